This design comes from an exercise in tuning for a short achievable clock period and few clock cycles on the open sky130 flow, not from production work.
In this exercise RTL edits were held to simulation tests only and were not proved equivalent to the original.
Order is by start time. A run may have started before the one above it ended, and the first run may already hold edits.
Some runs may be left out. An edit can pass the tests and still lose a function that they never use.

--- design.v ---
`timescale 1ns / 1ps
`default_nettype none
module Nbit_reg #(parameter n=1, r=0)
   (input  wire [n-1:0] in,
    output wire [n-1:0] out,
    input  wire         clk,
    input  wire         we,
    input  wire         gwe,
    input  wire         rst
    );
   reg [n-1:0] state;
   assign out = state;
   always @(posedge clk) 
     begin 
       if (gwe & rst) 
         state <= r;
       else if (gwe & we) 
         state <= in; 
     end
endmodule
`timescale 1ns / 1ps
`default_nettype none
module lc4_decoder(input  wire [15:0] insn,                
                   output wire [ 2:0] r1sel,               
                   output wire        r1re,                
                   output wire [ 2:0] r2sel,               
                   output wire        r2re,                
                   output wire [ 2:0] wsel,                
                   output wire        regfile_we,          
                   output wire        nzp_we,              
                   output wire        select_pc_plus_one,  
                   output wire        is_load,             
                   output wire        is_store,            
                   output wire        is_branch,           
                   output wire        is_control_insn      
                   );
   wire [3:0] opcode = insn[15:12];
   assign     is_branch = (opcode == 4'b0000 & insn != 0);
   wire       is_arith = (opcode == 4'b0001);
   wire       is_add = (is_arith & (insn[5:3] == 3'b000));
   wire       is_mul = (is_arith & (insn[5:3] == 3'b001));
   wire       is_sub = (is_arith & (insn[5:3] == 3'b010));
   wire       is_div = (is_arith & (insn[5:3] == 3'b011));
   wire       is_addi = (is_arith & insn[5]);
   wire       is_compare = (opcode == 4'b0010);
   wire       is_cmp = (is_compare & (insn[8:7] == 2'b00));
   wire       is_cmpu = (is_compare & (insn[8:7] == 2'b01));
   wire       is_cmpi = (is_compare & (insn[8:7] == 2'b10));
   wire       is_cmpiu = (is_compare & (insn[8:7] == 2'b11));
   wire       is_jsr = (insn[15:11] == 5'b01001);
   wire       is_jsrr = (insn[15:11] == 5'b01000);
   wire       is_logic = (opcode == 4'b0101);
   wire       is_and = (is_logic & (insn[5:3] == 3'b000));
   wire       is_not = (is_logic & (insn[5:3] == 3'b001));
   wire       is_or = (is_logic & (insn[5:3] == 3'b010));
   wire       is_xor = (is_logic & (insn[5:3] == 3'b011));
   wire       is_andi = (is_logic & insn[5]);
   wire       is_ldr = (opcode == 4'b0110);
   wire       is_str = (opcode == 4'b0111);
   wire       is_rti = (opcode == 4'b1000);
   wire       is_const = (opcode == 4'b1001);
   wire       is_shift = (opcode == 4'b1010);
   wire       is_sll = (is_shift & (insn[5:4] == 2'b00));
   wire       is_sra = (is_shift & (insn[5:4] == 2'b01));
   wire       is_srl = (is_shift & (insn[5:4] == 2'b10));
   wire       is_mod = (is_shift & (insn[5:4] == 2'b11));
   wire       is_jmpr = (insn[15:11] == 5'b11000);
   wire       is_jmp = (insn[15:11] == 5'b11001);
   wire       is_hiconst = (opcode == 4'b1101);
   wire       is_trap = (opcode == 4'b1111);
   assign r1sel = (is_compare | is_hiconst) ? insn[11:9] :   
                  (is_rti) ? 3'd7 : insn[8:6];
   assign r1re = is_arith | 
                 is_compare | 
                 is_jsrr | 
                 is_logic | 
                 is_ldr | 
                 is_str | 
                 is_rti | 
                 is_shift | 
                 is_jmpr |
                 is_hiconst
                 ;
   assign r2sel = (is_str) ? insn[11:9] : insn[2:0];  
   assign r2re = is_add | is_mul |  is_sub | is_div |
                 is_cmp | is_cmpu |
                 is_and | is_or | is_xor |
                 is_str |
                 is_mod;
   assign wsel = (is_jsr | is_jsrr | is_trap) ? 3'd7 : insn[11:9];   
   assign regfile_we = is_arith | is_jsr | is_jsrr | is_logic | is_ldr | is_const | is_shift | is_hiconst | is_trap;
   assign nzp_we = regfile_we | is_compare;
   assign select_pc_plus_one = is_trap | is_jsrr | is_jsr;
   assign is_load = is_ldr;
   assign is_store = is_str;
   assign is_control_insn =  is_jsr | is_jsrr | is_rti | is_jmpr | is_jmp | is_trap;
endmodule
`timescale 1ns / 1ps
`default_nettype none
module lc4_divider(input  wire [15:0] i_dividend,
                   input  wire [15:0] i_divisor,
                   output wire [15:0] o_remainder,
                   output wire [15:0] o_quotient);
      wire [15:0] dvd0, dvd1, dvd2, dvd3, dvd4, dvd5, dvd6, dvd7, dvd8, dvd9, dvd10, dvd11, dvd12, dvd13, dvd14, dvd15;
      wire [15:0] rem0, rem1, rem2, rem3, rem4, rem5, rem6, rem7, rem8, rem9, rem10, rem11, rem12, rem13, rem14, rem15; 
      wire [15:0] quo0, quo1, quo2, quo3, quo4, quo5, quo6, quo7, quo8, quo9, quo10, quo11, quo12, quo13, quo14, quo15; 
      lc4_divider_one_iter div0(.i_dividend(i_dividend), .i_divisor(i_divisor), .i_remainder(16'h0000), .i_quotient(16'h0000), .o_dividend(dvd0), .o_remainder(rem0), .o_quotient(quo0));
      lc4_divider_one_iter div1(.i_dividend(dvd0), .i_divisor(i_divisor), .i_remainder(rem0), .i_quotient(quo0), .o_dividend(dvd1), .o_remainder(rem1), .o_quotient(quo1));
      lc4_divider_one_iter div2(.i_dividend(dvd1), .i_divisor(i_divisor), .i_remainder(rem1), .i_quotient(quo1), .o_dividend(dvd2), .o_remainder(rem2), .o_quotient(quo2));
      lc4_divider_one_iter div3(.i_dividend(dvd2), .i_divisor(i_divisor), .i_remainder(rem2), .i_quotient(quo2), .o_dividend(dvd3), .o_remainder(rem3), .o_quotient(quo3));
      lc4_divider_one_iter div4(.i_dividend(dvd3), .i_divisor(i_divisor), .i_remainder(rem3), .i_quotient(quo3), .o_dividend(dvd4), .o_remainder(rem4), .o_quotient(quo4));
      lc4_divider_one_iter div5(.i_dividend(dvd4), .i_divisor(i_divisor), .i_remainder(rem4), .i_quotient(quo4), .o_dividend(dvd5), .o_remainder(rem5), .o_quotient(quo5));
      lc4_divider_one_iter div6(.i_dividend(dvd5), .i_divisor(i_divisor), .i_remainder(rem5), .i_quotient(quo5), .o_dividend(dvd6), .o_remainder(rem6), .o_quotient(quo6));
      lc4_divider_one_iter div7(.i_dividend(dvd6), .i_divisor(i_divisor), .i_remainder(rem6), .i_quotient(quo6), .o_dividend(dvd7), .o_remainder(rem7), .o_quotient(quo7));
      lc4_divider_one_iter div8(.i_dividend(dvd7), .i_divisor(i_divisor), .i_remainder(rem7), .i_quotient(quo7), .o_dividend(dvd8), .o_remainder(rem8), .o_quotient(quo8));
      lc4_divider_one_iter div9(.i_dividend(dvd8), .i_divisor(i_divisor), .i_remainder(rem8), .i_quotient(quo8), .o_dividend(dvd9), .o_remainder(rem9), .o_quotient(quo9));
      lc4_divider_one_iter div10(.i_dividend(dvd9), .i_divisor(i_divisor), .i_remainder(rem9), .i_quotient(quo9), .o_dividend(dvd10), .o_remainder(rem10), .o_quotient(quo10));
      lc4_divider_one_iter div11(.i_dividend(dvd10), .i_divisor(i_divisor), .i_remainder(rem10), .i_quotient(quo10), .o_dividend(dvd11), .o_remainder(rem11), .o_quotient(quo11));
      lc4_divider_one_iter div12(.i_dividend(dvd11), .i_divisor(i_divisor), .i_remainder(rem11), .i_quotient(quo11), .o_dividend(dvd12), .o_remainder(rem12), .o_quotient(quo12));
      lc4_divider_one_iter div13(.i_dividend(dvd12), .i_divisor(i_divisor), .i_remainder(rem12), .i_quotient(quo12), .o_dividend(dvd13), .o_remainder(rem13), .o_quotient(quo13));
      lc4_divider_one_iter div14(.i_dividend(dvd13), .i_divisor(i_divisor), .i_remainder(rem13), .i_quotient(quo13), .o_dividend(dvd14), .o_remainder(rem14), .o_quotient(quo14));
      lc4_divider_one_iter div15(.i_dividend(dvd14), .i_divisor(i_divisor), .i_remainder(rem14), .i_quotient(quo14), .o_dividend(), .o_remainder(rem15), .o_quotient(quo15));
      assign o_quotient = (i_divisor != 16'h0000) ? quo15 : 16'h0000;
      assign o_remainder = (i_divisor != 16'h0000) ? rem15 : 16'h0000;
endmodule  
module lc4_divider_one_iter(input  wire [15:0] i_dividend,
                            input  wire [15:0] i_divisor,
                            input  wire [15:0] i_remainder,
                            input  wire [15:0] i_quotient,
                            output wire [15:0] o_dividend,
                            output wire [15:0] o_remainder,
                            output wire [15:0] o_quotient);
      wire [15:0] remainder_temp, quotient_temp;
	assign remainder_temp = (i_remainder << 1) | ((i_dividend >> 15)&16'h0001);
	assign quotient_temp = i_quotient << 1;
	assign o_quotient = 	(i_divisor == 16'h0000) ? 16'h0000 :
				(remainder_temp < i_divisor) ? quotient_temp : 
				(quotient_temp | 16'h0001);
	assign o_remainder = 	(i_divisor == 16'h0000) ? 16'h0000 : 
				(remainder_temp < i_divisor) ? remainder_temp : 
				(remainder_temp - i_divisor);
	assign o_dividend = i_dividend << 1;
endmodule
`timescale 1ns / 1ps
`default_nettype none
module lc4_alu(input  wire [15:0] i_insn,
               input wire [15:0]  i_pc,
               input wire [15:0]  i_r1data,
               input wire [15:0]  i_r2data,
               output wire [15:0] o_result);
    wire [3:0] op = i_insn[15:12];
    wire [2:0] func0 = i_insn[5:3];
    wire [1:0] func1 = i_insn[8:7];
    wire func2 = i_insn[11];
    wire [2:0] func3 = i_insn[11:9];
    wire [16:0] zx_r1 = {1'b0, i_r1data};
    wire [16:0] sx_r1 = {{1{i_r1data[15]}}, i_r1data};
    wire [16:0] zx_r2 = {1'b0, i_r2data};
    wire [16:0] sx_r2 = {{1{i_r2data[15]}}, i_r2data};
    wire [4:0] imm5 = i_insn[4:0];
    wire [5:0] imm6 = i_insn[5:0];
    wire [6:0] imm7 = i_insn[6:0];
    wire [8:0] imm9 = i_insn[8:0];
    wire [10:0] imm11 = i_insn[10:0];
    wire [15:0] sx_imm5 = {{11{imm5[4]}}, imm5};
    wire [15:0] sx_imm6 = {{10{imm6[5]}}, imm6};
    wire [15:0] sx_imm7 = {{9{imm7[6]}}, imm7};
    wire [16:0] sx17_imm7 = {{10{imm7[6]}}, imm7};
    wire [15:0] sx_imm9 = {{7{imm9[8]}}, imm9};
    wire [15:0] sx_imm11 = {{5{imm11[10]}}, imm11};
    wire [3:0] uimm4 = i_insn[3:0];
    wire [7:0] uimm8 = i_insn[7:0];
    wire [16:0] zx17_uimm7 = {10'h0, imm7};
    wire [15:0] zx_uimm8 = {8'h0, uimm8};
    wire [15:0] zx_imm11 = {5'h0, imm11};
    wire is_arith = (op == 4'h1);
    wire is_log = (op == 4'h5); 
    wire is_compare = (op == 4'h2); 
    wire is_shift = (op == 4'hA); 
    wire is_branch = (op == 4'h0);
    wire is_jump = (op == 4'hC);
    wire is_jump_sub = (op == 4'h4);
    wire is_ldr = (op == 4'h6);
    wire is_str = (op == 4'h7);
    wire is_rti = (op == 4'h8);
    wire is_trap = (op == 4'hF);
    wire is_const = (op == 4'h9);
    wire is_hiconst = (op == 4'hD);
    wire [15:0] o_div, o_mod, o_sra;
    lc4_divider alu_div(.i_dividend(i_r1data), .i_divisor(i_r2data), .o_remainder(o_mod), .o_quotient(o_div));
    barrel_shift alu_shift(.shift_in(i_r1data), .shift_amt(uimm4), .shift_out(o_sra));
    wire [15:0] o_add = i_r1data + i_r2data;
    wire [15:0] o_mul = i_r1data * i_r2data;
    wire [15:0] o_sub = i_r1data - i_r2data;
    wire [15:0] o_addi = i_r1data + sx_imm5;
    wire [15:0] o_arith = 	(func0 == 3'h0) ? o_add :
                        (func0 == 3'h1) ? o_mul :
                        (func0 == 3'h2) ? o_sub :
                        (func0 == 3'h3) ? o_div :
                        (func0[2] == 3'b1) ? o_addi :
                        16'h0000;
    wire [15:0] o_and = i_r1data & i_r2data;
    wire [15:0] o_not = ~i_r1data;
    wire [15:0] o_or = i_r1data | i_r2data;
    wire [15:0] o_xor = i_r1data ^ i_r2data;
    wire [15:0] o_andi = i_r1data & sx_imm5;
    wire [15:0] o_log = 	(func0 == 3'h0) ? o_and :
                        (func0 == 3'h1) ? o_not :
                        (func0 == 3'h2) ? o_or :
                        (func0 == 3'h3) ? o_xor :
                        (func0[2] == 3'b1) ? o_andi :
                        16'h0000;
    wire [15:0] o_cmp, o_cmpu, o_cmpi, o_cmpiu;
    lc4_comparator lc4_cmp_cmp(.cmp_in1(sx_r1), .cmp_in2(sx_r2), .o_NZP(o_cmp));
    lc4_comparator lc4_cmp_cmpu(.cmp_in1(zx_r1), .cmp_in2(zx_r2), .o_NZP(o_cmpu));
    lc4_comparator lc4_cmp_cmpi(.cmp_in1(sx_r1), .cmp_in2(sx17_imm7), .o_NZP(o_cmpi));
    lc4_comparator lc4_cmp_cmpiu(.cmp_in1(zx_r1), .cmp_in2(zx17_uimm7), .o_NZP(o_cmpiu));
    wire [15:0] o_compare = 	(func1 == 2'h0) ? o_cmp :
                            (func1 == 2'h1) ? o_cmpu :
                            (func1 == 2'h2) ? o_cmpi :
                            (func1 == 2'h3) ? o_cmpiu :
                            16'h0000;	
    wire [15:0] o_sll = i_r1data << uimm4;
    wire [15:0] o_srl = i_r1data >> uimm4;
    wire [15:0] o_shift = 		(func0[2:1] == 2'h0) ? o_sll :
                            (func0[2:1] == 2'h1) ? o_sra :
                            (func0[2:1] == 2'h2) ? o_srl :
                            (func0[2:1] == 2'h3) ? o_mod :
                            16'h0000;
    wire [15:0] o_nop = i_pc + 16'h1 + sx_imm9;
    wire [15:0] o_br = i_pc + 16'h1 + sx_imm9;
    wire [15:0] o_branch = func3 ? o_br : o_nop; 
    wire [15:0] o_jmpr = i_r1data;
    wire [15:0] o_jmp = i_pc + 16'h1 + sx_imm11;
    wire [15:0] o_jump = func2 ? o_jmp : o_jmpr;
    wire [15:0] o_jsrr = i_r1data;
    wire [15:0] o_jsr = (i_pc & 16'h8000) | (zx_imm11 << 4);
    wire [15:0] o_jump_sub = func2 ? o_jsr : o_jsrr;
    wire [15:0] o_ldr = i_r1data + sx_imm6;
    wire [15:0] o_str = i_r1data + sx_imm6; 
    wire [15:0] o_rti = i_r1data;
    wire [15:0] o_trap = (16'h8000 | zx_uimm8);
    wire [15:0] o_const = sx_imm9;
    wire [15:0] o_hiconst = (i_r1data & 16'hFF) | (zx_uimm8 << 8);
    assign o_result = 	is_arith ? o_arith :
                    is_log ? o_log :
                    is_compare ? o_compare :  
                    is_shift ? o_shift :
                    is_branch ? o_branch : 
                    is_jump ? o_jump :
                    is_jump_sub ? o_jump_sub :
                    is_ldr ? o_ldr : 
                    is_str ? o_str :
                    is_rti ? o_rti :
                    is_trap ? o_trap :
                    is_const ? o_const :
                    is_hiconst ? o_hiconst :
                    16'h0000;
    endmodule
    module barrel_shift(input wire [15:0] shift_in,
                input wire [3:0] shift_amt,
                output wire [15:0] shift_out);
    wire [15:0] shift1 = shift_amt[0] ? {{1{shift_in[15]}}, shift_in[15:1]} : shift_in;
    wire [15:0] shift2 = shift_amt[1] ? {{2{shift1[15]}}, shift1[15:2]} : shift1;
    wire [15:0] shift4 = shift_amt[2] ? {{4{shift2[15]}}, shift2[15:4]} : shift2;
    assign shift_out = shift_amt[3] ? {{8{shift4[15]}}, shift4[15:8]} : shift4;
    endmodule			
    module lc4_comparator(	input wire [16:0] cmp_in1,
                input wire [16:0] cmp_in2,
                output wire [15:0] o_NZP);
    wire [16:0] sub_result = cmp_in1 - cmp_in2;
    assign o_NZP = 	(&(~(sub_result))) ? 16'h0 :
                sub_result[16] ? 16'hFFFF :
                16'h0001;
endmodule
`timescale 1ns / 1ps
`default_nettype none
module lc4_regfile_ss #(parameter n = 16)
   (input  wire         clk,
    input  wire         gwe,
    input  wire         rst,
    input  wire [  2:0] i_rs_A,       
    output wire [n-1:0] o_rs_data_A,  
    input  wire [  2:0] i_rt_A,       
    output wire [n-1:0] o_rt_data_A,  
    input  wire [  2:0] i_rs_B,       
    output wire [n-1:0] o_rs_data_B,  
    input  wire [  2:0] i_rt_B,       
    output wire [n-1:0] o_rt_data_B,  
    input  wire [  2:0]  i_rd_A,      
    input  wire [n-1:0]  i_wdata_A,   
    input  wire          i_rd_we_A,   
    input  wire [  2:0]  i_rd_B,      
    input  wire [n-1:0]  i_wdata_B,   
    input  wire          i_rd_we_B    
    );
    wire [n-1:0] r0_in, r1_in, r2_in, r3_in, r4_in, r5_in, r6_in, r7_in;  
    wire [n-1:0] r0_out, r1_out, r2_out, r3_out, r4_out, r5_out, r6_out, r7_out;  
    wire we_0, we_1, we_2, we_3, we_4, we_5, we_6, we_7;  
	assign r0_in = ((i_rd_B == 3'h0) && i_rd_we_B) ? i_wdata_B : i_wdata_A;
	assign r1_in = ((i_rd_B == 3'h1) && i_rd_we_B) ? i_wdata_B : i_wdata_A;
	assign r2_in = ((i_rd_B == 3'h2) && i_rd_we_B) ? i_wdata_B : i_wdata_A;
	assign r3_in = ((i_rd_B == 3'h3) && i_rd_we_B) ? i_wdata_B : i_wdata_A;
	assign r4_in = ((i_rd_B == 3'h4) && i_rd_we_B) ? i_wdata_B : i_wdata_A;
	assign r5_in = ((i_rd_B == 3'h5) && i_rd_we_B) ? i_wdata_B : i_wdata_A;
	assign r6_in = ((i_rd_B == 3'h6) && i_rd_we_B) ? i_wdata_B : i_wdata_A;
	assign r7_in = ((i_rd_B == 3'h7) && i_rd_we_B) ? i_wdata_B : i_wdata_A;
	assign we_0 = ((i_rd_A == 3'h0) & i_rd_we_A) | ((i_rd_B == 3'h0) & i_rd_we_B);
	assign we_1 = ((i_rd_A == 3'h1) & i_rd_we_A) | ((i_rd_B == 3'h1) & i_rd_we_B);
	assign we_2 = ((i_rd_A == 3'h2) & i_rd_we_A) | ((i_rd_B == 3'h2) & i_rd_we_B);
	assign we_3 = ((i_rd_A == 3'h3) & i_rd_we_A) | ((i_rd_B == 3'h3) & i_rd_we_B);
	assign we_4 = ((i_rd_A == 3'h4) & i_rd_we_A) | ((i_rd_B == 3'h4) & i_rd_we_B);
	assign we_5 = ((i_rd_A == 3'h5) & i_rd_we_A) | ((i_rd_B == 3'h5) & i_rd_we_B);
	assign we_6 = ((i_rd_A == 3'h6) & i_rd_we_A) | ((i_rd_B == 3'h6) & i_rd_we_B);
	assign we_7 = ((i_rd_A == 3'h7) & i_rd_we_A) | ((i_rd_B == 3'h7) & i_rd_we_B);
    Nbit_reg #(.n(n), .r(16'd0)) r0 (.in(r0_in), .out(r0_out), .clk(clk), .we(we_0), .gwe(gwe), .rst(rst));
    Nbit_reg #(.n(n), .r(16'd0)) r1 (.in(r1_in), .out(r1_out), .clk(clk), .we(we_1), .gwe(gwe), .rst(rst));
    Nbit_reg #(.n(n), .r(16'd0)) r2 (.in(r2_in), .out(r2_out), .clk(clk), .we(we_2), .gwe(gwe), .rst(rst));
    Nbit_reg #(.n(n), .r(16'd0)) r3 (.in(r3_in), .out(r3_out), .clk(clk), .we(we_3), .gwe(gwe), .rst(rst));
    Nbit_reg #(.n(n), .r(16'd0)) r4 (.in(r4_in), .out(r4_out), .clk(clk), .we(we_4), .gwe(gwe), .rst(rst));
    Nbit_reg #(.n(n), .r(16'd0)) r5 (.in(r5_in), .out(r5_out), .clk(clk), .we(we_5), .gwe(gwe), .rst(rst));
    Nbit_reg #(.n(n), .r(16'd0)) r6 (.in(r6_in), .out(r6_out), .clk(clk), .we(we_6), .gwe(gwe), .rst(rst));
    Nbit_reg #(.n(n), .r(16'd0)) r7 (.in(r7_in), .out(r7_out), .clk(clk), .we(we_7), .gwe(gwe), .rst(rst));
	assign o_rs_data_A = 	((i_rs_A == i_rd_B) && i_rd_we_B) ? i_wdata_B :  
							((i_rs_A == i_rd_A) && i_rd_we_A) ? i_wdata_A :  
							(i_rs_A == 3'h0) ? r0_out :
							(i_rs_A == 3'h1) ? r1_out :
							(i_rs_A == 3'h2) ? r2_out :
							(i_rs_A == 3'h3) ? r3_out :
							(i_rs_A == 3'h4) ? r4_out :
							(i_rs_A == 3'h5) ? r5_out :
							(i_rs_A == 3'h6) ? r6_out :
							r7_out; 
	assign o_rt_data_A = 	((i_rt_A == i_rd_B) && i_rd_we_B) ? i_wdata_B :  
							((i_rt_A == i_rd_A) && i_rd_we_A) ? i_wdata_A :  
							(i_rt_A == 3'h0) ? r0_out :
							(i_rt_A == 3'h1) ? r1_out :
							(i_rt_A == 3'h2) ? r2_out :
							(i_rt_A == 3'h3) ? r3_out :
							(i_rt_A == 3'h4) ? r4_out :
							(i_rt_A == 3'h5) ? r5_out :
							(i_rt_A == 3'h6) ? r6_out :
							r7_out;
	assign o_rs_data_B = 	((i_rs_B == i_rd_B) && i_rd_we_B) ? i_wdata_B :  
							((i_rs_B == i_rd_A) && i_rd_we_A) ? i_wdata_A :  
							(i_rs_B == 3'h0) ? r0_out :
							(i_rs_B == 3'h1) ? r1_out :
							(i_rs_B == 3'h2) ? r2_out :
							(i_rs_B == 3'h3) ? r3_out :
							(i_rs_B == 3'h4) ? r4_out :
							(i_rs_B == 3'h5) ? r5_out :
							(i_rs_B == 3'h6) ? r6_out :
							r7_out; 
	assign o_rt_data_B = 	((i_rt_B == i_rd_B) && i_rd_we_B) ? i_wdata_B :  
							((i_rt_B == i_rd_A) && i_rd_we_A) ? i_wdata_A :  
							(i_rt_B == 3'h0) ? r0_out :
							(i_rt_B == 3'h1) ? r1_out :
							(i_rt_B == 3'h2) ? r2_out :
							(i_rt_B == 3'h3) ? r3_out :
							(i_rt_B == 3'h4) ? r4_out :
							(i_rt_B == 3'h5) ? r5_out :
							(i_rt_B == 3'h6) ? r6_out :
							r7_out; 
endmodule
`timescale 1ns / 1ps
`default_nettype none
module lc4_processor(input wire         clk,              
                     input wire         rst,              
                     input wire         gwe,              
                     output wire [15:0] o_cur_pc,         
                     input wire [15:0]  i_cur_insn_A,     
                     input wire [15:0]  i_cur_insn_B,     
                     output wire [15:0] o_dmem_addr,      
                     input wire [15:0]  i_cur_dmem_data,  
                     output wire        o_dmem_we,        
                     output wire [15:0] o_dmem_towrite,   
                     output wire [ 1:0] test_stall_A,         
                     output wire [ 1:0] test_stall_B,         
                     output wire [15:0] test_cur_pc_A,        
                     output wire [15:0] test_cur_pc_B,
                     output wire [15:0] test_cur_insn_A,      
                     output wire [15:0] test_cur_insn_B,
                     output wire        test_regfile_we_A,    
                     output wire        test_regfile_we_B,
                     output wire [ 2:0] test_regfile_wsel_A,  
                     output wire [ 2:0] test_regfile_wsel_B,
                     output wire [15:0] test_regfile_data_A,  
                     output wire [15:0] test_regfile_data_B,
                     output wire        test_nzp_we_A,        
                     output wire        test_nzp_we_B,
                     output wire [ 2:0] test_nzp_new_bits_A,  
                     output wire [ 2:0] test_nzp_new_bits_B,
                     output wire        test_dmem_we_A,       
                     output wire        test_dmem_we_B,
                     output wire [15:0] test_dmem_addr_A,     
                     output wire [15:0] test_dmem_addr_B,
                     output wire [15:0] test_dmem_data_A,     
                     output wire [15:0] test_dmem_data_B
                     );
   wire [1:0] stall_A, stall_B;
   wire swap, flush, flush_A, flush_B;
   wire [15:0] F_pc_reg_out;
   wire [15:0] F_pc_A = swap ? D_IR_pc_B : F_pc_reg_out;
   wire [15:0] F_pc_B = F_pc_A + 16'h1;  
   wire [15:0] F_next_pc = flush_A ? X_alu_result_A : flush_B ? X_alu_result_B : F_pc_A + 16'h2;  
   wire F_we = flush | (~load_use_A);  
   Nbit_reg #(16, 16'h8200) pc_reg (.in(F_next_pc), .out(F_pc_reg_out), .clk(clk), .we(F_we), .gwe(gwe), .rst(rst));  
   wire [15:0] F_insn_A =  flush ? 16'h0 : i_cur_insn_A;
   wire [15:0] F_insn_B =  flush ? 16'h0 : i_cur_insn_B;
   assign o_cur_pc = F_pc_A;
   wire [1:0] F_stall = flush ? 2'h2 : 2'h0;
    wire [15:0] D_IR_pc_A;
    wire [15:0] D_IR_insn_A;
    wire [1:0] D_IR_stall_A;
    Nbit_reg #(16, 16'h0) FD_pc_A (.in(F_pc_A), .out(D_IR_pc_A), .clk(clk), .we(F_we), .gwe(gwe), .rst(rst));
    Nbit_reg #(16, 16'h0) FD_insn_A (.in(F_insn_A), .out(D_IR_insn_A), .clk(clk), .we(F_we), .gwe(gwe), .rst(rst));
    Nbit_reg #(2, 2'h2) FD_stall_A (.in(F_stall), .out(D_IR_stall_A), .clk(clk), .we(F_we), .gwe(gwe), .rst(rst));
    wire [15:0] D_IR_pc_B;
    wire [15:0] D_IR_insn_B;
    wire [1:0] D_IR_stall_B;
    Nbit_reg #(16, 16'h0) FD_pc_B (.in(F_pc_B), .out(D_IR_pc_B), .clk(clk), .we(F_we), .gwe(gwe), .rst(rst));
    Nbit_reg #(16, 16'h0) FD_insn_B (.in(F_insn_B), .out(D_IR_insn_B), .clk(clk), .we(F_we), .gwe(gwe), .rst(rst));
    Nbit_reg #(2, 2'h2) FD_stall_B (.in(F_stall), .out(D_IR_stall_B), .clk(clk), .we(F_we), .gwe(gwe), .rst(rst));
    wire [2:0] D_stall_r1_A;
    wire [2:0] D_stall_r2_A;
    wire [2:0] D_stall_rd_A;
    wire D_stall_r1re_A;
    wire D_stall_r2re_A;
    wire D_stall_is_load_A;
    wire D_stall_is_store_A;
    wire D_stall_is_branch_A;
    wire D_stall_regfile_we_A;
    wire [2:0] D_stall_r1_B;
    wire [2:0] D_stall_r2_B;
    wire [2:0] D_stall_rd_B;
    wire D_stall_r1re_B;
    wire D_stall_r2re_B;
    wire D_stall_is_load_B;
    wire D_stall_is_store_B;
    wire D_stall_is_branch_B;
    wire D_stall_regfile_we_B;
    wire D_stall_nzp_we_A;
    lc4_decoder stall_decoder_A(.insn(D_IR_insn_A), .r1sel(D_stall_r1_A), .r1re(D_stall_r1re_A), .r2sel(D_stall_r2_A), .r2re(D_stall_r2re_A), .wsel(D_stall_rd_A), 
    .regfile_we(D_stall_regfile_we_A), .nzp_we(D_stall_nzp_we_A), .select_pc_plus_one(), .is_load(D_stall_is_load_A), .is_store(D_stall_is_store_A), .is_branch(D_stall_is_branch_A), .is_control_insn());
    lc4_decoder stall_decoder_B(.insn(D_IR_insn_B), .r1sel(D_stall_r1_B), .r1re(D_stall_r1re_B), .r2sel(D_stall_r2_B), .r2re(D_stall_r2re_B), .wsel(D_stall_rd_B),
    .regfile_we(D_stall_regfile_we_B), .nzp_we(), .select_pc_plus_one(), .is_load(D_stall_is_load_B), .is_store(D_stall_is_store_B), .is_branch(D_stall_is_branch_B), .is_control_insn());
    wire load_use_A =   (    
                            X_IR_is_load_A &  
                            (
                                ((D_stall_r1_A == X_IR_rd_A) & D_stall_r1re_A) |  
                                ((D_stall_r2_A == X_IR_rd_A) & D_stall_r2re_A & ~D_stall_is_store_A) |  
                                (D_stall_is_branch_A & ~X_IR_nzp_we_B) 
                            ) 
                        ) |
                        (    
                            X_IR_is_load_B &  
                            (
                                ((D_stall_r1_A == X_IR_rd_B) & D_stall_r1re_A) |  
                                ((D_stall_r2_A == X_IR_rd_B) & D_stall_r2re_A & ~D_stall_is_store_A) |  
                                D_stall_is_branch_A  
                            )
                        );
    wire load_use_B =   (    
                            X_IR_is_load_A &  
                            (
                                ((D_stall_r1_B == X_IR_rd_A) & D_stall_r1re_B) |  
                                ((D_stall_r2_B == X_IR_rd_A) & D_stall_r2re_B & ~D_stall_is_store_B) |  
                                (D_stall_is_branch_B & ~X_IR_nzp_we_B)  
                            ) 
                        ) |
                        (    
                            X_IR_is_load_B &  
                            (
                                ((D_stall_r1_B == X_IR_rd_B) & D_stall_r1re_B) |  
                                ((D_stall_r2_B == X_IR_rd_B) & D_stall_r2re_B & ~D_stall_is_store_B) |  
                                D_stall_is_branch_B  
                            )
                        );
    wire ss_stall = (    
                        D_stall_regfile_we_A &
                        (
                            ((D_stall_rd_A == D_stall_r1_B) & D_stall_r1re_B) |
                            ((D_stall_rd_A == D_stall_r2_B) & D_stall_r2re_B & ~D_stall_is_store_B)
                        )
                    ) |
                    (D_stall_is_load_A & D_stall_is_load_B) |
                    (D_stall_is_load_A & D_stall_is_store_B) |
                    (D_stall_is_store_A & D_stall_is_load_B) |
                    (D_stall_is_store_A & D_stall_is_store_B) |
                    (D_stall_nzp_we_A & D_stall_is_branch_B);
    assign swap = ss_stall | load_use_B;
    wire [1:0] D_stall_A = flush ? 2'h2 : load_use_A ? 2'h3 : D_IR_stall_A;
    wire [1:0] D_stall_B = flush ? 2'h2 : (ss_stall | load_use_A) ? 2'h1 : load_use_B ? 2'h3 : D_IR_stall_B;
    wire [2:0] D_r1_A;
    wire [2:0] D_r2_A;
    wire [2:0] D_rd_A;
    wire D_r1re_A;
    wire D_r2re_A;
    wire D_select_pc_plus_one_A;
    wire D_is_load_A;
    wire D_is_store_A;
    wire D_is_branch_A;
    wire D_is_control_insn_A;
    wire D_regfile_we_A;
    wire D_nzp_we_A;
    wire [2:0] D_r1_B;
    wire [2:0] D_r2_B;
    wire [2:0] D_rd_B;
    wire D_r1re_B;
    wire D_r2re_B;
    wire D_select_pc_plus_one_B;
    wire D_is_load_B;
    wire D_is_store_B;
    wire D_is_branch_B;
    wire D_is_control_insn_B;
    wire D_regfile_we_B;
    wire D_nzp_we_B;
    wire [15:0] D_insn_A = (flush | load_use_A) ? 16'h0 : D_IR_insn_A;
    wire [15:0] D_insn_B = (flush | load_use_A | swap) ? 16'h0 : D_IR_insn_B; 
    lc4_decoder decoder_A (.insn(D_insn_A), .r1sel(D_r1_A), .r1re(D_r1re_A), .r2sel(D_r2_A), .r2re(D_r2re_A), .wsel(D_rd_A), .regfile_we(D_regfile_we_A), .nzp_we(D_nzp_we_A), .select_pc_plus_one(D_select_pc_plus_one_A),
                            .is_load(D_is_load_A), .is_store(D_is_store_A), .is_branch(D_is_branch_A), .is_control_insn(D_is_control_insn_A));
    lc4_decoder decoder_B (.insn(D_insn_B), .r1sel(D_r1_B), .r1re(D_r1re_B), .r2sel(D_r2_B), .r2re(D_r2re_B), .wsel(D_rd_B), .regfile_we(D_regfile_we_B), .nzp_we(D_nzp_we_B), .select_pc_plus_one(D_select_pc_plus_one_B),
                            .is_load(D_is_load_B), .is_store(D_is_store_B), .is_branch(D_is_branch_B), .is_control_insn(D_is_control_insn_B));
    wire [15:0] D_r1_data_A, D_r2_data_A, D_r1_data_B, D_r2_data_B;  
    lc4_regfile_ss regfile(.i_rs_A(D_r1_A), .i_rt_A(D_r2_A), .i_rd_A(W_IR_rd_A), .i_rd_we_A(W_IR_regfile_we_A), .i_wdata_A(W_rd_data_A), .o_rs_data_A(D_r1_data_A), .o_rt_data_A(D_r2_data_A),
                            .i_rs_B(D_r1_B), .i_rt_B(D_r2_B), .i_rd_B(W_IR_rd_B), .i_rd_we_B(W_IR_regfile_we_B), .i_wdata_B(W_rd_data_B), .o_rs_data_B(D_r1_data_B), .o_rt_data_B(D_r2_data_B),
                            .clk(clk) , .gwe(gwe), .rst(rst));  
    wire [15:0] X_IR_r1_data_A;
    wire [15:0] X_IR_r2_data_A;
    wire [2:0] X_IR_r1_A;
    wire [2:0] X_IR_r2_A;
    wire [2:0] X_IR_rd_A;
    wire X_IR_r1re_A;
    wire X_IR_r2re_A;
    wire X_IR_select_pc_plus_one_A;
    wire X_IR_is_load_A;
    wire X_IR_is_store_A;
    wire X_IR_is_branch_A;
    wire X_IR_is_control_insn_A;
    wire X_IR_regfile_we_A;
    wire X_IR_nzp_we_A;
    wire [1:0] X_IR_stall_A;
    wire [15:0] X_IR_pc_A;
    wire [15:0] X_IR_insn_A;
    wire [15:0] X_IR_r1_data_B;
    wire [15:0] X_IR_r2_data_B;
    wire [2:0] X_IR_r1_B;
    wire [2:0] X_IR_r2_B;
    wire [2:0] X_IR_rd_B;
    wire X_IR_r1re_B;
    wire X_IR_r2re_B;
    wire X_IR_select_pc_plus_one_B;
    wire X_IR_is_load_B;
    wire X_IR_is_store_B;
    wire X_IR_is_branch_B;
    wire X_IR_is_control_insn_B;
    wire X_IR_regfile_we_B;
    wire X_IR_nzp_we_B;
    wire [1:0] X_IR_stall_B;
    wire [15:0] X_IR_pc_B;
    wire [15:0] X_IR_insn_B;
    Nbit_reg #(16, 16'h0) DX_r1_data_A (.in(D_r1_data_A), .out(X_IR_r1_data_A), .clk(clk), .we(1'b1), .gwe(gwe), .rst(rst));
    Nbit_reg #(16, 16'h0) DX_r2_data_A (.in(D_r2_data_A), .out(X_IR_r2_data_A), .clk(clk), .we(1'b1), .gwe(gwe), .rst(rst));
    Nbit_reg #(3, 3'h0) DX_r1_A (.in(D_r1_A), .out(X_IR_r1_A), .clk(clk), .we(1'b1), .gwe(gwe), .rst(rst));
    Nbit_reg #(3, 3'h0) DX_r2_A (.in(D_r2_A), .out(X_IR_r2_A), .clk(clk), .we(1'b1), .gwe(gwe), .rst(rst));
    Nbit_reg #(3, 3'h0) DX_rd_A (.in(D_rd_A), .out(X_IR_rd_A), .clk(clk), .we(1'b1), .gwe(gwe), .rst(rst));
    Nbit_reg #(1, 1'h0) DX_r1re_A (.in(D_r1re_A), .out(X_IR_r1re_A), .clk(clk), .we(1'b1), .gwe(gwe), .rst(rst));
    Nbit_reg #(1, 1'h0) DX_r2re_A (.in(D_r2re_A), .out(X_IR_r2re_A), .clk(clk), .we(1'b1), .gwe(gwe), .rst(rst));
    Nbit_reg #(1, 1'h0) DX_select_pc_plus_one_A (.in(D_select_pc_plus_one_A), .out(X_IR_select_pc_plus_one_A), .clk(clk), .we(1'b1), .gwe(gwe), .rst(rst));
    Nbit_reg #(1, 1'h0) DX_is_load_A (.in(D_is_load_A), .out(X_IR_is_load_A), .clk(clk), .we(1'b1), .gwe(gwe), .rst(rst));
    Nbit_reg #(1, 1'h0) DX_is_store_A (.in(D_is_store_A), .out(X_IR_is_store_A), .clk(clk), .we(1'b1), .gwe(gwe), .rst(rst));
    Nbit_reg #(1, 1'h0) DX_is_branch_A (.in(D_is_branch_A), .out(X_IR_is_branch_A), .clk(clk), .we(1'b1), .gwe(gwe), .rst(rst));
    Nbit_reg #(1, 1'h0) DX_is_control_insn_A (.in(D_is_control_insn_A), .out(X_IR_is_control_insn_A), .clk(clk), .we(1'b1), .gwe(gwe), .rst(rst));
    Nbit_reg #(1, 1'h0) DX_regfile_we_A (.in(D_regfile_we_A), .out(X_IR_regfile_we_A), .clk(clk), .we(1'b1), .gwe(gwe), .rst(rst));
    Nbit_reg #(1, 1'h0) DX_nzp_we_A (.in(D_nzp_we_A), .out(X_IR_nzp_we_A), .clk(clk), .we(1'b1), .gwe(gwe), .rst(rst));
    Nbit_reg #(16, 16'h0) DX_pc_A (.in(D_IR_pc_A), .out(X_IR_pc_A), .clk(clk), .we(1'b1), .gwe(gwe), .rst(rst));
    Nbit_reg #(16, 16'h0) DX_insn_A (.in(D_insn_A), .out(X_IR_insn_A), .clk(clk), .we(1'b1), .gwe(gwe), .rst(rst));
    Nbit_reg #(2, 2'h2) DX_stall_A (.in(D_stall_A), .out(X_IR_stall_A), .clk(clk), .we(1'b1), .gwe(gwe), .rst(rst));
    Nbit_reg #(16, 16'h0) DX_r1_data_B (.in(D_r1_data_B), .out(X_IR_r1_data_B), .clk(clk), .we(1'b1), .gwe(gwe), .rst(rst));
    Nbit_reg #(16, 16'h0) DX_r2_data_B (.in(D_r2_data_B), .out(X_IR_r2_data_B), .clk(clk), .we(1'b1), .gwe(gwe), .rst(rst));
    Nbit_reg #(3, 3'h0) DX_r1_B (.in(D_r1_B), .out(X_IR_r1_B), .clk(clk), .we(1'b1), .gwe(gwe), .rst(rst));
    Nbit_reg #(3, 3'h0) DX_r2_B (.in(D_r2_B), .out(X_IR_r2_B), .clk(clk), .we(1'b1), .gwe(gwe), .rst(rst));
    Nbit_reg #(3, 3'h0) DX_rd_B (.in(D_rd_B), .out(X_IR_rd_B), .clk(clk), .we(1'b1), .gwe(gwe), .rst(rst));
    Nbit_reg #(1, 1'h0) DX_r1re_B (.in(D_r1re_B), .out(X_IR_r1re_B), .clk(clk), .we(1'b1), .gwe(gwe), .rst(rst));
    Nbit_reg #(1, 1'h0) DX_r2re_B (.in(D_r2re_B), .out(X_IR_r2re_B), .clk(clk), .we(1'b1), .gwe(gwe), .rst(rst));
    Nbit_reg #(1, 1'h0) DX_select_pc_plus_one_B (.in(D_select_pc_plus_one_B), .out(X_IR_select_pc_plus_one_B), .clk(clk), .we(1'b1), .gwe(gwe), .rst(rst));
    Nbit_reg #(1, 1'h0) DX_is_load_B (.in(D_is_load_B), .out(X_IR_is_load_B), .clk(clk), .we(1'b1), .gwe(gwe), .rst(rst));
    Nbit_reg #(1, 1'h0) DX_is_store_B (.in(D_is_store_B), .out(X_IR_is_store_B), .clk(clk), .we(1'b1), .gwe(gwe), .rst(rst));
    Nbit_reg #(1, 1'h0) DX_is_branch_B (.in(D_is_branch_B), .out(X_IR_is_branch_B), .clk(clk), .we(1'b1), .gwe(gwe), .rst(rst));
    Nbit_reg #(1, 1'h0) DX_is_control_insn_B (.in(D_is_control_insn_B), .out(X_IR_is_control_insn_B), .clk(clk), .we(1'b1), .gwe(gwe), .rst(rst));
    Nbit_reg #(1, 1'h0) DX_regfile_we_B (.in(D_regfile_we_B), .out(X_IR_regfile_we_B), .clk(clk), .we(1'b1), .gwe(gwe), .rst(rst));
    Nbit_reg #(1, 1'h0) DX_nzp_we_B (.in(D_nzp_we_B), .out(X_IR_nzp_we_B), .clk(clk), .we(1'b1), .gwe(gwe), .rst(rst));
    Nbit_reg #(16, 16'h0) DX_pc_B (.in(D_IR_pc_B), .out(X_IR_pc_B), .clk(clk), .we(1'b1), .gwe(gwe), .rst(rst));
    Nbit_reg #(16, 16'h0) DX_insn_B (.in(D_insn_B), .out(X_IR_insn_B), .clk(clk), .we(1'b1), .gwe(gwe), .rst(rst));
    Nbit_reg #(2, 2'h2) DX_stall_B (.in(D_stall_B), .out(X_IR_stall_B), .clk(clk), .we(1'b1), .gwe(gwe), .rst(rst));
    wire [15:0] X_r1_data_A = ((X_IR_r1_A == M_IR_rd_B) & M_IR_regfile_we_B & X_IR_r1re_A) ? M_IR_rd_data_B : 
                              ((X_IR_r1_A == M_IR_rd_A) & M_IR_regfile_we_A & X_IR_r1re_A) ? M_IR_rd_data_A :
                              ((X_IR_r1_A == W_IR_rd_B) & W_IR_regfile_we_B & X_IR_r1re_A) ? W_rd_data_B : 
                              ((X_IR_r1_A == W_IR_rd_A) & W_IR_regfile_we_A & X_IR_r1re_A) ? W_rd_data_A :
                              X_IR_r1_data_A;
    wire [15:0] X_r2_data_A = ((X_IR_r2_A == M_IR_rd_B) & M_IR_regfile_we_B & X_IR_r2re_A) ? M_IR_rd_data_B :
                              ((X_IR_r2_A == M_IR_rd_A) & M_IR_regfile_we_A & X_IR_r2re_A) ? M_IR_rd_data_A : 
                              ((X_IR_r2_A == W_IR_rd_B) & W_IR_regfile_we_B & X_IR_r2re_A) ? W_rd_data_B :
                              ((X_IR_r2_A == W_IR_rd_A) & W_IR_regfile_we_A & X_IR_r2re_A) ? W_rd_data_A :
                              X_IR_r2_data_A;
    wire [15:0] X_r1_data_B =   ((X_IR_r1_B == M_IR_rd_B) & M_IR_regfile_we_B & X_IR_r1re_B) ? M_IR_rd_data_B :
                                ((X_IR_r1_B == M_IR_rd_A) & M_IR_regfile_we_A & X_IR_r1re_B) ? M_IR_rd_data_A :
                                ((X_IR_r1_B == W_IR_rd_B) & W_IR_regfile_we_B & X_IR_r1re_B) ? W_rd_data_B : 
                                ((X_IR_r1_B == W_IR_rd_A) & W_IR_regfile_we_A & X_IR_r1re_B) ? W_rd_data_A :
                                X_IR_r1_data_B;
    wire [15:0] X_r2_data_B =   ((X_IR_r2_B == M_IR_rd_B) & M_IR_regfile_we_B & X_IR_r2re_B) ? M_IR_rd_data_B :
                                ((X_IR_r2_B == M_IR_rd_A) & M_IR_regfile_we_A & X_IR_r2re_B) ? M_IR_rd_data_A :
                                ((X_IR_r2_B == W_IR_rd_B) & W_IR_regfile_we_B & X_IR_r2re_B) ? W_rd_data_B : 
                                ((X_IR_r2_B == W_IR_rd_A) & W_IR_regfile_we_A & X_IR_r2re_B) ? W_rd_data_A :
                                X_IR_r2_data_B;
    wire [15:0] X_alu_result_A, X_alu_result_B;
    lc4_alu alu_A(.i_insn(X_IR_insn_A), .i_pc(X_IR_pc_A), .i_r1data(X_r1_data_A), .i_r2data(X_r2_data_A), .o_result(X_alu_result_A));
    wire [15:0] X_rd_data_A = X_IR_select_pc_plus_one_A ? (X_IR_pc_A+16'b1) : X_alu_result_A;
    lc4_alu alu_B(.i_insn(X_IR_insn_B), .i_pc(X_IR_pc_B), .i_r1data(X_r1_data_B), .i_r2data(X_r2_data_B), .o_result(X_alu_result_B));
    wire [15:0] X_rd_data_B = X_IR_select_pc_plus_one_B ? (X_IR_pc_B+16'b1) : X_alu_result_B;
    wire [15:0] X_nzp_in =  M_IR_nzp_we_B ? M_IR_rd_data_B :
                            M_IR_nzp_we_A ? M_IR_rd_data_A :
                            W_IR_nzp_we_B ? W_rd_data_B :
                            W_rd_data_A;
    wire [2:0] X_nzp_new_bits = X_nzp_in[15] ? 3'h4 : (X_nzp_in == 16'h0) ? 3'h2 : 3'h1;
    wire [2:0] X_nzp_bits = (M_IR_nzp_we_A | W_IR_nzp_we_A | M_IR_nzp_we_B | W_IR_nzp_we_B) ? X_nzp_new_bits : X_nzp_reg_out;
    wire [2:0] X_nzp_reg_out;
    Nbit_reg #(3, 3'b000) NZP_reg (.in(X_nzp_new_bits), .out(X_nzp_reg_out), .clk(clk), .we(W_IR_nzp_we_A | W_IR_nzp_we_B), .gwe(gwe), .rst(rst));
    wire X_p = X_nzp_bits[0];
    wire X_z = X_nzp_bits[1];
    wire X_n = X_nzp_bits[2];
    wire [2:0] X_nzp_se_A = X_IR_insn_A[11:9];
    wire X_bre_A =      X_nzp_se_A == 3'h0 ? 1'b0 :
                        X_nzp_se_A == 3'h1 ? X_p :
                        X_nzp_se_A == 3'h2 ? X_z :
                        X_nzp_se_A == 3'h3 ? X_z | X_p :
                        X_nzp_se_A == 3'h4 ? X_n :
                        X_nzp_se_A == 3'h5 ? X_n | X_p :
                        X_nzp_se_A == 3'h6 ? X_n | X_z :
                        X_n | X_z | X_p ;
    wire [2:0] X_nzp_se_B = X_IR_insn_B[11:9];
    wire X_bre_B =      X_nzp_se_B == 3'h0 ? 1'b0 :
                        X_nzp_se_B == 3'h1 ? X_p :
                        X_nzp_se_B == 3'h2 ? X_z :
                        X_nzp_se_B == 3'h3 ? X_z | X_p :
                        X_nzp_se_B == 3'h4 ? X_n :
                        X_nzp_se_B == 3'h5 ? X_n | X_p :
                        X_nzp_se_B == 3'h6 ? X_n | X_z :
                        X_n | X_z | X_p ;
    assign flush_A = (X_bre_A & X_IR_is_branch_A) | X_IR_is_control_insn_A;
    assign flush_B = ~flush_A & ((X_bre_B & X_IR_is_branch_B) | X_IR_is_control_insn_B);
    assign flush = (flush_A | flush_B);
    wire [1:0] X_stall_B = flush_A ? 2'h2 : X_IR_stall_B;
    wire [15:0] M_IR_alu_result_A;
    wire [15:0] M_IR_rd_data_A;
    wire [15:0] M_IR_r1_data_A;
    wire [15:0] M_IR_r2_data_A;
    wire [2:0] M_IR_r1_A;
    wire [2:0] M_IR_r2_A;
    wire [2:0] M_IR_rd_A;
    wire M_IR_r1re_A;
    wire M_IR_r2re_A;
    wire M_IR_select_pc_plus_one_A;
    wire M_IR_is_load_A;
    wire M_IR_is_store_A;
    wire M_IR_is_branch_A;
    wire M_IR_is_control_insn_A;
    wire M_IR_regfile_we_A;
    wire M_IR_nzp_we_A;
    wire [15:0] M_IR_pc_A;
    wire [15:0] M_IR_insn_A;
    wire [1:0] M_IR_stall_A;
    wire [15:0] M_IR_alu_result_B;
    wire [15:0] M_IR_rd_data_B;
    wire [15:0] M_IR_r1_data_B;
    wire [15:0] M_IR_r2_data_B;
    wire [2:0] M_IR_r1_B;
    wire [2:0] M_IR_r2_B;
    wire [2:0] M_IR_rd_B;
    wire M_IR_r1re_B;
    wire M_IR_r2re_B;
    wire M_IR_select_pc_plus_one_B;
    wire M_IR_is_load_B;
    wire M_IR_is_store_B;
    wire M_IR_is_branch_B;
    wire M_IR_is_control_insn_B;
    wire M_IR_regfile_we_B;
    wire M_IR_nzp_we_B;
    wire [15:0] M_IR_pc_B;
    wire [15:0] M_IR_insn_B;
    wire [1:0] M_IR_stall_B;
    Nbit_reg #(16, 16'h0) XM_alu_result_A (.in(X_alu_result_A), .out(M_IR_alu_result_A), .clk(clk), .we(1'b1), .gwe(gwe), .rst(rst));
    Nbit_reg #(16, 16'h0) XM_rd_data_A (.in(X_rd_data_A), .out(M_IR_rd_data_A), .clk(clk), .we(1'b1), .gwe(gwe), .rst(rst));
    Nbit_reg #(16, 16'h0) XM_r1_data_A (.in(X_r1_data_A), .out(M_IR_r1_data_A), .clk(clk), .we(1'b1), .gwe(gwe), .rst(rst));
    Nbit_reg #(16, 16'h0) XM_r2_data_A (.in(X_r2_data_A), .out(M_IR_r2_data_A), .clk(clk), .we(1'b1), .gwe(gwe), .rst(rst));
    Nbit_reg #(3, 3'h0) XM_r1_A (.in(X_IR_r1_A), .out(M_IR_r1_A), .clk(clk), .we(1'b1), .gwe(gwe), .rst(rst));
    Nbit_reg #(3, 3'h0) XM_r2_A (.in(X_IR_r2_A), .out(M_IR_r2_A), .clk(clk), .we(1'b1), .gwe(gwe), .rst(rst));
    Nbit_reg #(3, 3'h0) XM_rd_A (.in(X_IR_rd_A), .out(M_IR_rd_A), .clk(clk), .we(1'b1), .gwe(gwe), .rst(rst));
    Nbit_reg #(1, 1'h0) XM_r1re_A (.in(X_IR_r1re_A), .out(M_IR_r1re_A), .clk(clk), .we(1'b1), .gwe(gwe), .rst(rst));
    Nbit_reg #(1, 1'h0) XM_r2re_A (.in(X_IR_r2re_A), .out(M_IR_r2re_A), .clk(clk), .we(1'b1), .gwe(gwe), .rst(rst));
    Nbit_reg #(1, 1'h0) XM_select_pc_plus_one_A (.in(X_IR_select_pc_plus_one_A), .out(M_IR_select_pc_plus_one_A), .clk(clk), .we(1'b1), .gwe(gwe), .rst(rst));
    Nbit_reg #(1, 1'h0) XM_is_load_A (.in(X_IR_is_load_A), .out(M_IR_is_load_A), .clk(clk), .we(1'b1), .gwe(gwe), .rst(rst));
    Nbit_reg #(1, 1'h0) XM_is_store_A (.in(X_IR_is_store_A), .out(M_IR_is_store_A), .clk(clk), .we(1'b1), .gwe(gwe), .rst(rst));
    Nbit_reg #(1, 1'h0) XM_is_branch_A (.in(X_IR_is_branch_A), .out(M_IR_is_branch_A), .clk(clk), .we(1'b1), .gwe(gwe), .rst(rst));
    Nbit_reg #(1, 1'h0) XM_is_control_insn_A (.in(X_IR_is_control_insn_A), .out(M_IR_is_control_insn_A), .clk(clk), .we(1'b1), .gwe(gwe), .rst(rst));
    Nbit_reg #(1, 1'h0) XM_regfile_we_A (.in(X_IR_regfile_we_A), .out(M_IR_regfile_we_A), .clk(clk), .we(1'b1), .gwe(gwe), .rst(rst));
    Nbit_reg #(1, 1'h0) XM_nzp_we_A (.in(X_IR_nzp_we_A), .out(M_IR_nzp_we_A), .clk(clk), .we(1'b1), .gwe(gwe), .rst(rst));
    Nbit_reg #(16, 16'h0) XM_pc_A (.in(X_IR_pc_A), .out(M_IR_pc_A), .clk(clk), .we(1'b1), .gwe(gwe), .rst(rst));
    Nbit_reg #(16, 16'h0) XM_insn_A (.in(X_IR_insn_A), .out(M_IR_insn_A), .clk(clk), .we(1'b1), .gwe(gwe), .rst(rst));
    Nbit_reg #(2, 2'h2) XM_stall_A (.in(X_IR_stall_A), .out(M_IR_stall_A), .clk(clk), .we(1'b1), .gwe(gwe), .rst(rst));
    Nbit_reg #(16, 16'h0) XM_alu_result_B (.in(flush_A ? 16'h0 : X_alu_result_B), .out(M_IR_alu_result_B), .clk(clk), .we(1'b1), .gwe(gwe), .rst(rst));
    Nbit_reg #(16, 16'h0) XM_rd_data_B (.in(flush_A ? 16'h0 : X_rd_data_B), .out(M_IR_rd_data_B), .clk(clk), .we(1'b1), .gwe(gwe), .rst(rst));
    Nbit_reg #(16, 16'h0) XM_r1_data_B (.in(flush_A ? 16'h0 : X_r1_data_B), .out(M_IR_r1_data_B), .clk(clk), .we(1'b1), .gwe(gwe), .rst(rst));
    Nbit_reg #(16, 16'h0) XM_r2_data_B (.in(flush_A ? 16'h0 : X_r2_data_B), .out(M_IR_r2_data_B), .clk(clk), .we(1'b1), .gwe(gwe), .rst(rst));
    Nbit_reg #(3, 3'h0) XM_r1_B (.in(flush_A ? 3'h0 : X_IR_r1_B), .out(M_IR_r1_B), .clk(clk), .we(1'b1), .gwe(gwe), .rst(rst));
    Nbit_reg #(3, 3'h0) XM_r2_B (.in(flush_A ? 3'h0 : X_IR_r2_B), .out(M_IR_r2_B), .clk(clk), .we(1'b1), .gwe(gwe), .rst(rst));
    Nbit_reg #(3, 3'h0) XM_rd_B (.in(flush_A ? 3'h0 : X_IR_rd_B), .out(M_IR_rd_B), .clk(clk), .we(1'b1), .gwe(gwe), .rst(rst));
    Nbit_reg #(1, 1'h0) XM_r1re_B (.in(flush_A ? 1'h0 : X_IR_r1re_B), .out(M_IR_r1re_B), .clk(clk), .we(1'b1), .gwe(gwe), .rst(rst));
    Nbit_reg #(1, 1'h0) XM_r2re_B (.in(flush_A ? 1'h0 : X_IR_r2re_B), .out(M_IR_r2re_B), .clk(clk), .we(1'b1), .gwe(gwe), .rst(rst));
    Nbit_reg #(1, 1'h0) XM_select_pc_plus_one_B (.in(flush_A ? 1'h0 : X_IR_select_pc_plus_one_B), .out(M_IR_select_pc_plus_one_B), .clk(clk), .we(1'b1), .gwe(gwe), .rst(rst));
    Nbit_reg #(1, 1'h0) XM_is_load_B (.in(flush_A ? 1'h0 : X_IR_is_load_B), .out(M_IR_is_load_B), .clk(clk), .we(1'b1), .gwe(gwe), .rst(rst));
    Nbit_reg #(1, 1'h0) XM_is_store_B (.in(flush_A ? 1'h0 : X_IR_is_store_B), .out(M_IR_is_store_B), .clk(clk), .we(1'b1), .gwe(gwe), .rst(rst));
    Nbit_reg #(1, 1'h0) XM_is_branch_B (.in(flush_A ? 1'h0 : X_IR_is_branch_B), .out(M_IR_is_branch_B), .clk(clk), .we(1'b1), .gwe(gwe), .rst(rst));
    Nbit_reg #(1, 1'h0) XM_is_control_insn_B (.in(flush_A ? 1'h0 : X_IR_is_control_insn_B), .out(M_IR_is_control_insn_B), .clk(clk), .we(1'b1), .gwe(gwe), .rst(rst));
    Nbit_reg #(1, 1'h0) XM_regfile_we_B (.in(flush_A ? 1'h0 : X_IR_regfile_we_B), .out(M_IR_regfile_we_B), .clk(clk), .we(1'b1), .gwe(gwe), .rst(rst));
    Nbit_reg #(1, 1'h0) XM_nzp_we_B (.in(flush_A ? 1'h0 : X_IR_nzp_we_B), .out(M_IR_nzp_we_B), .clk(clk), .we(1'b1), .gwe(gwe), .rst(rst));
    Nbit_reg #(16, 16'h0) XM_pc_B (.in(flush_A ? 16'h0 : X_IR_pc_B), .out(M_IR_pc_B), .clk(clk), .we(1'b1), .gwe(gwe), .rst(rst));
    Nbit_reg #(16, 16'h0) XM_insn_B (.in(flush_A ? 16'h0 : X_IR_insn_B), .out(M_IR_insn_B), .clk(clk), .we(1'b1), .gwe(gwe), .rst(rst));
    Nbit_reg #(2, 2'h2) XM_stall_B (.in(X_stall_B), .out(M_IR_stall_B), .clk(clk), .we(1'b1), .gwe(gwe), .rst(rst));
    wire [15:0] M_dmem_addr_A = (M_IR_is_load_A | M_IR_is_store_A) ? M_IR_alu_result_A : 16'h0; 
    wire [15:0] M_dmem_addr_B = (M_IR_is_load_B | M_IR_is_store_B) ? M_IR_alu_result_B : 16'h0; 
    wire [15:0] M_dmem_wdata_A =    ~M_IR_is_store_A ? 16'h0 :
                                    ((M_IR_r2_A == W_IR_rd_B) & W_IR_regfile_we_B) ? W_rd_data_B :  
                                    ((M_IR_r2_A == W_IR_rd_A) & W_IR_regfile_we_A) ? W_rd_data_A : 
                                    M_IR_r2_data_A;
    wire [15:0] M_dmem_wdata_B =    ~M_IR_is_store_B ? 16'h0 :
                                    ((M_IR_r2_B == M_IR_rd_A) & M_IR_regfile_we_A) ? M_IR_rd_data_A :
                                    ((M_IR_r2_B == W_IR_rd_B) & W_IR_regfile_we_B) ? W_rd_data_B:  
                                    ((M_IR_r2_B == W_IR_rd_A) & W_IR_regfile_we_A) ? W_rd_data_A: 
                                    M_IR_r2_data_B;
    wire [15:0] M_dmem_rdata_A = M_IR_is_load_A ? i_cur_dmem_data : 16'h0;  
    wire [15:0] M_dmem_rdata_B = M_IR_is_load_B ? i_cur_dmem_data : 16'h0;
    assign o_dmem_towrite = M_IR_is_store_A ? M_dmem_wdata_A : M_dmem_wdata_B;
    assign o_dmem_we = M_IR_is_store_A | M_IR_is_store_B;
    assign o_dmem_addr =    (M_IR_is_load_A | M_IR_is_store_A) ? M_IR_alu_result_A : 
                            (M_IR_is_load_B | M_IR_is_store_B) ? M_IR_alu_result_B :
                            16'h0;
    wire [15:0] W_IR_dmem_addr_A;
    wire [15:0] W_IR_dmem_wdata_A;
    wire [15:0] W_IR_dmem_rdata_A;
    wire [15:0] W_IR_alu_result_A;
    wire [15:0] W_IR_rd_data_A;
    wire [15:0] W_IR_r1_data_A;
    wire [15:0] W_IR_r2_data_A;
    wire [2:0] W_IR_r1_A;
    wire [2:0] W_IR_r2_A;
    wire [2:0] W_IR_rd_A;
    wire W_IR_r1re_A;
    wire W_IR_r2re_A;
    wire W_IR_select_pc_plus_one_A;
    wire W_IR_is_load_A;
    wire W_IR_is_store_A;
    wire W_IR_is_branch_A;
    wire W_IR_is_control_insn_A;
    wire W_IR_regfile_we_A;
    wire W_IR_nzp_we_A;
    wire [15:0] W_IR_pc_A;
    wire [15:0] W_IR_insn_A;
    wire [1:0] W_IR_stall_A;
    wire [15:0] W_IR_dmem_addr_B;
    wire [15:0] W_IR_dmem_wdata_B;
    wire [15:0] W_IR_dmem_rdata_B;
    wire [15:0] W_IR_alu_result_B;
    wire [15:0] W_IR_rd_data_B;
    wire [15:0] W_IR_r1_data_B;
    wire [15:0] W_IR_r2_data_B;
    wire [2:0] W_IR_r1_B;
    wire [2:0] W_IR_r2_B;
    wire [2:0] W_IR_rd_B;
    wire W_IR_r1re_B;
    wire W_IR_r2re_B;
    wire W_IR_select_pc_plus_one_B;
    wire W_IR_is_load_B;
    wire W_IR_is_store_B;
    wire W_IR_is_branch_B;
    wire W_IR_is_control_insn_B;
    wire W_IR_regfile_we_B;
    wire W_IR_nzp_we_B;
    wire [15:0] W_IR_pc_B;
    wire [15:0] W_IR_insn_B;
    wire [1:0] W_IR_stall_B;
    Nbit_reg #(16, 16'h0) MW_dmem_addr_A (.in(M_dmem_addr_A), .out(W_IR_dmem_addr_A), .clk(clk), .we(1'b1), .gwe(gwe), .rst(rst));
    Nbit_reg #(16, 16'h0) MW_dmem_wdata_A (.in(M_dmem_wdata_A), .out(W_IR_dmem_wdata_A), .clk(clk), .we(1'b1), .gwe(gwe), .rst(rst));
    Nbit_reg #(16, 16'h0) MW_dmem_rdata_A (.in(M_dmem_rdata_A), .out(W_IR_dmem_rdata_A), .clk(clk), .we(1'b1), .gwe(gwe), .rst(rst));
    Nbit_reg #(16, 16'h0) MW_alu_result_A (.in(M_IR_alu_result_A), .out(W_IR_alu_result_A), .clk(clk), .we(1'b1), .gwe(gwe), .rst(rst));
    Nbit_reg #(16, 16'h0) MW_rd_data_A (.in(M_IR_rd_data_A), .out(W_IR_rd_data_A), .clk(clk), .we(1'b1), .gwe(gwe), .rst(rst));
    Nbit_reg #(16, 16'h0) MW_r1_data_A (.in(M_IR_r1_data_A), .out(W_IR_r1_data_A), .clk(clk), .we(1'b1), .gwe(gwe), .rst(rst));
    Nbit_reg #(16, 16'h0) MW_r2_data_A (.in(M_IR_r2_data_A), .out(W_IR_r2_data_A), .clk(clk), .we(1'b1), .gwe(gwe), .rst(rst));
    Nbit_reg #(3, 3'h0) MW_r1_A (.in(M_IR_r1_A), .out(W_IR_r1_A), .clk(clk), .we(1'b1), .gwe(gwe), .rst(rst));
    Nbit_reg #(3, 3'h0) MW_r2_A (.in(M_IR_r2_A), .out(W_IR_r2_A), .clk(clk), .we(1'b1), .gwe(gwe), .rst(rst));
    Nbit_reg #(3, 3'h0) MW_rd_A (.in(M_IR_rd_A), .out(W_IR_rd_A), .clk(clk), .we(1'b1), .gwe(gwe), .rst(rst));
    Nbit_reg #(1, 1'h0) MW_r1re_A (.in(M_IR_r1re_A), .out(W_IR_r1re_A), .clk(clk), .we(1'b1), .gwe(gwe), .rst(rst));
    Nbit_reg #(1, 1'h0) MW_r2re_A (.in(M_IR_r2re_A), .out(W_IR_r2re_A), .clk(clk), .we(1'b1), .gwe(gwe), .rst(rst));
    Nbit_reg #(1, 1'h0) MW_select_pc_plus_one_A (.in(M_IR_select_pc_plus_one_A), .out(W_IR_select_pc_plus_one_A), .clk(clk), .we(1'b1), .gwe(gwe), .rst(rst));
    Nbit_reg #(1, 1'h0) MW_is_load_A (.in(M_IR_is_load_A), .out(W_IR_is_load_A), .clk(clk), .we(1'b1), .gwe(gwe), .rst(rst));
    Nbit_reg #(1, 1'h0) MW_is_store_A (.in(M_IR_is_store_A), .out(W_IR_is_store_A), .clk(clk), .we(1'b1), .gwe(gwe), .rst(rst));
    Nbit_reg #(1, 1'h0) MW_is_branch_A (.in(M_IR_is_branch_A), .out(W_IR_is_branch_A), .clk(clk), .we(1'b1), .gwe(gwe), .rst(rst));
    Nbit_reg #(1, 1'h0) MW_is_control_insn_A (.in(M_IR_is_control_insn_A), .out(W_IR_is_control_insn_A), .clk(clk), .we(1'b1), .gwe(gwe), .rst(rst));
    Nbit_reg #(1, 1'h0) MW_regfile_we_A (.in(M_IR_regfile_we_A), .out(W_IR_regfile_we_A), .clk(clk), .we(1'b1), .gwe(gwe), .rst(rst));
    Nbit_reg #(1, 1'h0) MW_nzp_we_A (.in(M_IR_nzp_we_A), .out(W_IR_nzp_we_A), .clk(clk), .we(1'b1), .gwe(gwe), .rst(rst));
    Nbit_reg #(16, 16'h0) MW_pc_A (.in(M_IR_pc_A), .out(W_IR_pc_A), .clk(clk), .we(1'b1), .gwe(gwe), .rst(rst));
    Nbit_reg #(16, 16'h0) MW_insn_A (.in(M_IR_insn_A), .out(W_IR_insn_A), .clk(clk), .we(1'b1), .gwe(gwe), .rst(rst));
    Nbit_reg #(2, 2'h2) MW_stall_A (.in(M_IR_stall_A), .out(W_IR_stall_A), .clk(clk), .we(1'b1), .gwe(gwe), .rst(rst));
    Nbit_reg #(16, 16'h0) MW_dmem_addr_B (.in(M_dmem_addr_B), .out(W_IR_dmem_addr_B), .clk(clk), .we(1'b1), .gwe(gwe), .rst(rst));
    Nbit_reg #(16, 16'h0) MW_dmem_wdata_B (.in(M_dmem_wdata_B), .out(W_IR_dmem_wdata_B), .clk(clk), .we(1'b1), .gwe(gwe), .rst(rst));
    Nbit_reg #(16, 16'h0) MW_dmem_rdata_B (.in(M_dmem_rdata_B), .out(W_IR_dmem_rdata_B), .clk(clk), .we(1'b1), .gwe(gwe), .rst(rst));
    Nbit_reg #(16, 16'h0) MW_alu_result_B (.in(M_IR_alu_result_B), .out(W_IR_alu_result_B), .clk(clk), .we(1'b1), .gwe(gwe), .rst(rst));
    Nbit_reg #(16, 16'h0) MW_rd_data_B (.in(M_IR_rd_data_B), .out(W_IR_rd_data_B), .clk(clk), .we(1'b1), .gwe(gwe), .rst(rst));
    Nbit_reg #(16, 16'h0) MW_r1_data_B (.in(M_IR_r1_data_B), .out(W_IR_r1_data_B), .clk(clk), .we(1'b1), .gwe(gwe), .rst(rst));
    Nbit_reg #(16, 16'h0) MW_r2_data_B (.in(M_IR_r2_data_B), .out(W_IR_r2_data_B), .clk(clk), .we(1'b1), .gwe(gwe), .rst(rst));
    Nbit_reg #(3, 3'h0) MW_r1_B (.in(M_IR_r1_B), .out(W_IR_r1_B), .clk(clk), .we(1'b1), .gwe(gwe), .rst(rst));
    Nbit_reg #(3, 3'h0) MW_r2_B (.in(M_IR_r2_B), .out(W_IR_r2_B), .clk(clk), .we(1'b1), .gwe(gwe), .rst(rst));
    Nbit_reg #(3, 3'h0) MW_rd_B (.in(M_IR_rd_B), .out(W_IR_rd_B), .clk(clk), .we(1'b1), .gwe(gwe), .rst(rst));
    Nbit_reg #(1, 1'h0) MW_r1re_B (.in(M_IR_r1re_B), .out(W_IR_r1re_B), .clk(clk), .we(1'b1), .gwe(gwe), .rst(rst));
    Nbit_reg #(1, 1'h0) MW_r2re_B (.in(M_IR_r2re_B), .out(W_IR_r2re_B), .clk(clk), .we(1'b1), .gwe(gwe), .rst(rst));
    Nbit_reg #(1, 1'h0) MW_select_pc_plus_one_B (.in(M_IR_select_pc_plus_one_B), .out(W_IR_select_pc_plus_one_B), .clk(clk), .we(1'b1), .gwe(gwe), .rst(rst));
    Nbit_reg #(1, 1'h0) MW_is_load_B (.in(M_IR_is_load_B), .out(W_IR_is_load_B), .clk(clk), .we(1'b1), .gwe(gwe), .rst(rst));
    Nbit_reg #(1, 1'h0) MW_is_store_B (.in(M_IR_is_store_B), .out(W_IR_is_store_B), .clk(clk), .we(1'b1), .gwe(gwe), .rst(rst));
    Nbit_reg #(1, 1'h0) MW_is_branch_B (.in(M_IR_is_branch_B), .out(W_IR_is_branch_B), .clk(clk), .we(1'b1), .gwe(gwe), .rst(rst));
    Nbit_reg #(1, 1'h0) MW_is_control_insn_B (.in(M_IR_is_control_insn_B), .out(W_IR_is_control_insn_B), .clk(clk), .we(1'b1), .gwe(gwe), .rst(rst));
    Nbit_reg #(1, 1'h0) MW_regfile_we_B (.in(M_IR_regfile_we_B), .out(W_IR_regfile_we_B), .clk(clk), .we(1'b1), .gwe(gwe), .rst(rst));
    Nbit_reg #(1, 1'h0) MW_nzp_we_B (.in(M_IR_nzp_we_B), .out(W_IR_nzp_we_B), .clk(clk), .we(1'b1), .gwe(gwe), .rst(rst));
    Nbit_reg #(16, 16'h0) MW_pc_B (.in(M_IR_pc_B), .out(W_IR_pc_B), .clk(clk), .we(1'b1), .gwe(gwe), .rst(rst));
    Nbit_reg #(16, 16'h0) MW_insn_B (.in(M_IR_insn_B), .out(W_IR_insn_B), .clk(clk), .we(1'b1), .gwe(gwe), .rst(rst));
    Nbit_reg #(2, 2'h2) MW_stall_B (.in(M_IR_stall_B), .out(W_IR_stall_B), .clk(clk), .we(1'b1), .gwe(gwe), .rst(rst));
    wire [15:0] W_rd_data_A = W_IR_is_load_A ? W_IR_dmem_rdata_A : W_IR_rd_data_A;  
    wire [15:0] W_rd_data_B = W_IR_is_load_B ? W_IR_dmem_rdata_B : W_IR_rd_data_B;  
    assign test_stall_A = W_IR_stall_A;
    assign test_cur_pc_A = W_IR_pc_A;
    assign test_cur_insn_A = W_IR_insn_A;
    assign test_regfile_we_A = W_IR_regfile_we_A; 
    assign test_regfile_wsel_A = W_IR_rd_A;
    assign test_regfile_data_A = W_rd_data_A;
    assign test_nzp_we_A = W_IR_nzp_we_A;
    assign test_nzp_new_bits_A = (W_rd_data_A[15] == 1) ? 3'b100 : (W_rd_data_A == 16'b0) ? 3'b010 : 3'b001;
    assign test_dmem_we_A = W_IR_is_store_A;
    assign test_dmem_addr_A = W_IR_dmem_addr_A;
    assign test_dmem_data_A = W_IR_is_store_A ? W_IR_dmem_wdata_A : W_IR_dmem_rdata_A;
    assign test_stall_B = W_IR_stall_B;
    assign test_cur_pc_B = W_IR_pc_B;
    assign test_cur_insn_B = W_IR_insn_B;
    assign test_regfile_we_B = W_IR_regfile_we_B; 
    assign test_regfile_wsel_B = W_IR_rd_B;
    assign test_regfile_data_B = W_rd_data_B;
    assign test_nzp_we_B = W_IR_nzp_we_B;
    assign test_nzp_new_bits_B = (W_rd_data_B[15] == 1) ? 3'b100 : (W_rd_data_B == 16'b0) ? 3'b010 : 3'b001;
    assign test_dmem_we_B = W_IR_is_store_B;
    assign test_dmem_addr_B = W_IR_dmem_addr_B;
    assign test_dmem_data_B = W_IR_is_store_B ? W_IR_dmem_wdata_B : W_IR_dmem_rdata_B;
endmodule
--- config.mk ---
export PLATFORM = sky130hd
export DESIGN_NAME = lc4_processor
export DESIGN_NICKNAME = lc4_processor
export VERILOG_FILES = /design/flow/design.v
export SDC_FILE = /design/flow/constraint.sdc
export NUM_CORES = 4
export LEC_CHECK = 0
export CAP_MARGIN = 20
export CORE_MARGIN = 2
export CORE_UTILIZATION = 40
export SLEW_MARGIN = 20
--- constraint.sdc ---
create_clock -name core_clock -period 40.0 [get_ports {clk}]
set_input_delay 8.0000 -clock core_clock [delete_from_list [all_inputs] [get_ports {clk}]]
set_output_delay 8.0000 -clock core_clock [all_outputs]
set_load 0.01 [all_outputs]
--- run.sh ---
#!/bin/bash
# synth_recipe.tcl (not shown) runs the flow's synth.tcl, then flattens the netlist and writes it again
# the make line also repeats each setting of config.mk as NAME=value (left out here)
make -C /OpenROAD-flow-scripts/flow DESIGN_CONFIG=/design/flow/config.mk WORK_HOME=/design/flow/orfs CLKGATE_MAP_FILE= SYNTH_SCRIPT=/design/flow/synth_recipe.tcl finish
==> results of run 1 <==
critical path: cells and delay by family (launching register included):
kind / cells / cell delay (ns)
fa+ha+maj: 15 / 4.92
xor+xnor: 1 / 0.14
simple gates: 40 / 9.07
buf+inv: 21 / 4.09
mux: 4 / 0.90
compound gates: 79 / 18.27
flops: 1 / 0.35
worst paths after layout:
kind	end	slack (ns)	depth (start not counted)
worst max-delay path	pc_reg.state[15]	2.14	160
worst min-delay path	MW_pc_B.state[11]	0.44	2
worst max register to register	pc_reg.state[15]	2.14	160
worst min register to register	MW_pc_B.state[11]	0.44	2
layer usage:
metal	vias to the layer above	part of all wire
met5	-	0.00030
met4	24	0.082
met3	1680	0.10
met2	6488	0.43
met1	51502	0.39
li1	46920	-
area by class of cell:
type                            count  area [um^2]  area share
Tap cell                         3026         3786     0.03475
Clock inverter                     55        754.5    0.006925
Multi-Input combinational cell  10200        72740      0.6677
Timing Repair Buffer             1368        11060      0.1015
Antenna cell                       11        27.53   0.0002527
Inverter                          651         2467     0.02265
Sequential cell                   774        15530      0.1426
Clock buffer                      122         2577     0.02366
kinds of logic (layout without fill, tap and decap cells):
logic type,count (synthesis),in the layout
xor+xnor,659,659
compound gates,4157,4157
simple gates,3937,3937
buf+inv,1518,2196
fa+ha+maj,1039,1039
mux,394,394
flops,774,774
other cells,1,25
what timing repair did:
item / 4_1_cts / 5_1_grt
pin swaps: 1 / 8
resized for setup: 7 / 187
setup endpoints to repair: 60 / 80
buffers inserted: 2 / 14
hold buffers: 0 / 0
endpoints found under the hold margin: 0 / 0
through the flow:
step           instance area (um^2)  utilization  hold slack (ns)  cells  setup TNS (ns)
3_5_place_dp                 104700       0.4544           0.4402  16001          -3.004
4_1_cts                      108100       0.4691           0.4427  16180               0
3_3_place_gp                 104700       0.4544           0.4364  16001         -0.1721
6_report                     108900       0.4730           0.4366  16207               0
2_1_floorplan                 92920            -           0.4254  12492               0
5_1_grt                      108900       0.4729           0.4556  16199         -0.1148
cells in the mapped netlist (45+ instances only):
| cell type | instances |
|---|---|
| a211o_1 | 55 |
| a211oi_1 | 346 |
| a21boi_0 | 65 |
| a21o_1 | 172 |
| a21oi_1 | 946 |
| a221oi_1 | 61 |
| a22o_1 | 215 |
| a22oi_1 | 79 |
| a31oi_1 | 120 |
| and2_1 | 109 |
| and3_1 | 88 |
| buf_1 | 64 |
| buf_2 | 45 |
| clkbuf_1 | 739 |
| dfxtp_1 | 774 |
| fa_1 | 200 |
| ha_1 | 838 |
| inv_1 | 599 |
| mux2_2 | 68 |
| mux2i_1 | 259 |
| mux4_2 | 65 |
| nand2_1 | 1207 |
| nand2b_1 | 116 |
| nand3_1 | 236 |
| nand4_1 | 68 |
| nor2_1 | 1421 |
| nor2b_1 | 85 |
| nor3_1 | 241 |
| nor4_1 | 85 |
| o2111ai_1 | 50 |
| o211ai_1 | 121 |
| o21a_1 | 168 |
| o21ai_0 | 670 |
| o21bai_1 | 50 |
| o221ai_1 | 121 |
| o22ai_1 | 132 |
| o2bb2ai_1 | 260 |
| o31ai_1 | 79 |
| or2_2 | 55 |
| or3_1 | 91 |
| xnor2_1 | 414 |
| xor2_1 | 234 |
==> results.yml, run 1 <==
status:
  status: "no timing/DRC/antenna violations"
synth:
  ys_warn_count: 5
  synthArstFlopShare: 0
  synth_seq_cells: 774
  synth_area_leaders: "dfxtp_1 17%, ha_1 11%, nor2_1 5.7%"
  synthCells: 12479
  synth_compound_gate_area_share: 0.3073
  synth_top_area_cell: "dfxtp_1"
  synthXorXnorAreaFrac: 0.06371
  ys.flop_type: "dfxtp_1"
  synth_adder_area_share: 0.1561
  synth_top_area_share: 0.1668
  synth_edf_count: 0
  synth_top_family_by_area: "compound AO/OA/AOI/OAI gates"
  ys_types: 112
  yosys.area_share.simple: 0.1910
  syn_area_um2: 92870
  syn_avg_cell_area_um2: 7.442
  ys_seq_area_frac: 0.1668
  synth.mux.area_fraction: 0.05219
global_routing:
  grt_pass1_vias: 102012
  top_usage_layer: "met2"
  overflow: 0
  use_met1: 0.4910
  grt_use_total: 0.3944
  grt_util_met3: 0.09102
  grt_pass1_wl_um: 701300
  grt_max_degree: 95
  antenna_found_initial: 22
  met2_usage: 0.6048
clock_network:
  cts_tree: "built"
  cts_made_buffers: 94
  cts_root_buffer: "clkbuf_16"
  clkLatencyLatePin_ns: 0.82
  cts_max_level: 3
  cts_buffer_depth: 3
  cts_sinks: 774
  path_clk_slew_ns: 0.07
sta:
  finClkSkew_ns: 0.06176
  slew_viol_final: 0
  setup_ws_ns: 2.144
  fmax_ghz: 0.02642
  finalHoldViolCount: 0
  worst_slew_pin_slew_ns: 1.220
  period_minus_slack_ns: 37.86
  slew_headroom: 0.1705
  finalCritPeriodShare: 0.9464
  setup_viol: 0
setup_path:
  cp.arrival_ns: 38.60
  crit_path_frequent_cell: "buf_4"
  worstSetupPathType: "flop to flop"
  crit_required_ns: 40.74
  crit_start: "MW_rd_B.state[0]"
  cpPeakStageDelay_ns: 0.61
  end_kind: "flop"
  crit_fanout: 23
  worst_setup_path_start_kind: "flop"
  worstReg2RegStart: "MW_rd_B.state[0]"
  critPathSlowestCell: "or4b_2"
place:
  portBuffers: 281
  gp_congestion: 1.068
  dp_worst_setup_slack_ns: -0.4121
  hpwlAfterDp_um: 368700
min_path:
  hp-class: "flop to flop"
  min_from: "XM_pc_B.state[11]"
drt:
  vias_per_cell: 6.578
  drc_errors: 0
  drt_wl_total_um: 487900
  routedWlPerCell_um: 30.11
  postRouteAntennaNets: 0
  dr.pass1.iters: 10
  dr_total_vias: 106614
  drt-initial-drc-count: 13241
floorplan:
  die_y_um: 485.9
  io-pin-count: 282
  initial_core_util: 0.4032
  die_w_um: 485.9
  die-area_um2: 236100
  fp.coreArea_um2: 230300
  num_rows: 176
flow_run:
  drv_cap: 0
layout:
  drive_above_1_share: 0.1330
  nFillCells: 22917
  final_common_cell: "nor2_1"
  final_nets: 14178
  final_cell_mix: "1400 x nor2_1, 1204 x nand2_1, 1078 x buf_4, 939 x a21oi_1, 838 x ha_1"
  area_delta_synth_final_pct: 17.31
Testbench counts, summed over its fixed seeds: cycles 26,228.
Power of run 1 is not shown: default switching activity piles up to over one toggle a cycle in this logic, so the estimate is an artifact.
==> run 2: changes to the inputs <==
==> design.v (replaced) <==
`timescale 1ns / 1ps
`default_nettype none
module Nbit_reg #(parameter n=1, r=0)
   (input  wire [n-1:0] in,
    output wire [n-1:0] out,
    input  wire         clk,
    input  wire         we,
    input  wire         gwe,
    input  wire         rst
    );
   reg [n-1:0] state;
   assign out = state;
   always @(posedge clk) 
     begin 
       if (gwe & rst) 
         state <= r;
       else if (gwe & we) 
         state <= in; 
     end
endmodule
`timescale 1ns / 1ps
`default_nettype none
module lc4_decoder(input  wire [15:0] insn,
                   output wire [ 2:0] r1sel,       
                   output wire        r1re,
                   output wire [ 2:0] r2sel,       
                   output wire        r2re,
                   output wire [ 2:0] wsel,        
                   output wire        regfile_we,
                   output wire        nzp_we,
                   output wire        is_load,
                   output wire        is_store,
                   output wire        is_br,       
                   output wire        is_jdir,     
                   output wire        is_jind,     
                   output wire        is_div,      
                   output wire        is_mul,
                   output wire        is_pcp1      
                   );
   wire [3:0] op = insn[15:12];
   wire is_arith   = (op == 4'h1);
   wire is_cmp     = (op == 4'h2);
   wire is_jsr     = (insn[15:11] == 5'b01001);
   wire is_jsrr    = (insn[15:11] == 5'b01000);
   wire is_logic   = (op == 4'h5);
   wire is_ldr     = (op == 4'h6);
   wire is_str     = (op == 4'h7);
   wire is_rti     = (op == 4'h8);
   wire is_const   = (op == 4'h9);
   wire is_shift   = (op == 4'hA);
   wire is_jmpr    = (insn[15:11] == 5'b11000);
   wire is_jmp     = (insn[15:11] == 5'b11001);
   wire is_hiconst = (op == 4'hD);
   wire is_trap    = (op == 4'hF);
   wire is_mod     = is_shift & (insn[5:4] == 2'b11);
   assign r1sel = (is_cmp | is_hiconst) ? insn[11:9] : is_rti ? 3'd7 : insn[8:6];
   assign r1re  = is_arith | is_cmp | is_jsrr | is_logic | is_ldr | is_str | is_rti |
                  is_shift | is_jmpr | is_hiconst;
   assign r2sel = is_str ? insn[11:9] : insn[2:0];
   assign r2re  = (is_arith & ~insn[5]) | (is_cmp & ~insn[8]) |
                  (is_logic & ~insn[5] & (insn[4:3] != 2'b01)) | is_str | is_mod;
   assign wsel  = (is_jsr | is_jsrr | is_trap) ? 3'd7 : insn[11:9];
   assign regfile_we = is_arith | is_jsr | is_jsrr | is_logic | is_ldr | is_const |
                       is_shift | is_hiconst | is_trap;
   assign nzp_we   = regfile_we | is_cmp;
   assign is_load  = is_ldr;
   assign is_store = is_str;
   assign is_br    = (op == 4'h0) & (insn[11:9] != 3'b000);
   assign is_jdir  = is_jmp | is_jsr | is_trap;
   assign is_jind  = is_jmpr | is_jsrr | is_rti;
   assign is_div   = (is_arith & (insn[5:3] == 3'b011)) | is_mod;
   assign is_mul   = is_arith & (insn[5:3] == 3'b001);
   assign is_pcp1  = is_jsr | is_jsrr | is_trap;
endmodule
`timescale 1ns / 1ps
`default_nettype none
module lc4_divider
  (input  wire        clk,
   input  wire        gwe,
   input  wire        start,
   input  wire [15:0] i_dividend,
   input  wire [15:0] i_divisor,
   output wire [15:0] o_remainder,
   output wire [15:0] o_quotient);
   reg [15:0] s_rem, s_dvd, s_dsr;
   reg [17:0] s_dsr3;
   function [31:0] step4;
      input [31:0] st;
      input [15:0] d;
      input [17:0] d3;
      reg [17:0] r4;
      reg [18:0] t1, t2, t3;
      begin
         r4 = {st[31:16], st[15:14]};
         t1 = {1'b0, r4} - {3'b000, d};
         t2 = {1'b0, r4} - {2'b00, d, 1'b0};
         t3 = {1'b0, r4} - {1'b0, d3};
         if (!t3[18])      step4 = {t3[15:0], st[13:0], 2'd3};
         else if (!t2[18]) step4 = {t2[15:0], st[13:0], 2'd2};
         else if (!t1[18]) step4 = {t1[15:0], st[13:0], 2'd1};
         else              step4 = {r4[15:0], st[13:0], 2'd0};
      end
   endfunction
   wire [0:0] fr1;
   wire [1:0] fr2;
   wire [2:0] fr3;
   wire [3:0] fr4;
   wire [3:0] fq;
   wire       g1 = (i_divisor[15:1] == 15'd0) & ({i_dividend[15]} >= i_divisor[0:0]);
   assign fr1 = g1 ? {i_dividend[15]} - i_divisor[0:0] : {i_dividend[15]};
   wire [1:0] c2 = {fr1, i_dividend[14]};
   wire       g2 = (i_divisor[15:2] == 14'd0) & (c2 >= i_divisor[1:0]);
   assign fr2 = g2 ? c2 - i_divisor[1:0] : c2;
   wire [2:0] c3 = {fr2, i_dividend[13]};
   wire       g3 = (i_divisor[15:3] == 13'd0) & (c3 >= i_divisor[2:0]);
   assign fr3 = g3 ? c3 - i_divisor[2:0] : c3;
   wire [3:0] c4 = {fr3, i_dividend[12]};
   wire       g4 = (i_divisor[15:4] == 12'd0) & (c4 >= i_divisor[3:0]);
   assign fr4 = g4 ? c4 - i_divisor[3:0] : c4;
   assign fq = {g1, g2, g3, g4};
   wire [31:0] f4 = {12'h000, fr4, i_dividend[11:0], fq};
   wire [31:0] n1 = step4({s_rem, s_dvd}, s_dsr, s_dsr3);
   wire [31:0] n2 = step4(n1, s_dsr, s_dsr3);
   always @(posedge clk) begin
      if (gwe) begin
         if (start) begin
            s_rem  <= f4[31:16];
            s_dvd  <= f4[15:0];
            s_dsr  <= i_divisor;
            s_dsr3 <= {2'b00, i_divisor} + {1'b0, i_divisor, 1'b0};
         end else begin
            s_rem <= n2[31:16];
            s_dvd <= n2[15:0];
         end
      end
   end
   wire dz = (s_dsr == 16'h0000);
   assign o_remainder = dz ? 16'h0000 : n2[31:16];
   assign o_quotient  = dz ? 16'h0000 : n2[15:0];
endmodule
`timescale 1ns / 1ps
`default_nettype none
module lc4_alu(input  wire [15:0] i_insn,
               input  wire [15:0] i_pcp1,
               input  wire [15:0] i_r1data,
               input  wire [15:0] i_r2data,
               output wire [15:0] o_result,
               output reg  [15:0] o_fast);    
   wire [15:0] rs = i_r1data;
   wire [15:0] rt = i_r2data;
   wire [15:0] sx5 = {{11{i_insn[4]}}, i_insn[4:0]};
   wire        cmp_signed = ~i_insn[7];
   wire [16:0] c1 = {cmp_signed & rs[15], rs};
   wire [16:0] c2 = i_insn[8] ? (cmp_signed ? {{10{i_insn[6]}}, i_insn[6:0]} : {10'h0, i_insn[6:0]})
                              : {cmp_signed & rt[15], rt};
   wire [16:0] cd = c1 - c2;
   wire [15:0] cmp_res = (c1 == c2) ? 16'h0000 : cd[16] ? 16'hFFFF : 16'h0001;
   wire [31:0] sra32 = {{16{rs[15]}}, rs} >> i_insn[3:0];
   wire [15:0] sra = sra32[15:0];
   wire is_mul = (i_insn[15:12] == 4'h1) & (i_insn[5:3] == 3'b001);
   wire [15:0] mul = rs * rt;
   assign o_result = is_mul ? mul : o_fast;
   always @(*) begin
      case (i_insn[15:12])
        4'h1: begin
           if (i_insn[5]) o_fast = rs + sx5;
           else case (i_insn[4:3])
                  2'd0: o_fast = rs + rt;
                  2'd1: o_fast = 16'h0000;
                  2'd2: o_fast = rs - rt;
                  default: o_fast = 16'h0000;
                endcase
        end
        4'h2: o_fast = cmp_res;
        4'h5: begin
           if (i_insn[5]) o_fast = rs & sx5;
           else case (i_insn[4:3])
                  2'd0: o_fast = rs & rt;
                  2'd1: o_fast = ~rs;
                  2'd2: o_fast = rs | rt;
                  default: o_fast = rs ^ rt;
                endcase
        end
        4'h9: o_fast = {{7{i_insn[8]}}, i_insn[8:0]};
        4'hA: case (i_insn[5:4])
                2'd0: o_fast = rs << i_insn[3:0];
                2'd1: o_fast = sra;
                2'd2: o_fast = rs >> i_insn[3:0];
                default: o_fast = 16'h0000;
              endcase
        4'hD: o_fast = {i_insn[7:0], rs[7:0]};
        4'h4, 4'hF: o_fast = i_pcp1;
        default: o_fast = 16'h0000;
      endcase
   end
endmodule
`timescale 1ns / 1ps
`default_nettype none
module lc4_regfile_ss #(parameter n = 16)
   (input  wire         clk,
    input  wire         gwe,
    input  wire         rst,
    input  wire [  2:0] i_rs_A,
    output wire [n-1:0] o_rs_data_A,
    input  wire [  2:0] i_rt_A,
    output wire [n-1:0] o_rt_data_A,
    input  wire [  2:0] i_rs_B,
    output wire [n-1:0] o_rs_data_B,
    input  wire [  2:0] i_rt_B,
    output wire [n-1:0] o_rt_data_B,
    input  wire [  2:0] i_rd_A,
    input  wire [n-1:0] i_wdata_A,
    input  wire         i_rd_we_A,
    input  wire [  2:0] i_rd_B,
    input  wire [n-1:0] i_wdata_B,
    input  wire         i_rd_we_B);
   reg [n-1:0] r [0:7];
   integer i;
   always @(posedge clk) begin
      if (gwe) begin
         for (i = 0; i < 8; i = i + 1) begin
            if (rst) r[i] <= {n{1'b0}};
            else if (i_rd_we_B && i_rd_B == i) r[i] <= i_wdata_B;
            else if (i_rd_we_A && i_rd_A == i) r[i] <= i_wdata_A;
         end
      end
   end
   wire [n-1:0] q0 = r[0], q1 = r[1], q2 = r[2], q3 = r[3], q4 = r[4], q5 = r[5], q6 = r[6], q7 = r[7];
   function [n-1:0] rd;
      input [2:0] s;
      input weA, weB;
      input [2:0] dA, dB;
      input [n-1:0] wA, wB, v0, v1, v2, v3, v4, v5, v6, v7;
      begin
         if (weB && dB == s) rd = wB;
         else if (weA && dA == s) rd = wA;
         else case (s)
           3'd0: rd = v0; 3'd1: rd = v1; 3'd2: rd = v2; 3'd3: rd = v3;
           3'd4: rd = v4; 3'd5: rd = v5; 3'd6: rd = v6; default: rd = v7;
         endcase
      end
   endfunction
   assign o_rs_data_A = rd(i_rs_A, i_rd_we_A, i_rd_we_B, i_rd_A, i_rd_B, i_wdata_A, i_wdata_B, q0, q1, q2, q3, q4, q5, q6, q7);
   assign o_rt_data_A = rd(i_rt_A, i_rd_we_A, i_rd_we_B, i_rd_A, i_rd_B, i_wdata_A, i_wdata_B, q0, q1, q2, q3, q4, q5, q6, q7);
   assign o_rs_data_B = rd(i_rs_B, i_rd_we_A, i_rd_we_B, i_rd_A, i_rd_B, i_wdata_A, i_wdata_B, q0, q1, q2, q3, q4, q5, q6, q7);
   assign o_rt_data_B = rd(i_rt_B, i_rd_we_A, i_rd_we_B, i_rd_A, i_rd_B, i_wdata_A, i_wdata_B, q0, q1, q2, q3, q4, q5, q6, q7);
endmodule
`timescale 1ns / 1ps
`default_nettype none
module lc4_processor(input wire         clk,
                     input wire         rst,
                     input wire         gwe,
                     output wire [15:0] o_cur_pc,
                     input wire [15:0]  i_cur_insn_A,
                     input wire [15:0]  i_cur_insn_B,
                     output wire [15:0] o_dmem_addr,
                     input wire [15:0]  i_cur_dmem_data,
                     output wire        o_dmem_we,
                     output wire [15:0] o_dmem_towrite,
                     output wire [ 1:0] test_stall_A,
                     output wire [ 1:0] test_stall_B,
                     output wire [15:0] test_cur_pc_A,
                     output wire [15:0] test_cur_pc_B,
                     output wire [15:0] test_cur_insn_A,
                     output wire [15:0] test_cur_insn_B,
                     output wire        test_regfile_we_A,
                     output wire        test_regfile_we_B,
                     output wire [ 2:0] test_regfile_wsel_A,
                     output wire [ 2:0] test_regfile_wsel_B,
                     output wire [15:0] test_regfile_data_A,
                     output wire [15:0] test_regfile_data_B,
                     output wire        test_nzp_we_A,
                     output wire        test_nzp_we_B,
                     output wire [ 2:0] test_nzp_new_bits_A,
                     output wire [ 2:0] test_nzp_new_bits_B,
                     output wire        test_dmem_we_A,
                     output wire        test_dmem_we_B,
                     output wire [15:0] test_dmem_addr_A,
                     output wire [15:0] test_dmem_addr_B,
                     output wire [15:0] test_dmem_data_A,
                     output wire [15:0] test_dmem_data_B
                     );
   localparam DIV_N     = 4;      
   function [2:0] nzp_of;
      input [15:0] v;
      begin
         nzp_of = v[15] ? 3'b100 : (v == 16'h0000) ? 3'b010 : 3'b001;
      end
   endfunction
   reg [15:0] f_pc;
   reg [3:0]  q_v;
   reg [15:0] q_insn [0:3];
   reg [15:0] q_pc   [0:3];
   reg [15:0] q_pnpc [0:3];
   reg [15:0] q_pcp1 [0:3];
   reg [3:0]  q_pn;                  
   reg        btb_v   [0:31];
   reg [10:0] btb_tag [0:31];
   reg [15:0] btb_tgt [0:31];
   reg        xA_v, xB_v;
   reg [15:0] xA_insn, xB_insn, xA_pc, xB_pc, xA_pcp1, xB_pcp1;
   reg [15:0] xA_pnpc, xB_pnpc, xA_tgt, xB_tgt;
   reg        xA_badt, xB_badt, xA_badnt, xB_badnt;
   reg        xA_we, xB_we, xA_nzw, xB_nzw, xA_ld, xB_ld, xA_st, xB_st;
   reg        xA_br, xB_br, xA_jd, xB_jd, xA_ji, xB_ji, xA_div;
   reg [2:0]  xA_rd, xB_rd;
   reg [15:0] xA_op1, xA_op2, xB_op1, xB_op2;
   reg [3:0]  xA_s1, xA_s2, xB_s1, xB_s2;      
   reg [4:0]  xA_sd;                           
   reg [5:0]  xB_sd;                           
   reg [3:0]  xA_ns;                           
   reg [4:0]  xB_ns;                           
   reg [2:0]  div_cnt;
   reg        mA_v, mB_v;
   reg [15:0] mA_insn, mB_insn, mA_pc, mB_pc, mA_res, mB_res;
   reg        mA_we, mB_we, mA_nzw, mB_nzw, mA_ld, mB_ld, mA_st, mB_st;
   reg [2:0]  mA_rd, mB_rd, mA_nzp, mB_nzp;
   reg [15:0] mem_addr, mem_wdata;
   reg        mem_we;
   reg [1:0]  wA_stall, wB_stall;
   reg [15:0] wA_insn, wB_insn, wA_pc, wB_pc, wA_data, wB_data;
   reg        wA_we, wB_we, wA_nzw, wB_nzw, wA_st, wB_st;
   reg [2:0]  wA_rd, wB_rd, wA_nzp, wB_nzp;
   reg [15:0] w_daddr, w_ddata;
   reg [2:0]  nzp_reg;
   wire [15:0] f_pcp1 = f_pc + 16'd1;
   wire [15:0] f_pcp2 = f_pc + 16'd2;
   wire [4:0]  bi0 = f_pc[4:0];
   wire [4:0]  bi1 = f_pcp1[4:0];
   wire        hit0 = btb_v[bi0] & (btb_tag[bi0] == f_pc[15:5]);
   wire        hit1 = btb_v[bi1] & (btb_tag[bi1] == f_pcp1[15:5]);
   wire [15:0] tgt0 = btb_tgt[bi0];
   wire [15:0] tgt1 = btb_tgt[bi1];
   wire [15:0] pnpc0 = hit0 ? tgt0 : f_pcp1;
   wire [15:0] pnpc1 = hit1 ? tgt1 : f_pcp2;
   wire        pn0 = ~hit0 | (tgt0 == f_pcp1);
   wire        pn1 = ~hit1 | (tgt1 == f_pcp2);
   wire        fv1 = ~hit0;
   wire [15:0] f_pred = hit0 ? tgt0 : hit1 ? tgt1 : f_pcp2;
   assign o_cur_pc = f_pc;
   wire [15:0] dA_insn = q_insn[0], dB_insn = q_insn[1];
   wire [15:0] dA_pc = q_pc[0], dB_pc = q_pc[1];
   wire [15:0] dA_pnpc = q_pnpc[0], dB_pnpc = q_pnpc[1];
   wire [15:0] dA_pcp1 = q_pcp1[0], dB_pcp1 = q_pcp1[1];
   wire        dA_v = q_v[0], dB_v = q_v[1];
   wire [2:0] dA_r1, dA_r2, dA_rd, dB_r1, dB_r2, dB_rd;
   wire dA_r1re, dA_r2re, dA_we, dA_nzw, dA_ld, dA_st, dA_br, dA_jd, dA_ji, dA_div, dA_mul, dA_pcp1s;
   wire dB_r1re, dB_r2re, dB_we, dB_nzw, dB_ld, dB_st, dB_br, dB_jd, dB_ji, dB_div, dB_mul, dB_pcp1s;
   lc4_decoder decA(.insn(dA_insn), .r1sel(dA_r1), .r1re(dA_r1re), .r2sel(dA_r2), .r2re(dA_r2re),
                    .wsel(dA_rd), .regfile_we(dA_we), .nzp_we(dA_nzw), .is_load(dA_ld), .is_store(dA_st),
                    .is_br(dA_br), .is_jdir(dA_jd), .is_jind(dA_ji), .is_div(dA_div), .is_mul(dA_mul),
                    .is_pcp1(dA_pcp1s));
   lc4_decoder decB(.insn(dB_insn), .r1sel(dB_r1), .r1re(dB_r1re), .r2sel(dB_r2), .r2re(dB_r2re),
                    .wsel(dB_rd), .regfile_we(dB_we), .nzp_we(dB_nzw), .is_load(dB_ld), .is_store(dB_st),
                    .is_br(dB_br), .is_jdir(dB_jd), .is_jind(dB_ji), .is_div(dB_div), .is_mul(dB_mul),
                    .is_pcp1(dB_pcp1s));
   wire [15:0] rf_A1, rf_A2, rf_B1, rf_B2;
   lc4_regfile_ss regfile(.clk(clk), .gwe(gwe), .rst(rst),
                          .i_rs_A(dA_r1), .o_rs_data_A(rf_A1), .i_rt_A(dA_r2), .o_rt_data_A(rf_A2),
                          .i_rs_B(dB_r1), .o_rs_data_B(rf_B1), .i_rt_B(dB_r2), .o_rt_data_B(rf_B2),
                          .i_rd_A(wA_rd), .i_wdata_A(wA_data), .i_rd_we_A(wA_we),
                          .i_rd_B(wB_rd), .i_wdata_B(wB_data), .i_rd_we_B(wB_we));
   function [15:0] dtarget;
      input [15:0] insn;
      input [15:0] pc;
      input [15:0] pcp1;
      begin
         case (insn[15:12])
           4'h0:    dtarget = pcp1 + {{7{insn[8]}}, insn[8:0]};
           4'hC:    dtarget = pcp1 + {{5{insn[10]}}, insn[10:0]};
           4'h4:    dtarget = {pc[15], insn[10:0], 4'h0};
           4'hF:    dtarget = {8'h80, insn[7:0]};
           default: dtarget = pcp1;
         endcase
      end
   endfunction
   wire [15:0] dA_tgt = dtarget(dA_insn, dA_pc, dA_pcp1);
   wire [15:0] dB_tgt = dtarget(dB_insn, dB_pc, dB_pcp1);
   wire dA_eqt = (dA_pnpc == dA_tgt), dB_eqt = (dB_pnpc == dB_tgt);
   wire dA_eqn = q_pn[0], dB_eqn = q_pn[1];
   wire dA_al = dA_jd | (dA_br & (dA_insn[11:9] == 3'b111));
   wire dB_al = dB_jd | (dB_br & (dB_insn[11:9] == 3'b111));
   wire dA_mis = dA_al ? ~dA_eqt : dA_br ? ~(dA_eqt | dA_eqn) : dA_ji ? 1'b0 : ~dA_eqn;
   wire dB_mis = dB_al ? ~dB_eqt : dB_br ? ~(dB_eqt | dB_eqn) : dB_ji ? 1'b0 : ~dB_eqn;
   wire [15:0] dA_np = dA_al ? dA_tgt : dA_pcp1;     
   wire [15:0] dB_np = dB_al ? dB_tgt : dB_pcp1;
   wire dA_pt = dA_al | dA_eqt, dB_pt = dB_al | dB_eqt;
   wire dA_o0 = (dA_insn[8:0] == 9'd0), dB_o0 = (dB_insn[8:0] == 9'd0);
   function [4:0] fwd;    
      input [2:0] r;
      input xbv, xbwe, xbld; input [2:0] xbrd;
      input xav, xawe, xald; input [2:0] xard;
      input mbv, mbwe;       input [2:0] mbrd;
      input mav, mawe;       input [2:0] mard;
      reg hxb, hxa, hmb, hma;
      begin
         hxb = xbv & xbwe & (xbrd == r);
         hxa = xav & xawe & (xard == r);
         hmb = mbv & mbwe & (mbrd == r);
         hma = mav & mawe & (mard == r);
         fwd[4] = (hxb & xbld) | (~hxb & hxa & xald);
         fwd[3] = hxb;
         fwd[2] = ~hxb & hxa;
         fwd[1] = ~hxb & ~hxa & hmb;
         fwd[0] = ~hxb & ~hxa & ~hmb & hma;
      end
   endfunction
   wire [4:0] fA1 = fwd(dA_r1, xB_v, xB_we, xB_ld, xB_rd, xA_v, xA_we, xA_ld, xA_rd, mB_v, mB_we, mB_rd, mA_v, mA_we, mA_rd);
   wire [4:0] fA2 = fwd(dA_r2, xB_v, xB_we, xB_ld, xB_rd, xA_v, xA_we, xA_ld, xA_rd, mB_v, mB_we, mB_rd, mA_v, mA_we, mA_rd);
   wire [4:0] fB1 = fwd(dB_r1, xB_v, xB_we, xB_ld, xB_rd, xA_v, xA_we, xA_ld, xA_rd, mB_v, mB_we, mB_rd, mA_v, mA_we, mA_rd);
   wire [4:0] fB2 = fwd(dB_r2, xB_v, xB_we, xB_ld, xB_rd, xA_v, xA_we, xA_ld, xA_rd, mB_v, mB_we, mB_rd, mA_v, mA_we, mA_rd);
   wire [4:0] fN  = fwd(3'd0, xB_v, xB_nzw, xB_ld, 3'd0, xA_v, xA_nzw, xA_ld, 3'd0, mB_v, mB_nzw, 3'd0, mA_v, mA_nzw, 3'd0);
   wire hB1 = dA_we & (dA_rd == dB_r1);
   wire hB2 = dA_we & (dA_rd == dB_r2);
   wire x_hold;
   wire x_misp;
   wire stallA = (dA_r1re & fA1[4]) | (dA_r2re & ~dA_st & fA2[4]) | (dA_br & fN[4]);
   wire stallB = (dB_r1re & (hB1 | fB1[4])) |
                 (dB_r2re & ~dB_st & (hB2 | fB2[4])) |
                 (dB_br & (dA_nzw ? (dA_ld | dA_mul | dA_div) : fN[4]));
   wire issA = dA_v & ~x_hold & ~stallA;
   wire issB = issA & dB_v & ~stallB & ~dA_mis & ~dA_div & ~dB_div & ~((dA_ld | dA_st) & (dB_ld | dB_st));
   wire d_redir = ~x_misp & ((issA & dA_mis) | (issB & dB_mis));
   wire [15:0] d_tgt = (issA & dA_mis) ? dA_np : dB_np;
   function [15:0] byp;
      input [3:0] s;
      input [15:0] v, mb, ma, wb, wa;
      begin
         byp = ({16{s[3]}} & mb) | ({16{s[2]}} & ma) | ({16{s[1]}} & wb) | ({16{s[0]}} & wa) |
               ({16{~|s}} & v);
      end
   endfunction
   wire [15:0] opA1 = byp(xA_s1, xA_op1, mB_res, mA_res, wB_data, wA_data);
   wire [15:0] opA2 = byp(xA_s2, xA_op2, mB_res, mA_res, wB_data, wA_data);
   wire [15:0] opB1 = byp(xB_s1, xB_op1, mB_res, mA_res, wB_data, wA_data);
   wire [15:0] opB2 = byp(xB_s2, xB_op2, mB_res, mA_res, wB_data, wA_data);
   wire [15:0] aluA, aluB, fastA;
   lc4_alu alu_A(.i_insn(xA_insn), .i_pcp1(xA_pcp1), .i_r1data(opA1), .i_r2data(opA2), .o_result(aluA), .o_fast(fastA));
   lc4_alu alu_B(.i_insn(xB_insn), .i_pcp1(xB_pcp1), .i_r1data(opB1), .i_r2data(opB2), .o_result(aluB), .o_fast());
   wire [15:0] div_rem, div_quo;
   wire div_start = (div_cnt == 3'd0);
   lc4_divider divider
     (.clk(clk), .gwe(gwe), .start(div_start), .i_dividend(opA1), .i_divisor(opA2),
      .o_remainder(div_rem), .o_quotient(div_quo));
   assign x_hold = xA_v & xA_div & (div_cnt != DIV_N - 1);
   wire [15:0] resA = xA_div ? (xA_insn[15] ? div_rem : div_quo) : aluA;
   wire [15:0] resB = aluB;
   wire [15:0] addrA = opA1 + {{10{xA_insn[5]}}, xA_insn[5:0]};
   wire [15:0] addrB = opB1 + {{10{xB_insn[5]}}, xB_insn[5:0]};
   wire [15:0] sdA = xA_sd[4] ? i_cur_dmem_data : byp(xA_sd[3:0], xA_op2, mB_res, mA_res, wB_data, wA_data);
   wire [15:0] sdB = xB_sd[5] ? aluA : xB_sd[4] ? i_cur_dmem_data :
                     byp(xB_sd[3:0], xB_op2, mB_res, mA_res, wB_data, wA_data);
   wire [2:0] nzA = xA_ns[3] ? mB_nzp : xA_ns[2] ? mA_nzp : xA_ns[1] ? wB_nzp : xA_ns[0] ? wA_nzp : nzp_reg;
   wire [2:0] nzB = xB_ns[4] ? nzp_of(fastA) :
                    xB_ns[3] ? mB_nzp : xB_ns[2] ? mA_nzp : xB_ns[1] ? wB_nzp : xB_ns[0] ? wA_nzp : nzp_reg;
   wire tkA = |(xA_insn[11:9] & nzA);
   wire tkB = |(xB_insn[11:9] & nzB);
   wire mpA = xA_v & ((xA_br & (tkA ? xA_badt : xA_badnt)) | (xA_ji & (opA1 != xA_pnpc)));
   wire mpB = xB_v & ~mpA & ((xB_br & (tkB ? xB_badt : xB_badnt)) | (xB_ji & (opB1 != xB_pnpc)));
   assign x_misp = mpA | mpB;
   wire [15:0] actA = xA_ji ? opA1 : tkA ? xA_tgt : xA_pcp1;
   wire [15:0] actB = xB_ji ? opB1 : tkB ? xB_tgt : xB_pcp1;
   wire [15:0] x_tgt = mpA ? actA : actB;
   wire uA = xA_v & (xA_br | xA_jd | xA_ji);
   wire uB = xB_v & ~mpA & (xB_br | xB_jd | xB_ji);
   wire takA = ~xA_br | tkA;
   wire takB = ~xB_br | tkB;
   wire [15:0] ctA = xA_ji ? opA1 : xA_tgt;
   wire [15:0] ctB = xB_ji ? opB1 : xB_tgt;
   wire [2:0] q_n = q_v[0] + q_v[1] + q_v[2] + q_v[3];
   wire [1:0] q_k = issA + issB;
   wire [2:0] q_pos = q_n - q_k;
   wire       f_acc = ~x_misp & ~d_redir & (q_pos <= 3'd2);
   wire       q_flush = x_misp | d_redir;
   integer i, j;
   reg [3:0]  nq_v;
   reg [15:0] nq_insn [0:3];
   reg [15:0] nq_pc   [0:3];
   reg [15:0] nq_pnpc [0:3];
   reg [15:0] nq_pcp1 [0:3];
   reg [3:0]  nq_pn;
   always @(*) begin
      for (i = 0; i < 4; i = i + 1) begin
         if (i + q_k < 4) begin
            nq_v[i]    = q_v[i + q_k];
            nq_insn[i] = q_insn[i + q_k];
            nq_pc[i]   = q_pc[i + q_k];
            nq_pnpc[i] = q_pnpc[i + q_k];
            nq_pcp1[i] = q_pcp1[i + q_k];
            nq_pn[i]   = q_pn[i + q_k];
         end else begin
            nq_v[i]    = 1'b0;
            nq_insn[i] = q_insn[3];
            nq_pc[i]   = q_pc[3];
            nq_pnpc[i] = q_pnpc[3];
            nq_pcp1[i] = q_pcp1[3];
            nq_pn[i]   = q_pn[3];
         end
         if (f_acc && q_pos == i) begin
            nq_v[i]    = 1'b1;
            nq_insn[i] = i_cur_insn_A;
            nq_pc[i]   = f_pc;
            nq_pnpc[i] = pnpc0;
            nq_pcp1[i] = f_pcp1;
            nq_pn[i]   = pn0;
         end
         if (f_acc && q_pos + 1 == i) begin
            nq_v[i]    = fv1;
            nq_insn[i] = i_cur_insn_B;
            nq_pc[i]   = f_pcp1;
            nq_pnpc[i] = pnpc1;
            nq_pcp1[i] = f_pcp2;
            nq_pn[i]   = pn1;
         end
         if (q_flush) nq_v[i] = 1'b0;
      end
   end
   always @(posedge clk) begin
      if (gwe) begin
         if (rst) begin
            f_pc <= 16'h8200;
            q_v <= 4'b0000;
            for (j = 0; j < 32; j = j + 1) btb_v[j] <= 1'b0;
            xA_v <= 1'b0; xB_v <= 1'b0;
            div_cnt <= 3'd0;
            mA_v <= 1'b0; mB_v <= 1'b0; mem_we <= 1'b0;
            wA_stall <= 2'd2; wB_stall <= 2'd2;
            wA_we <= 1'b0; wB_we <= 1'b0; wA_nzw <= 1'b0; wB_nzw <= 1'b0;
            nzp_reg <= 3'b000;
         end else begin
            f_pc <= x_misp ? x_tgt : d_redir ? d_tgt : f_acc ? f_pred : f_pc;
            q_v <= nq_v;
            q_pn <= nq_pn;
            if (uA) begin
               if (takA) begin
                  btb_v[xA_pc[4:0]] <= 1'b1;
                  btb_tag[xA_pc[4:0]] <= xA_pc[15:5];
                  btb_tgt[xA_pc[4:0]] <= ctA;
               end else if (btb_tag[xA_pc[4:0]] == xA_pc[15:5])
                  btb_v[xA_pc[4:0]] <= 1'b0;
            end
            if (uB) begin
               if (takB) begin
                  btb_v[xB_pc[4:0]] <= 1'b1;
                  btb_tag[xB_pc[4:0]] <= xB_pc[15:5];
                  btb_tgt[xB_pc[4:0]] <= ctB;
               end else if (btb_tag[xB_pc[4:0]] == xB_pc[15:5])
                  btb_v[xB_pc[4:0]] <= 1'b0;
            end
            div_cnt <= x_hold ? div_cnt + 3'd1 : 3'd0;
            if (~x_hold) begin
               xA_v <= issA & ~x_misp;
               xB_v <= issB & ~x_misp;
            end
            mA_v <= xA_v & ~x_hold;
            mB_v <= xB_v & ~mpA;
            mem_we <= (xA_v & xA_st & ~x_hold) | (xB_v & xB_st & ~mpA);
            wA_stall <= mA_v ? 2'd0 : 2'd2;
            wB_stall <= mB_v ? 2'd0 : 2'd2;
            wA_we <= mA_v & mA_we;
            wB_we <= mB_v & mB_we;
            wA_nzw <= mA_v & mA_nzw;
            wB_nzw <= mB_v & mB_nzw;
            if (wB_nzw) nzp_reg <= wB_nzp;
            else if (wA_nzw) nzp_reg <= wA_nzp;
         end
         for (j = 0; j < 4; j = j + 1) begin
            q_insn[j] <= nq_insn[j];
            q_pc[j]   <= nq_pc[j];
            q_pnpc[j] <= nq_pnpc[j];
            q_pcp1[j] <= nq_pcp1[j];
         end
         if (~x_hold) begin
            xA_insn <= dA_insn; xA_pc <= dA_pc; xA_pcp1 <= dA_pcp1; xA_pnpc <= dA_pnpc; xA_tgt <= dA_tgt;
            xA_badt <= ~dA_pt & ~dA_o0; xA_badnt <= dA_pt & ~dA_o0;
            xA_we <= dA_we; xA_nzw <= dA_nzw; xA_ld <= dA_ld; xA_st <= dA_st;
            xA_br <= dA_br; xA_jd <= dA_jd; xA_ji <= dA_ji; xA_div <= dA_div; xA_rd <= dA_rd;
            xA_op1 <= rf_A1; xA_op2 <= rf_A2;
            xA_s1 <= fA1[3:0]; xA_s2 <= fA2[3:0];
            xA_sd <= {fA2[4], fA2[3] & ~xB_ld, fA2[2] & ~xA_ld, fA2[1:0]};
            xA_ns <= fN[3:0];
            xB_insn <= dB_insn; xB_pc <= dB_pc; xB_pcp1 <= dB_pcp1; xB_pnpc <= dB_pnpc; xB_tgt <= dB_tgt;
            xB_badt <= ~dB_pt & ~dB_o0; xB_badnt <= dB_pt & ~dB_o0;
            xB_we <= dB_we; xB_nzw <= dB_nzw; xB_ld <= dB_ld; xB_st <= dB_st;
            xB_br <= dB_br; xB_jd <= dB_jd; xB_ji <= dB_ji; xB_rd <= dB_rd;
            xB_op1 <= rf_B1; xB_op2 <= rf_B2;
            xB_s1 <= fB1[3:0]; xB_s2 <= fB2[3:0];
            xB_sd <= hB2 ? 6'b100000 : {1'b0, fB2[4], fB2[3] & ~xB_ld, fB2[2] & ~xA_ld, fB2[1:0]};
            xB_ns <= dA_nzw ? 5'b10000 : {1'b0, fN[3:0]};
         end
         mA_insn <= xA_insn; mA_pc <= xA_pc; mA_res <= resA; mA_nzp <= nzp_of(resA);
         mA_we <= xA_we; mA_nzw <= xA_nzw; mA_ld <= xA_ld; mA_st <= xA_st; mA_rd <= xA_rd;
         mB_insn <= xB_insn; mB_pc <= xB_pc; mB_res <= resB; mB_nzp <= nzp_of(resB);
         mB_we <= xB_we; mB_nzw <= xB_nzw; mB_ld <= xB_ld; mB_st <= xB_st; mB_rd <= xB_rd;
         mem_addr <= (xA_ld | xA_st) ? addrA : addrB;
         mem_wdata <= xA_st ? sdA : sdB;
         wA_insn <= mA_insn; wA_pc <= mA_pc; wA_rd <= mA_rd; wA_st <= mA_st;
         wA_data <= mA_ld ? i_cur_dmem_data : mA_res;
         wA_nzp  <= mA_ld ? nzp_of(i_cur_dmem_data) : mA_nzp;
         wB_insn <= mB_insn; wB_pc <= mB_pc; wB_rd <= mB_rd; wB_st <= mB_st;
         wB_data <= mB_ld ? i_cur_dmem_data : mB_res;
         wB_nzp  <= mB_ld ? nzp_of(i_cur_dmem_data) : mB_nzp;
         w_daddr <= mem_addr;
         w_ddata <= mem_we ? mem_wdata : i_cur_dmem_data;
      end
   end
   assign o_dmem_addr    = mem_addr;
   assign o_dmem_we      = mem_we;
   assign o_dmem_towrite = mem_wdata;
   assign test_stall_A        = wA_stall;
   assign test_stall_B        = wB_stall;
   assign test_cur_pc_A       = wA_pc;
   assign test_cur_pc_B       = wB_pc;
   assign test_cur_insn_A     = wA_insn;
   assign test_cur_insn_B     = wB_insn;
   assign test_regfile_we_A   = wA_we;
   assign test_regfile_we_B   = wB_we;
   assign test_regfile_wsel_A = wA_rd;
   assign test_regfile_wsel_B = wB_rd;
   assign test_regfile_data_A = wA_data;
   assign test_regfile_data_B = wB_data;
   assign test_nzp_we_A       = wA_nzw;
   assign test_nzp_we_B       = wB_nzw;
   assign test_nzp_new_bits_A = wA_nzp;
   assign test_nzp_new_bits_B = wB_nzp;
   assign test_dmem_we_A      = wA_st;
   assign test_dmem_we_B      = wB_st;
   assign test_dmem_addr_A    = w_daddr;
   assign test_dmem_addr_B    = w_daddr;
   assign test_dmem_data_A    = w_ddata;
   assign test_dmem_data_B    = w_ddata;
endmodule
==> run 2 against run 1 <==
  * Still clean on timing, DRC and antenna
  * Global-route usage down 6.3 points
  * Sequential share of layout area up 22 points
  * Die area up 59%
  * Utilization down 2.6 points
  * First-iteration DRC count up 45%
  * Synthesized cell count up 9.8%
  * Via count up 17%
  * Critical endpoint is now btb_tgt[24][2]
==> results.yml, run 2 <==
status:
  status: "no timing/DRC/antenna violations"
global_routing:
  use_met1: 0.4182
  antenna_found_initial: 40
  met2_usage: 0.5043
  grt_pass1_vias: 115738
  overflow: 0
  top_usage_layer: "met2"
  grt_use_total: 0.3315
  grt_max_degree: 104
  grt_util_met3: 0.08638
  grt_pass1_wl_um: 894100
sta:
  worst_slew_pin_slew_ns: 1.233
  finalCritPeriodShare: 0.2843
  fmax_ghz: 0.08794
  setup_viol: 0
  finalHoldViolCount: 0
  tns_ns: 0
  rsz0062_at_grt: "no"
  slew_headroom: 0.1725
  period_minus_slack_ns: 11.37
  slew_viol_final: 0
  finClkSkew_ns: 0.1239
layout:
  final_common_cell: "edfxtp_1"
  area_delta_synth_final_pct: 11.24
  fin_util: 0.4467
  nFillCells: 34470
  largest_register_ffs: 512
  drive_above_1_share: 0.1772
  final_cell_mix: "1958 x edfxtp_1, 1702 x nand2_1, 822 x mux2i_1, 816 x a21oi_1, 789 x mux4_2"
  final_nets: 14115
  final_area_um2: 164700
clock_network:
  cts_setup_buffers: 0
  cts_tree: "built"
  postCtsHoldBufs: 0
  clkLatencyLatePin_ns: 1.04
  cts.repair.resized: 0
  cts_max_level: 4
  cts_root_buffer: "clkbuf_16"
  cts_sinks: 1973
  cts_buffer_depth: 4
  path_clk_slew_ns: 0.06
  cts_made_buffers: 227
setup_path:
  crit_fanout: 51
  worst_setup_path_start_kind: "input pin"
  crit_required_ns: 40.65
  worstReg2RegStart: "xA_s2[1]"
  end_kind: "flop"
  worstSetupPathType: "input pin to flop"
  crit_start: "gwe"
  cp.arrival_ns: 12.02
synth:
  synthCells: 13699
  synth_edf_count: 1958
  synth_seq_cells: 1973
  ys.flop_type: "edfxtp_1"
  syn_area_um2: 148000
  synth_top_area_share: 0.3972
  ys_seq_area_frac: 0.3992
  syn_avg_cell_area_um2: 10.81
  ys_types: 111
  ys_warn_count: 13
  synth_area_leaders: "edfxtp_1 40%, mux4_2 12%, mux2i_1 5.6%"
  synthArstFlopShare: 0
  yosys-top-cells-count: "1958 x edfxtp_1, 1734 x nand2_1, 888 x clkbuf_1, 827 x mux2i_1, 821 x a21oi_1"
  synth_most_common_cell: "edfxtp_1"
  synth_top_area_cell: "edfxtp_1"
floorplan:
  io-pin-count: 282
  initial_core_util: 0.4016
  die-area_um2: 374900
  die_w_um: 612.3
  fp.coreArea_um2: 368600
  num_rows: 223
  die_y_um: 612.3
place:
  gp_congestion: 1.028
  portBuffers: 279
  hpwlAfterDp_um: 447500
  placed_area_um2: 156700
drt:
  vias_per_cell: 6.713
  postRouteAntennaNets: 0
  drt-initial-drc-count: 19210
  drt_wl_total_um: 641400
  dr.pass1.iters: 10
  dr_total_vias: 124716
  drc_errors: 0
  routedWlPerCell_um: 34.53
min_path:
  hp-class: "flop to flop"
  min_from: "mB_pc[2]"
flow_run:
  drv_cap: 0
run 2: cell types whose count changed after synthesis, moves of 164 or more:
cell	change
a211oi_1	-236
a22oi_1	+164
dfxtp_1	-759
edfxtp_1	+1958
ha_1	-381
mux2_2	+447
mux2i_1	+568
mux4_2	+724
nand2_1	+527
nor2_1	-672
o2bb2ai_1	-253
run 2: kinds of logic (layout without fill, tap and decap cells):
family	Yosys count	after routing	share of synthesized area
simple gates	3465	3465	0.1031
mux	2156	2156	0.2171
other cells	1	15	0.00002533
compound gates	3162	3162	0.1385
fa+ha+maj	638	638	0.06297
xor+xnor	509	509	0.03030
flops	1973	1973	0.3992
buf+inv	1795	1709	0.04874
run 2: per-layer routing:
metal	vias up	part of all wire	wire length (um)
met4	38	0.078	50050
li1	51378	-	-
met2	9216	0.44	280900
met1	62044	0.36	231200
met3	2040	0.12	78890
met5	-	0.00061	393
run 2: final timing paths:
kind | endpoint | slack (ns) | cells past startpoint
max | btb_tgt[24][2] | 28.63 | 9
min | wB_pc[2] | 0.36 | 0
max reg2reg | q_insn[2][10] | 29.08 | 30
min reg2reg | wB_pc[2] | 0.36 | 0
run 2: metrics by stage:
step	worst slack, ns	instances	hold WS (ns)
after floorplan	25.62	13700	0.4003
after global placement	27.86	18136	0.4004
after detailed placement	27.83	18141	0.4045
after CTS	28.83	18556	0.3712
after global routing	28.58	18565	0.3605
final	28.63	18577	0.3570
run 2: cell type report:
type,count,area (um^2),area share
multi-input combinational,9932,82940,0.5037
tap,4950,6193,0.03761
inverter,531,2001,0.01215
timing repair buffer,763,6624,0.04023
clock inverter,168,1956,0.01188
clock buffer,247,5777,0.03508
antenna,13,32.53,0.0001976
sequential,1973,59130,0.3591
run 2: critical path, cell delays in order:
cell and delay, ns:
buf_8 0.40, nand2_1 0.26, inv_1 0.21, nand4_1 0.33, a21o_2 0.42, nor3_4 0.57
nand2_2 0.83, o21ai_4 0.58, buf_16 0.25
Testbench counts for the RTL of run 2, summed over its fixed seeds: cycles 22,580.
Power of run 2 is left out for the same reason.
==> run 3: changes to the inputs <==
--- a/design.v
+++ b/design.v
@@ -146,2 +146,4 @@
                input  wire [15:0] i_r2data,
+               input  wire [15:0] i_m1,       
+               input  wire [15:0] i_m2,
                output wire [15:0] o_result,
@@ -160,3 +162,3 @@
    wire is_mul = (i_insn[15:12] == 4'h1) & (i_insn[5:3] == 3'b001);
-   wire [15:0] mul = rs * rt;
+   wire [15:0] mul = i_m1 * i_m2;
    assign o_result = is_mul ? mul : o_fast;
@@ -283,2 +285,10 @@
    localparam DIV_N     = 4;      
+   localparam ALT_FETCH = 1'b1;
+   localparam ALT_MINQ  = 3'd1;
+   localparam D_RESOLVE = 1'b1;
+   localparam CASCADE   = 1'b1;
+   localparam EARLY_LD  = 1'b1;
+   localparam EARLY_ST  = 1'b1;
+   localparam DIV_PRE   = 1'b0;
+   localparam SPLIT_BR  = 1'b0;   
    function [2:0] nzp_of;
@@ -290,2 +300,5 @@
    reg [15:0] f_pc;
+   reg        f_alt;         
+   reg        f_altB;        
+   reg [15:0] f_resume;      
    reg [3:0]  q_v;
@@ -296,5 +309,16 @@
    reg [3:0]  q_pn;                  
-   reg        btb_v   [0:31];
-   reg [10:0] btb_tag [0:31];
-   reg [15:0] btb_tgt [0:31];
+   localparam BTB_AW = 5;                  
+   localparam BTB_N  = 1 << BTB_AW;
+   reg        btb_v   [0:BTB_N-1];
+   reg [1:0]  btb_c   [0:BTB_N-1];            
+   reg [15:0] btb_ti  [0:BTB_N-1];            
+   reg        btb_tiv [0:BTB_N-1];
+   reg        fill_pend;                      
+   reg [BTB_AW-1:0] fill_idx;                 
+   reg        buA_ind, buB_ind;
+   reg [15:BTB_AW] btb_tag [0:BTB_N-1];
+   reg [15:0] btb_tgt [0:BTB_N-1];
+   reg        buA_set, buA_clr, buB_set, buB_clr;    
+   reg        buA_hit, buB_hit;
+   reg [15:0] buA_pc, buA_tgt, buB_pc, buB_tgt;
    reg        xA_v, xB_v;
@@ -304,3 +328,7 @@
    reg        xA_we, xB_we, xA_nzw, xB_nzw, xA_ld, xB_ld, xA_st, xB_st;
-   reg        xA_br, xB_br, xA_jd, xB_jd, xA_ji, xB_ji, xA_div;
+   reg        xB_c1, xB_c2;
+   reg        xA_early, xB_early, xA_nl, xB_nl;   
+   reg        xA_est, mA_est;                     
+   reg [15:0] xA_esd;
+   reg        xA_br, xB_br, xA_jd, xB_jd, xA_ji, xB_ji, xA_div, xA_mul, xB_mul;
    reg [2:0]  xA_rd, xB_rd;
@@ -313,2 +341,4 @@
    reg [2:0]  div_cnt;
+   reg        x_hold_r;
+   reg        xA_pre;        
    reg        mA_v, mB_v;
@@ -323,10 +353,12 @@
    reg [2:0]  wA_rd, wB_rd, wA_nzp, wB_nzp;
-   reg [15:0] w_daddr, w_ddata;
+   reg [15:0] mA_daddr, mB_daddr, wA_daddr, wB_daddr, wA_ddata, wB_ddata;
    reg [2:0]  nzp_reg;
    wire [15:0] f_pcp1 = f_pc + 16'd1;
+   wire [1:0]  buA_c = btb_c[buA_pc[BTB_AW-1:0]];
+   wire [1:0]  buB_c = btb_c[buB_pc[BTB_AW-1:0]];
    wire [15:0] f_pcp2 = f_pc + 16'd2;
-   wire [4:0]  bi0 = f_pc[4:0];
-   wire [4:0]  bi1 = f_pcp1[4:0];
-   wire        hit0 = btb_v[bi0] & (btb_tag[bi0] == f_pc[15:5]);
-   wire        hit1 = btb_v[bi1] & (btb_tag[bi1] == f_pcp1[15:5]);
+   wire [BTB_AW-1:0] bi0 = f_pc[BTB_AW-1:0];
+   wire [BTB_AW-1:0] bi1 = f_pcp1[BTB_AW-1:0];
+   wire        hit0 = btb_v[bi0] & btb_c[bi0][1] & (btb_tag[bi0] == f_pc[15:BTB_AW]);
+   wire        hit1 = btb_v[bi1] & btb_c[bi1][1] & (btb_tag[bi1] == f_pcp1[15:BTB_AW]);
    wire [15:0] tgt0 = btb_tgt[bi0];
@@ -337,4 +369,11 @@
    wire        pn1 = ~hit1 | (tgt1 == f_pcp2);
-   wire        fv1 = ~hit0;
-   wire [15:0] f_pred = hit0 ? tgt0 : hit1 ? tgt1 : f_pcp2;
+   wire        tic0 = hit0 & btb_tiv[bi0];
+   wire [15:0] tgt0p1 = tgt0 + 16'd1;
+   wire        fv1 = ~hit0 | tic0;
+   wire [15:0] f1_insn = tic0 ? btb_ti[bi0] : i_cur_insn_B;
+   wire [15:0] f1_pc   = tic0 ? tgt0 : f_pcp1;
+   wire [15:0] f1_pnpc = tic0 ? tgt0p1 : pnpc1;
+   wire [15:0] f1_pcp1 = tic0 ? tgt0p1 : f_pcp2;
+   wire        f1_pn   = tic0 | pn1;
+   wire [15:0] f_pred = hit0 ? (tic0 ? tgt0p1 : tgt0) : hit1 ? tgt1 : f_pcp2;
    assign o_cur_pc = f_pc;
@@ -382,7 +421,20 @@
    wire dB_al = dB_jd | (dB_br & (dB_insn[11:9] == 3'b111));
-   wire dA_mis = dA_al ? ~dA_eqt : dA_br ? ~(dA_eqt | dA_eqn) : dA_ji ? 1'b0 : ~dA_eqn;
-   wire dB_mis = dB_al ? ~dB_eqt : dB_br ? ~(dB_eqt | dB_eqn) : dB_ji ? 1'b0 : ~dB_eqn;
-   wire [15:0] dA_np = dA_al ? dA_tgt : dA_pcp1;     
-   wire [15:0] dB_np = dB_al ? dB_tgt : dB_pcp1;
-   wire dA_pt = dA_al | dA_eqt, dB_pt = dB_al | dB_eqt;
+   wire [15:0] fastA, fastB;
+   wire hXB = xB_v & xB_nzw, hXA = xA_v & xA_nzw, hMB = mB_v & mB_nzw, hMA = mA_v & mA_nzw;
+   wire [2:0] d_nzp = hXB ? nzp_of(fastB) : hXA ? nzp_of(fastA) : hMB ? mB_nzp : hMA ? mA_nzp :
+                      wB_nzw ? wB_nzp : wA_nzw ? wA_nzp : nzp_reg;
+   wire d_nzp_ok = hXB ? ~(xB_ld | xB_mul | xB_c1 | xB_c2) : hXA ? ~(xA_ld | xA_mul | xA_div) :
+                   hMB ? ~mB_ld : hMA ? ~mA_ld : 1'b1;
+   wire dA_res = dA_br & ~dA_al & d_nzp_ok & D_RESOLVE;
+   wire dB_res = dB_br & ~dB_al & d_nzp_ok & ~dA_nzw & D_RESOLVE;
+   wire dA_tk = |(dA_insn[11:9] & d_nzp);
+   wire dB_tk = |(dB_insn[11:9] & d_nzp);
+   wire dA_mis_s = dA_al ? ~dA_eqt : dA_br ? (~dA_res & ~(dA_eqt | dA_eqn)) : dA_ji ? 1'b0 : ~dA_eqn;
+   wire dB_mis_s = dB_al ? ~dB_eqt : dB_br ? (~dB_res & ~(dB_eqt | dB_eqn)) : dB_ji ? 1'b0 : ~dB_eqn;
+   wire dA_mis = dA_mis_s | (dA_res & (dA_tk ? ~dA_eqt : ~dA_eqn));
+   wire dB_mis = dB_mis_s | (dB_res & (dB_tk ? ~dB_eqt : ~dB_eqn));
+   wire dA_pt = dA_al | (dA_res ? dA_tk : dA_eqt);
+   wire dB_pt = dB_al | (dB_res ? dB_tk : dB_eqt);
+   wire [15:0] dA_np = dA_pt ? dA_tgt : dA_pcp1;     
+   wire [15:0] dB_np = dB_pt ? dB_tgt : dB_pcp1;
    wire dA_o0 = (dA_insn[8:0] == 9'd0), dB_o0 = (dB_insn[8:0] == 9'd0);
@@ -407,7 +459,7 @@
    endfunction
-   wire [4:0] fA1 = fwd(dA_r1, xB_v, xB_we, xB_ld, xB_rd, xA_v, xA_we, xA_ld, xA_rd, mB_v, mB_we, mB_rd, mA_v, mA_we, mA_rd);
-   wire [4:0] fA2 = fwd(dA_r2, xB_v, xB_we, xB_ld, xB_rd, xA_v, xA_we, xA_ld, xA_rd, mB_v, mB_we, mB_rd, mA_v, mA_we, mA_rd);
-   wire [4:0] fB1 = fwd(dB_r1, xB_v, xB_we, xB_ld, xB_rd, xA_v, xA_we, xA_ld, xA_rd, mB_v, mB_we, mB_rd, mA_v, mA_we, mA_rd);
-   wire [4:0] fB2 = fwd(dB_r2, xB_v, xB_we, xB_ld, xB_rd, xA_v, xA_we, xA_ld, xA_rd, mB_v, mB_we, mB_rd, mA_v, mA_we, mA_rd);
-   wire [4:0] fN  = fwd(3'd0, xB_v, xB_nzw, xB_ld, 3'd0, xA_v, xA_nzw, xA_ld, 3'd0, mB_v, mB_nzw, 3'd0, mA_v, mA_nzw, 3'd0);
+   wire [4:0] fA1 = fwd(dA_r1, xB_v, xB_we, xB_nl, xB_rd, xA_v, xA_we, xA_nl, xA_rd, mB_v, mB_we, mB_rd, mA_v, mA_we, mA_rd);
+   wire [4:0] fA2 = fwd(dA_r2, xB_v, xB_we, xB_nl, xB_rd, xA_v, xA_we, xA_nl, xA_rd, mB_v, mB_we, mB_rd, mA_v, mA_we, mA_rd);
+   wire [4:0] fB1 = fwd(dB_r1, xB_v, xB_we, xB_nl, xB_rd, xA_v, xA_we, xA_nl, xA_rd, mB_v, mB_we, mB_rd, mA_v, mA_we, mA_rd);
+   wire [4:0] fB2 = fwd(dB_r2, xB_v, xB_we, xB_nl, xB_rd, xA_v, xA_we, xA_nl, xA_rd, mB_v, mB_we, mB_rd, mA_v, mA_we, mA_rd);
+   wire [4:0] fN  = fwd(3'd0, xB_v, xB_nzw, xB_nl, 3'd0, xA_v, xA_nzw, xA_nl, 3'd0, mB_v, mB_nzw, 3'd0, mA_v, mA_nzw, 3'd0);
    wire hB1 = dA_we & (dA_rd == dB_r1);
@@ -417,7 +469,24 @@
    wire stallA = (dA_r1re & fA1[4]) | (dA_r2re & ~dA_st & fA2[4]) | (dA_br & fN[4]);
-   wire stallB = (dB_r1re & (hB1 | fB1[4])) |
-                 (dB_r2re & ~dB_st & (hB2 | fB2[4])) |
-                 (dB_br & (dA_nzw ? (dA_ld | dA_mul | dA_div) : fN[4]));
+   wire casc_ok = CASCADE & ~dA_ld & ~dA_mul & ~dA_div & ~dB_mul & ~dB_div & ~dB_ji;
+   wire dB_c1 = dB_r1re & hB1;
+   wire dB_c2 = dB_r2re & ~dB_st & hB2;
+   wire stallB = (dB_r1re & (hB1 ? ~casc_ok : fB1[4])) |
+                 (dB_r2re & ~dB_st & (hB2 ? ~casc_ok : fB2[4])) |
+                 (dB_br & (dA_nzw ? (dA_ld | dA_mul | dA_div | (SPLIT_BR & ~dB_al)) : fN[4]));
    wire issA = dA_v & ~x_hold & ~stallA;
-   wire issB = issA & dB_v & ~stallB & ~dA_mis & ~dA_div & ~dB_div & ~((dA_ld | dA_st) & (dB_ld | dB_st));
+   wire x_nmem = (xA_v & (xA_nl | (xA_st & ~xA_est))) | (xB_v & (xB_nl | xB_st));   
+   wire eA_ok = EARLY_LD & dA_ld & ~x_nmem & ~fA1[3] & ~fA1[2] & ~(fA1[1] & mB_ld) & ~(fA1[0] & mA_ld);
+   wire eB_ok = EARLY_LD & dB_ld & ~x_nmem & ~fB1[3] & ~fB1[2] & ~(fB1[1] & mB_ld) & ~(fB1[0] & mA_ld) &
+                ~hB1 & ~dA_st & ~(dA_ld & eA_ok) & ~dA_div;
+   wire [15:0] baseA = fA1[1] ? mB_res : fA1[0] ? mA_res : rf_A1;
+   wire [15:0] baseB = fB1[1] ? mB_res : fB1[0] ? mA_res : rf_B1;
+   wire [15:0] eaddrA = baseA + {{10{dA_insn[5]}}, dA_insn[5:0]};
+   wire [15:0] eaddrB = baseB + {{10{dB_insn[5]}}, dB_insn[5:0]};
+   wire esA_ok = EARLY_ST & dA_st & ~x_nmem & ~fA1[3] & ~fA1[2] & ~(fA1[1] & mB_ld) & ~(fA1[0] & mA_ld) &
+                 ~fA2[3] & ~fA2[2] & ~(fA2[1] & mB_ld) & ~(fA2[0] & mA_ld);
+   wire [15:0] esdA = fA2[1] ? mB_res : fA2[0] ? mA_res : rf_A2;
+   wire mem2_ok = (dA_ld & eA_ok) | (dA_ld & dB_ld & eB_ok) | (dA_st & esA_ok);
+   wire divB_ok = ~dB_br & ~dB_jd & ~dB_ji & ~hB1 & ~hB2;
+   wire issB = issA & dB_v & ~stallB & ~dA_mis_s & (~dA_div | divB_ok) & ~dB_div &
+               ~((dA_ld | dA_st) & (dB_ld | dB_st) & ~mem2_ok);
    wire d_redir = ~x_misp & ((issA & dA_mis) | (issB & dB_mis));
@@ -436,15 +505,27 @@
    wire [15:0] opB2 = byp(xB_s2, xB_op2, mB_res, mA_res, wB_data, wA_data);
-   wire [15:0] aluA, aluB, fastA;
-   lc4_alu alu_A(.i_insn(xA_insn), .i_pcp1(xA_pcp1), .i_r1data(opA1), .i_r2data(opA2), .o_result(aluA), .o_fast(fastA));
-   lc4_alu alu_B(.i_insn(xB_insn), .i_pcp1(xB_pcp1), .i_r1data(opB1), .i_r2data(opB2), .o_result(aluB), .o_fast());
+   wire [15:0] opB1c = xB_c1 ? fastA : opB1;
+   wire [15:0] opB2c = xB_c2 ? fastA : opB2;
+   wire [15:0] aluA, aluB;
+   lc4_alu alu_A(.i_insn(xA_insn), .i_pcp1(xA_pcp1), .i_r1data(opA1), .i_r2data(opA2),
+                 .i_m1(opA1), .i_m2(opA2), .o_result(aluA), .o_fast(fastA));
+   lc4_alu alu_B(.i_insn(xB_insn), .i_pcp1(xB_pcp1), .i_r1data(opB1c), .i_r2data(opB2c),
+                 .i_m1(opB1), .i_m2(opB2), .o_result(aluB), .o_fast());
+   lc4_alu alu_Bn(.i_insn(xB_insn), .i_pcp1(xB_pcp1), .i_r1data(opB1), .i_r2data(opB2),
+                  .i_m1(16'h0000), .i_m2(16'h0000), .o_result(), .o_fast(fastB));
    wire [15:0] div_rem, div_quo;
-   wire div_start = (div_cnt == 3'd0);
+   wire div_pre = DIV_PRE & dA_div & ~fA1[3] & ~fA1[2] & ~(fA1[1] & mB_ld) & ~(fA1[0] & mA_ld) &
+                  ~fA2[3] & ~fA2[2] & ~(fA2[1] & mB_ld) & ~(fA2[0] & mA_ld);
+   wire [15:0] dvA1 = fA1[1] ? mB_res : fA1[0] ? mA_res : rf_A1;
+   wire [15:0] dvA2 = fA2[1] ? mB_res : fA2[0] ? mA_res : rf_A2;
+   wire div_pre_go = issA & div_pre;
+   wire div_start = div_pre_go | (xA_v & xA_div & ~xA_pre & (div_cnt == 3'd0));
    lc4_divider divider
-     (.clk(clk), .gwe(gwe), .start(div_start), .i_dividend(opA1), .i_divisor(opA2),
+     (.clk(clk), .gwe(gwe), .start(div_start),
+      .i_dividend(div_pre_go ? dvA1 : opA1), .i_divisor(div_pre_go ? dvA2 : opA2),
       .o_remainder(div_rem), .o_quotient(div_quo));
-   assign x_hold = xA_v & xA_div & (div_cnt != DIV_N - 1);
-   wire [15:0] resA = xA_div ? (xA_insn[15] ? div_rem : div_quo) : aluA;
-   wire [15:0] resB = aluB;
+   assign x_hold = x_hold_r;     
+   wire [15:0] resA = xA_est ? xA_esd : xA_early ? i_cur_dmem_data : xA_div ? (xA_insn[15] ? div_rem : div_quo) : aluA;
+   wire [15:0] resB = xB_early ? i_cur_dmem_data : aluB;
    wire [15:0] addrA = opA1 + {{10{xA_insn[5]}}, xA_insn[5:0]};
-   wire [15:0] addrB = opB1 + {{10{xB_insn[5]}}, xB_insn[5:0]};
+   wire [15:0] addrB = opB1c + {{10{xB_insn[5]}}, xB_insn[5:0]};
    wire [15:0] sdA = xA_sd[4] ? i_cur_dmem_data : byp(xA_sd[3:0], xA_op2, mB_res, mA_res, wB_data, wA_data);
@@ -472,4 +553,13 @@
    wire [2:0] q_pos = q_n - q_k;
-   wire       f_acc = ~x_misp & ~d_redir & (q_pos <= 3'd2);
+   wire alt_ok_A = dA_br & ~dA_al & ~dA_res & ~dA_o0;
+   wire alt_ok_B = dB_br & ~dB_al & ~dB_res & ~dB_o0;
+   wire alt_start = ~x_misp & ~d_redir & ALT_FETCH &
+                    ((issA & alt_ok_A) | (issB & alt_ok_B)) & (q_pos >= ALT_MINQ);
+   wire alt_useB = ~(issA & alt_ok_A);
+   wire [15:0] alt_pc = alt_useB ? (dB_eqt ? dB_pcp1 : dB_tgt) : (dA_eqt ? dA_pcp1 : dA_tgt);
+   wire alt_hit = f_alt & (f_altB ? mpB : mpA);
+   wire       f_acc = alt_hit | (~f_alt & ~x_misp & ~d_redir & (q_pos <= 3'd2));
    wire       q_flush = x_misp | d_redir;
+   wire [2:0] ins_pos = alt_hit ? 3'd0 : q_pos;
+   wire [15:0] main_next = f_alt ? f_resume : f_acc ? f_pred : f_pc;
    integer i, j;
@@ -498,4 +588,3 @@
          end
-         if (f_acc && q_pos == i) begin
-            nq_v[i]    = 1'b1;
+         if (q_pos == i) begin
             nq_insn[i] = i_cur_insn_A;
@@ -506,11 +595,26 @@
          end
-         if (f_acc && q_pos + 1 == i) begin
-            nq_v[i]    = fv1;
-            nq_insn[i] = i_cur_insn_B;
-            nq_pc[i]   = f_pcp1;
-            nq_pnpc[i] = pnpc1;
-            nq_pcp1[i] = f_pcp2;
-            nq_pn[i]   = pn1;
+         if (q_pos + 1 == i) begin
+            nq_insn[i] = f1_insn;
+            nq_pc[i]   = f1_pc;
+            nq_pnpc[i] = f1_pnpc;
+            nq_pcp1[i] = f1_pcp1;
+            nq_pn[i]   = f1_pn;
+         end
+         if (alt_hit && i == 0) begin
+            nq_insn[i] = i_cur_insn_A;
+            nq_pc[i]   = f_pc;
+            nq_pnpc[i] = pnpc0;
+            nq_pcp1[i] = f_pcp1;
+            nq_pn[i]   = pn0;
+         end
+         if (alt_hit && i == 1) begin
+            nq_insn[i] = f1_insn;
+            nq_pc[i]   = f1_pc;
+            nq_pnpc[i] = f1_pnpc;
+            nq_pcp1[i] = f1_pcp1;
+            nq_pn[i]   = f1_pn;
          end
          if (q_flush) nq_v[i] = 1'b0;
+         if (f_acc && ins_pos == i) nq_v[i] = 1'b1;
+         if (f_acc && ins_pos + 1 == i) nq_v[i] = fv1;
       end
@@ -521,4 +625,11 @@
             f_pc <= 16'h8200;
+            f_alt <= 1'b0;
             q_v <= 4'b0000;
-            for (j = 0; j < 32; j = j + 1) btb_v[j] <= 1'b0;
+            for (j = 0; j < BTB_N; j = j + 1) begin
+               btb_v[j] <= 1'b0;
+               btb_tiv[j] <= 1'b0;
+            end
+            fill_pend <= 1'b0;
+            buA_set <= 1'b0; buA_clr <= 1'b0; buB_set <= 1'b0; buB_clr <= 1'b0;
+            x_hold_r <= 1'b0;
             xA_v <= 1'b0; xB_v <= 1'b0;
@@ -530,29 +641,49 @@
          end else begin
-            f_pc <= x_misp ? x_tgt : d_redir ? d_tgt : f_acc ? f_pred : f_pc;
+            f_pc <= alt_hit ? f_pred : x_misp ? x_tgt : d_redir ? d_tgt : alt_start ? alt_pc : main_next;
+            f_alt <= alt_start;
+            f_altB <= alt_useB;
+            if (alt_start) f_resume <= main_next;
             q_v <= nq_v;
             q_pn <= nq_pn;
-            if (uA) begin
-               if (takA) begin
-                  btb_v[xA_pc[4:0]] <= 1'b1;
-                  btb_tag[xA_pc[4:0]] <= xA_pc[15:5];
-                  btb_tgt[xA_pc[4:0]] <= ctA;
-               end else if (btb_tag[xA_pc[4:0]] == xA_pc[15:5])
-                  btb_v[xA_pc[4:0]] <= 1'b0;
-            end
-            if (uB) begin
-               if (takB) begin
-                  btb_v[xB_pc[4:0]] <= 1'b1;
-                  btb_tag[xB_pc[4:0]] <= xB_pc[15:5];
-                  btb_tgt[xB_pc[4:0]] <= ctB;
-               end else if (btb_tag[xB_pc[4:0]] == xB_pc[15:5])
-                  btb_v[xB_pc[4:0]] <= 1'b0;
+            fill_pend <= hit0 & ~btb_tiv[bi0] &
+                         (alt_hit | (~x_misp & ~d_redir & ~alt_start & ~f_alt & f_acc)) &
+                         ~(buA_set & (buA_pc[BTB_AW-1:0] == bi0)) & ~(buB_set & (buB_pc[BTB_AW-1:0] == bi0));
+            fill_idx <= bi0;
+            if (fill_pend) begin
+               btb_ti[fill_idx] <= i_cur_insn_A;
+               btb_tiv[fill_idx] <= 1'b1;
             end
+            buA_ind <= xA_ji; buB_ind <= xB_ji;
+            buA_set <= uA & takA;
+            buA_clr <= uA & ~takA;
+            buA_hit <= btb_v[xA_pc[BTB_AW-1:0]] & (btb_tag[xA_pc[BTB_AW-1:0]] == xA_pc[15:BTB_AW]);
+            buB_set <= uB & takB;
+            buB_clr <= uB & ~takB;
+            buB_hit <= btb_v[xB_pc[BTB_AW-1:0]] & (btb_tag[xB_pc[BTB_AW-1:0]] == xB_pc[15:BTB_AW]);
+            if (buA_set) begin
+               btb_v[buA_pc[BTB_AW-1:0]] <= 1'b1;
+               btb_tag[buA_pc[BTB_AW-1:0]] <= buA_pc[15:BTB_AW];
+               btb_tgt[buA_pc[BTB_AW-1:0]] <= buA_tgt;
+               btb_c[buA_pc[BTB_AW-1:0]] <= ~buA_hit ? 2'd3 : (buA_c == 2'd3) ? 2'd3 : buA_c + 2'd1;
+               if (~buA_hit | buA_ind) btb_tiv[buA_pc[BTB_AW-1:0]] <= 1'b0;
+            end else if (buA_clr & buA_hit)
+               btb_c[buA_pc[BTB_AW-1:0]] <= (buA_c == 2'd0) ? 2'd0 : buA_c - 2'd1;
+            if (buB_set) begin
+               btb_v[buB_pc[BTB_AW-1:0]] <= 1'b1;
+               btb_tag[buB_pc[BTB_AW-1:0]] <= buB_pc[15:BTB_AW];
+               btb_tgt[buB_pc[BTB_AW-1:0]] <= buB_tgt;
+               btb_c[buB_pc[BTB_AW-1:0]] <= ~buB_hit ? 2'd3 : (buB_c == 2'd3) ? 2'd3 : buB_c + 2'd1;
+               if (~buB_hit | buB_ind) btb_tiv[buB_pc[BTB_AW-1:0]] <= 1'b0;
+            end else if (buB_clr & buB_hit)
+               btb_c[buB_pc[BTB_AW-1:0]] <= (buB_c == 2'd0) ? 2'd0 : buB_c - 2'd1;
             div_cnt <= x_hold ? div_cnt + 3'd1 : 3'd0;
+            x_hold_r <= x_hold ? (div_cnt != (xA_pre ? DIV_N - 3 : DIV_N - 2)) : (issA & dA_div & ~x_misp);
             if (~x_hold) begin
                xA_v <= issA & ~x_misp;
-               xB_v <= issB & ~x_misp;
+               xB_v <= issB & ~x_misp & ~dA_mis;
             end
             mA_v <= xA_v & ~x_hold;
-            mB_v <= xB_v & ~mpA;
-            mem_we <= (xA_v & xA_st & ~x_hold) | (xB_v & xB_st & ~mpA);
+            mB_v <= xB_v & ~mpA & ~x_hold;
+            mem_we <= (((xA_v & xA_st & ~xA_est) | (xB_v & xB_st & ~mpA)) & ~x_hold) |
+                      (issA & esA_ok & ~x_misp);
             wA_stall <= mA_v ? 2'd0 : 2'd2;
@@ -576,6 +707,8 @@
             xA_we <= dA_we; xA_nzw <= dA_nzw; xA_ld <= dA_ld; xA_st <= dA_st;
-            xA_br <= dA_br; xA_jd <= dA_jd; xA_ji <= dA_ji; xA_div <= dA_div; xA_rd <= dA_rd;
+            xA_early <= eA_ok; xA_nl <= dA_ld & ~eA_ok;
+            xA_est <= esA_ok; xA_esd <= esdA;
+            xA_br <= dA_br; xA_jd <= dA_jd; xA_ji <= dA_ji; xA_div <= dA_div; xA_pre <= div_pre; xA_mul <= dA_mul; xA_rd <= dA_rd;
             xA_op1 <= rf_A1; xA_op2 <= rf_A2;
             xA_s1 <= fA1[3:0]; xA_s2 <= fA2[3:0];
-            xA_sd <= {fA2[4], fA2[3] & ~xB_ld, fA2[2] & ~xA_ld, fA2[1:0]};
+            xA_sd <= {fA2[4], fA2[3] & ~xB_nl, fA2[2] & ~xA_nl, fA2[1:0]};
             xA_ns <= fN[3:0];
@@ -584,14 +717,23 @@
             xB_we <= dB_we; xB_nzw <= dB_nzw; xB_ld <= dB_ld; xB_st <= dB_st;
-            xB_br <= dB_br; xB_jd <= dB_jd; xB_ji <= dB_ji; xB_rd <= dB_rd;
+            xB_early <= eB_ok; xB_nl <= dB_ld & ~eB_ok;
+            xB_br <= dB_br; xB_jd <= dB_jd; xB_ji <= dB_ji; xB_mul <= dB_mul; xB_c1 <= dB_c1; xB_c2 <= dB_c2; xB_rd <= dB_rd;
             xB_op1 <= rf_B1; xB_op2 <= rf_B2;
             xB_s1 <= fB1[3:0]; xB_s2 <= fB2[3:0];
-            xB_sd <= hB2 ? 6'b100000 : {1'b0, fB2[4], fB2[3] & ~xB_ld, fB2[2] & ~xA_ld, fB2[1:0]};
+            xB_sd <= hB2 ? (dA_ld ? 6'b010000 : 6'b100000) :
+                     {1'b0, fB2[4], fB2[3] & ~xB_nl, fB2[2] & ~xA_nl, fB2[1:0]};
             xB_ns <= dA_nzw ? 5'b10000 : {1'b0, fN[3:0]};
+         end else begin
+            xB_op1 <= opB1; xB_op2 <= xB_st ? sdB : opB2;
+            xB_s1 <= 4'd0; xB_s2 <= 4'd0; xB_sd <= 6'd0;
          end
+         buA_pc <= xA_pc; buA_tgt <= ctA; buB_pc <= xB_pc; buB_tgt <= ctB;
          mA_insn <= xA_insn; mA_pc <= xA_pc; mA_res <= resA; mA_nzp <= nzp_of(resA);
-         mA_we <= xA_we; mA_nzw <= xA_nzw; mA_ld <= xA_ld; mA_st <= xA_st; mA_rd <= xA_rd;
+         mA_we <= xA_we; mA_nzw <= xA_nzw; mA_ld <= xA_nl; mA_st <= xA_st; mA_est <= xA_est; mA_rd <= xA_rd;
          mB_insn <= xB_insn; mB_pc <= xB_pc; mB_res <= resB; mB_nzp <= nzp_of(resB);
-         mB_we <= xB_we; mB_nzw <= xB_nzw; mB_ld <= xB_ld; mB_st <= xB_st; mB_rd <= xB_rd;
-         mem_addr <= (xA_ld | xA_st) ? addrA : addrB;
-         mem_wdata <= xA_st ? sdA : sdB;
+         mB_we <= xB_we; mB_nzw <= xB_nzw; mB_ld <= xB_nl; mB_st <= xB_st; mB_rd <= xB_rd;
+         mem_addr <= x_nmem ? ((xA_v & (xA_nl | (xA_st & ~xA_est))) ? addrA : addrB) :
+                     (issA & (eA_ok | esA_ok)) ? eaddrA : eaddrB;
+         mA_daddr <= (xA_early | xA_est) ? mem_addr : addrA;
+         mB_daddr <= xB_early ? mem_addr : addrB;
+         mem_wdata <= (xA_v & xA_st & ~xA_est) ? sdA : (xB_v & xB_st) ? sdB : esdA;
          wA_insn <= mA_insn; wA_pc <= mA_pc; wA_rd <= mA_rd; wA_st <= mA_st;
@@ -602,4 +744,6 @@
          wB_nzp  <= mB_ld ? nzp_of(i_cur_dmem_data) : mB_nzp;
-         w_daddr <= mem_addr;
-         w_ddata <= mem_we ? mem_wdata : i_cur_dmem_data;
+         wA_daddr <= mA_daddr;
+         wB_daddr <= mB_daddr;
+         wA_ddata <= mA_ld ? i_cur_dmem_data : (mA_st & ~mA_est) ? mem_wdata : mA_res;
+         wB_ddata <= mB_ld ? i_cur_dmem_data : mB_st ? mem_wdata : mB_res;
       end
@@ -627,6 +771,6 @@
    assign test_dmem_we_B      = wB_st;
-   assign test_dmem_addr_A    = w_daddr;
-   assign test_dmem_addr_B    = w_daddr;
-   assign test_dmem_data_A    = w_ddata;
-   assign test_dmem_data_B    = w_ddata;
+   assign test_dmem_addr_A    = wA_daddr;
+   assign test_dmem_addr_B    = wB_daddr;
+   assign test_dmem_data_A    = wA_ddata;
+   assign test_dmem_data_B    = wB_ddata;
 endmodule
==> flow/run.sh (new file) <==
#!/bin/bash
# Own layout flow: the standard ORFS flow, with timing repair asked to
# leave 31 ns of setup slack at the 40 ns clock, so that repair_timing works
# on every path longer than 9 ns instead of stopping once 40 ns is met.
# The clock, constraints, synthesis, floorplan, power grid and tap cells are
# the standard ones. make's full output goes to layout.log in this folder;
# ORFS's per-step logs stay under orfs/logs.
set -euo pipefail
bash standard.sh SETUP_SLACK_MARGIN=31 finish > layout.log 2>&1
==> standard.sh (new file) <==
#!/bin/bash
# synth_recipe.tcl (not shown) runs the flow's synth.tcl, then flattens the netlist and writes it again
# the make line also repeats each setting of config.mk as NAME=value (left out here)
make -C /OpenROAD-flow-scripts/flow DESIGN_CONFIG=/design/flow/config.mk WORK_HOME=/design/flow/orfs CLKGATE_MAP_FILE= SYNTH_SCRIPT=/design/flow/synth_recipe.tcl "${@:-finish}"
--- a/config.mk
+++ b/config.mk
@@ -9,3 +9,3 @@
 export CORE_MARGIN = 2
-export CORE_UTILIZATION = 40
+export CORE_UTILIZATION = 50
 export SLEW_MARGIN = 20
removed: run.sh
==> run 3 against run 2 <==
  * Worst hold slack improved by 0.055 ns
  * Global-route usage increased by 12 points
  * Sequential share of layout area increased by 0.65 points
  * Via count increased by 33%
  * First-iteration DRC count increased by 38%
  * Register-to-register slack improved by 1.8 ns
  * Clock skew decreased by 0.055 ns
  * Area after synthesis increased by 29%
  * Design area increased by 36%
  * Critical endpoint is now test_cur_pc_B[3]
==> results.yml, run 3 <==
status:
  status: "no timing/DRC/antenna violations"
floorplan:
  io-pin-count: 282
  die_w_um: 622.3
  die_y_um: 622.3
  initial_core_util: 0.5012
  num_rows: 227
  die-area_um2: 387300
  fp.coreArea_um2: 381400
global_routing:
  grt_use_total: 0.4544
  overflow: 0
  grt_max_degree: 140
  grt_pass1_vias: 154276
  grt_pass1_wl_um: 1241000
  antenna_found_initial: 59
sta:
  worst_slew_pin_slew_ns: 1.394
  setup_viol: 0
  tns_ns: 0
  finalHoldViolCount: 0
  rsz0062_at_grt: "yes"
  slew_viol_final: 0
  setup_ws_ns: 30.23
  finClkSkew_ns: 0.06844
  fmax_ghz: 0.1024
  slew_headroom: 0.04399
  finalCritPeriodShare: 0.2441
  period_minus_slack_ns: 9.766
setup_path:
  crit_buf_inv: 1
  end_kind: "primary output"
  worstPathCellList: "buf_2"
  timing.rr.end: "mA_nzp[0]"
  worstRegToRegCells: 29
  crit_required_ns: 32.00
  cp.depth: 1
  worstSetupPathType: "flop to primary output"
  crit_fanout: 1
  rrSetupSlack_ns: 30.87
  worstReg2RegStart: "xA_s1[1]"
  critPathSlowestCell: "edfxtp_1"
  cp_top_family: "flip-flops"
  cpPeakStageDelay_ns: 0.56
  crit_start: "wB_pc[3]"
  worst_setup_path_start_kind: "flop"
  cp.arrival_ns: 1.77
min_path:
  min_from: "mB_insn[14]"
  min_to: "wB_insn[14]"
  min_path_cells: 0
  hp-class: "flop to flop"
clock_network:
  cts_max_level: 5
  clkLatencyLatePin_ns: 1.01
  postCtsHoldBufs: 0
  cts_tree: "built"
  cts_buffer_depth: 4
  path_clk_slew_ns: 0.06
  cts_made_buffers: 320
  cts_sinks: 2746
  cts_root_buffer: "clkbuf_16"
layout:
  area_delta_synth_final_pct: 16.76
  final_area_um2: 223200
  final_cell_mix: "2657 x edfxtp_1, 2124 x nand2_1, 1124 x a21oi_1, 1076 x nor2_1, 997 x mux4_2"
  drive_above_1_share: 0.2479
  final_common_cell: "edfxtp_1"
  final_nets: 18634
  fin_util: 0.5852
place:
  placed_area_um2: 204600
  dp_worst_setup_slack_ns: 28.32
  hpwlAfterDp_um: 598900
  gp_congestion: 1.085
  portBuffers: 279
synth:
  synth_compound_gate_area_share: 0.1437
  yosys-top-cells-count: "2657 x edfxtp_1, 2162 x nand2_1, 1251 x clkbuf_1, 1168 x nor2_1, 1148 x a21oi_1"
  synth_top_area_cell: "edfxtp_1"
  synthXorXnorAreaFrac: 0.02664
  synth_most_common_cell: "edfxtp_1"
  synth_top_family_by_area: "multiplexers"
  yosys.area_share.simple: 0.1064
  synthCells: 17540
  syn_avg_cell_area_um2: 10.90
  ys_types: 104
  synth.mux.area_fraction: 0.1966
  ys.flop_type: "edfxtp_1"
  synth_area_leaders: "edfxtp_1 42%, mux4_2 12%, mux2_2 5.7%"
  synth_top_area_share: 0.4174
  synth_seq_cells: 2746
  synth_edf_count: 2657
  synth_adder_area_share: 0.05663
  ys_warn_count: 13
  syn_area_um2: 191200
  ys_seq_area_frac: 0.4267
  synthArstFlopShare: 0
drt:
  routedWlPerCell_um: 39.13
  drt_wl_total_um: 907100
  dr.pass1.iters: 8
  drc_errors: 0
  postRouteAntennaNets: 0
  vias_per_cell: 7.152
  drt-initial-drc-count: 26585
  dr_total_vias: 165794
flow_run:
  drv_cap: 0
run 3: changes by cell type in the layout (fill, tap and decap cells not counted), moves of 342 or more:
cell      before   now
buf_4        468   847
nand2_1     1702  2124
edfxtp_1    1958  2657
mux2i_1      822   398
nor2_1       734  1076
mux2_4         1   544
run 3: cell type report:
class                      instances  area [um^2]
tap                             5038         6304
clock buffer                     390         8468
antenna                           52        130.1
clock inverter                   192         1987
inverter                         679         2703
fill                           31732       158200
timing repair inverter             1        8.758
timing repair buffer            1453        14670
sequential                      2746        81610
multi-input combinational      12630       107300
run 3: kinds of logic after synthesis:
logic type	count (synthesis)
AND/OR/NAND/NOR	4619
AO/OA/AOI/OAI	4268
XOR/XNOR	580
other	1
multiplexers	2388
flip-flops	2746
adder cells (fa/ha/maj)	757
buffers and inverters	2181
run 3: worst max-delay path by stage:
stage | to | slack [ns]
2_1_floorplan | xA_badnt | 27.49
3_3_place_gp | btb_tgt[25][8] | 28.34
3_5_place_dp | btb_tag[13][10] | 28.32
4_1_cts | test_cur_pc_A[2] | 30.20
5_1_grt | test_regfile_data_B[7] | 30.25
6_report | test_cur_pc_B[3] | 30.23
run 3: routing by layer:
layer | share of wire | GRT usage | vias to the layer above
li1 | - | - | 67316
met1 | 0.34 | 0.5473 | 81850
met2 | 0.42 | 0.6622 | 13071
met3 | 0.13 | 0.1399 | 3531
met4 | 0.11 | 0.3924 | 26
met5 | 0.00034 | 0.003210 | -
run 3: metrics by stage:
| stage | instances | hold WS [ns] |
|---|---|---|
| 5_1_grt | 23135 | 0.4159 |
| 6_report | 23181 | 0.4117 |
| 3_5_place_dp | 22029 | 0.4045 |
| 2_1_floorplan | 17541 | 0.4003 |
| 4_1_cts | 22956 | 0.4152 |
| 3_3_place_gp | 22015 | 0.4017 |
run 3: repair_timing:
| action | 4_1_cts | 5_1_grt |
|---|---|---|
| cloned | 35 | 17 |
| setup endpoints to repair | 3960 | 1879 |
| buffers inserted | 310 | 136 |
| resized for setup | 1507 | 215 |
| pin swaps | 74 | 59 |
Testbench counts for the RTL of run 3, summed over its fixed seeds: cycles 19,348.
Power of run 3 is not shown: the default activity estimate is doubtful for this run.
==> run 4: changes to the inputs <==
--- a/design.v
+++ b/design.v
@@ -284,3 +284,3 @@
                      );
-   localparam DIV_N     = 4;      
+   localparam DIV_N     = 3;      
    localparam ALT_FETCH = 1'b1;
@@ -346,2 +346,3 @@
    reg        mA_we, mB_we, mA_nzw, mB_nzw, mA_ld, mB_ld, mA_st, mB_st;
+   reg        mA_lt, mA_dv;      
    reg [2:0]  mA_rd, mB_rd, mA_nzp, mB_nzp;
@@ -426,3 +427,3 @@
    wire d_nzp_ok = hXB ? ~(xB_ld | xB_mul | xB_c1 | xB_c2) : hXA ? ~(xA_ld | xA_mul | xA_div) :
-                   hMB ? ~mB_ld : hMA ? ~mA_ld : 1'b1;
+                   hMB ? ~mB_ld : hMA ? ~mA_lt : 1'b1;
    wire dA_res = dA_br & ~dA_al & d_nzp_ok & D_RESOLVE;
@@ -459,7 +460,7 @@
    endfunction
-   wire [4:0] fA1 = fwd(dA_r1, xB_v, xB_we, xB_nl, xB_rd, xA_v, xA_we, xA_nl, xA_rd, mB_v, mB_we, mB_rd, mA_v, mA_we, mA_rd);
-   wire [4:0] fA2 = fwd(dA_r2, xB_v, xB_we, xB_nl, xB_rd, xA_v, xA_we, xA_nl, xA_rd, mB_v, mB_we, mB_rd, mA_v, mA_we, mA_rd);
-   wire [4:0] fB1 = fwd(dB_r1, xB_v, xB_we, xB_nl, xB_rd, xA_v, xA_we, xA_nl, xA_rd, mB_v, mB_we, mB_rd, mA_v, mA_we, mA_rd);
-   wire [4:0] fB2 = fwd(dB_r2, xB_v, xB_we, xB_nl, xB_rd, xA_v, xA_we, xA_nl, xA_rd, mB_v, mB_we, mB_rd, mA_v, mA_we, mA_rd);
-   wire [4:0] fN  = fwd(3'd0, xB_v, xB_nzw, xB_nl, 3'd0, xA_v, xA_nzw, xA_nl, 3'd0, mB_v, mB_nzw, 3'd0, mA_v, mA_nzw, 3'd0);
+   wire [4:0] fA1 = fwd(dA_r1, xB_v, xB_we, xB_nl, xB_rd, xA_v, xA_we, xA_nl | xA_div, xA_rd, mB_v, mB_we, mB_rd, mA_v, mA_we, mA_rd);
+   wire [4:0] fA2 = fwd(dA_r2, xB_v, xB_we, xB_nl, xB_rd, xA_v, xA_we, xA_nl | xA_div, xA_rd, mB_v, mB_we, mB_rd, mA_v, mA_we, mA_rd);
+   wire [4:0] fB1 = fwd(dB_r1, xB_v, xB_we, xB_nl, xB_rd, xA_v, xA_we, xA_nl | xA_div, xA_rd, mB_v, mB_we, mB_rd, mA_v, mA_we, mA_rd);
+   wire [4:0] fB2 = fwd(dB_r2, xB_v, xB_we, xB_nl, xB_rd, xA_v, xA_we, xA_nl | xA_div, xA_rd, mB_v, mB_we, mB_rd, mA_v, mA_we, mA_rd);
+   wire [4:0] fN  = fwd(3'd0, xB_v, xB_nzw, xB_nl, 3'd0, xA_v, xA_nzw, xA_nl | xA_div, 3'd0, mB_v, mB_nzw, 3'd0, mA_v, mA_nzw, 3'd0);
    wire hB1 = dA_we & (dA_rd == dB_r1);
@@ -468,3 +469,4 @@
    wire x_misp;
-   wire stallA = (dA_r1re & fA1[4]) | (dA_r2re & ~dA_st & fA2[4]) | (dA_br & fN[4]);
+   wire stallA = (dA_r1re & fA1[4]) | (dA_r2re & ~dA_st & fA2[4]) | (dA_br & fN[4]) |
+                 (dA_st & ~fA2[3] & fA2[2] & xA_div);
    wire casc_ok = CASCADE & ~dA_ld & ~dA_mul & ~dA_div & ~dB_mul & ~dB_div & ~dB_ji;
@@ -472,3 +474,4 @@
    wire dB_c2 = dB_r2re & ~dB_st & hB2;
-   wire stallB = (dB_r1re & (hB1 ? ~casc_ok : fB1[4])) |
+   wire stallB = (dB_st & ~hB2 & ~fB2[3] & fB2[2] & xA_div) |
+                 (dB_r1re & (hB1 ? ~casc_ok : fB1[4])) |
                  (dB_r2re & ~dB_st & (hB2 ? ~casc_ok : fB2[4])) |
@@ -477,12 +480,30 @@
    wire x_nmem = (xA_v & (xA_nl | (xA_st & ~xA_est))) | (xB_v & (xB_nl | xB_st));   
-   wire eA_ok = EARLY_LD & dA_ld & ~x_nmem & ~fA1[3] & ~fA1[2] & ~(fA1[1] & mB_ld) & ~(fA1[0] & mA_ld);
-   wire eB_ok = EARLY_LD & dB_ld & ~x_nmem & ~fB1[3] & ~fB1[2] & ~(fB1[1] & mB_ld) & ~(fB1[0] & mA_ld) &
+   wire xB_fast = ~xB_ld & ~xB_mul & ~xB_c1 & ~xB_c2;
+   wire xA_fast = ~xA_ld & ~xA_mul & ~xA_div;
+   function known;
+      input [4:0] f;
+      input xbf, xaf, mbl, mal;
+      begin
+         known = ~(f[3] & ~xbf) & ~(f[2] & ~xaf) & ~(f[1] & mbl) & ~(f[0] & mal);
+      end
+   endfunction
+   function [15:0] dval;
+      input [4:0] f;
+      input [15:0] xb, xa, mb, ma, rf;
+      begin
+         dval = f[3] ? xb : f[2] ? xa : f[1] ? mb : f[0] ? ma : rf;
+      end
+   endfunction
+   wire kA1 = known(fA1, xB_fast, xA_fast, mB_ld, mA_lt);
+   wire kA2 = known(fA2, xB_fast, xA_fast, mB_ld, mA_lt);
+   wire kB1 = known(fB1, xB_fast, xA_fast, mB_ld, mA_lt);
+   wire eA_ok = EARLY_LD & dA_ld & ~x_nmem & kA1;
+   wire eB_ok = EARLY_LD & dB_ld & ~x_nmem & kB1 &
                 ~hB1 & ~dA_st & ~(dA_ld & eA_ok) & ~dA_div;
-   wire [15:0] baseA = fA1[1] ? mB_res : fA1[0] ? mA_res : rf_A1;
-   wire [15:0] baseB = fB1[1] ? mB_res : fB1[0] ? mA_res : rf_B1;
+   wire [15:0] baseA = dval(fA1, fastB, fastA, mB_res, mA_res, rf_A1);
+   wire [15:0] baseB = dval(fB1, fastB, fastA, mB_res, mA_res, rf_B1);
    wire [15:0] eaddrA = baseA + {{10{dA_insn[5]}}, dA_insn[5:0]};
    wire [15:0] eaddrB = baseB + {{10{dB_insn[5]}}, dB_insn[5:0]};
-   wire esA_ok = EARLY_ST & dA_st & ~x_nmem & ~fA1[3] & ~fA1[2] & ~(fA1[1] & mB_ld) & ~(fA1[0] & mA_ld) &
-                 ~fA2[3] & ~fA2[2] & ~(fA2[1] & mB_ld) & ~(fA2[0] & mA_ld);
-   wire [15:0] esdA = fA2[1] ? mB_res : fA2[0] ? mA_res : rf_A2;
+   wire esA_ok = EARLY_ST & dA_st & ~x_nmem & kA1 & kA2;
+   wire [15:0] esdA = dval(fA2, fastB, fastA, mB_res, mA_res, rf_A2);
    wire mem2_ok = (dA_ld & eA_ok) | (dA_ld & dB_ld & eB_ok) | (dA_st & esA_ok);
@@ -515,4 +536,4 @@
    wire [15:0] div_rem, div_quo;
-   wire div_pre = DIV_PRE & dA_div & ~fA1[3] & ~fA1[2] & ~(fA1[1] & mB_ld) & ~(fA1[0] & mA_ld) &
-                  ~fA2[3] & ~fA2[2] & ~(fA2[1] & mB_ld) & ~(fA2[0] & mA_ld);
+   wire div_pre = DIV_PRE & dA_div & ~fA1[3] & ~fA1[2] & ~(fA1[1] & mB_ld) & ~(fA1[0] & mA_lt) &
+                  ~fA2[3] & ~fA2[2] & ~(fA2[1] & mB_ld) & ~(fA2[0] & mA_lt);
    wire [15:0] dvA1 = fA1[1] ? mB_res : fA1[0] ? mA_res : rf_A1;
@@ -526,3 +547,4 @@
    assign x_hold = x_hold_r;     
-   wire [15:0] resA = xA_est ? xA_esd : xA_early ? i_cur_dmem_data : xA_div ? (xA_insn[15] ? div_rem : div_quo) : aluA;
+   wire [15:0] resA = xA_est ? xA_esd : xA_early ? i_cur_dmem_data : aluA;
+   wire [15:0] divres = mA_insn[15] ? div_rem : div_quo;
    wire [15:0] resB = xB_early ? i_cur_dmem_data : aluB;
@@ -730,3 +752,3 @@
          mA_insn <= xA_insn; mA_pc <= xA_pc; mA_res <= resA; mA_nzp <= nzp_of(resA);
-         mA_we <= xA_we; mA_nzw <= xA_nzw; mA_ld <= xA_nl; mA_st <= xA_st; mA_est <= xA_est; mA_rd <= xA_rd;
+         mA_we <= xA_we; mA_nzw <= xA_nzw; mA_ld <= xA_nl; mA_lt <= xA_nl | xA_div; mA_dv <= xA_div; mA_st <= xA_st; mA_est <= xA_est; mA_rd <= xA_rd;
          mB_insn <= xB_insn; mB_pc <= xB_pc; mB_res <= resB; mB_nzp <= nzp_of(resB);
@@ -739,4 +761,4 @@
          wA_insn <= mA_insn; wA_pc <= mA_pc; wA_rd <= mA_rd; wA_st <= mA_st;
-         wA_data <= mA_ld ? i_cur_dmem_data : mA_res;
-         wA_nzp  <= mA_ld ? nzp_of(i_cur_dmem_data) : mA_nzp;
+         wA_data <= mA_ld ? i_cur_dmem_data : mA_dv ? divres : mA_res;
+         wA_nzp  <= mA_ld ? nzp_of(i_cur_dmem_data) : mA_dv ? nzp_of(divres) : mA_nzp;
          wB_insn <= mB_insn; wB_pc <= mB_pc; wB_rd <= mB_rd; wB_st <= mB_st;
--- a/config.mk
+++ b/config.mk
@@ -7,5 +7,5 @@
 export LEC_CHECK = 0
-export CAP_MARGIN = 20
+export CAP_MARGIN = 30
 export CORE_MARGIN = 2
 export CORE_UTILIZATION = 50
-export SLEW_MARGIN = 20
+export SLEW_MARGIN = 30
==> run 4 against run 3 <==
  * Now fails the layout checks on capacitance limit, slew limit
  * Sequential share of layout area shrank 2.0 points
  * Clock-buffer cell count grew 3
  * Sequential cell count grew 2
  * Register-to-register slack gained 0.18 ns
  * Non-clock buffer count grew 577
  * Synthesized cell count grew 2.1%
  * Via count grew 8.2%
  * Critical path type unchanged
  * Critical endpoint is now o_cur_pc[5]
==> results.yml, run 4 <==
status:
  status: "failed layout checks"
  check.faults: "capacitance limit, slew limit"
clock_network:
  cts_made_buffers: 319
  cts_max_level: 5
  cts_buffer_depth: 4
  cts_root_buffer: "clkbuf_16"
  postCtsHoldBufs: 0
  cts_tree: "built"
  path_clk_slew_ns: 0.06
  cts_sinks: 2748
  clkLatencyLatePin_ns: 1.05
layout:
  drive_above_1_share: 0.2778
  area_delta_synth_final_pct: 22.31
  final_common_cell: "edfxtp_1"
  fin_cells: 24100
  fin_util: 0.6131
  multi_input_area_um2: 110800
  final_cell_mix: "2659 x edfxtp_1, 2059 x nand2_1, 1137 x nor2_1, 1101 x a21oi_1, 1021 x mux4_2"
  final_nets: 19538
  nFillCells: 30703
  regArea_um2: 81670
synth:
  synth_top_area_share: 0.4136
  synth_most_common_cell: "edfxtp_1"
  synth_area_leaders: "edfxtp_1 41%, mux4_2 12%, mux2_2 5.1%"
  synthCells: 17914
  syn_area_um2: 193000
  ys.flop_type: "edfxtp_1"
  syn_avg_cell_area_um2: 10.78
  synth_edf_count: 2659
  synth_top_area_cell: "edfxtp_1"
  ys_warn_count: 13
  synthArstFlopShare: 0
  synth_seq_cells: 2748
  yosys-top-cells-count: "2659 x edfxtp_1, 2233 x nand2_1, 1282 x clkbuf_1, 1252 x nor2_1, 1143 x a21oi_1"
  ys_seq_area_frac: 0.4228
  ys_types: 111
global_routing:
  use_met1: 0.5698
  grt_util_met3: 0.1246
  antenna_found_initial: 71
  grt_max_degree: 186
  overflow: 0
  grt_use_total: 0.4747
  grt_pass1_wl_um: 1301000
  met2_usage: 0.7015
  top_usage_layer: "met2"
  grt_pass1_vias: 160180
sta:
  worst_slew_pin_slew_ns: 2.006
  fmax_ghz: 0.1018
  period_minus_slack_ns: 9.825
  finalCritPeriodShare: 0.2456
  tns_ns: 0
  slew_viol_final: 9
  slew_headroom: -0.3425
  rsz0062_at_grt: "yes"
  finalHoldViolCount: 0
  setup_viol: 0
  finClkSkew_ns: 0.1013
  setup_ws_ns: 30.18
drt:
  postRouteAntennaNets: 0
  drt-initial-drc-count: 31053
  dr.pass1.iters: 12
  vias_per_cell: 7.445
  drc_errors: 0
  dr_total_vias: 179419
  routedWlPerCell_um: 42.31
  drt_wl_total_um: 1020000
setup_path:
  end_kind: "primary output"
  cp_top_family: "flip-flops"
  cp.arrival_ns: 1.82
  worst_setup_path_start_kind: "flop"
  crit_buf_inv: 2
  critPathSlowestCell: "edfxtp_1"
  worstPathCellList: "buf_12 -> buf_12"
  crit_fanout: 2
  crit_path_frequent_cell: "buf_12"
  cpPeakStageDelay_ns: 0.44
  crit_required_ns: 32.00
  worstSetupPathType: "flop to primary output"
floorplan:
  fp.coreArea_um2: 385100
  io-pin-count: 282
  initial_core_util: 0.5013
  die_w_um: 625.4
  num_rows: 228
  die_y_um: 625.4
  die-area_um2: 391100
place:
  gp_congestion: 1.049
  dp_worst_setup_slack_ns: 26.49
  dp.cells: 22470
  portBuffers: 279
  hpwlAfterDp_um: 630100
min_path:
  hp-class: "flop to flop"
flow_run:
  drv_cap: 2
[run 4: layout make-up]
cell class | instances | share of cell area
Multi-Input combinational cell | 12970 | 0.4693
Sequential cell | 2748 | 0.3459
Timing Repair Buffer | 2030 | 0.1025
Clock buffer | 393 | 0.03560
Tap cell | 5060 | 0.02681
Inverter | 659 | 0.01121
Clock inverter | 182 | 0.007986
Antenna cell | 56 | 0.0005935
Timing Repair inverter | 2 | 0.0001060
[run 4: metal layers]
metal | vias to the layer above | part of all wire
met5 | - | 0.0020
met4 | 73 | 0.12
met3 | 5243 | 0.14
met2 | 16602 | 0.41
met1 | 87495 | 0.32
li1 | 70006 | -
[run 4: worst register-to-register path: cells and delay by family, from the launching register on]
| kind | cells | cell delay (ns) |
|---|---|---|
| DFF | 1 | 0.52 |
| xor gates and xnor gates | 7 | 1.39 |
| and+or+nand+nor | 4 | 1.12 |
| AOI/OAI and AO/OA | 6 | 1.24 |
| adders and majority gates | 6 | 2.90 |
| buffers and inverters | 8 | 1.58 |
[run 4: timing repair]
item / CTS / global route
gates cloned: 83 / 121
pin swaps: 116 / 246
gates resized for setup: 1799 / 782
buffers inserted: 499 / 288
setup endpoints to repair: 4204 / 3070
[run 4: worst paths after layout]
check	slack, ns	depth (start not counted)	to	start
hold reg to reg	0.42	0	wB_daddr[11]	mB_daddr[11]
setup reg to reg	31.05	31	mB_nzp[0]	wA_data[9]
setup / recovery	30.18	2	o_cur_pc[5]	f_pc[5]
hold / removal	0.42	0	wB_daddr[11]	mB_daddr[11]
[run 4: cell families (layout without fill, tap and decap cells)]
kind of cell,Yosys count,in the layout,share of synthesized area
AND/OR/NAND/NOR,4917,4941,0.1125
AO/OA/AOI/OAI,4411,4416,0.1483
flip-flops,2748,2748,0.4228
multiplexers,2272,2272,0.1896
buffers and inverters,2226,3266,0.04406
adder cells (fa/ha/maj),761,761,0.05635
XOR/XNOR,578,578,0.02622
other,1,58,0.00001943
[run 4: per-stage QoR]
step                instance area (um^2)  hold WS [ns]
floorplan                         198200        0.4003
global placement                  206700        0.4019
detailed placement                207600        0.4045
CTS                               227300        0.4179
global route                      236000        0.4236
finish                            236100        0.4165
Testbench counts for the RTL of run 4, summed over its fixed seeds: cycles 19,097.
Power of run 4 is not shown: the default activity estimate is doubtful for this run.

## port drivers added, routing unchanged
The flow's constraints put no driver on any port. The routed layouts listed below were extracted and timed again, unchanged, in two steps.
Step 1 sets driving cells, clkbuf_16 on the clock port and buf_2 on the other inputs (assumed; they add their load-dependent delay and slew).
Step 2 moves the port delays by t, midway between the first and last clock arrival at a register: inputs arrive t later, outputs are due t later. That takes back most of the time a late clock gives input paths.
Slacks: ideal ports / drivers / drivers and shift; pairs: ideal ports / drivers.
run | t (ns) | slack for setup (ns) | worst setup path after step 2
run 1 | 0.863 | 2.144 / 2.144 / 2.144 | register to register
run 2 | 1.083 | 28.628 / 28.681 / 27.598 | input to register
run 3 | 1.097 | 30.234 / 30.108 / 29.635 | input to register
run 4 | 1.133 | 30.175 / 30.048 / 28.950 | input to register
The setup slack of run 4, which loses most, moves by -0.127 ns with the drivers and by -1.225 ns with both steps.
